Context: an optimization exercise on an open-source flow, tuned for small area. The choices shown serve that exercise and are no tape-out recipe.
Where RTL was checked, it was by simulation tests only, not by an equivalence proof against the original.
Order is by start time. A run may have started before the one above it ended, and the first run may already hold edits.
Some runs may be left out. An edit can pass the tests and still lose a function that they never use.
For runs 3 to 9, only the layout was checked, not whether the RTL still works.

===== flow/run.sh =====
#!/bin/bash
# synth_recipe.tcl (not shown) runs the flow's synth.tcl, then flattens the netlist and writes it again
# the make line also repeats each setting of config.mk as NAME=value (left out here)
make -C /OpenROAD-flow-scripts/flow DESIGN_CONFIG=/design/flow/config.mk WORK_HOME=/design/flow/orfs CLKGATE_MAP_FILE= SYNTH_SCRIPT=/design/flow/synth_recipe.tcl finish

===== flow/config.mk =====
export PLATFORM = sky130hd
export DESIGN_NAME = game_of_silicon
export DESIGN_NICKNAME = game_of_silicon
export VERILOG_FILES = /design/flow/design.v
export SDC_FILE = /design/flow/constraint.sdc
export NUM_CORES = 8
export LEC_CHECK = 0
export ABC_AREA = 1
export CAP_MARGIN = 20
export CORE_MARGIN = 2
export CORE_UTILIZATION = 40
export SLEW_MARGIN = 20

===== flow/constraint.sdc =====
create_clock -name core_clock -period 400.0 [get_ports {clk}]
set_input_delay 80.0000 -clock core_clock [delete_from_list [all_inputs] [get_ports {clk}]]
set_output_delay 80.0000 -clock core_clock [all_outputs]
set_load 0.01 [all_outputs]

===== flow/design.v =====
module clock_divider #(
    parameter IN_FREQUENCY  = 10 ** 7,
    parameter OUT_FREQUENCY = 100
) (
    input  logic clk,
    input  logic rst,
    input  logic en,
    output logic tick
);
  localparam MAX_COUNT = IN_FREQUENCY / OUT_FREQUENCY / 2 - 1;
  localparam COUNTER_WIDTH = $clog2(MAX_COUNT + 1);
  logic [COUNTER_WIDTH-1:0] counter;
  logic outclk;
  assign tick = en && counter >= COUNTER_WIDTH'(MAX_COUNT) && !outclk;
  always_ff @(posedge clk) begin
    if (rst) begin
      counter <= 0;
      outclk  <= 0;
    end else if (en) begin
      if (counter >= COUNTER_WIDTH'(MAX_COUNT)) begin
        counter <= 0;
        outclk  <= ~outclk;
      end else begin
        counter <= counter + 1'b1;
      end
    end
  end
endmodule
module game_of_life #(
    parameter WIDTH = 20,
    HEIGHT = 15
) (
    input logic clk,
    input logic rst,
    input logic reset,
    input logic step,
    input logic load,
    input logic [HEIGHT-1:0][WIDTH-1:0] load_grid,
    output logic [HEIGHT-1:0][WIDTH-1:0] grid
);
  logic [HEIGHT-1:0][WIDTH-1:0] next_grid;
  function automatic logic [3:0] count_neighbors(input int x, input int y);
    logic [3:0] count;
    int nx;
    int ny;
    count = 0;
    for (int dx = -1; dx <= 1; dx++) begin
      for (int dy = -1; dy <= 1; dy++) begin
        nx = x + dx;
        ny = y + dy;
        if ((dx != 0 || dy != 0) && nx >= 0 && nx < WIDTH && ny >= 0 && ny < HEIGHT) begin
          count += grid[ny][nx];
        end
      end
    end
    count_neighbors = count;
  endfunction
  logic [HEIGHT-1:0][WIDTH-1:0] counter;
  logic [HEIGHT-1:0][WIDTH-1:0] next_counter;
  always_comb begin
    next_counter = counter;
    next_counter += 1;
    next_counter ^= next_counter >> 3;
    next_counter <<= next_counter % 4;
  end
  always_ff @(posedge clk) begin
    if (rst) begin
      counter <= 0;
    end else if (reset) begin
      counter <= next_counter;
    end
  end
  always_comb begin
    for (int x = 0; x < WIDTH; x++) begin
      for (int y = 0; y < HEIGHT; y++) begin
        logic [3:0] neighbors;
        neighbors = count_neighbors(x, y);
        if (grid[y][x] == 1 && (neighbors < 2 || neighbors > 3)) begin
          next_grid[y][x] = 0;
        end else if (grid[y][x] == 0 && neighbors == 3) begin
          next_grid[y][x] = 1;
        end else begin
          next_grid[y][x] = grid[y][x];
        end
      end
    end
  end
  always_ff @(posedge clk) begin
    if (rst) begin
      grid <= 0;
    end else if (load) begin
      grid <= load_grid;
    end else if (~reset) begin
      grid <= counter;
    end else if (step) begin
      grid <= next_grid;
    end
  end
endmodule
module vga #(
    parameter H_PIXELS = 800,
    H_SYNCTIME = 128,
    H_PORCH = 88 + 40,
    V_LINES = 600,
    V_SYNCTIME = 4,
    V_PORCH = 1 + 23,
    CELL_SIZE = 40
) (
    input logic clk,
    input logic rst,
    output logic hsync,
    output logic vsync,
    output logic [2:0] rgb,
    input logic [V_LINES/CELL_SIZE-1:0][H_PIXELS/CELL_SIZE-1:0] grid
);
  localparam H_PERIOD = H_PIXELS + H_SYNCTIME + H_PORCH;
  localparam V_PERIOD = V_LINES + V_SYNCTIME + V_PORCH;
  logic [$clog2(H_PERIOD):0] hcnt;
  logic [$clog2(V_PERIOD):0] vcnt;
  logic blank;
  assign blank = (hcnt >= H_PIXELS || vcnt >= V_LINES) ? 1 : 0;
  logic hsync_rise;
  assign hsync_rise = !hsync && hcnt >= H_PIXELS && hcnt < (H_PIXELS + H_SYNCTIME);
  always_ff @(posedge clk) begin
    if (rst) begin
      hcnt <= 0;
    end else if (hcnt < H_PERIOD) begin
      hcnt <= hcnt + 1;
    end else begin
      hcnt <= 0;
    end
  end
  always_ff @(posedge clk) begin
    if (rst) begin
      vcnt <= 0;
    end else if (hsync_rise) begin
      if (vcnt < V_PERIOD) begin
        vcnt <= vcnt + 1;
      end else begin
        vcnt <= 0;
      end
    end
  end
  always_ff @(posedge clk) begin
    if (rst) begin
      hsync <= 0;
    end else if (hcnt >= H_PIXELS && hcnt < (H_PIXELS + H_SYNCTIME)) begin
      hsync <= 1;
    end else begin
      hsync <= 0;
    end
  end
  always_ff @(posedge clk) begin
    if (rst) begin
      vsync <= 0;
    end else if (hsync_rise) begin
      if (vcnt >= V_LINES && vcnt < (V_LINES + V_SYNCTIME)) begin
        vsync <= 1;
      end else begin
        vsync <= 0;
      end
    end
  end
  always_ff @(posedge clk) begin
    if (rst) begin
      rgb <= 3'b000;
    end else if (!blank && grid[vcnt/CELL_SIZE][hcnt/CELL_SIZE]) begin
      rgb <= 3'b101;   
    end else begin
      rgb <= 3'b000;   
    end
  end
endmodule
module counter #(
    parameter WIDTH = 20,
    HEIGHT = 15
) (
    input logic [HEIGHT-1:0][WIDTH-1:0] grid,
    output logic [31:0] display_data
);
  typedef enum logic [7:0] {
    SEG_EMPTY = 8'b00000000,
    SEG_TM = 8'b00000001,
    SEG_TR = 8'b00000010,
    SEG_BR = 8'b00000100,
    SEG_BM = 8'b00001000,
    SEG_BL = 8'b00010000,
    SEG_TL = 8'b00100000,
    SEG_MM = 8'b01000000,
    SEG_DOT = 8'b10000000,
    SEG_0 = 8'b00111111,
    SEG_1 = 8'b00000110,
    SEG_2 = 8'b01011011,
    SEG_3 = 8'b01001111,
    SEG_4 = 8'b01100110,
    SEG_5 = 8'b01101101,
    SEG_6 = 8'b01111101,
    SEG_7 = 8'b00000111,
    SEG_8 = 8'b01111111,
    SEG_9 = 8'b01101111
  } segment_t;
  function automatic segment_t digit(int index);
    case (index)
      0: digit = SEG_0;
      1: digit = SEG_1;
      2: digit = SEG_2;
      3: digit = SEG_3;
      4: digit = SEG_4;
      5: digit = SEG_5;
      6: digit = SEG_6;
      7: digit = SEG_7;
      8: digit = SEG_8;
      9: digit = SEG_9;
      default: digit = SEG_EMPTY;
    endcase
  endfunction
  always_comb begin
    int live_cell_count;
    live_cell_count = 0;
    for (int i = 0; i < HEIGHT; i++) begin
      for (int j = 0; j < WIDTH; j++) begin
        if (grid[i][j]) begin
          live_cell_count += 1;
        end
      end
    end
    display_data = {
      digit((live_cell_count / 1000) % 10),
      digit((live_cell_count / 100) % 10),
      digit((live_cell_count / 10) % 10),
      digit(live_cell_count % 10)
    };
  end
endmodule
module display (
    input logic clk,
    input logic rst,
    input logic tick,
    input logic [31:0] display_data,
    output logic [7:0] segment_pins,
    output logic [3:0] display_select
);
  logic [1:0] display_counter;
  always_ff @(posedge clk) begin
    if (rst) begin
      display_select  <= 0;
      segment_pins    <= 0;
      display_counter <= 0;
    end else if (tick) begin
      display_select  <= 4'b1 << display_counter;
      segment_pins    <= display_data[display_counter*8+:8];
      display_counter <= display_counter + 1;
    end
  end
endmodule
module game_of_silicon (
    input logic clk,
    input logic rst,
    input logic reset,
    input logic load,
    input logic [299:0] load_grid,
    output logic [299:0] grid_out,
    output logic [7:0] segment_pins,
    output logic [3:0] display_select,
    output logic [2:0] rgb,
    output logic vsync,
    output logic hsync
);
  logic tick_display;
  clock_divider #(
      .IN_FREQUENCY (16),
      .OUT_FREQUENCY(1)
  ) divider_display (
      .clk (clk),
      .rst (rst),
      .en  (1'b1),
      .tick(tick_display)
  );
  logic tick_generation;
  clock_divider #(
      .IN_FREQUENCY (8),
      .OUT_FREQUENCY(1)
  ) divider_generation (
      .clk (clk),
      .rst (rst),
      .en  (tick_display),
      .tick(tick_generation)
  );
  localparam WIDTH = 20;
  localparam HEIGHT = 15;
  localparam CELL_SIZE = 40;
  logic [HEIGHT-1:0][WIDTH-1:0] grid;
  game_of_life #(
      .WIDTH (WIDTH),
      .HEIGHT(HEIGHT)
  ) game_of_life (
      .clk  (clk),
      .rst  (rst),
      .reset(reset),
      .step (tick_generation),
      .load (load),
      .load_grid(load_grid),
      .grid (grid)
  );
  assign grid_out = grid;
  vga #(
      .CELL_SIZE(CELL_SIZE)
  ) vga (
      .clk  (clk),
      .rst  (rst),
      .hsync(hsync),
      .vsync(vsync),
      .rgb  (rgb),
      .grid (grid)
  );
  logic [31:0] display_data;
  counter counter (
      .grid(grid),
      .display_data(display_data)
  );
  display display (
      .clk(clk),
      .rst(rst),
      .tick(tick_display),
      .display_data(display_data),
      .segment_pins(segment_pins),
      .display_select(display_select)
  );
endmodule

==> impl_metrics.yaml, run 1 <==
outcome:
  status: "timing/DRC/antenna clean"
global_route:
  grt_max_degree: 205
  grt_overflow: 0
  grt_pass1_wl_um: 2150000
  antenna_found_initial: 120
  grt_use_total_pct: 28.3
  grt_pass1_vias: 380000
timing:
  setup_viol: 0
  worst_slew_pin_slew_ns: 1.24
  rsz0062_at_grt: "false"
  max_freq_mhz: 3.71
  slew_headroom_pct: 16.8
  period_share_pct: 67.5
  fin_crit_ns: 269.85
  finalHoldWorstSlack_ns: 0.446
  report.final.slew_viol_count: 0
  worst_slack_ns: 130.15
  worst_clock_skew_ns: 0.154
  tns_ns: 0
  hold_viol: 0
synthesis:
  async_flop_share_pct: 0
  synth-xor-area-share_pct: 2.22
  synth-seq-cells: 645
  synth_edf_count: 0
  synthesis.instances: 69600
  yosysWarnings: 6
  synth-compound-area-share_pct: 6.73
  ys.flop_type: "dfxtp_1"
  mappedNetlistArea_um2: 375000
  synth_adder_area_share_pct: 9.64
  synth_top_family_by_area: "simple AND/OR/NAND/NOR gates"
  synth.distinct_cells: 129
  yosysSeqAreaShare_pct: 3.44
  synth-simple-area-share_pct: 63.3
  postSynthAreaPerCell_um2: 5.39
  synthMuxAreaShare_pct: 0.0304
clock_tree:
  cts_buffers: 100
  postCtsSetupBuffers: 0
  h-tree-depth: 3
  cts_sinks: 645
  cts-root-buf: "clkbuf_16"
  insertion_delay_ns: 1.05
  cts_max_path_buffers: 4
  cts_hold_buf: 0
  ctsResizeCount: 0
  cts_tree: "done"
  path_clk_slew_ns: 0.06
routing:
  avgRoutedWirePerCell_um: 16.8
  via_count: 420000
  routed_wl_um: 1380000
  drt-pass1-iter-count: 9
  ant_nets: 0
  drc: 0
  drt_iter0_drc: 34100
  viasPerCell: 5.08
floorplan:
  core_um2: 935000
  die_w_um: 972
  die_area_um2: 945000
  ioPinCount: 621
  die_h_um: 972
  std_cell_rows: 355
  start_util_pct: 40.1
setup_path:
  cp_common_cell: "nand2_1"
  cpPeakStageDelay_ns: 0.49
  cp_num_buf_inv: 128
  cp-endpoint: "display.segment_pins[0]$_SDFFE_PP0P_"
  slowest_stage: "dfxtp_1"
  r2r_cells: 1478
  worstPathRequired_ns: 400.88
  r2r_start: "game_of_life.grid[1]$_SDFFE_PP0P_"
  critical_path_depth: 736
  reg2reg_to: "display.segment_pins[0]$_SDFFE_PP0P_"
  start_kind: "flip-flop"
  reg2reg_slack_ns: 130.15
  crit_fanout: 7
  endpoint_kind: "flip-flop"
  critPathKind: "reg -> reg"
  critPathTopFamily: "simple AND/OR/NAND/NOR gates"
  worstPathArrival_ns: 270.73
  cp-startpoint: "game_of_life.grid[1]$_SDFFE_PP0P_"
layout:
  areaGrowthSynthToFinish_pct: 6.18
  finish.utilization_pct: 42.6
  nets: 72500
  drive_gt1_share_pct: 16.8
placement:
  gp_congestion: 1.03
  dp.final_hpwl_um: 1180000
  dp_worst_setup_slack_ns: 132.10
  port_buffers: 618
min_path:
  min-delay-start: "divider_display.counter[0]$_SDFF_PP0_"
  min_path_cells: 1
  min_to: "divider_display.counter[0]$_SDFF_PP0_"
  hold_path.class: "reg -> reg"
flow_run:
  cap_violations: 0
sequential cells by signal (all words and copies together) (netlist names):
| name | flops |
|---|---|
| vga.vcnt | 11 |
| divider_display.outclk | 1 |
| display.display_select | 4 |
| display.segment_pins | 7 |
| vga.hsync | 1 |
| divider_generation.counter | 2 |
| vga.vsync | 1 |
| game_of_life.counter | 299 |
| divider_display.counter | 3 |
| display.display_counter | 2 |
| vga.hcnt | 12 |
| divider_generation.outclk | 1 |
| vga.rgb | 1 |
| game_of_life.grid | 300 |
Yosys cell counts (645+ instances only):
library cell  count  share of area [%]
nand4_1        1742                2.9
nand2_1       19300                 19
nand3_2        1698                4.5
dfxtp_1         645                3.4
nor2_1         7008                7.0
fa_1           1073                5.7
inv_2           896               0.90
xor2_1          746                1.7
a21oi_1        1116                1.5
nand3b_1       1223                2.4
nand2_2        5744                9.6
nor2_2          995                1.7
nand3_1        8200                 11
ha_1           1172                3.9
o21ai_0        1234                1.6
inv_1         11600                 12
per-stage QoR:
step | cell area, um^2 | std cells
after floorplan | 375000 | 69600
after detailed placement | 395000 | 82300
final | 398000 | 82600
after global routing | 398000 | 82500
after CTS | 398000 | 82500
after global placement | 395000 | 82300
routing by layer:
metal	track usage, %	share of wire (%)	vias up
li1	-	-	221000
met1	39.4	47	187000
met2	42.2	40	11100
met3	8.18	10	1445
met4	8.10	3.5	66
met5	0.165	0.045	-
kinds of logic (layout without fill, tap and decap cells):
kind of cell	Yosys count	count (layout)
and+or+nand+nor	48000	48000
AOI/OAI and AO/OA	4133	4133
xor gates and xnor gates	901	901
buffers and inverters	13700	14100
DFF	645	645
muxes	11	11
other	1	57
adders and majority gates	2245	2245
cells in the final DEF (no fill, tap or decap), types with 896 or more instances in the layout:
cell,Yosys,layout
nand2_1,19300,19300
inv_1,11600,11600
nand3_1,8200,8200
nor2_1,7008,7001
nand2_2,5744,5744
nand4_1,1742,1742
nand3_2,1698,1698
nand3b_1,1223,1223
o21ai_0,1234,1222
ha_1,1172,1171
a21oi_1,1116,1116
fa_1,1073,1073
nor2_2,995,997
inv_2,896,896
area by class of cell:
type / count / area (um^2)
sequential: 645 / 12900
antenna: 54 / 135
fill: 105000 / 536000
tap: 12500 / 15600
inverter: 12800 / 48900
clock inverter: 50 / 633
clock buffer: 130 / 2770
multi-input combinational: 55300 / 307000
timing repair buffer: 1084 / 9740
Power of run 1 is not shown: the default activity estimate is doubtful for this run.
==> run 2, diff against run 1 <==
==> flow/design.v (replaced) <==
module gos_ha (input logic a, b, output logic s, c);
  assign s = a ^ b;
  assign c = a & b;
endmodule
module gos_fa (input logic a, b, ci, output logic s, co);
  assign s  = a ^ b ^ ci;
  assign co = (a & b) | (ci & (a ^ b));
endmodule
module gos_xor2 (input logic a, b, output logic y);
  assign y = a ^ b;
endmodule
module gos_a21o (input logic a1, a2, b1, output logic y);
  assign y = (a1 & a2) | b1;
endmodule
module gos_colsum (input logic d0, d1, s, output logic c0, c1);
  gos_xor2 u_x (.a(d0), .b(s), .y(c0));
  gos_a21o u_o (.a1(d0), .a2(s), .b1(d1), .y(c1));
endmodule
module gos_cellnext #(parameter U1Z = 0) (
    input  logic u0, u1, k, n0, s,
    input  logic nsel_f, sel_h, sel_l, sel_s,
    input  logic lg, sv,
    output logic d
);
  logic u1e, f;
  assign u1e = U1Z ? 1'b0 : u1;
  assign f = ~nsel_f & ~u1e & (u0 ^ k) & (n0 | s);
  assign d = f | (sel_h & s) | (sel_l & lg) | (sel_s & sv);
endmodule
module gos_add3 #(parameter N = 3) (input logic a, b, ci, output logic s, co);
  if (N == 3) begin : g3
    gos_fa u (.a(a), .b(b), .ci(ci), .s(s), .co(co));
  end else if (N == 2) begin : g2
    gos_ha u (.a(a), .b(b), .s(s), .c(co));
  end else begin : g1
    assign s  = a;
    assign co = 1'b0;
  end
endmodule
module gos_sbit #(parameter NY = 4) (
    input logic [3:0] z, input logic hs,
    input logic [3:0] y, input logic sq,
    output logic d
);
  logic [3:0] ze;
  assign ze = z & ((4'b1 << NY) - 4'b1);
  assign d = (ze[0] & y[0]) | (ze[1] & y[1]) | (ze[2] & y[2]) | (ze[3] & y[3]) | (hs & sq);
endmodule
module gos_life (
    input  logic [299:0] g,
    input  logic [299:0] lg,
    input  logic [299:0] sv,
    input  logic nsel_f, sel_h, sel_l, sel_s,
    output logic [299:0] gn,
    output logic [299:0] pn0, pk, pu0, pu1, pc0, pc1
);
  logic [299:0] d0, d1, c0, c1, n0, k, u0, u1;
  genvar x, y;
  for (y = 0; y < 15; y++) begin : row
    for (x = 0; x < 20; x++) begin : col
      localparam int I = y * 20 + x;
      if (y > 0 && y < 14) begin : gd
        gos_ha u_d (.a(g[I-20]), .b(g[I+20]), .s(d0[I]), .c(d1[I]));
        gos_colsum u_c (.d0(d0[I]), .d1(d1[I]), .s(g[I]), .c0(c0[I]), .c1(c1[I]));
      end else if (y == 0) begin : gt
        assign d0[I] = g[I+20];
        assign d1[I] = 1'b0;
        gos_ha u_c (.a(d0[I]), .b(g[I]), .s(c0[I]), .c(c1[I]));
      end else begin : gb
        assign d0[I] = g[I-20];
        assign d1[I] = 1'b0;
        gos_ha u_c (.a(d0[I]), .b(g[I]), .s(c0[I]), .c(c1[I]));
      end
    end
  end
  for (y = 0; y < 15; y++) begin : row2
    for (x = 0; x < 20; x++) begin : col2
      localparam int I = y * 20 + x;
      localparam int NL = (x > 0 ? 1 : 0) + (x < 19 ? 1 : 0);
      localparam int NH = NL + ((y > 0 && y < 14) ? 1 : 0);
      logic lo_b, lo_c, hi_a, hi_b, hi_c;
      logic l0, l1, r0, r1;
      if (x > 0) begin : gl
        assign l0 = c0[I-1];
        assign l1 = c1[I-1];
      end else begin : gl0
        assign l0 = 1'b0;
        assign l1 = 1'b0;
      end
      if (x < 19) begin : gr
        assign r0 = c0[I+1];
        assign r1 = c1[I+1];
      end else begin : gr0
        assign r0 = 1'b0;
        assign r1 = 1'b0;
      end
      assign lo_b = (x > 0) ? l0 : r0;
      assign lo_c = (x > 0 && x < 19) ? r0 : 1'b0;
      gos_add3 #(.N(NL + 1)) u_lo (.a(d0[I]), .b(lo_b), .ci(lo_c), .s(n0[I]), .co(k[I]));
      if (y > 0 && y < 14) begin : gh3
        assign hi_a = d1[I];
        assign hi_b = (x > 0) ? l1 : r1;
        assign hi_c = (x > 0 && x < 19) ? r1 : 1'b0;
      end else begin : gh2
        assign hi_a = (x > 0) ? l1 : r1;
        assign hi_b = (x > 0 && x < 19) ? r1 : 1'b0;
        assign hi_c = 1'b0;
      end
      gos_add3 #(.N(NH)) u_hi (.a(hi_a), .b(hi_b), .ci(hi_c), .s(u0[I]), .co(u1[I]));
      gos_cellnext #(.U1Z(NH == 1 ? 1 : 0)) u_n (
          .u0(u0[I]), .u1(u1[I]), .k(k[I]), .n0(n0[I]), .s(g[I]),
          .nsel_f(nsel_f), .sel_h(sel_h), .sel_l(sel_l), .sel_s(sel_s),
          .lg(lg[I]), .sv(sv[I]), .d(gn[I]));
    end
  end
  assign pn0 = n0;
  assign pk  = k;
  assign pu0 = u0;
  assign pu1 = u1;
  assign pc0 = c0;
  assign pc1 = c1;
endmodule
module gos_gen (
    input  logic [299:0] s,
    input  logic rst, reset,
    output logic [299:0] sn
);
  logic [299:0] x, y;
  logic [300:0] c;
  logic [3:0] z;
  logic hs;
  assign c[1] = s[0];
  assign x[0] = ~s[0];
  genvar i;
  for (i = 1; i < 300; i++) begin : inc
    if (i < 299) begin : h
      gos_ha u (.a(s[i]), .b(c[i]), .s(x[i]), .c(c[i+1]));
    end else begin : t
      gos_xor2 u (.a(s[i]), .b(c[i]), .y(x[i]));
    end
  end
  for (i = 0; i < 300; i++) begin : xs
    if (i < 297) begin : g
      gos_xor2 u (.a(x[i]), .b(x[i+3]), .y(y[i]));
    end else begin : t
      assign y[i] = x[i];
    end
  end
  gos_selgen u_sel (.rst(rst), .reset(reset), .sh(y[1:0]), .z(z), .hs(hs));
  for (i = 0; i < 300; i++) begin : sb
    localparam int NY = (i < 3) ? i + 1 : 4;
    logic [3:0] yy;
    assign yy[0] = y[i];
    assign yy[1] = (i >= 1) ? y[(i >= 1) ? i-1 : 0] : 1'b0;
    assign yy[2] = (i >= 2) ? y[(i >= 2) ? i-2 : 0] : 1'b0;
    assign yy[3] = (i >= 3) ? y[(i >= 3) ? i-3 : 0] : 1'b0;
    gos_sbit #(.NY(NY)) u (.z(z), .hs(hs), .y(yy), .sq(s[i]), .d(sn[i]));
  end
endmodule
module gos_selgen (input logic rst, reset, input logic [1:0] sh,
                   output logic [3:0] z, output logic hs);
  assign z  = {4{~rst & reset}} & (4'b1 << sh);
  assign hs = ~rst & ~reset;
endmodule
module gos_vga (
    input  logic rst,
    input  logic [5:0] hs, vs,
    input  logic [4:0] hc,
    input  logic [3:0] vc,
    output logic [5:0] hs_n, vs_n,
    output logic [4:0] hc_n,
    output logic [3:0] vc_n,
    output logic hsync, vsync,
    output logic [19:0] colsel,
    output logic [14:0] rowsel
);
  logic hwrap, hsw, vadv, vwrap, vsw;
  assign hwrap = (hc == 5'd26) && (hs == 6'd16);
  assign hsw   = (hs == 6'd39);
  assign hs_n  = (rst || hwrap || hsw) ? 6'd0 : hs + 6'd1;
  assign hc_n  = (rst || hwrap) ? 5'd0 : (hsw ? hc + 5'd1 : hc);
  assign vadv  = (hc == 5'd20) && (hs == 6'd0);
  assign vwrap = (vc == 4'd15) && (vs == 6'd28);
  assign vsw   = (vs == 6'd39);
  assign vs_n  = rst ? 6'd0 : (vadv ? ((vwrap || vsw) ? 6'd0 : vs + 6'd1) : vs);
  assign vc_n  = rst ? 4'd0 : (vadv ? (vwrap ? 4'd0 : (vsw ? vc + 4'd1 : vc)) : vc);
  assign hsync = ((hc == 5'd20) && (hs != 6'd0)) || (hc == 5'd21) || (hc == 5'd22) ||
                 ((hc == 5'd23) && (hs <= 6'd8));
  assign vsync = (vc == 4'd15) && (vs >= 6'd1) && (vs <= 6'd4);
  for (genvar i = 0; i < 20; i++) begin : cs
    assign colsel[i] = (hc == 5'(i));
  end
  for (genvar i = 0; i < 15; i++) begin : rs
    assign rowsel[i] = ~rst && (vc == 4'(i));
  end
endmodule
module gos_pixel (
    input  logic [299:0] g,
    input  logic [19:0] colsel,
    input  logic [14:0] rowsel,
    output logic pix
);
  logic [14:0] rv;
  for (genvar r = 0; r < 15; r++) begin : rr
    assign rv[r] = |(g[r*20 +: 20] & colsel);
  end
  assign pix = |(rv & rowsel);
endmodule
module gos_count (
    input  logic [299:0] g, pn0, pk, pu0, pu1, pc0, pc1,
    output logic [8:0] n
);
  logic t1, t2, t3, t4, t5, t6, t7, t8, t9, t10, t11, t12, t13, t14, t15, t16, t17, t18, t19, t20, t21, t22, t23, t24, t25, t26, t27, t28, t29, t30, t31, t32, t33, t34, t35, t36, t37, t38, t39, t40, t41, t42, t43, t44, t45, t46, t47, t48, t49, t50, t51, t52, t53, t54, t55, t56, t57, t58, t59, t60, t61, t62, t63, t64, t65, t66, t67, t68, t69, t70, t71, t72, t73, t74, t75, t76, t77, t78, t79, t80, t81, t82, t83, t84, t85, t86, t87, t88, t89, t90, t91, t92, t93, t94, t95, t96, t97, t98, t99, t100, t101, t102, t103, t104, t105, t106, t107, t108, t109, t110, t111, t112, t113, t114, t115, t116, t117, t118, t119, t120, t121, t122, t123, t124, t125, t126, t127, t128, t129, t130, t131, t132, t133, t134, t135, t136, t137, t138, t139, t140, t141, t142, t143, t144, t145, t146, t147, t148, t149, t150, t151, t152, t153, t154, t155, t156, t157, t158, t159, t160, t161, t162, t163, t164, t165, t166, t167, t168, t169, t170, t171, t172, t173, t174, t175, t176, t177, t178, t179, t180, t181, t182, t183, t184, t185, t186, t187, t188, t189, t190, t191, t192, t193, t194, t195, t196, t197, t198, t199, t200, t201, t202, t203, t204, t205, t206, t207, t208, t209, t210, t211, t212, t213, t214, t215, t216, t217, t218, t219, t220, t221, t222, t223, t224, t225, t226, t227, t228, t229, t230, t231, t232, t233, t234, t235, t236, t237, t238, t239, t240, t241, t242, t243, t244, t245, t246, t247, t248, t249, t250, t251, t252, t253, t254, t255, t256, t257, t258, t259, t260, t261, t262, t263, t264, t265, t266, t267, t268, t269, t270, t271, t272, t273, t274, t275, t276, t277, t278, t279, t280, t281, t282, t283, t284, t285, t286, t287, t288, t289, t290, t291, t292, t293, t294, t295, t296, t297, t298, t299, t300, t301, t302, t303, t304, t305, t306, t307, t308, t309, t310, t311, t312, t313, t314, t315, t316, t317, t318, t319, t320, t321, t322, t323, t324, t325, t326, t327, t328, t329, t330, t331, t332;
  gos_fa u_t1 (.a(pn0[21]), .b(g[21]), .ci(pn0[24]), .s(t1), .co(t2));
  gos_fa u_t3 (.a(g[24]), .b(pn0[27]), .ci(g[27]), .s(t3), .co(t4));
  gos_fa u_t5 (.a(pn0[30]), .b(g[30]), .ci(pn0[33]), .s(t5), .co(t6));
  gos_fa u_t7 (.a(g[33]), .b(pn0[36]), .ci(g[36]), .s(t7), .co(t8));
  gos_fa u_t9 (.a(pc0[38]), .b(pc0[39]), .ci(pn0[81]), .s(t9), .co(t10));
  gos_fa u_t11 (.a(g[81]), .b(pn0[84]), .ci(g[84]), .s(t11), .co(t12));
  gos_fa u_t13 (.a(pn0[87]), .b(g[87]), .ci(pn0[90]), .s(t13), .co(t14));
  gos_fa u_t15 (.a(g[90]), .b(pn0[93]), .ci(g[93]), .s(t15), .co(t16));
  gos_fa u_t17 (.a(pn0[96]), .b(g[96]), .ci(pc0[98]), .s(t17), .co(t18));
  gos_fa u_t19 (.a(pc0[99]), .b(pn0[141]), .ci(g[141]), .s(t19), .co(t20));
  gos_fa u_t21 (.a(pn0[144]), .b(g[144]), .ci(pn0[147]), .s(t21), .co(t22));
  gos_fa u_t23 (.a(g[147]), .b(pn0[150]), .ci(g[150]), .s(t23), .co(t24));
  gos_fa u_t25 (.a(pn0[153]), .b(g[153]), .ci(pn0[156]), .s(t25), .co(t26));
  gos_fa u_t27 (.a(g[156]), .b(pc0[158]), .ci(pc0[159]), .s(t27), .co(t28));
  gos_fa u_t29 (.a(pn0[201]), .b(g[201]), .ci(pn0[204]), .s(t29), .co(t30));
  gos_fa u_t31 (.a(g[204]), .b(pn0[207]), .ci(g[207]), .s(t31), .co(t32));
  gos_fa u_t33 (.a(pn0[210]), .b(g[210]), .ci(pn0[213]), .s(t33), .co(t34));
  gos_fa u_t35 (.a(g[213]), .b(pn0[216]), .ci(g[216]), .s(t35), .co(t36));
  gos_fa u_t37 (.a(pc0[218]), .b(pc0[219]), .ci(pn0[261]), .s(t37), .co(t38));
  gos_fa u_t39 (.a(g[261]), .b(pn0[264]), .ci(g[264]), .s(t39), .co(t40));
  gos_fa u_t41 (.a(pn0[267]), .b(g[267]), .ci(pn0[270]), .s(t41), .co(t42));
  gos_fa u_t43 (.a(g[270]), .b(pn0[273]), .ci(g[273]), .s(t43), .co(t44));
  gos_fa u_t45 (.a(pn0[276]), .b(g[276]), .ci(pc0[278]), .s(t45), .co(t46));
  gos_fa u_t47 (.a(pc0[279]), .b(t1), .ci(t3), .s(t47), .co(t48));
  gos_fa u_t49 (.a(t5), .b(t7), .ci(t9), .s(t49), .co(t50));
  gos_fa u_t51 (.a(t11), .b(t13), .ci(t15), .s(t51), .co(t52));
  gos_fa u_t53 (.a(t17), .b(t19), .ci(t21), .s(t53), .co(t54));
  gos_fa u_t55 (.a(t23), .b(t25), .ci(t27), .s(t55), .co(t56));
  gos_fa u_t57 (.a(t29), .b(t31), .ci(t33), .s(t57), .co(t58));
  gos_fa u_t59 (.a(t35), .b(t37), .ci(t39), .s(t59), .co(t60));
  gos_fa u_t61 (.a(t41), .b(t43), .ci(t45), .s(t61), .co(t62));
  gos_fa u_t63 (.a(t47), .b(t49), .ci(t51), .s(t63), .co(t64));
  gos_fa u_t65 (.a(t53), .b(t55), .ci(t57), .s(t65), .co(t66));
  gos_fa u_t67 (.a(t59), .b(t61), .ci(t63), .s(t67), .co(t68));
  gos_ha u_t69 (.a(t65), .b(t67), .s(t69), .c(t70));
  gos_fa u_t71 (.a(pk[21]), .b(pu0[21]), .ci(pk[24]), .s(t71), .co(t72));
  gos_fa u_t73 (.a(pu0[24]), .b(pk[27]), .ci(pu0[27]), .s(t73), .co(t74));
  gos_fa u_t75 (.a(pk[30]), .b(pu0[30]), .ci(pk[33]), .s(t75), .co(t76));
  gos_fa u_t77 (.a(pu0[33]), .b(pk[36]), .ci(pu0[36]), .s(t77), .co(t78));
  gos_fa u_t79 (.a(pc1[38]), .b(pc1[39]), .ci(pk[81]), .s(t79), .co(t80));
  gos_fa u_t81 (.a(pu0[81]), .b(pk[84]), .ci(pu0[84]), .s(t81), .co(t82));
  gos_fa u_t83 (.a(pk[87]), .b(pu0[87]), .ci(pk[90]), .s(t83), .co(t84));
  gos_fa u_t85 (.a(pu0[90]), .b(pk[93]), .ci(pu0[93]), .s(t85), .co(t86));
  gos_fa u_t87 (.a(pk[96]), .b(pu0[96]), .ci(pc1[98]), .s(t87), .co(t88));
  gos_fa u_t89 (.a(pc1[99]), .b(pk[141]), .ci(pu0[141]), .s(t89), .co(t90));
  gos_fa u_t91 (.a(pk[144]), .b(pu0[144]), .ci(pk[147]), .s(t91), .co(t92));
  gos_fa u_t93 (.a(pu0[147]), .b(pk[150]), .ci(pu0[150]), .s(t93), .co(t94));
  gos_fa u_t95 (.a(pk[153]), .b(pu0[153]), .ci(pk[156]), .s(t95), .co(t96));
  gos_fa u_t97 (.a(pu0[156]), .b(pc1[158]), .ci(pc1[159]), .s(t97), .co(t98));
  gos_fa u_t99 (.a(pk[201]), .b(pu0[201]), .ci(pk[204]), .s(t99), .co(t100));
  gos_fa u_t101 (.a(pu0[204]), .b(pk[207]), .ci(pu0[207]), .s(t101), .co(t102));
  gos_fa u_t103 (.a(pk[210]), .b(pu0[210]), .ci(pk[213]), .s(t103), .co(t104));
  gos_fa u_t105 (.a(pu0[213]), .b(pk[216]), .ci(pu0[216]), .s(t105), .co(t106));
  gos_fa u_t107 (.a(pc1[218]), .b(pc1[219]), .ci(pk[261]), .s(t107), .co(t108));
  gos_fa u_t109 (.a(pu0[261]), .b(pk[264]), .ci(pu0[264]), .s(t109), .co(t110));
  gos_fa u_t111 (.a(pk[267]), .b(pu0[267]), .ci(pk[270]), .s(t111), .co(t112));
  gos_fa u_t113 (.a(pu0[270]), .b(pk[273]), .ci(pu0[273]), .s(t113), .co(t114));
  gos_fa u_t115 (.a(pk[276]), .b(pu0[276]), .ci(pc1[278]), .s(t115), .co(t116));
  gos_fa u_t117 (.a(pc1[279]), .b(t2), .ci(t4), .s(t117), .co(t118));
  gos_fa u_t119 (.a(t6), .b(t8), .ci(t10), .s(t119), .co(t120));
  gos_fa u_t121 (.a(t12), .b(t14), .ci(t16), .s(t121), .co(t122));
  gos_fa u_t123 (.a(t18), .b(t20), .ci(t22), .s(t123), .co(t124));
  gos_fa u_t125 (.a(t24), .b(t26), .ci(t28), .s(t125), .co(t126));
  gos_fa u_t127 (.a(t30), .b(t32), .ci(t34), .s(t127), .co(t128));
  gos_fa u_t129 (.a(t36), .b(t38), .ci(t40), .s(t129), .co(t130));
  gos_fa u_t131 (.a(t42), .b(t44), .ci(t46), .s(t131), .co(t132));
  gos_fa u_t133 (.a(t48), .b(t50), .ci(t52), .s(t133), .co(t134));
  gos_fa u_t135 (.a(t54), .b(t56), .ci(t58), .s(t135), .co(t136));
  gos_fa u_t137 (.a(t60), .b(t62), .ci(t64), .s(t137), .co(t138));
  gos_fa u_t139 (.a(t66), .b(t68), .ci(t70), .s(t139), .co(t140));
  gos_fa u_t141 (.a(t71), .b(t73), .ci(t75), .s(t141), .co(t142));
  gos_fa u_t143 (.a(t77), .b(t79), .ci(t81), .s(t143), .co(t144));
  gos_fa u_t145 (.a(t83), .b(t85), .ci(t87), .s(t145), .co(t146));
  gos_fa u_t147 (.a(t89), .b(t91), .ci(t93), .s(t147), .co(t148));
  gos_fa u_t149 (.a(t95), .b(t97), .ci(t99), .s(t149), .co(t150));
  gos_fa u_t151 (.a(t101), .b(t103), .ci(t105), .s(t151), .co(t152));
  gos_fa u_t153 (.a(t107), .b(t109), .ci(t111), .s(t153), .co(t154));
  gos_fa u_t155 (.a(t113), .b(t115), .ci(t117), .s(t155), .co(t156));
  gos_fa u_t157 (.a(t119), .b(t121), .ci(t123), .s(t157), .co(t158));
  gos_fa u_t159 (.a(t125), .b(t127), .ci(t129), .s(t159), .co(t160));
  gos_fa u_t161 (.a(t131), .b(t133), .ci(t135), .s(t161), .co(t162));
  gos_fa u_t163 (.a(t137), .b(t139), .ci(t141), .s(t163), .co(t164));
  gos_fa u_t165 (.a(t143), .b(t145), .ci(t147), .s(t165), .co(t166));
  gos_fa u_t167 (.a(t149), .b(t151), .ci(t153), .s(t167), .co(t168));
  gos_fa u_t169 (.a(t155), .b(t157), .ci(t159), .s(t169), .co(t170));
  gos_fa u_t171 (.a(t161), .b(t163), .ci(t165), .s(t171), .co(t172));
  gos_fa u_t173 (.a(t167), .b(t169), .ci(t171), .s(t173), .co(t174));
  gos_fa u_t175 (.a(pu1[21]), .b(pu1[24]), .ci(pu1[27]), .s(t175), .co(t176));
  gos_fa u_t177 (.a(pu1[30]), .b(pu1[33]), .ci(pu1[36]), .s(t177), .co(t178));
  gos_fa u_t179 (.a(pu1[81]), .b(pu1[84]), .ci(pu1[87]), .s(t179), .co(t180));
  gos_fa u_t181 (.a(pu1[90]), .b(pu1[93]), .ci(pu1[96]), .s(t181), .co(t182));
  gos_fa u_t183 (.a(pu1[141]), .b(pu1[144]), .ci(pu1[147]), .s(t183), .co(t184));
  gos_fa u_t185 (.a(pu1[150]), .b(pu1[153]), .ci(pu1[156]), .s(t185), .co(t186));
  gos_fa u_t187 (.a(pu1[201]), .b(pu1[204]), .ci(pu1[207]), .s(t187), .co(t188));
  gos_fa u_t189 (.a(pu1[210]), .b(pu1[213]), .ci(pu1[216]), .s(t189), .co(t190));
  gos_fa u_t191 (.a(pu1[261]), .b(pu1[264]), .ci(pu1[267]), .s(t191), .co(t192));
  gos_fa u_t193 (.a(pu1[270]), .b(pu1[273]), .ci(pu1[276]), .s(t193), .co(t194));
  gos_fa u_t195 (.a(t72), .b(t74), .ci(t76), .s(t195), .co(t196));
  gos_fa u_t197 (.a(t78), .b(t80), .ci(t82), .s(t197), .co(t198));
  gos_fa u_t199 (.a(t84), .b(t86), .ci(t88), .s(t199), .co(t200));
  gos_fa u_t201 (.a(t90), .b(t92), .ci(t94), .s(t201), .co(t202));
  gos_fa u_t203 (.a(t96), .b(t98), .ci(t100), .s(t203), .co(t204));
  gos_fa u_t205 (.a(t102), .b(t104), .ci(t106), .s(t205), .co(t206));
  gos_fa u_t207 (.a(t108), .b(t110), .ci(t112), .s(t207), .co(t208));
  gos_fa u_t209 (.a(t114), .b(t116), .ci(t118), .s(t209), .co(t210));
  gos_fa u_t211 (.a(t120), .b(t122), .ci(t124), .s(t211), .co(t212));
  gos_fa u_t213 (.a(t126), .b(t128), .ci(t130), .s(t213), .co(t214));
  gos_fa u_t215 (.a(t132), .b(t134), .ci(t136), .s(t215), .co(t216));
  gos_fa u_t217 (.a(t138), .b(t140), .ci(t142), .s(t217), .co(t218));
  gos_fa u_t219 (.a(t144), .b(t146), .ci(t148), .s(t219), .co(t220));
  gos_fa u_t221 (.a(t150), .b(t152), .ci(t154), .s(t221), .co(t222));
  gos_fa u_t223 (.a(t156), .b(t158), .ci(t160), .s(t223), .co(t224));
  gos_fa u_t225 (.a(t162), .b(t164), .ci(t166), .s(t225), .co(t226));
  gos_fa u_t227 (.a(t168), .b(t170), .ci(t172), .s(t227), .co(t228));
  gos_fa u_t229 (.a(t174), .b(t175), .ci(t177), .s(t229), .co(t230));
  gos_fa u_t231 (.a(t179), .b(t181), .ci(t183), .s(t231), .co(t232));
  gos_fa u_t233 (.a(t185), .b(t187), .ci(t189), .s(t233), .co(t234));
  gos_fa u_t235 (.a(t191), .b(t193), .ci(t195), .s(t235), .co(t236));
  gos_fa u_t237 (.a(t197), .b(t199), .ci(t201), .s(t237), .co(t238));
  gos_fa u_t239 (.a(t203), .b(t205), .ci(t207), .s(t239), .co(t240));
  gos_fa u_t241 (.a(t209), .b(t211), .ci(t213), .s(t241), .co(t242));
  gos_fa u_t243 (.a(t215), .b(t217), .ci(t219), .s(t243), .co(t244));
  gos_fa u_t245 (.a(t221), .b(t223), .ci(t225), .s(t245), .co(t246));
  gos_fa u_t247 (.a(t227), .b(t229), .ci(t231), .s(t247), .co(t248));
  gos_fa u_t249 (.a(t233), .b(t235), .ci(t237), .s(t249), .co(t250));
  gos_fa u_t251 (.a(t239), .b(t241), .ci(t243), .s(t251), .co(t252));
  gos_fa u_t253 (.a(t245), .b(t247), .ci(t249), .s(t253), .co(t254));
  gos_ha u_t255 (.a(t251), .b(t253), .s(t255), .c(t256));
  gos_fa u_t257 (.a(t176), .b(t178), .ci(t180), .s(t257), .co(t258));
  gos_fa u_t259 (.a(t182), .b(t184), .ci(t186), .s(t259), .co(t260));
  gos_fa u_t261 (.a(t188), .b(t190), .ci(t192), .s(t261), .co(t262));
  gos_fa u_t263 (.a(t194), .b(t196), .ci(t198), .s(t263), .co(t264));
  gos_fa u_t265 (.a(t200), .b(t202), .ci(t204), .s(t265), .co(t266));
  gos_fa u_t267 (.a(t206), .b(t208), .ci(t210), .s(t267), .co(t268));
  gos_fa u_t269 (.a(t212), .b(t214), .ci(t216), .s(t269), .co(t270));
  gos_fa u_t271 (.a(t218), .b(t220), .ci(t222), .s(t271), .co(t272));
  gos_fa u_t273 (.a(t224), .b(t226), .ci(t228), .s(t273), .co(t274));
  gos_fa u_t275 (.a(t230), .b(t232), .ci(t234), .s(t275), .co(t276));
  gos_fa u_t277 (.a(t236), .b(t238), .ci(t240), .s(t277), .co(t278));
  gos_fa u_t279 (.a(t242), .b(t244), .ci(t246), .s(t279), .co(t280));
  gos_fa u_t281 (.a(t248), .b(t250), .ci(t252), .s(t281), .co(t282));
  gos_fa u_t283 (.a(t254), .b(t256), .ci(t257), .s(t283), .co(t284));
  gos_fa u_t285 (.a(t259), .b(t261), .ci(t263), .s(t285), .co(t286));
  gos_fa u_t287 (.a(t265), .b(t267), .ci(t269), .s(t287), .co(t288));
  gos_fa u_t289 (.a(t271), .b(t273), .ci(t275), .s(t289), .co(t290));
  gos_fa u_t291 (.a(t277), .b(t279), .ci(t281), .s(t291), .co(t292));
  gos_fa u_t293 (.a(t283), .b(t285), .ci(t287), .s(t293), .co(t294));
  gos_fa u_t295 (.a(t289), .b(t291), .ci(t293), .s(t295), .co(t296));
  gos_fa u_t297 (.a(t258), .b(t260), .ci(t262), .s(t297), .co(t298));
  gos_fa u_t299 (.a(t264), .b(t266), .ci(t268), .s(t299), .co(t300));
  gos_fa u_t301 (.a(t270), .b(t272), .ci(t274), .s(t301), .co(t302));
  gos_fa u_t303 (.a(t276), .b(t278), .ci(t280), .s(t303), .co(t304));
  gos_fa u_t305 (.a(t282), .b(t284), .ci(t286), .s(t305), .co(t306));
  gos_fa u_t307 (.a(t288), .b(t290), .ci(t292), .s(t307), .co(t308));
  gos_fa u_t309 (.a(t294), .b(t296), .ci(t297), .s(t309), .co(t310));
  gos_fa u_t311 (.a(t299), .b(t301), .ci(t303), .s(t311), .co(t312));
  gos_fa u_t313 (.a(t305), .b(t307), .ci(t309), .s(t313), .co(t314));
  gos_ha u_t315 (.a(t311), .b(t313), .s(t315), .c(t316));
  gos_fa u_t317 (.a(t298), .b(t300), .ci(t302), .s(t317), .co(t318));
  gos_fa u_t319 (.a(t304), .b(t306), .ci(t308), .s(t319), .co(t320));
  gos_fa u_t321 (.a(t310), .b(t312), .ci(t314), .s(t321), .co(t322));
  gos_fa u_t323 (.a(t316), .b(t317), .ci(t319), .s(t323), .co(t324));
  gos_ha u_t325 (.a(t321), .b(t323), .s(t325), .c(t326));
  gos_fa u_t327 (.a(t318), .b(t320), .ci(t322), .s(t327), .co(t328));
  gos_fa u_t329 (.a(t324), .b(t326), .ci(t327), .s(t329), .co(t330));
  gos_ha u_t331 (.a(t328), .b(t330), .s(t331), .c(t332));
  assign n = {t332, t331, t329, t325, t315, t295, t255, t173, t69};
endmodule
module gos_display (
    input  logic [8:0] n,
    input  logic rst, tick,
    input  logic [1:0] kp,
    input  logic [3:0] code,
    output logic [1:0] kp_n,
    output logic [3:0] code_n,
    output logic [7:0] segment_pins,
    output logic [3:0] display_select
);
  logic [3:0] ones, tens;
  logic [1:0] hund;
  gos_bcd2 u_bcd (.n(n), .ones(ones), .tens(tens), .hund(hund));
  gos_dispsel u_sel (.ones(ones), .tens(tens), .hund(hund), .rst(rst), .tick(tick), .kp(kp),
                     .code(code), .kp_n(kp_n), .code_n(code_n));
  gos_seg u_seg (.code(code), .kp(kp), .segment_pins(segment_pins), .display_select(display_select));
endmodule
module gos_dd3 #(parameter TOP0 = 0) (input logic [3:0] x, output logic [3:0] y);
  logic x3;
  assign x3 = TOP0 ? 1'b0 : x[3];
  assign y[3] = x3 | (x[2] & x[0]) | (x[2] & x[1]);
  assign y[2] = (x3 & x[0]) | (x[2] & ~x[1] & ~x[0]);
  assign y[1] = (x3 & ~x[0]) | (~x[2] & x[1]) | (x[1] & x[0]);
  assign y[0] = (x3 & ~x[0]) | (~x3 & ~x[2] & x[0]) | (x[2] & x[1] & ~x[0]);
endmodule
module gos_bcd2 (input logic [8:0] n, output logic [3:0] ones, tens, output logic [1:0] hund);
  logic [3:0] a1,a2,a3,a4,a5,a6,b1,b2,b3;
  gos_dd3 #(1) u1 (.x({1'b0,n[8:6]}), .y(a1));
  gos_dd3 #(0) u2 (.x({a1[2:0],n[5]}), .y(a2));
  gos_dd3 #(0) u3 (.x({a2[2:0],n[4]}), .y(a3));
  gos_dd3 #(0) u4 (.x({a3[2:0],n[3]}), .y(a4));
  gos_dd3 #(1) v1 (.x({1'b0,a1[3],a2[3],a3[3]}), .y(b1));
  gos_dd3 #(0) u5 (.x({a4[2:0],n[2]}), .y(a5));
  gos_dd3 #(0) v2 (.x({b1[2:0],a4[3]}), .y(b2));
  gos_dd3 #(0) u6 (.x({a5[2:0],n[1]}), .y(a6));
  gos_dd3 #(0) v3 (.x({b2[2:0],a5[3]}), .y(b3));
  assign ones = {a6[2:0], n[0]};
  assign tens = {b3[2:0], a6[3]};
  assign hund = {b2[3], b3[3]};   
endmodule
module gos_dispsel (input logic [3:0] ones, tens, input logic [1:0] hund,
    input logic rst, tick, input logic [1:0] kp, input logic [3:0] code,
    output logic [1:0] kp_n, output logic [3:0] code_n);
  logic [1:0] k; logic [3:0] dig;
  assign k = kp + 2'd1;
  always_comb case (k) 2'd0: dig = ones; 2'd1: dig = tens; 2'd2: dig = {2'b0,hund}; default: dig = 4'd0; endcase
  assign kp_n   = rst ? 2'd3 : (tick ? k : kp);
  assign code_n = rst ? 4'd15 : (tick ? dig : code);
endmodule
module gos_seg (input logic [3:0] code, input logic [1:0] kp, output logic [7:0] segment_pins, output logic [3:0] display_select);
  always_comb begin
    case (code)
      4'd0: segment_pins = 8'h3f; 4'd1: segment_pins = 8'h06; 4'd2: segment_pins = 8'h5b; 4'd3: segment_pins = 8'h4f;
      4'd4: segment_pins = 8'h66; 4'd5: segment_pins = 8'h6d; 4'd6: segment_pins = 8'h7d; 4'd7: segment_pins = 8'h07;
      4'd8: segment_pins = 8'h7f; 4'd9: segment_pins = 8'h6f; default: segment_pins = 8'h00;
    endcase
  end
  assign display_select = (code == 4'd15) ? 4'd0 : (4'd1 << kp);
endmodule
module game_of_silicon (
    input logic clk,
    input logic rst,
    input logic reset,
    input logic load,
    input logic [299:0] load_grid,
    output logic [299:0] grid_out,
    output logic [7:0] segment_pins,
    output logic [3:0] display_select,
    output logic [2:0] rgb,
    output logic vsync,
    output logic hsync
);
  logic [299:0] grid, gen;
  logic [6:0]   tcnt;       
  logic [1:0]   kp;
  logic [3:0]   code;
  logic [5:0]   hs, vs;
  logic [4:0]   hc;
  logic [3:0]   vc;
  logic         pix_q;
  logic [299:0] grid_n, gen_n;
  logic [6:0]   tcnt_n;
  logic [1:0]   kp_n;
  logic [3:0]   code_n;
  logic [5:0]   hs_n, vs_n;
  logic [4:0]   hc_n;
  logic [3:0]   vc_n;
  logic         pix;
  always_ff @(posedge clk) begin
    grid  <= grid_n;
    gen   <= gen_n;
    tcnt  <= tcnt_n;
    kp    <= kp_n;
    code  <= code_n;
    hs    <= hs_n;
    vs    <= vs_n;
    hc    <= hc_n;
    vc    <= vc_n;
    pix_q <= pix;
  end
  logic tick_display, tick_generation;
  gos_ticks u_ticks (.rst(rst), .t(tcnt), .t_n(tcnt_n), .td(tick_display), .tg(tick_generation));
  logic nsel_f, sel_h, sel_l, sel_s;
  gos_gridsel u_gsel (.rst(rst), .load(load), .reset(reset), .step(tick_generation),
                      .nsel_f(nsel_f), .sel_h(sel_h), .sel_l(sel_l), .sel_s(sel_s));
  logic [299:0] pn0, pk, pu0, pu1, pc0, pc1;
  gos_life u_life (.g(grid), .lg(load_grid), .sv(gen), .nsel_f(nsel_f), .sel_h(sel_h),
                   .sel_l(sel_l), .sel_s(sel_s), .gn(grid_n),
                   .pn0(pn0), .pk(pk), .pu0(pu0), .pu1(pu1), .pc0(pc0), .pc1(pc1));
  gos_gen u_gen (.s(gen), .rst(rst), .reset(reset), .sn(gen_n));
  logic [8:0] n;
  gos_count u_cnt (.g(grid), .pn0(pn0), .pk(pk), .pu0(pu0), .pu1(pu1), .pc0(pc0), .pc1(pc1), .n(n));
  gos_display u_disp (.n(n), .rst(rst), .tick(tick_display), .kp(kp), .code(code),
                      .kp_n(kp_n), .code_n(code_n), .segment_pins(segment_pins),
                      .display_select(display_select));
  logic [19:0] colsel;
  logic [14:0] rowsel;
  gos_vga u_vga (.rst(rst), .hs(hs), .vs(vs), .hc(hc), .vc(vc), .hs_n(hs_n), .vs_n(vs_n),
                 .hc_n(hc_n), .vc_n(vc_n), .hsync(hsync), .vsync(vsync),
                 .colsel(colsel), .rowsel(rowsel));
  gos_pixel u_pix (.g(grid), .colsel(colsel), .rowsel(rowsel), .pix(pix));
  assign grid_out = grid;
  assign rgb = {pix_q, 1'b0, pix_q};
endmodule
module gos_ticks (input logic rst, input logic [6:0] t, output logic [6:0] t_n,
                  output logic td, tg);
  assign td  = (t[3:0] == 4'hf);
  assign tg  = (t == 7'd63);
  assign t_n = rst ? 7'd8 : t + 7'd1;
endmodule
module gos_gridsel (input logic rst, load, reset, step,
                    output logic nsel_f, sel_h, sel_l, sel_s);
  assign sel_l  = ~rst & load;
  assign sel_s  = ~rst & ~load & ~reset;
  assign sel_h  = ~rst & ~load & reset & ~step;
  assign nsel_f = ~(~rst & ~load & reset & step);
endmodule
--- a/flow/config.mk
+++ b/flow/config.mk
@@ -7,3 +7,3 @@
 export LEC_CHECK = 0
-export ABC_AREA = 1
+export ABC_AREA = 0
 export CAP_MARGIN = 20
@@ -12 +12,2 @@
 export SLEW_MARGIN = 20
+export SYNTH_HIERARCHICAL = 1
==> run 2 against run 1 <==
Design area fell by 81%. Global-route usage rose by 5.7 points. Die area fell by 83%. Non-clock buffer count fell by 279. Synthesized cell count fell by 92%. Still clean on timing, DRC and antenna. Register-to-register slack improved by 210 ns. Utilization rose by 5.9 points. Via count fell by 86%. Count of clock-buffer cells in the layout fell by 3. Largest cell class unchanged. Clock skew fell by 0.11 ns. Sequential share of layout area rose by 14 points. Synthesized area fell by 84%.
==> impl_metrics.yaml, run 2 <==
timing:
  tns_ns: 0
  rsz0062_at_grt: "false"
  max_freq_mhz: 12.0
  finalHoldWorstSlack_ns: 0.447
  setup_viol: 0
  period_share_pct: 20.8
  worst_slew_pin_slew_ns: 1.34
  slew_headroom_pct: 10.4
  report.final.slew_viol_count: 0
  hold_viol: 0
  fin_crit_ns: 83.24
  worst_clock_skew_ns: 0.0442
layout:
  top_regs: "gen x300, grid x300, tcnt x7"
  areaGrowthSynthToFinish_pct: 20.8
  drive_gt1_share_pct: 6.14
  final_common_cell: "ha_1"
  num-fill-cells: 14000
  nets: 8037
  mostFrequentLayoutCells: "ha_1 (721), fa_1 (665), dfxtp_1 (635), clkdlybuf4s50_1 (618), a222oi_1 (600)"
placement:
  port_buffers: 618
  dp.final_hpwl_um: 208000
  gp_congestion: 0.962
setup_path:
  crit_fanout: 7
  worstPathRequired_ns: 320.00
  reg2reg_slack_ns: 344.06
  critPathKind: "reg -> out"
  endpoint_kind: "output port"
  r2r_start: "gen[1]$_DFF_P_"
  r2r_cells: 302
  start_kind: "flip-flop"
  reg2reg_to: "gen[296]$_DFF_P_"
  worstPathArrival_ns: 3.24
clock_tree:
  cts_hold_buf: 0
  cts_buffers: 87
  ctsResizeCount: 0
  insertion_delay_ns: 0.73
  postCtsSetupBuffers: 0
  cts_tree: "done"
  cts_sinks: 635
  path_clk_slew_ns: 0.06
  h-tree-depth: 3
  cts_max_path_buffers: 3
  cts-root-buf: "clkbuf_16"
synthesis:
  yosysWarnings: 9
  mappedNetlistArea_um2: 61600
  synthesis.instances: 5521
  postSynthAreaPerCell_um2: 11.2
routing:
  drc: 0
  ant_nets: 0
  drt_iter0_drc: 9563
  routed_wl_um: 274000
  via_count: 57200
  drt-pass1-iter-count: 13
  viasPerCell: 6.76
  avgRoutedWirePerCell_um: 32.4
floorplan:
  std_cell_rows: 144
  die_h_um: 396
  die_area_um2: 157000
  die_w_um: 396
  ioPinCount: 621
  core_um2: 154000
  start_util_pct: 40.1
global_route:
  grt_use_total_pct: 34.1
  grt_pass1_vias: 57400
  antenna_found_initial: 4
  grt_max_degree: 169
  grt_overflow: 0
  grt_pass1_wl_um: 399000
min_path:
  min-delay-start: "tcnt[0]$_DFF_P_"
  min_path_cells: 1
  min_to: "tcnt[0]$_DFF_P_"
  hold_path.class: "reg -> reg"
flow_run:
  cap_violations: 0
outcome:
  status: "timing/DRC/antenna clean"
-- run 2: cell type report --
class / count / area [um^2] / share of cell area, %
clock buffer: 127 / 2580 / 3.47
sequential: 635 / 12700 / 17.1
tap: 2044 / 2560 / 3.44
antenna: 4 / 10.0 / 0.0134
multi-input combinational: 4778 / 48400 / 65.1
clock inverter: 31 / 357 / 0.479
inverter: 39 / 146 / 0.197
timing repair buffer: 805 / 7620 / 10.2
-- run 2: worst max path at each step --
stage                   from               end  slack [ns]  cells past startpoint
2_1_floorplan           load   grid[0]$_DFF_P_      303.80                      3
3_3_place_gp           reset  gen[154]$_DFF_P_      316.33                      7
3_5_place_dp             rst  grid[34]$_DFF_P_      316.28                      7
4_1_cts        hs[0]$_DFF_P_             hsync      316.70                      6
5_1_grt        hs[0]$_DFF_P_             hsync      316.56                      6
6_report       hs[0]$_DFF_P_             hsync      316.76                      6
-- run 2: per-layer routing --
| metal | global-route usage (%) | vias to the layer above | routed length [um] |
|---|---|---|---|
| met4 | 21.4 | 6 | 19100 |
| met3 | 8.90 | 780 | 31500 |
| met2 | 50.3 | 3968 | 117000 |
| met1 | 44.2 | 28500 | 106000 |
| met5 | 0 | - | 34 |
| li1 | - | 24000 | - |
-- run 2: per-stage QoR --
| stage | instance area, um^2 | worst slack (ns) | instances | utilization, % |
|---|---|---|---|---|
| after CTS | 74400 | 316.70 | 8459 | 48.5 |
| after detailed placement | 71500 | 316.28 | 8301 | 46.5 |
| after floorplan | 61600 | 303.80 | 5521 | - |
| after global routing | 74400 | 316.56 | 8459 | 48.5 |
| final | 74400 | 316.76 | 8463 | 48.5 |
| after global placement | 71500 | 316.33 | 8301 | 46.5 |
-- run 2: critical path: stages, from the launching register on --
cell             delay (ns)
dfxtp_1                0.37
inv_1                  0.06
ha_1                   0.22
or4b_1                 0.31
o21ai_0                0.12
a211oi_1               0.75
clkdlybuf4s50_1        0.69
Power of run 2 is left out: the tool's default activity adds up to more than one toggle a clock period on the data nets, which glitch-free logic cannot reach.
==> run 3, diff against run 2 <==
--- a/flow/design.v
+++ b/flow/design.v
@@ -193,16 +193,33 @@
   for (genvar i = 0; i < 15; i++) begin : rs
-    assign rowsel[i] = ~rst && (vc == 4'(i));
+    assign rowsel[i] = (vc == 4'(i));
   end
 endmodule
-module gos_pixel (
-    input  logic [299:0] g,
-    input  logic [19:0] colsel,
-    input  logic [14:0] rowsel,
-    output logic pix
-);
-  logic [14:0] rv;
+module gos_aoi222 (input logic a1, a2, b1, b2, c1, c2, output logic y);
+  assign y = ~((a1 & a2) | (b1 & b2) | (c1 & c2));
+endmodule
+module gos_aoi22 (input logic a1, a2, b1, b2, output logic y);
+  assign y = ~((a1 & a2) | (b1 & b2));
+endmodule
+module gos_rowpix (input logic [19:0] g, colsel, input logic rowsel, output logic yn);
+  logic [6:0] t;
+  for (genvar i = 0; i < 6; i++) begin : a
+    gos_aoi222 u (.a1(g[3*i]), .a2(colsel[3*i]), .b1(g[3*i+1]), .b2(colsel[3*i+1]),
+                  .c1(g[3*i+2]), .c2(colsel[3*i+2]), .y(t[i]));
+  end
+  gos_aoi22 u6 (.a1(g[18]), .a2(colsel[18]), .b1(g[19]), .b2(colsel[19]), .y(t[6]));
+  gos_rowcomb u_c (.t(t), .rowsel(rowsel), .yn(yn));
+endmodule
+module gos_rowcomb (input logic [6:0] t, input logic rowsel, output logic yn);
+  assign yn = ~(rowsel & ~(&t));
+endmodule
+module gos_pixel (input logic [299:0] g, input logic [19:0] colsel, input logic [14:0] rowsel, input logic rst,
+                  output logic pix);
+  logic [14:0] rn;
   for (genvar r = 0; r < 15; r++) begin : rr
-    assign rv[r] = |(g[r*20 +: 20] & colsel);
+    gos_rowpix u (.g(g[r*20 +: 20]), .colsel(colsel), .rowsel(rowsel[r]), .yn(rn[r]));
   end
-  assign pix = |(rv & rowsel);
+  gos_pixcomb u_c (.rn(rn), .rst(rst), .pix(pix));
+endmodule
+module gos_pixcomb (input logic [14:0] rn, input logic rst, output logic pix);
+  assign pix = ~rst & ~(&rn);
 endmodule
@@ -501,3 +518,3 @@
                  .colsel(colsel), .rowsel(rowsel));
-  gos_pixel u_pix (.g(grid), .colsel(colsel), .rowsel(rowsel), .pix(pix));
+  gos_pixel u_pix (.g(grid), .colsel(colsel), .rowsel(rowsel), .rst(rst), .pix(pix));
   assign grid_out = grid;
--- a/flow/config.mk
+++ b/flow/config.mk
@@ -8,6 +8,7 @@
 export ABC_AREA = 0
-export CAP_MARGIN = 20
+export CAP_MARGIN = 0
 export CORE_MARGIN = 2
-export CORE_UTILIZATION = 40
-export SLEW_MARGIN = 20
+export CORE_UTILIZATION = 65
+export CTS_BUF_LIST = sky130_fd_sc_hd__clkbuf_2 sky130_fd_sc_hd__clkbuf_4
+export SLEW_MARGIN = 0
 export SYNTH_HIERARCHICAL = 1
==> run 3 against run 2 <==
Sequential cell count unchanged. Register-to-register slack got worse by 0.18 ns. Global-route usage increased by 15 points. First-iteration DRC count rose by 25%. Maximum frequency is essentially flat. Design area shrank 3.1%. Non-clock buffer count decreased by 52. Critical path type unchanged. Highest routed layer unchanged.
==> impl_metrics.yaml, run 3 <==
outcome:
  status: "timing/DRC/antenna clean"
timing:
  worst_slew_pin_slew_ns: 1.26
  period_share_pct: 20.8
  slew_headroom_pct: 16.1
  worst_clock_skew_ns: 0.0682
  hold_viol: 0
  rsz0062_at_grt: "false"
  report.final.slew_viol_count: 0
  max_freq_mhz: 12.0
  fin_crit_ns: 83.32
  tns_ns: 0
  setup_viol: 0
setup_path:
  r2r_cells: 302
  reg2reg_to: "gen[296]$_DFF_P_"
  slowest_stage: "clkdlybuf4s50_1"
  worstPathArrival_ns: 3.32
  crit_chain: "inv_1, ha_1, inv_1, or4_1, o21ai_0, a211oi_1, clkdlybuf4s50_1"
  r2r_start: "gen[0]$_DFF_P_"
  cpPeakStageDelay_ns: 0.68
  cp_common_cell: "inv_1"
  reg2reg_slack_ns: 343.88
  worstPathRequired_ns: 320.00
  start_kind: "flip-flop"
  endpoint_kind: "output port"
  critPathKind: "reg -> out"
  crit_fanout: 4
placement:
  port_buffers: 618
  gp_congestion: 1.00
  dp.final_hpwl_um: 180000
min_path:
  min_path_cells: 1
  min_to: "tcnt[0]$_DFF_P_"
  min-delay-start: "tcnt[0]$_DFF_P_"
  hold_path.class: "reg -> reg"
layout:
  drive_gt1_share_pct: 7.30
  mostFrequentLayoutCells: "ha_1 (722), a222oi_1 (690), fa_1 (665), dfxtp_1 (635), clkdlybuf4s50_1 (618)"
  areaGrowthSynthToFinish_pct: 17.9
  final_common_cell: "ha_1"
  nets: 8044
  top_regs: "gen x300, grid x300, tcnt x7"
routing:
  drt_iter0_drc: 12000
  ant_nets: 0
  drt-pass1-iter-count: 17
  avgRoutedWirePerCell_um: 31.2
  drc: 0
  via_count: 58300
  viasPerCell: 7.52
  routed_wl_um: 242000
global_route:
  grt_overflow: 0
  grt_pass1_wl_um: 363000
  grt_use_total_pct: 48.9
  antenna_found_initial: 9
  grt_max_degree: 179
  grt_pass1_vias: 58400
clock_tree:
  cts-root-buf: "clkbuf_4"
  insertion_delay_ns: 1.21
  h-tree-depth: 4
  postCtsSetupBuffers: 0
  cts_sinks: 635
  cts_hold_buf: 0
  cts_buffers: 190
  cts_tree: "done"
  ctsResizeCount: 0
  cts_max_path_buffers: 3
  path_clk_slew_ns: 0.07
floorplan:
  die_w_um: 311
  core_um2: 93300
  std_cell_rows: 112
  start_util_pct: 65.6
  die_area_um2: 96600
  die_h_um: 311
  ioPinCount: 621
synthesis:
  synthesis.instances: 5457
  mappedNetlistArea_um2: 61200
  postSynthAreaPerCell_um2: 11.2
  yosysWarnings: 9
flow_run:
  cap_violations: 0
run 3: cell types whose count changed in the layout (fill, tap and decap cells not counted), moves of 14 or more:
cell	change
buf_4	-50
clkbuf_1	-18
a22oi_2	+15
clkbuf_16	-90
clkinv_1	+41
a221oi_2	-24
clkbuf_4	+275
a22oi_1	-72
clkbuf_8	-19
a222oi_1	+90
a221oi_1	-14
a22o_1	-38
run 3: critical path: cells and delay by family (launching register included):
kind	cells	cell delay, ns
flip-flops	1	0.37
buffers and inverters	3	0.80
AO/OA/AOI/OAI	2	0.68
AND/OR/NAND/NOR	1	0.10
adder cells (fa/ha/maj)	1	0.20
run 3: area by class of cell:
class                      instances  area, um^2
fill                            6488       21200
multi-input combinational       4732       48100
timing repair buffer             753        7220
inverter                          41         154
sequential                       635       12700
tap                             1254        1570
clock buffer                     275        2060
clock inverter                    56         287
antenna                           11        27.5
run 3: metal layers:
metal / GRT usage [%] / part of all wire, % / up-vias
met1: 60.8 / 34 / 28000
met2: 71.1 / 42 / 5046
li1: - / - / 24100
met3: 16.5 / 15 / 1136
met5: 0 / 0.029 / -
met4: 35.6 / 8.7 / 12
run 3: per-stage QoR:
stage | cell area [um^2] | hold WS, ns | setup WS (ns) | instances | util, %
after global placement | 69800 | 0.428 | 316.03 | 7415 | 74.7
after floorplan | 61200 | 0.413 | 303.80 | 5457 | -
after global routing | 72100 | 0.485 | 316.56 | 7754 | 77.3
after detailed placement | 69800 | 0.445 | 315.89 | 7415 | 74.7
after CTS | 72100 | 0.461 | 316.67 | 7746 | 77.3
final | 72100 | 0.460 | 316.68 | 7757 | 77.3
run 3: how the worst max path moves through the flow:
| stage | startpoint | end | slack [ns] | cells past startpoint |
|---|---|---|---|---|
| detailed placement | reset | grid[157]$_DFF_P_ | 315.89 | 7 |
| CTS | hs[0]$_DFF_P_ | hsync | 316.67 | 7 |
| global route | hs[0]$_DFF_P_ | hsync | 316.56 | 7 |
| global placement | reset | grid[177]$_DFF_P_ | 316.03 | 7 |
| floorplan | load | grid[0]$_DFF_P_ | 303.80 | 3 |
| finish | hs[0]$_DFF_P_ | hsync | 316.68 | 7 |
Power of run 3 is left out for the same reason.
==> run 4, diff against run 3 <==
--- a/flow/config.mk
+++ b/flow/config.mk
@@ -8,7 +8,7 @@
 export ABC_AREA = 0
-export CAP_MARGIN = 0
+export CAP_MARGIN = 20
 export CORE_MARGIN = 2
 export CORE_UTILIZATION = 65
-export CTS_BUF_LIST = sky130_fd_sc_hd__clkbuf_2 sky130_fd_sc_hd__clkbuf_4
-export SLEW_MARGIN = 0
+export CTS_BUF_LIST = sky130_fd_sc_hd__clkbuf_4 sky130_fd_sc_hd__clkbuf_8
+export SLEW_MARGIN = 20
 export SYNTH_HIERARCHICAL = 1
==> run 4 against run 3 <==
Sequential cell count did not move. Routed wire length barely moved. First-iteration DRC count fell by 4.0%. Design area rose by 0.40%. Count of clock-buffer cells in the layout fell by 82. Critical path depth did not move. Final cell count fell by 1.5%.
==> impl_metrics.yaml, run 4 <==
outcome:
  status: "timing/DRC/antenna clean"
setup_path:
  endpoint_kind: "flip-flop"
  worstPathArrival_ns: 84.20
  crit_chain: "clkdlybuf4s50_1, nor4b_4, buf_4, buf_4, buf_4, a222oi_1, o41ai_1"
  r2r_cells: 302
  cp_num_buf_inv: 4
  crit_fanout: 82
  start_kind: "input port"
  slowest_stage: "buf_4"
  cpPeakStageDelay_ns: 0.94
  worstPathRequired_ns: 400.72
  critPathKind: "in -> reg"
  reg2reg_to: "gen[296]$_DFF_P_"
  reg2reg_slack_ns: 343.75
  cp_common_cell: "buf_4"
  critPathTopFamily: "buffers and inverters"
  r2r_start: "gen[0]$_DFF_P_"
clock_tree:
  insertion_delay_ns: 0.86
  cts_buffers: 119
  postCtsSetupBuffers: 0
  cts_max_path_buffers: 3
  cts_hold_buf: 0
  h-tree-depth: 3
  ctsResizeCount: 0
  cts_sinks: 635
  path_clk_slew_ns: 0.07
  cts_tree: "done"
  cts-root-buf: "clkbuf_8"
synthesis:
  postSynthAreaPerCell_um2: 11.2
  mappedNetlistArea_um2: 61200
  yosysWarnings: 9
  synthesis.instances: 5457
global_route:
  grt_pass1_vias: 57900
  grt_overflow: 0
  grt_pass1_wl_um: 363000
  grt_max_degree: 179
  grt_use_total_pct: 48.8
  antenna_found_initial: 13
routing:
  via_count: 58000
  ant_nets: 0
  routed_wl_um: 242000
  viasPerCell: 7.59
  drt-pass1-iter-count: 17
  avgRoutedWirePerCell_um: 31.6
  drc: 0
  drt_iter0_drc: 11500
flow_run:
  cap_violations: 0
timing:
  period_share_pct: 20.9
  rsz0062_at_grt: "false"
  report.final.slew_viol_count: 0
  fin_crit_ns: 83.48
  max_freq_mhz: 12.0
  finalHoldWorstSlack_ns: 0.464
  tns_ns: 0
  worst_clock_skew_ns: 0.0432
  setup_viol: 0
  worst_slew_pin_slew_ns: 1.18
  hold_viol: 0
  slew_headroom_pct: 21.0
  worst_slack_ns: 316.52
min_path:
  min-delay-start: "tcnt[0]$_DFF_P_"
  min_path_cells: 1
  hold_path.class: "reg -> reg"
  min_to: "tcnt[0]$_DFF_P_"
floorplan:
  start_util_pct: 65.6
  die_area_um2: 96600
  die_h_um: 311
  ioPinCount: 621
  die_w_um: 311
  core_um2: 93300
  std_cell_rows: 112
placement:
  gp_congestion: 1.00
  place_area_um2: 69800
  dp.final_hpwl_um: 180000
  dp_worst_setup_slack_ns: 315.89
  port_buffers: 618
layout:
  drive_gt1_share_pct: 6.35
  final_common_cell: "ha_1"
  areaGrowthSynthToFinish_pct: 18.3
  final_area_um2: 72400
  nets: 7973
  mostFrequentLayoutCells: "ha_1 (722), a222oi_1 (690), fa_1 (665), dfxtp_1 (635), clkdlybuf4s50_1 (618)"
  top_regs: "gen x300, grid x300, tcnt x7"
[run 4: layer usage]
layer	vias up	part of all wire [%]	global-route usage (%)
met5	-	0.058	0.247
met4	18	8.8	35.2
met3	1115	15	15.8
met2	5107	42	71.2
met1	27900	34	60.9
li1	23900	-	-
[run 4: through the flow]
step	std cells	util, %
after floorplan	5457	-
after global placement	7415	74.7
after detailed placement	7415	74.7
after CTS	7636	77.6
after global routing	7639	77.6
final	7642	77.6
[run 4: worst max-delay path by stage]
stage	start	endpoint	slack, ns	depth (start not counted)
after floorplan	load	grid[0]$_DFF_P_	303.80	3
after global placement	reset	grid[177]$_DFF_P_	316.03	7
after detailed placement	reset	grid[157]$_DFF_P_	315.89	7
after CTS	reset	grid[155]$_DFF_P_	316.77	7
after global routing	reset	grid[200]$_DFF_P_	316.42	7
final	reset	grid[155]$_DFF_P_	316.52	7
[run 4: worst register-to-register path, delay by kind of cell (launching register included)]
family | cells | cell delay (ns)
AO/OA/AOI/OAI | 1 | 0.33
XOR/XNOR | 2 | 0.41
flip-flops | 1 | 0.35
adder cells (fa/ha/maj) | 298 | 54.96
AND/OR/NAND/NOR | 1 | 0.08
[run 4: final cells by class]
type | count | area, um^2
Inverter | 41 | 154
Tap cell | 1254 | 1570
Clock buffer | 193 | 2410
Multi-Input combinational cell | 4732 | 48100
Timing Repair Buffer | 753 | 7220
Antenna cell | 6 | 15.0
Clock inverter | 28 | 239
Sequential cell | 635 | 12700
Fill cell | 6407 | 20900
Power of run 4 is left out for the same reason.
==> run 5, diff against run 4 <==
==> flow/flow/run.sh (new file) <==
#!/bin/bash
set -o pipefail
cp standard.sh standard_copy.txt
export BUFFER_PORTS_ARGS="-buffer_cell sky130_fd_sc_hd__buf_1"
bash standard.sh > standard_run.log 2>&1
==> flow/standard.sh (new file) <==
#!/bin/bash
# synth_recipe.tcl (not shown) runs the flow's synth.tcl, then flattens the netlist and writes it again
# the make line also repeats each setting of config.mk as NAME=value (left out here)
make -C /OpenROAD-flow-scripts/flow DESIGN_CONFIG=/design/flow/config.mk WORK_HOME=/design/flow/orfs CLKGATE_MAP_FILE= SYNTH_SCRIPT=/design/flow/synth_recipe.tcl "${@:-finish}"
removed: flow/run.sh
==> run 5 against run 4 <==
Critical path depth is 1 lower. Routed wire length decreased by 0.13%. Critical endpoint is now gen[163]$_DFF_P_. Sequential cell count is the same. Critical path type unchanged. Still clean. Non-clock buffer count rose by 1.
==> impl_metrics.yaml, run 5 <==
outcome:
  status: "timing/DRC/antenna clean"
global_route:
  grt_max_degree: 159
  grt_overflow: 0
  grt_pass1_vias: 56800
  grt_pass1_wl_um: 361000
  grt_use_total_pct: 48.9
  antenna_found_initial: 7
layout:
  areaGrowthSynthToFinish_pct: 12.0
  mostFrequentLayoutCells: "ha_1 (722), a222oi_1 (690), fa_1 (665), dfxtp_1 (635), buf_1 (618)"
  final_common_cell: "ha_1"
  nets: 7973
  top_regs: "gen x300, grid x300, tcnt x7"
  num-fill-cells: 7032
  drive_gt1_share_pct: 6.30
timing:
  max_freq_mhz: 12.1
  period_share_pct: 20.7
  report.final.slew_viol_count: 0
  worst_clock_skew_ns: 0.0436
  tns_ns: 0
  setup_viol: 0
  slew_headroom_pct: 16.0
  fin_crit_ns: 82.76
  worst_slew_pin_slew_ns: 1.26
  rsz0062_at_grt: "false"
  hold_viol: 0
clock_tree:
  cts-root-buf: "clkbuf_8"
  cts_tree: "done"
  cts_buffers: 118
  h-tree-depth: 3
  ctsResizeCount: 0
  cts_hold_buf: 0
  insertion_delay_ns: 0.84
  path_clk_slew_ns: 0.06
  cts_sinks: 635
  postCtsSetupBuffers: 0
  cts_max_path_buffers: 3
routing:
  drc: 0
  via_count: 57600
  viasPerCell: 7.54
  routed_wl_um: 241000
  ant_nets: 0
  avgRoutedWirePerCell_um: 31.6
  drt-pass1-iter-count: 14
  drt_iter0_drc: 11600
setup_path:
  slowest_stage: "buf_4"
  cp_num_buf_inv: 3
  critPathTopFamily: "buffers and inverters"
  endpoint_kind: "flip-flop"
  cp_common_cell: "buf_4"
  crit_chain: "buf_1, and4b_4, buf_4, buf_4, a222oi_1, nand2_1"
  start_kind: "input port"
  worstPathArrival_ns: 83.51
  cpPeakStageDelay_ns: 0.91
  critPathKind: "in -> reg"
  worstPathRequired_ns: 400.74
  crit_fanout: 89
synthesis:
  mappedNetlistArea_um2: 61200
  yosysWarnings: 9
  postSynthAreaPerCell_um2: 11.2
  synthesis.instances: 5457
flow_run:
  cap_violations: 0
floorplan:
  start_util_pct: 65.6
  die_w_um: 311
  ioPinCount: 621
  std_cell_rows: 112
  die_h_um: 311
  die_area_um2: 96600
  core_um2: 93300
placement:
  dp.final_hpwl_um: 179000
  port_buffers: 618
  gp_congestion: 1.00
min_path:
  hold_path.class: "reg -> reg"
[run 5: path summary, 6_finish.rpt]
| check | startpoint | end | slack [ns] | cells after the start |
|---|---|---|---|---|
| max | reset | gen[163]$_DFF_P_ | 317.24 | 6 |
| min | tcnt[0]$_DFF_P_ | tcnt[0]$_DFF_P_ | 0.45 | 1 |
| max reg2reg | gen[1]$_DFF_P_ | gen[296]$_DFF_P_ | 343.80 | 302 |
| min reg2reg | tcnt[0]$_DFF_P_ | tcnt[0]$_DFF_P_ | 0.45 | 1 |
[run 5: layer usage]
metal  vias to the layer above  GRT usage [%]  wire length, um
met4                         8           33.9            20200
met3                       974           15.0            34700
met5                         -              0               51
met1                     28000           61.9            84400
met2                      4753           71.3           102000
li1                      23800              -                -
[run 5: area by class of cell]
type                    instances  area, um^2  area share [%]
repair buffers                754        3400            4.96
clock inverters                21         138           0.201
flip-flops and latches        635       12700            18.5
clock buffers                 196        2480            3.62
multi-input cells            4732       48100            70.2
diodes                          3        7.51          0.0110
inverters                      41         154           0.224
well taps                    1254        1570            2.29
[run 5: stage by stage]
step / hold slack [ns] / instance area, um^2 / setup slack (ns) / std cells / util [%]
5_1_grt: 0.473 / 68600 / 317.19 / 7635 / 73.5
3_5_place_dp: 0.434 / 65900 / 316.65 / 7413 / 70.6
2_1_floorplan: 0.413 / 61200 / 303.80 / 5457 / -
6_report: 0.447 / 68600 / 317.24 / 7636 / 73.5
3_3_place_gp: 0.429 / 65900 / 316.76 / 7413 / 70.6
4_1_cts: 0.450 / 68500 / 317.47 / 7630 / 73.4
Power of run 5 is left out for the same reason.
==> run 6, diff against run 5 <==
--- a/flow/design.v
+++ b/flow/design.v
@@ -52,3 +52,3 @@
     input  logic [299:0] sv,
-    input  logic nsel_f, sel_h, sel_l, sel_s,
+    input  logic rst, nload, rl, nrl, reset, nreset, step,
     output logic [299:0] gn,
@@ -57,3 +57,9 @@
   logic [299:0] d0, d1, c0, c1, n0, k, u0, u1;
+  logic [14:0] nsel_f, sel_h, sel_l, sel_s;
   genvar x, y;
+  for (y = 0; y < 15; y++) begin : rsel
+    gos_rowsel u (.rst(rst), .nload(nload), .rl(rl), .nrl(nrl), .reset(reset), .nreset(nreset),
+                  .step(step), .nsel_f(nsel_f[y]), .sel_h(sel_h[y]), .sel_l(sel_l[y]),
+                  .sel_s(sel_s[y]));
+  end
   for (y = 0; y < 15; y++) begin : row
@@ -111,3 +117,3 @@
           .u0(u0[I]), .u1(u1[I]), .k(k[I]), .n0(n0[I]), .s(g[I]),
-          .nsel_f(nsel_f), .sel_h(sel_h), .sel_l(sel_l), .sel_s(sel_s),
+          .nsel_f(nsel_f[y]), .sel_h(sel_h[y]), .sel_l(sel_l[y]), .sel_s(sel_s[y]),
           .lg(lg[I]), .sv(sv[I]), .d(gn[I]));
@@ -122,2 +128,9 @@
 endmodule
+module gos_rowsel (input logic rst, nload, rl, nrl, reset, nreset, step,
+                   output logic nsel_f, sel_h, sel_l, sel_s);
+  gos_nor2 u_l (.a(rst), .b(nload), .y(sel_l));
+  gos_nor2 u_s (.a(rl), .b(reset), .y(sel_s));
+  gos_nor3 u_h (.a(rl), .b(nreset), .c(step), .y(sel_h));
+  gos_nand3 u_f (.a(nrl), .b(reset), .c(step), .y(nsel_f));
+endmodule
 module gos_gen (
@@ -129,4 +142,6 @@
   logic [300:0] c;
-  logic [3:0] z;
-  logic hs;
+  logic [3:0] shn;
+  logic nrr;
+  logic [14:0][3:0] z;
+  logic [14:0] hs;
   assign c[1] = s[0];
@@ -148,3 +163,6 @@
   end
-  gos_selgen u_sel (.rst(rst), .reset(reset), .sh(y[1:0]), .z(z), .hs(hs));
+  gos_selgen u_sel (.rst(rst), .reset(reset), .sh(y[1:0]), .shn(shn), .nrr(nrr));
+  for (i = 0; i < 15; i++) begin : gsel
+    gos_grpsel u (.rst(rst), .reset(reset), .nrr(nrr), .shn(shn), .z(z[i]), .hs(hs[i]));
+  end
   for (i = 0; i < 300; i++) begin : sb
@@ -156,3 +174,3 @@
     assign yy[3] = (i >= 3) ? y[(i >= 3) ? i-3 : 0] : 1'b0;
-    gos_sbit #(.NY(NY)) u (.z(z), .hs(hs), .y(yy), .sq(s[i]), .d(sn[i]));
+    gos_sbit #(.NY(NY)) u (.z(z[i/20]), .hs(hs[i/20]), .y(yy), .sq(s[i]), .d(sn[i]));
   end
@@ -160,5 +178,18 @@
 module gos_selgen (input logic rst, reset, input logic [1:0] sh,
+                   output logic [3:0] shn, output logic nrr);
+  assign shn = ~(4'b1 << sh);
+  assign nrr = rst | ~reset;
+endmodule
+module gos_grpsel (input logic rst, reset, nrr, input logic [3:0] shn,
                    output logic [3:0] z, output logic hs);
-  assign z  = {4{~rst & reset}} & (4'b1 << sh);
-  assign hs = ~rst & ~reset;
+  for (genvar k = 0; k < 4; k++) begin : zk
+    gos_nor2 u (.a(nrr), .b(shn[k]), .y(z[k]));
+  end
+  gos_nor2 u_h (.a(rst), .b(reset), .y(hs));
+endmodule
+module gos_nor3 (input logic a, b, c, output logic y);
+  assign y = ~(a | b | c);
+endmodule
+module gos_nand3 (input logic a, b, c, output logic y);
+  assign y = ~(a & b & c);
 endmodule
@@ -176,22 +207,51 @@
 );
-  logic hwrap, hsw, vadv, vwrap, vsw;
-  assign hwrap = (hc == 5'd26) && (hs == 6'd16);
-  assign hsw   = (hs == 6'd39);
-  assign hs_n  = (rst || hwrap || hsw) ? 6'd0 : hs + 6'd1;
-  assign hc_n  = (rst || hwrap) ? 5'd0 : (hsw ? hc + 5'd1 : hc);
-  assign vadv  = (hc == 5'd20) && (hs == 6'd0);
-  assign vwrap = (vc == 4'd15) && (vs == 6'd28);
-  assign vsw   = (vs == 6'd39);
-  assign vs_n  = rst ? 6'd0 : (vadv ? ((vwrap || vsw) ? 6'd0 : vs + 6'd1) : vs);
-  assign vc_n  = rst ? 4'd0 : (vadv ? (vwrap ? 4'd0 : (vsw ? vc + 4'd1 : vc)) : vc);
-  assign hsync = ((hc == 5'd20) && (hs != 6'd0)) || (hc == 5'd21) || (hc == 5'd22) ||
-                 ((hc == 5'd23) && (hs <= 6'd8));
-  assign vsync = (vc == 4'd15) && (vs >= 6'd1) && (vs <= 6'd4);
+  logic vadv;
+  logic [3:0] ca, ra, rb;
+  logic [4:0] cb;
+  gos_hcnt u_h (.rst(rst), .hs(hs), .hc(hc), .hs_n(hs_n), .hc_n(hc_n), .vadv(vadv), .hsync(hsync));
+  gos_vcnt u_v (.rst(rst), .vadv(vadv), .vs(vs), .vc(vc), .vs_n(vs_n), .vc_n(vc_n), .vsync(vsync));
+  gos_pre2 u_ca (.a(hc[1:0]), .yn(ca));
+  gos_pre3 u_cb (.a(hc[4:2]), .yn(cb));
+  gos_pre2 u_ra (.a(vc[1:0]), .yn(ra));
+  gos_pre2 u_rb (.a(vc[3:2]), .yn(rb));
   for (genvar i = 0; i < 20; i++) begin : cs
-    assign colsel[i] = (hc == 5'(i));
+    gos_nor2 u (.a(ca[i % 4]), .b(cb[i / 4]), .y(colsel[i]));
   end
   for (genvar i = 0; i < 15; i++) begin : rs
-    assign rowsel[i] = (vc == 4'(i));
+    gos_nor2 u (.a(ra[i % 4]), .b(rb[i / 4]), .y(rowsel[i]));
   end
 endmodule
+module gos_nor2 (input logic a, b, output logic y);
+  assign y = ~(a | b);
+endmodule
+module gos_pre2 (input logic [1:0] a, output logic [3:0] yn);
+  for (genvar i = 0; i < 4; i++) begin : p
+    assign yn[i] = (a != 2'(i));
+  end
+endmodule
+module gos_pre3 (input logic [2:0] a, output logic [4:0] yn);
+  for (genvar i = 0; i < 5; i++) begin : p
+    assign yn[i] = (a != 3'(i));
+  end
+endmodule
+module gos_hcnt (input logic rst, input logic [5:0] hs, input logic [4:0] hc,
+                 output logic [5:0] hs_n, output logic [4:0] hc_n, output logic vadv, hsync);
+  logic hsw, hwrap;
+  assign hsw   = hs[5] & hs[2] & hs[1] & hs[0];
+  assign hwrap = hc[4] & hc[3] & hc[1] & (hs == 6'd16);
+  assign hs_n  = (rst | hwrap | hsw) ? 6'd0 : hs + 6'd1;
+  assign hc_n  = (rst | hwrap) ? 5'd0 : hc + {4'd0, hsw};
+  assign vadv  = (hc == 5'd20) & (hs == 6'd0);
+  assign hsync = ((hc == 5'd20) & (hs != 6'd0)) | (hc == 5'd21) | (hc == 5'd22) |
+                 ((hc == 5'd23) & (hs <= 6'd8));
+endmodule
+module gos_vcnt (input logic rst, vadv, input logic [5:0] vs, input logic [3:0] vc,
+                 output logic [5:0] vs_n, output logic [3:0] vc_n, output logic vsync);
+  logic vsw, vwrap;
+  assign vsw   = vs[5] & vs[2] & vs[1] & vs[0];
+  assign vwrap = (&vc) & (vs == 6'd28);
+  assign vs_n  = (rst | (vadv & (vsw | vwrap))) ? 6'd0 : vs + {5'd0, vadv};
+  assign vc_n  = rst ? 4'd0 : vc + {3'd0, vadv & (vsw | vwrap)};
+  assign vsync = (&vc) & (vs >= 6'd1) & (vs <= 6'd4);
+endmodule
 module gos_aoi222 (input logic a1, a2, b1, b2, c1, c2, output logic y);
@@ -410,6 +470,69 @@
   logic [1:0] hund;
+  logic [3:0] ksel;
+  logic hold;
   gos_bcd2 u_bcd (.n(n), .ones(ones), .tens(tens), .hund(hund));
-  gos_dispsel u_sel (.ones(ones), .tens(tens), .hund(hund), .rst(rst), .tick(tick), .kp(kp),
-                     .code(code), .kp_n(kp_n), .code_n(code_n));
-  gos_seg u_seg (.code(code), .kp(kp), .segment_pins(segment_pins), .display_select(display_select));
+  gos_kp u_kp (.rst(rst), .tick(tick), .kp(kp), .kp_n(kp_n), .ksel(ksel), .hold(hold));
+  for (genvar b = 0; b < 4; b++) begin : cb
+    gos_codebit #(.HB(b < 2)) u (.rst(rst), .hold(hold), .ksel(ksel), .o(ones[b]), .t(tens[b]),
+                                 .h(hund[b < 2 ? b : 0]), .q(code[b]), .d(code_n[b]));
+  end
+  gos_seg7 u_seg (.c(code), .seg(segment_pins[6:0]));
+  assign segment_pins[7] = 1'b0;
+  gos_dsel u_ds (.c(code), .kp(kp), .sel(display_select));
+endmodule
+module gos_kp (input logic rst, tick, input logic [1:0] kp, output logic [1:0] kp_n,
+               output logic [3:0] ksel, output logic hold);
+  logic t;
+  assign t = tick & ~rst;
+  assign kp_n[0] = rst | (kp[0] ^ tick);
+  assign kp_n[1] = rst | (kp[1] ^ (tick & kp[0]));
+  assign ksel[0] = t & kp[1] & kp[0];
+  assign ksel[1] = t & ~kp[1] & ~kp[0];
+  assign ksel[2] = t & ~kp[1] & kp[0];
+  assign ksel[3] = t & kp[1] & ~kp[0];
+  assign hold = ~tick & ~rst;
+endmodule
+module gos_codebit #(parameter HB = 1) (input logic rst, hold, input logic [3:0] ksel,
+                                        input logic o, t, h, q, output logic d);
+  logic he;
+  assign he = HB ? h : 1'b0;
+  assign d = rst | (ksel[0] & o) | (ksel[1] & t) | (ksel[2] & he) | (hold & q);
+endmodule
+module gos_seg7 (input logic [3:0] c, output logic [6:0] seg);
+  gos_s0 u0 (.c(c), .y(seg[0]));
+  gos_s1 u1 (.c(c), .y(seg[1]));
+  gos_s2 u2 (.c(c), .y(seg[2]));
+  gos_s3 u3 (.c(c), .y(seg[3]));
+  gos_s4 u4 (.c(c), .y(seg[4]));
+  gos_s5 u5 (.c(c), .y(seg[5]));
+  gos_s6 u6 (.c(c), .y(seg[6]));
+endmodule
+module gos_s0 (input logic [3:0] c, output logic y);
+  assign y = ~(c[3] & c[2] | c[2] & ~c[1] & ~c[0] | ~c[3] & ~c[2] & ~c[1] & c[0]);
+endmodule
+module gos_s1 (input logic [3:0] c, output logic y);
+  assign y = ~c[2] | ~c[1] & ~c[0] | ~c[3] & c[1] & c[0];
+endmodule
+module gos_s2 (input logic [3:0] c, output logic y);
+  assign y = ~c[1] | ~c[3] & c[2] | ~c[2] & c[0];
+endmodule
+module gos_s3 (input logic [3:0] c, output logic y);
+  assign y = ~(c[2] & c[1] & c[0] | c[2] & ~c[1] & ~c[0] | ~c[3] & ~c[2] & ~c[1] & c[0]);
+endmodule
+module gos_s4 (input logic [3:0] c, output logic y);
+  assign y = ~c[0] & (~c[2] | c[1]);
+endmodule
+module gos_s5 (input logic [3:0] c, output logic y);
+  assign y = ~(c[1] & c[0] | ~c[2] & c[1] | ~c[3] & ~c[2] & c[0]);
+endmodule
+module gos_s6 (input logic [3:0] c, output logic y);
+  assign y = ~(~c[3] & ~c[2] & ~c[1] | c[2] & c[1] & c[0]);
+endmodule
+module gos_dsel (input logic [3:0] c, input logic [1:0] kp, output logic [3:0] sel);
+  logic v;
+  assign v = ~(&c);
+  assign sel[0] = v & ~kp[1] & ~kp[0];
+  assign sel[1] = v & ~kp[1] & kp[0];
+  assign sel[2] = v & kp[1] & ~kp[0];
+  assign sel[3] = v & kp[1] & kp[0];
 endmodule
@@ -438,21 +561,2 @@
 endmodule
-module gos_dispsel (input logic [3:0] ones, tens, input logic [1:0] hund,
-    input logic rst, tick, input logic [1:0] kp, input logic [3:0] code,
-    output logic [1:0] kp_n, output logic [3:0] code_n);
-  logic [1:0] k; logic [3:0] dig;
-  assign k = kp + 2'd1;
-  always_comb case (k) 2'd0: dig = ones; 2'd1: dig = tens; 2'd2: dig = {2'b0,hund}; default: dig = 4'd0; endcase
-  assign kp_n   = rst ? 2'd3 : (tick ? k : kp);
-  assign code_n = rst ? 4'd15 : (tick ? dig : code);
-endmodule
-module gos_seg (input logic [3:0] code, input logic [1:0] kp, output logic [7:0] segment_pins, output logic [3:0] display_select);
-  always_comb begin
-    case (code)
-      4'd0: segment_pins = 8'h3f; 4'd1: segment_pins = 8'h06; 4'd2: segment_pins = 8'h5b; 4'd3: segment_pins = 8'h4f;
-      4'd4: segment_pins = 8'h66; 4'd5: segment_pins = 8'h6d; 4'd6: segment_pins = 8'h7d; 4'd7: segment_pins = 8'h07;
-      4'd8: segment_pins = 8'h7f; 4'd9: segment_pins = 8'h6f; default: segment_pins = 8'h00;
-    endcase
-  end
-  assign display_select = (code == 4'd15) ? 4'd0 : (4'd1 << kp);
-endmodule
 module game_of_silicon (
@@ -500,8 +604,8 @@
   gos_ticks u_ticks (.rst(rst), .t(tcnt), .t_n(tcnt_n), .td(tick_display), .tg(tick_generation));
-  logic nsel_f, sel_h, sel_l, sel_s;
-  gos_gridsel u_gsel (.rst(rst), .load(load), .reset(reset), .step(tick_generation),
-                      .nsel_f(nsel_f), .sel_h(sel_h), .sel_l(sel_l), .sel_s(sel_s));
+  logic nload, rl, nrl, nreset;
+  gos_gridsel u_gsel (.rst(rst), .load(load), .reset(reset),
+                      .nload(nload), .rl(rl), .nrl(nrl), .nreset(nreset));
   logic [299:0] pn0, pk, pu0, pu1, pc0, pc1;
-  gos_life u_life (.g(grid), .lg(load_grid), .sv(gen), .nsel_f(nsel_f), .sel_h(sel_h),
-                   .sel_l(sel_l), .sel_s(sel_s), .gn(grid_n),
+  gos_life u_life (.g(grid), .lg(load_grid), .sv(gen), .rst(rst), .nload(nload), .rl(rl),
+                   .nrl(nrl), .reset(reset), .nreset(nreset), .step(tick_generation), .gn(grid_n),
                    .pn0(pn0), .pk(pk), .pu0(pu0), .pu1(pu1), .pc0(pc0), .pc1(pc1));
@@ -528,8 +632,8 @@
 endmodule
-module gos_gridsel (input logic rst, load, reset, step,
-                    output logic nsel_f, sel_h, sel_l, sel_s);
-  assign sel_l  = ~rst & load;
-  assign sel_s  = ~rst & ~load & ~reset;
-  assign sel_h  = ~rst & ~load & reset & ~step;
-  assign nsel_f = ~(~rst & ~load & reset & step);
+module gos_gridsel (input logic rst, load, reset,
+                    output logic nload, rl, nrl, nreset);
+  assign nload  = ~load;
+  assign rl     = rst | load;
+  assign nrl    = ~(rst | load);
+  assign nreset = ~reset;
 endmodule
==> flow/flow/run.sh (replaced) <==
#!/bin/bash
# Layout flow: the standard flow (standard.sh: ORFS synthesis to finish),
# with three changes to how the layout is made:
#  - the port buffers that ORFS puts on every input and output are the
#    smallest buffer cell (buf_1) instead of ORFS's default pick;
#  - the clock tree uses larger sink clusters and no dummy loads;
#  - after placement, logic cells that drive only a few pins are swapped to the
#    smallest drive strength of the same function (flow/downsize.tcl), and
#    repair_design then fixes any slew or capacitance limit.
# Every tool's output goes to standard_run.log here and to ORFS's own logs
# under orfs/logs.
set -o pipefail
HERE=$(pwd)
export BUFFER_PORTS_ARGS="-buffer_cell sky130_fd_sc_hd__buf_1"
export CTS_ARGS="-sink_clustering_enable -repair_clock_nets -dont_use_dummy_load -sink_clustering_size 22 -sink_clustering_max_diameter 120 -buf_list {sky130_fd_sc_hd__clkbuf_8 sky130_fd_sc_hd__clkbuf_16}"
export POST_RESIZE_TCL="$HERE/flow/downsize.tcl"
bash standard.sh > standard_run.log 2>&1
==> flow/flow/downsize.tcl (new file) <==
# Swap logic cells to the smallest drive strength of the same function when
# they drive only a few pins; repair_design afterwards fixes any slew or
# capacitance limit the smaller cells break.
set block [ord::get_db_block]
set db [ord::get_db]
set swapped 0
set saved 0.0
foreach inst [$block getInsts] {
  set master [$inst getMaster]
  set name [$master getName]
  if {![regexp {^(sky130_fd_sc_hd__[a-z0-9]+)_([0-9]+)$} $name -> base drive]} { continue }
  if {$drive <= 1} { continue }
  # leave clock-tree, delay and port buffers alone
  set short [string range $base 16 end]
  if {[regexp {^(clkbuf|clkinv|clkdly|dlygate|dlymetal|bufinv|buf|conb|diode|tap|fill|decap|df|dl|sdf|edf|sedf)} $short]} { continue }
  # fanout of the output pins
  set fanout 0
  foreach it [$inst getITerms] {
    if {[$it isOutputSignal]} {
      set net [$it getNet]
      if {$net ne "NULL"} { set fanout [expr {$fanout + [llength [$net getITerms]] - 1 + [llength [$net getBTerms]]}] }
    }
  }
  if {$fanout > 6} { continue }
  set best ""
  set best_area [expr {[$master getWidth] * [$master getHeight]}]
  foreach d {1 0} {
    set cand [$db findMaster ${base}_$d]
    if {$cand eq "NULL"} { continue }
    set a [expr {[$cand getWidth] * [$cand getHeight]}]
    if {$a < $best_area} { set best $cand; set best_area $a }
  }
  if {$best eq ""} { continue }
  set old [expr {[$master getWidth] * [$master getHeight]}]
  replace_cell [$inst getName] [$best getName]
  incr swapped
  set saved [expr {$saved + ($old - $best_area) / 1e6}]
}
puts "downsize: swapped $swapped cells, [format %.1f $saved] um2 less"
estimate_parasitics -placement
repair_design
--- a/flow/config.mk
+++ b/flow/config.mk
@@ -10,4 +10,3 @@
 export CORE_MARGIN = 2
-export CORE_UTILIZATION = 65
-export CTS_BUF_LIST = sky130_fd_sc_hd__clkbuf_4 sky130_fd_sc_hd__clkbuf_8
+export CORE_UTILIZATION = 45
 export SLEW_MARGIN = 20
==> run 6 against run 5 <==
Via count down 1.2%. Die area up 44%. Global-route usage fell by 12 points. Critical path depth unchanged. Maximum frequency grew 0.43%. Critical endpoint is now hsync. Design area fell by 0.23%. Final cell count up 7.1%. Clock skew increased by 0.028 ns. Setup slack improved by 0.36 ns.
==> impl_metrics.yaml, run 6 <==
outcome:
  status: "timing/DRC/antenna clean"
synthesis:
  postSynthAreaPerCell_um2: 11.1
  yosysWarnings: 7
  synthesis.instances: 5532
  mappedNetlistArea_um2: 61400
flow_run:
  cap_violations: 0
global_route:
  grt_max_degree: 61
  grt_use_total_pct: 37.1
  antenna_found_initial: 5
  grt_pass1_vias: 55700
  grt_overflow: 0
  grt_pass1_wl_um: 387000
setup_path:
  crit_chain: "inv_1, ha_1, or4b_1, o41ai_1, a31oi_1, buf_1"
  worstPathRequired_ns: 320.00
  crit_fanout: 4
  cpPeakStageDelay_ns: 0.54
  critPathKind: "reg -> out"
  cp_num_buf_inv: 2
  worstPathArrival_ns: 2.41
  critPathTopFamily: "simple AND/OR/NAND/NOR gates"
  start_kind: "flip-flop"
  slowest_stage: "or4b_1"
  endpoint_kind: "output port"
layout:
  mostFrequentLayoutCells: "ha_1 (705), a222oi_1 (690), fa_1 (665), dfxtp_1 (635), buf_1 (617)"
  drive_gt1_share_pct: 5.32
  final_common_cell: "ha_1"
  areaGrowthSynthToFinish_pct: 11.4
  num-fill-cells: 12500
  top_regs: "gen x300, grid x300, tcnt x7"
  nets: 8070
timing:
  tns_ns: 0
  hold_viol: 0
  max_freq_mhz: 12.1
  period_share_pct: 20.6
  setup_viol: 0
  slew_headroom_pct: 22.2
  fin_crit_ns: 82.41
  report.final.slew_viol_count: 0
  worst_clock_skew_ns: 0.0719
  worst_slew_pin_slew_ns: 1.16
  rsz0062_at_grt: "false"
clock_tree:
  path_clk_slew_ns: 0.11
  postCtsSetupBuffers: 0
  cts_max_path_buffers: 3
  cts_tree: "done"
  cts_sinks: 635
  cts_hold_buf: 0
  insertion_delay_ns: 0.69
  ctsResizeCount: 0
  cts-root-buf: "clkbuf_16"
  h-tree-depth: 2
  cts_buffers: 37
floorplan:
  std_cell_rows: 135
  die_h_um: 373
  start_util_pct: 45.3
  ioPinCount: 621
  die_w_um: 373
  die_area_um2: 139000
  core_um2: 135000
routing:
  avgRoutedWirePerCell_um: 32.7
  drc: 0
  via_count: 56900
  drt_iter0_drc: 10800
  routed_wl_um: 267000
  viasPerCell: 6.96
  ant_nets: 0
  drt-pass1-iter-count: 14
placement:
  dp.final_hpwl_um: 209000
  gp_congestion: 1.03
  port_buffers: 618
min_path:
  hold_path.class: "reg -> reg"
## run 6: metal layers
metal	global-route usage, %	vias to the layer above	part of all wire, %
li1	-	24000	-
met1	49.1	28200	39
met4	21.8	12	6.9
met5	0.274	-	0.037
met3	9.85	686	12
met2	54.5	4001	42
## run 6: worst register-to-register path, delay by kind of cell, from the launching register on
kind	cells	cell delay, ns
AO/OA/AOI/OAI	1	0.34
AND/OR/NAND/NOR	1	0.10
flip-flops	1	0.38
adder cells (fa/ha/maj)	298	54.39
XOR/XNOR	2	0.41
## run 6: cell type report
| cell class | instances | area, um^2 | area share [%] |
|---|---|---|---|
| sequential | 635 | 12700 | 18.6 |
| multi-input combinational | 4835 | 48300 | 70.6 |
| tap | 1781 | 2230 | 3.26 |
| clock buffer | 37 | 926 | 1.35 |
| antenna | 2 | 5.00 | 0.00732 |
| timing repair buffer | 864 | 4170 | 6.09 |
| inverter | 23 | 86.3 | 0.126 |
## run 6: metrics by stage
step	util [%]	instance area, um^2	setup slack, ns	hold WS, ns	cells
detailed placement	49.8	67500	317.18	0.421	8138
floorplan	-	61400	317.73	0.413	5532
finish	50.5	68400	317.59	0.437	8177
global route	50.5	68400	317.48	0.460	8175
CTS	50.5	68400	317.58	0.443	8175
global placement	49.9	67600	316.98	0.425	8137
## run 6: path summary, 6_finish.rpt
path | from | endpoint | slack (ns) | cells after the start
min reg2reg | tcnt[0]$_DFF_P_ | tcnt[0]$_DFF_P_ | 0.44 | 1
min | tcnt[0]$_DFF_P_ | tcnt[0]$_DFF_P_ | 0.44 | 1
max reg2reg | gen[0]$_DFF_P_ | gen[296]$_DFF_P_ | 344.34 | 302
max | hs[0]$_DFF_P_ | hsync | 317.59 | 6
Power of run 6 is left out for the same reason.
==> run 7, diff against run 6 <==
--- a/flow/flow/run.sh
+++ b/flow/flow/run.sh
@@ -14,3 +14,3 @@
 export BUFFER_PORTS_ARGS="-buffer_cell sky130_fd_sc_hd__buf_1"
-export CTS_ARGS="-sink_clustering_enable -repair_clock_nets -dont_use_dummy_load -sink_clustering_size 22 -sink_clustering_max_diameter 120 -buf_list {sky130_fd_sc_hd__clkbuf_8 sky130_fd_sc_hd__clkbuf_16}"
+export CTS_ARGS="-sink_clustering_enable -repair_clock_nets -dont_use_dummy_load -sink_clustering_size 25 -sink_clustering_max_diameter 110 -buf_list {sky130_fd_sc_hd__clkbuf_8 sky130_fd_sc_hd__clkbuf_16}"
 export POST_RESIZE_TCL="$HERE/flow/downsize.tcl"
==> run 7 against run 6 <==
Via count increased by 0.21%. Setup slack got worse by 0.0050 ns. Utilization increased by 0.057 points. Still clean. Non-clock buffer count did not move. Routed wire length is 0.12% higher.
==> impl_metrics.yaml, run 7 <==
placement:
  dp_worst_setup_slack_ns: 317.18
  gp_congestion: 1.03
  dp.final_hpwl_um: 209000
  port_buffers: 618
global_route:
  grt_use_total_pct: 37.1
  grt_overflow: 0
  grt_pass1_wl_um: 387000
  grt_pass1_vias: 55700
  grt_max_degree: 61
  antenna_found_initial: 6
synthesis:
  yosysWarnings: 7
  synthesis.instances: 5532
  mappedNetlistArea_um2: 61400
  postSynthAreaPerCell_um2: 11.1
clock_tree:
  h-tree-depth: 2
  cts_tree: "done"
  cts_hold_buf: 0
  cts_buffers: 40
  cts-root-buf: "clkbuf_16"
  path_clk_slew_ns: 0.10
  postCtsSetupBuffers: 0
  cts_max_path_buffers: 3
  insertion_delay_ns: 0.68
  ctsResizeCount: 0
  cts_sinks: 635
flow_run:
  cap_violations: 0
timing:
  max_freq_mhz: 12.1
  tns_ns: 0
  setup_viol: 0
  fin_crit_ns: 82.41
  finalHoldWorstSlack_ns: 0.440
  worst_clock_skew_ns: 0.0746
  period_share_pct: 20.6
  worst_slack_ns: 317.59
  slew_headroom_pct: 21.3
  report.final.slew_viol_count: 0
  rsz0062_at_grt: "false"
  worst_slew_pin_slew_ns: 1.18
  hold_viol: 0
routing:
  routed_wl_um: 268000
  ant_nets: 0
  avgRoutedWirePerCell_um: 32.7
  drc: 0
  drt_iter0_drc: 10800
  via_count: 57100
  drt-pass1-iter-count: 14
  viasPerCell: 6.97
setup_path:
  worstPathArrival_ns: 2.41
  critPathKind: "reg -> out"
  endpoint_kind: "output port"
  crit_fanout: 3
  worstPathRequired_ns: 320.00
  start_kind: "flip-flop"
floorplan:
  die_area_um2: 139000
  die_w_um: 373
  die_h_um: 373
  ioPinCount: 621
  std_cell_rows: 135
  start_util_pct: 45.3
  core_um2: 135000
layout:
  mostFrequentLayoutCells: "ha_1 (705), a222oi_1 (690), fa_1 (665), dfxtp_1 (635), buf_1 (617)"
  final_common_cell: "ha_1"
  nets: 8073
  areaGrowthSynthToFinish_pct: 11.5
  drive_gt1_share_pct: 5.36
  top_regs: "gen x300, grid x300, tcnt x7"
min_path:
  hold_path.class: "reg -> reg"
outcome:
  status: "timing/DRC/antenna clean"
==> run 7: metal layers <==
metal  global-route usage [%]  vias up  routed length, um
met5                    0.274        -                102
met4                     22.0       10              18300
met3                     9.93      665              32900
met2                     54.5     4068             113000
met1                     49.0    28200             103000
li1                         -    24100                  -
==> run 7: cell type report <==
cell class	count	area [um^2]
fillers	12500	67000
multi-input cells	4835	48300
flip-flops and latches	635	12700
repair buffers	864	4170
well taps	1781	2230
clock buffers	40	1000
inverters	23	86.3
diodes	3	7.51
==> run 7: final timing paths <==
check / start / slack [ns] / cells past startpoint / end
worst max-delay path: hs[1]$_DFF_P_ / 317.59 / 6 / hsync
worst min-delay path: tcnt[0]$_DFF_P_ / 0.44 / 1 / tcnt[0]$_DFF_P_
worst max register to register: gen[0]$_DFF_P_ / 344.29 / 302 / gen[296]$_DFF_P_
worst min register to register: tcnt[0]$_DFF_P_ / 0.44 / 1 / tcnt[0]$_DFF_P_
==> run 7: worst max-delay path, stage by stage, from the launching register on <==
cell     delay, ns
dfxtp_1       0.34
inv_1         0.06
ha_1          0.15
or4b_1        0.55
o41ai_1       0.30
a31oi_1       0.14
buf_1         0.22
==> run 7: through the flow <==
step	instances	utilization, %	area, um^2
6_report	8181	50.5	68500
2_1_floorplan	5532	-	61400
3_3_place_gp	8137	49.9	67600
3_5_place_dp	8138	49.8	67500
4_1_cts	8178	50.5	68500
5_1_grt	8178	50.5	68500
Power of run 7 is left out for the same reason.
==> run 8, diff against run 7 <==
--- a/flow/flow/run.sh
+++ b/flow/flow/run.sh
@@ -14,3 +14,3 @@
 export BUFFER_PORTS_ARGS="-buffer_cell sky130_fd_sc_hd__buf_1"
-export CTS_ARGS="-sink_clustering_enable -repair_clock_nets -dont_use_dummy_load -sink_clustering_size 25 -sink_clustering_max_diameter 110 -buf_list {sky130_fd_sc_hd__clkbuf_8 sky130_fd_sc_hd__clkbuf_16}"
+export CTS_ARGS="-sink_clustering_enable -repair_clock_nets -dont_use_dummy_load -sink_clustering_size 22 -sink_clustering_max_diameter 120 -buf_list {sky130_fd_sc_hd__clkbuf_8 sky130_fd_sc_hd__clkbuf_16}"
 export POST_RESIZE_TCL="$HERE/flow/downsize.tcl"
--- a/flow/config.mk
+++ b/flow/config.mk
@@ -11,2 +11,3 @@
 export CORE_UTILIZATION = 45
+export GPL_TIMING_DRIVEN = 0
 export SLEW_MARGIN = 20
==> run 8 against run 7 <==
Via count shrank 2.4%. Count of clock-buffer cells in the layout down 3. Synthesized area is the same. Utilization shrank 0.38 points. Worst hold slack better by 0.0048 ns. Critical path depth grew 3. Maximum frequency is 0.10% lower. First-iteration DRC count fell by 16%. Synthesized cell count unchanged. Global-route usage is 1.5 points lower. Setup slack got worse by 0.085 ns. Critical path type is now in -> reg. Critical endpoint is now gen[82]$_DFF_P_.
==> impl_metrics.yaml, run 8 <==
outcome:
  status: "timing/DRC/antenna clean"
layout:
  final_common_cell: "ha_1"
  mostFrequentLayoutCells: "ha_1 (705), a222oi_1 (690), fa_1 (665), buf_1 (655), dfxtp_1 (635)"
  nets: 7908
  top_regs: "gen x300, grid x300, tcnt x7"
  drive_gt1_share_pct: 3.69
  areaGrowthSynthToFinish_pct: 10.7
floorplan:
  core_um2: 135000
  die_h_um: 373
  die_area_um2: 139000
  start_util_pct: 45.3
  std_cell_rows: 135
  ioPinCount: 621
  die_w_um: 373
global_route:
  grt_max_degree: 33
  grt_pass1_vias: 54700
  grt_use_total_pct: 35.6
  grt_overflow: 0
  antenna_found_initial: 8
  grt_pass1_wl_um: 373000
synthesis:
  synthesis.instances: 5532
  mappedNetlistArea_um2: 61400
  postSynthAreaPerCell_um2: 11.1
  yosysWarnings: 7
clock_tree:
  path_clk_slew_ns: 0.10
  cts_tree: "done"
  cts-root-buf: "clkbuf_16"
  insertion_delay_ns: 0.68
  cts_hold_buf: 0
  ctsResizeCount: 0
  h-tree-depth: 2
  postCtsSetupBuffers: 0
  cts_buffers: 37
  cts_max_path_buffers: 3
  cts_sinks: 635
setup_path:
  critPathTopFamily: "buffers and inverters"
  cp_num_buf_inv: 5
  worstPathRequired_ns: 400.59
  crit_fanout: 32
  cpPeakStageDelay_ns: 0.77
  slowest_stage: "nor2_2"
  critPathKind: "in -> reg"
  crit_chain: "buf_2, buf_12, buf_16, buf_12, nand2b_4, buf_16, nor2_2, a222oi_1, nand2_1"
  worstPathArrival_ns: 83.09
  endpoint_kind: "flip-flop"
  start_kind: "input port"
routing:
  via_count: 55700
  drt_iter0_drc: 9108
  avgRoutedWirePerCell_um: 32.0
  routed_wl_um: 256000
  ant_nets: 0
  drc: 0
  drt-pass1-iter-count: 14
  viasPerCell: 6.95
timing:
  tns_ns: 0
  report.final.slew_viol_count: 0
  rsz0062_at_grt: "false"
  period_share_pct: 20.6
  worst_slew_pin_slew_ns: 1.23
  max_freq_mhz: 12.1
  slew_headroom_pct: 17.9
  hold_viol: 0
  worst_clock_skew_ns: 0.0690
  setup_viol: 0
  fin_crit_ns: 82.50
min_path:
  hold_path.class: "reg -> reg"
placement:
  dp.final_hpwl_um: 202000
  gp_congestion: 0.968
  port_buffers: 618
flow_run:
  cap_violations: 0
-- run 8: worst paths after layout --
check | startpoint | endpoint | slack, ns | cells after the start
setup reg to reg | gen[1]$_DFF_P_ | gen[296]$_DFF_P_ | 344.33 | 302
hold reg to reg | tcnt[0]$_DFF_P_ | tcnt[0]$_DFF_P_ | 0.44 | 1
hold / removal | tcnt[0]$_DFF_P_ | tcnt[0]$_DFF_P_ | 0.44 | 1
setup / recovery | reset | gen[82]$_DFF_P_ | 317.50 | 9
-- run 8: routing by layer --
| metal | up-vias | track usage, % | wire length [um] |
|---|---|---|---|
| li1 | 23800 | - | - |
| met1 | 27700 | 47.1 | 101000 |
| met2 | 3552 | 53.4 | 110000 |
| met3 | 591 | 9.27 | 29100 |
| met4 | 14 | 18.6 | 15900 |
| met5 | - | 0 | 88 |
-- run 8: final cells by class --
cell class,instances,area (um^2)
plain buffers,39,154
well taps,1781,2230
repair buffers,663,3240
inverters,23,88.8
diodes,1,2.50
flip-flops and latches,635,12700
fillers,12500,67500
multi-input cells,4835,48600
clock buffers,37,926
-- run 8: per-stage QoR --
stage               setup WS [ns]  utilization (%)  instances  hold slack, ns  area (um^2)
global route               317.43             50.2       8013           0.498        68000
floorplan                  317.73                -       5532           0.413        61400
CTS                        317.46             50.1       8012           0.442        67900
detailed placement         316.74             49.5       7975           0.424        67000
finish                     317.50             50.2       8014           0.445        68000
global placement           310.59             48.7       7931           0.426        65900
-- run 8: worst register-to-register path: cells and delay by family (launching register included) --
family,cells,cell delay [ns]
AO/OA/AOI/OAI,1,0.33
XOR/XNOR,2,0.40
adder cells (fa/ha/maj),298,54.36
flip-flops,1,0.35
AND/OR/NAND/NOR,1,0.08
Power of run 8 is left out for the same reason.
==> run 9, diff against run 8 <==
--- a/flow/flow/run.sh
+++ b/flow/flow/run.sh
@@ -15,2 +15,3 @@
 export CTS_ARGS="-sink_clustering_enable -repair_clock_nets -dont_use_dummy_load -sink_clustering_size 22 -sink_clustering_max_diameter 120 -buf_list {sky130_fd_sc_hd__clkbuf_8 sky130_fd_sc_hd__clkbuf_16}"
+export GPL_KEEP_OVERFLOW=0
 export POST_RESIZE_TCL="$HERE/flow/downsize.tcl"
--- a/flow/config.mk
+++ b/flow/config.mk
@@ -11,3 +11,2 @@
 export CORE_UTILIZATION = 45
-export GPL_TIMING_DRIVEN = 0
 export SLEW_MARGIN = 20
==> run 9 against run 8 <==
Largest cell class unchanged. Maximum frequency decreased by 0.10%. Clock skew is 0.027 ns lower. Still clean. Sequential share of layout area about the same. Final cell count down 0.44%. Synthesized area is the same.
==> impl_metrics.yaml, run 9 <==
routing:
  route.met3.wl_um: 30900
  drc: 0
  viasPerCell: 7.05
  top_layer: "met5"
  ant_nets: 0
  drt_iter0_drc: 10100
  met1_length_um: 103000
  avgRoutedWirePerCell_um: 32.8
  drt-pass1-iter-count: 13
  routed_wl_um: 262000
  met2WireLength_um: 113000
  via_count: 56300
layout:
  final_common_cell: "ha_1"
  num_antenna_cells: 0
  areaGrowthSynthToFinish_pct: 10.5
  nets: 7874
  finish.utilization_pct: 50.1
  mostFrequentLayoutCells: "ha_1 (705), a222oi_1 (690), fa_1 (665), dfxtp_1 (635), buf_1 (616)"
  drive_gt1_share_pct: 3.74
  num-fill-cells: 12500
  top_regs: "gen x300, grid x300, tcnt x7"
  finalNonFillerCells: 7979
placement:
  port_buffers: 618
  dp_worst_setup_slack_ns: 316.94
  dp.final_hpwl_um: 205000
  gp_congestion: 0.995
  dp_cells: 7942
clock_tree:
  h-tree-depth: 2
  cts_buffers: 37
  cts_hold_buf: 0
  ctsResizeCount: 0
  cts_max_path_buffers: 3
  cts-root-buf: "clkbuf_16"
  cts_tree: "done"
  cts_sinks: 635
  path_clk_slew_ns: 0.09
  insertion_delay_ns: 0.68
  postCtsSetupBuffers: 0
setup_path:
  worstPathRequired_ns: 320.00
  crit_chain: "nand4_1, or2_2, a2111oi_1, buf_1"
  r2r_cells: 302
  slowest_stage: "a2111oi_1"
  critPathKind: "reg -> out"
  reg2reg_slack_ns: 344.27
  crit_fanout: 7
  endpoint_kind: "output port"
  reg2reg_to: "gen[296]$_DFF_P_"
  r2r_start: "gen[1]$_DFF_P_"
  worstPathArrival_ns: 2.58
  start_kind: "flip-flop"
  cpPeakStageDelay_ns: 0.68
timing:
  period_share_pct: 20.6
  hold_viol: 0
  rsz0062_at_grt: "false"
  worst_slack_ns: 317.42
  setup_viol: 0
  max_freq_mhz: 12.1
  fin_crit_ns: 82.58
  worst_clock_skew_ns: 0.0417
  slew_headroom_pct: 15.4
  report.final.slew_viol_count: 0
  worst_slew_pin_slew_ns: 1.26
  tns_ns: 0
synthesis:
  yosysWarnings: 7
  postSynthAreaPerCell_um2: 11.1
  mappedNetlistArea_um2: 61400
  synthesis.instances: 5532
min_path:
  min_path_cells: 1
  hold_path.class: "reg -> reg"
  min_to: "tcnt[0]$_DFF_P_"
  min-delay-start: "tcnt[0]$_DFF_P_"
floorplan:
  std_cell_rows: 135
  start_util_pct: 45.3
  die_h_um: 373
  die_area_um2: 139000
  die_w_um: 373
  core_um2: 135000
  ioPinCount: 621
global_route:
  grt_overflow: 0
  grt_pass1_vias: 54900
  grt_pass1_wl_um: 382000
  antenna_found_initial: 3
  grt_use_total_pct: 36.5
  grt_max_degree: 33
flow_run:
  cap_violations: 0
outcome:
  status: "timing/DRC/antenna clean"
==> run 9: worst max-delay path by stage <==
stage	startpoint	to	slack, ns	cells past startpoint
after floorplan	rst	gen[10]$_DFF_P_	317.73	4
after detailed placement	rst	grid[5]$_DFF_P_	316.94	5
after CTS	vc[2]$_DFF_P_	vsync	316.95	4
after global placement	reset	gen[96]$_DFF_P_	311.87	5
after global routing	vc[2]$_DFF_P_	vsync	317.15	4
final	vc[2]$_DFF_P_	vsync	317.42	4
==> run 9: stage by stage <==
step	hold slack, ns	instance area [um^2]
finish	0.444	67800
global route	0.467	67800
CTS	0.445	67800
detailed placement	0.425	66900
global placement	0.426	65700
floorplan	0.413	61400
==> run 9: final cells by class <==
cell class	instances	area (um^2)	area share, %
clock buffers	37	926	1.36
multi-input cells	4835	48600	71.7
inverters	23	88.8	0.131
well taps	1781	2230	3.28
repair buffers	668	3280	4.83
flip-flops and latches	635	12700	18.7
==> run 9: metal layers <==
metal	vias to the layer above	track usage (%)
met4	6	16.4
met1	28100	49.5
li1	23700	-
met2	3827	55.2
met3	617	8.38
met5	-	0
==> run 9: worst max-delay path, delay by kind of cell, from the launching register on <==
family	cells	cell delay, ns
AOI/OAI and AO/OA	1	0.68
buffers and inverters	1	0.22
DFF	1	0.50
and+or+nand+nor	2	0.54
Power of run 9 is left out for the same reason.
==> run 10, diff against run 9 <==
--- a/flow/design.v
+++ b/flow/design.v
@@ -52,3 +52,3 @@
     input  logic [299:0] sv,
-    input  logic rst, nload, rl, nrl, reset, nreset, step,
+    input  logic nsel_f, sel_h, sel_l, sel_s,
     output logic [299:0] gn,
@@ -57,9 +57,3 @@
   logic [299:0] d0, d1, c0, c1, n0, k, u0, u1;
-  logic [14:0] nsel_f, sel_h, sel_l, sel_s;
   genvar x, y;
-  for (y = 0; y < 15; y++) begin : rsel
-    gos_rowsel u (.rst(rst), .nload(nload), .rl(rl), .nrl(nrl), .reset(reset), .nreset(nreset),
-                  .step(step), .nsel_f(nsel_f[y]), .sel_h(sel_h[y]), .sel_l(sel_l[y]),
-                  .sel_s(sel_s[y]));
-  end
   for (y = 0; y < 15; y++) begin : row
@@ -117,3 +111,3 @@
           .u0(u0[I]), .u1(u1[I]), .k(k[I]), .n0(n0[I]), .s(g[I]),
-          .nsel_f(nsel_f[y]), .sel_h(sel_h[y]), .sel_l(sel_l[y]), .sel_s(sel_s[y]),
+          .nsel_f(nsel_f), .sel_h(sel_h), .sel_l(sel_l), .sel_s(sel_s),
           .lg(lg[I]), .sv(sv[I]), .d(gn[I]));
@@ -128,9 +122,2 @@
 endmodule
-module gos_rowsel (input logic rst, nload, rl, nrl, reset, nreset, step,
-                   output logic nsel_f, sel_h, sel_l, sel_s);
-  gos_nor2 u_l (.a(rst), .b(nload), .y(sel_l));
-  gos_nor2 u_s (.a(rl), .b(reset), .y(sel_s));
-  gos_nor3 u_h (.a(rl), .b(nreset), .c(step), .y(sel_h));
-  gos_nand3 u_f (.a(nrl), .b(reset), .c(step), .y(nsel_f));
-endmodule
 module gos_gen (
@@ -142,6 +129,4 @@
   logic [300:0] c;
-  logic [3:0] shn;
-  logic nrr;
-  logic [14:0][3:0] z;
-  logic [14:0] hs;
+  logic [3:0] z;
+  logic hs;
   assign c[1] = s[0];
@@ -163,6 +148,3 @@
   end
-  gos_selgen u_sel (.rst(rst), .reset(reset), .sh(y[1:0]), .shn(shn), .nrr(nrr));
-  for (i = 0; i < 15; i++) begin : gsel
-    gos_grpsel u (.rst(rst), .reset(reset), .nrr(nrr), .shn(shn), .z(z[i]), .hs(hs[i]));
-  end
+  gos_selgen u_sel (.rst(rst), .reset(reset), .sh(y[1:0]), .z(z), .hs(hs));
   for (i = 0; i < 300; i++) begin : sb
@@ -174,3 +156,3 @@
     assign yy[3] = (i >= 3) ? y[(i >= 3) ? i-3 : 0] : 1'b0;
-    gos_sbit #(.NY(NY)) u (.z(z[i/20]), .hs(hs[i/20]), .y(yy), .sq(s[i]), .d(sn[i]));
+    gos_sbit #(.NY(NY)) u (.z(z), .hs(hs), .y(yy), .sq(s[i]), .d(sn[i]));
   end
@@ -178,18 +160,5 @@
 module gos_selgen (input logic rst, reset, input logic [1:0] sh,
-                   output logic [3:0] shn, output logic nrr);
-  assign shn = ~(4'b1 << sh);
-  assign nrr = rst | ~reset;
-endmodule
-module gos_grpsel (input logic rst, reset, nrr, input logic [3:0] shn,
                    output logic [3:0] z, output logic hs);
-  for (genvar k = 0; k < 4; k++) begin : zk
-    gos_nor2 u (.a(nrr), .b(shn[k]), .y(z[k]));
-  end
-  gos_nor2 u_h (.a(rst), .b(reset), .y(hs));
-endmodule
-module gos_nor3 (input logic a, b, c, output logic y);
-  assign y = ~(a | b | c);
-endmodule
-module gos_nand3 (input logic a, b, c, output logic y);
-  assign y = ~(a & b & c);
+  assign z  = {4{~rst & reset}} & (4'b1 << sh);
+  assign hs = ~rst & ~reset;
 endmodule
@@ -461,5 +430,4 @@
     input  logic rst, tick,
-    input  logic [1:0] kp,
+    input  logic [1:0] m,
     input  logic [3:0] code,
-    output logic [1:0] kp_n,
     output logic [3:0] code_n,
@@ -473,3 +441,3 @@
   gos_bcd2 u_bcd (.n(n), .ones(ones), .tens(tens), .hund(hund));
-  gos_kp u_kp (.rst(rst), .tick(tick), .kp(kp), .kp_n(kp_n), .ksel(ksel), .hold(hold));
+  gos_ksel u_kp (.rst(rst), .tick(tick), .m(m), .ksel(ksel), .hold(hold));
   for (genvar b = 0; b < 4; b++) begin : cb
@@ -480,14 +448,12 @@
   assign segment_pins[7] = 1'b0;
-  gos_dsel u_ds (.c(code), .kp(kp), .sel(display_select));
+  gos_dsel u_ds (.c(code), .m(m), .sel(display_select));
 endmodule
-module gos_kp (input logic rst, tick, input logic [1:0] kp, output logic [1:0] kp_n,
-               output logic [3:0] ksel, output logic hold);
+module gos_ksel (input logic rst, tick, input logic [1:0] m,
+                 output logic [3:0] ksel, output logic hold);
   logic t;
   assign t = tick & ~rst;
-  assign kp_n[0] = rst | (kp[0] ^ tick);
-  assign kp_n[1] = rst | (kp[1] ^ (tick & kp[0]));
-  assign ksel[0] = t & kp[1] & kp[0];
-  assign ksel[1] = t & ~kp[1] & ~kp[0];
-  assign ksel[2] = t & ~kp[1] & kp[0];
-  assign ksel[3] = t & kp[1] & ~kp[0];
+  assign ksel[0] = t & ~m[1] & ~m[0];
+  assign ksel[1] = t & ~m[1] & m[0];
+  assign ksel[2] = t & m[1] & ~m[0];
+  assign ksel[3] = t & m[1] & m[0];
   assign hold = ~tick & ~rst;
@@ -530,9 +496,9 @@
 endmodule
-module gos_dsel (input logic [3:0] c, input logic [1:0] kp, output logic [3:0] sel);
+module gos_dsel (input logic [3:0] c, input logic [1:0] m, output logic [3:0] sel);
   logic v;
   assign v = ~(&c);
-  assign sel[0] = v & ~kp[1] & ~kp[0];
-  assign sel[1] = v & ~kp[1] & kp[0];
-  assign sel[2] = v & kp[1] & ~kp[0];
-  assign sel[3] = v & kp[1] & kp[0];
+  assign sel[0] = v & ~m[1] & m[0];
+  assign sel[1] = v & m[1] & ~m[0];
+  assign sel[2] = v & m[1] & m[0];
+  assign sel[3] = v & ~m[1] & ~m[0];
 endmodule
@@ -576,3 +542,2 @@
   logic [6:0]   tcnt;       
-  logic [1:0]   kp;
   logic [3:0]   code;
@@ -584,3 +549,2 @@
   logic [6:0]   tcnt_n;
-  logic [1:0]   kp_n;
   logic [3:0]   code_n;
@@ -594,3 +558,2 @@
     tcnt  <= tcnt_n;
-    kp    <= kp_n;
     code  <= code_n;
@@ -604,8 +567,8 @@
   gos_ticks u_ticks (.rst(rst), .t(tcnt), .t_n(tcnt_n), .td(tick_display), .tg(tick_generation));
-  logic nload, rl, nrl, nreset;
-  gos_gridsel u_gsel (.rst(rst), .load(load), .reset(reset),
-                      .nload(nload), .rl(rl), .nrl(nrl), .nreset(nreset));
+  logic nsel_f, sel_h, sel_l, sel_s;
+  gos_gridsel u_gsel (.rst(rst), .load(load), .reset(reset), .step(tick_generation),
+                      .nsel_f(nsel_f), .sel_h(sel_h), .sel_l(sel_l), .sel_s(sel_s));
   logic [299:0] pn0, pk, pu0, pu1, pc0, pc1;
-  gos_life u_life (.g(grid), .lg(load_grid), .sv(gen), .rst(rst), .nload(nload), .rl(rl),
-                   .nrl(nrl), .reset(reset), .nreset(nreset), .step(tick_generation), .gn(grid_n),
+  gos_life u_life (.g(grid), .lg(load_grid), .sv(gen), .nsel_f(nsel_f), .sel_h(sel_h),
+                   .sel_l(sel_l), .sel_s(sel_s), .gn(grid_n),
                    .pn0(pn0), .pk(pk), .pu0(pu0), .pu1(pu1), .pc0(pc0), .pc1(pc1));
@@ -614,4 +577,4 @@
   gos_count u_cnt (.g(grid), .pn0(pn0), .pk(pk), .pu0(pu0), .pu1(pu1), .pc0(pc0), .pc1(pc1), .n(n));
-  gos_display u_disp (.n(n), .rst(rst), .tick(tick_display), .kp(kp), .code(code),
-                      .kp_n(kp_n), .code_n(code_n), .segment_pins(segment_pins),
+  gos_display u_disp (.n(n), .rst(rst), .tick(tick_display), .m(tcnt[5:4]), .code(code),
+                      .code_n(code_n), .segment_pins(segment_pins),
                       .display_select(display_select));
@@ -632,8 +595,8 @@
 endmodule
-module gos_gridsel (input logic rst, load, reset,
-                    output logic nload, rl, nrl, nreset);
-  assign nload  = ~load;
-  assign rl     = rst | load;
-  assign nrl    = ~(rst | load);
-  assign nreset = ~reset;
+module gos_gridsel (input logic rst, load, reset, step,
+                    output logic nsel_f, sel_h, sel_l, sel_s);
+  assign sel_l  = ~rst & load;
+  assign sel_s  = ~rst & ~load & ~reset;
+  assign sel_h  = ~rst & ~load & reset & ~step;
+  assign nsel_f = ~(~rst & ~load & reset & step);
 endmodule
==> flow/flow/run.sh (replaced) <==
#!/bin/bash
# Layout flow: the standard flow (standard.sh: ORFS synthesis to finish),
# with these changes to how the layout is made:
#  - the port buffers that ORFS puts on every input and output are the
#    smallest buffer cell (buf_1) instead of ORFS's default pick;
#  - placement keeps every net to at most 40 pins (flow/fanout.tcl);
#  - after global placement, the buffers that timing-driven placement put on
#    flip-flop outputs are taken out again (flow/unbuf.tcl);
#  - after the resize step, logic cells that drive only a few pins are swapped
#    to the smallest drive strength of the same function (flow/downsize.tcl),
#    and repair_design then fixes any slew or capacitance limit;
#  - the clock tree uses larger sink clusters and no dummy loads.
# Every tool's output goes to standard_run.log here and to ORFS's own logs
# under orfs/logs.
set -o pipefail
HERE=$(pwd)
export BUFFER_PORTS_ARGS="-buffer_cell sky130_fd_sc_hd__buf_1"
export CTS_ARGS="-sink_clustering_enable -repair_clock_nets -dont_use_dummy_load -sink_clustering_size 22 -sink_clustering_max_diameter 120 -buf_list {sky130_fd_sc_hd__clkbuf_8 sky130_fd_sc_hd__clkbuf_16}"
export PRE_GLOBAL_PLACE_TCL="$HERE/flow/fanout.tcl"
export POST_GLOBAL_PLACE_TCL="$HERE/flow/unbuf.tcl"
export POST_RESIZE_TCL="$HERE/flow/downsize.tcl"
bash standard.sh > standard_run.log 2>&1
==> flow/flow/fanout.tcl (new file) <==
set_max_fanout 40 [current_design]
==> flow/flow/unbuf.tcl (new file) <==
# Timing-driven global placement buffers some flip-flop outputs although every
# path has hundreds of ns of slack; take those buffers out again (the port
# buffers stay).  repair_design in the resize step adds back any buffer a
# slew or capacitance limit needs.
set block [ord::get_db_block]
set removed 0
for {set pass 0} {$pass < 4} {incr pass} {
  set victims {}
  foreach inst [$block getInsts] {
    set name [$inst getName]
    if {[string match input* $name] || [string match output* $name]} { continue }
    if {![regexp {^sky130_fd_sc_hd__buf_[0-9]+$} [[$inst getMaster] getName]]} { continue }
    set a [$inst findITerm A]
    set x [$inst findITerm X]
    if {$a eq "NULL" || $x eq "NULL"} { continue }
    set in_net [$a getNet]
    set out_net [$x getNet]
    if {$in_net eq "NULL" || $out_net eq "NULL"} { continue }
    if {[llength [$out_net getBTerms]] > 0 || [llength [$in_net getBTerms]] > 0} { continue }
    set drv ""
    foreach it [$in_net getITerms] {
      if {[$it isOutputSignal]} { set drv [$it getInst] }
    }
    if {$drv eq ""} { continue }
    if {[string match "*dfxtp*" [[$drv getMaster] getName]]} { lappend victims $inst }
  }
  if {[llength $victims] == 0} { break }
  foreach inst $victims {
    set in_net [[$inst findITerm A] getNet]
    set out_net [[$inst findITerm X] getNet]
    set loads {}
    foreach it [$out_net getITerms] {
      if {[$it getInst] ne $inst} { lappend loads $it }
    }
    foreach it $loads {
      $it disconnect
      $it connect $in_net
    }
    odb::dbInst_destroy $inst
    odb::dbNet_destroy $out_net
    incr removed
  }
}
puts "unbuf: removed $removed buffers on flip-flop outputs"
--- a/flow/config.mk
+++ b/flow/config.mk
@@ -10,3 +10,3 @@
 export CORE_MARGIN = 2
-export CORE_UTILIZATION = 45
+export CORE_UTILIZATION = 60
 export SLEW_MARGIN = 20
==> run 10 against run 9 <==
Critical path depth is the same. Non-clock buffer count grew 50. Die area shrank 26%. Critical path type unchanged. Worst hold slack lost 0.0031 ns. Design area shrank 2.7%. Synthesized area shrank 1.1%. Still clean.
==> impl_metrics.yaml, run 10 <==
timing:
  slew_headroom_pct: 26.0
  report.final.slew_viol_count: 0
  fin_crit_ns: 82.75
  max_freq_mhz: 12.1
  rsz0062_at_grt: "false"
  tns_ns: 0
  setup_viol: 0
  worst_slew_pin_slew_ns: 1.11
  worst_clock_skew_ns: 0.0263
  period_share_pct: 20.7
  hold_viol: 0
floorplan:
  die_area_um2: 104000
  std_cell_rows: 116
  start_util_pct: 60.6
  ioPinCount: 621
  die_w_um: 322
  die_h_um: 322
  core_um2: 100000
global_route:
  grt_pass1_wl_um: 356000
  antenna_found_initial: 10
  grt_pass1_vias: 55000
  grt_use_total_pct: 45.5
  grt_max_degree: 41
  grt_overflow: 0
routing:
  avgRoutedWirePerCell_um: 32.1
  drt-pass1-iter-count: 12
  drc: 0
  routed_wl_um: 240000
  ant_nets: 0
  via_count: 56100
  drt_iter0_drc: 10700
  viasPerCell: 7.51
setup_path:
  critPathKind: "reg -> out"
  endpoint_kind: "output port"
  crit_chain: "nand4_1, or2_2, a2111oi_0, buf_1"
  worstPathArrival_ns: 2.75
  crit_fanout: 7
  slowest_stage: "a2111oi_0"
  cpPeakStageDelay_ns: 0.80
  worstPathRequired_ns: 320.00
  start_kind: "flip-flop"
clock_tree:
  cts_sinks: 633
  postCtsSetupBuffers: 0
  cts_tree: "done"
  h-tree-depth: 2
  cts-root-buf: "clkbuf_16"
  ctsResizeCount: 0
  cts_buffers: 35
  cts_hold_buf: 0
  path_clk_slew_ns: 0.09
  cts_max_path_buffers: 3
  insertion_delay_ns: 0.63
synthesis:
  mappedNetlistArea_um2: 60800
  postSynthAreaPerCell_um2: 11.3
  synthesis.instances: 5391
  yosysWarnings: 7
layout:
  finalNonFillerCells: 7471
  top_regs: "gen x300, grid x300, tcnt x7"
  num-fill-cells: 8211
  mostFrequentLayoutCells: "ha_1 (704), a222oi_1 (690), fa_1 (665), dfxtp_1 (633), buf_1 (619)"
  final_common_cell: "ha_1"
  areaGrowthSynthToFinish_pct: 8.61
  nets: 7780
  final_area_um2: 66000
  drive_gt1_share_pct: 2.57
outcome:
  status: "timing/DRC/antenna clean"
placement:
  port_buffers: 618
  dp_cells: 7427
  place_area_um2: 65100
  dp.final_hpwl_um: 186000
flow_run:
  cap_violations: 0
min_path:
  hold_path.class: "reg -> reg"
[run 10: changes by cell type in the layout (fill, tap and decap cells not counted), sizes merged, moves of 3 or more]
cell | previous run | this run
and4bb | 1 | 4
buf | 668 | 718
diode | 0 | 9
nor2 | 463 | 358
nand3 | 40 | 25
nor3 | 20 | 6
or2 | 7 | 4
nand2b | 26 | 22
[run 10: through the flow]
| stage | hold WS, ns | utilization [%] | worst slack [ns] |
|---|---|---|---|
| after floorplan | 0.413 | - | 303.80 |
| after global placement | 0.424 | 66.0 | 316.87 |
| after detailed placement | 0.425 | 64.9 | 316.86 |
| after CTS | 0.448 | 65.8 | 317.41 |
| after global routing | 0.465 | 65.8 | 317.25 |
| final | 0.441 | 65.8 | 317.25 |
[run 10: metal layers]
| metal | up-vias | wire length (um) | global-route usage (%) |
|---|---|---|---|
| met3 | 791 | 31200 | 10.8 |
| met2 | 4347 | 103000 | 67.7 |
| li1 | 23400 | - | - |
| met1 | 27600 | 88500 | 60.2 |
| met4 | 2 | 17000 | 27.4 |
| met5 | - | 17 | 0 |
[run 10: layout make-up]
| type | instances | area (um^2) | share of cell area (%) |
|---|---|---|---|
| diodes | 9 | 22.5 | 0.0341 |
| repair buffers | 718 | 3070 | 4.65 |
| multi-input cells | 4698 | 47600 | 72.1 |
| inverters | 21 | 78.8 | 0.119 |
| clock buffers | 35 | 876 | 1.33 |
| flip-flops and latches | 633 | 12700 | 19.2 |
| well taps | 1357 | 1700 | 2.57 |
[run 10: final timing paths]
kind	startpoint	to	slack (ns)	depth (start not counted)
min reg2reg	tcnt[0]$_DFF_P_	tcnt[0]$_DFF_P_	0.44	1
max	vc[2]$_DFF_P_	vsync	317.25	4
min	tcnt[0]$_DFF_P_	tcnt[0]$_DFF_P_	0.44	1
max reg2reg	gen[1]$_DFF_P_	gen[296]$_DFF_P_	343.94	302
[run 10: critical path: cells and delay by family (launching register included)]
kind,cells,cell delay (ns)
flops,1,0.56
simple gates,2,0.54
buf+inv,1,0.22
compound gates,1,0.80
Power of run 10 is left out for the same reason.
==> run 11, diff against run 10 <==
--- a/flow/config.mk
+++ b/flow/config.mk
@@ -10,3 +10,3 @@
 export CORE_MARGIN = 2
-export CORE_UTILIZATION = 60
+export CORE_UTILIZATION = 45
 export SLEW_MARGIN = 20
==> run 11 against run 10 <==
Still clean on timing, DRC and antenna. First-iteration DRC count decreased by 8.9%. Die area increased by 33%. Via count decreased by 1.2%. Count of clock-buffer cells in the layout increased by 2. Register-to-register slack improved by 0.28 ns. Critical path depth unchanged. Sequential share of layout area decreased by 0.15 points. Largest cell class unchanged.
==> impl_metrics.yaml, run 11 <==
outcome:
  status: "timing/DRC/antenna clean"
global_route:
  grt_overflow: 0
  grt_pass1_vias: 54400
  grt_max_degree: 41
  grt_use_total_pct: 36.5
  antenna_found_initial: 6
  grt_pass1_wl_um: 374000
setup_path:
  reg2reg_slack_ns: 344.22
  start_kind: "flip-flop"
  worstPathArrival_ns: 2.88
  crit_chain: "nand4_1, or2_2, a2111oi_0, buf_1"
  worstPathRequired_ns: 320.00
  r2r_start: "gen[1]$_DFF_P_"
  cp-startpoint: "vc[2]$_DFF_P_"
  endpoint_kind: "output port"
  cpPeakStageDelay_ns: 0.94
  cp-endpoint: "vsync"
  crit_fanout: 7
  critPathKind: "reg -> out"
  r2r_cells: 302
  reg2reg_to: "gen[296]$_DFF_P_"
  slowest_stage: "a2111oi_0"
floorplan:
  ioPinCount: 621
  die_h_um: 371
  die_area_um2: 138000
  core_um2: 134000
  std_cell_rows: 134
  die_w_um: 371
  start_util_pct: 45.4
routing:
  drt-pass1-iter-count: 13
  avgRoutedWirePerCell_um: 32.7
  drt_iter0_drc: 9732
  viasPerCell: 7.04
  via_count: 55400
  routed_wl_um: 258000
  ant_nets: 0
  drc: 0
clock_tree:
  path_clk_slew_ns: 0.10
  cts_max_path_buffers: 3
  cts_hold_buf: 0
  cts_sinks: 633
  insertion_delay_ns: 0.67
  cts-root-buf: "clkbuf_16"
  postCtsSetupBuffers: 0
  ctsResizeCount: 0
  cts_buffers: 37
  cts_tree: "done"
  h-tree-depth: 2
timing:
  slew_headroom_pct: 18.3
  hold_viol: 0
  max_freq_mhz: 12.1
  setup_viol: 0
  worst_clock_skew_ns: 0.0671
  tns_ns: 0
  fin_crit_ns: 82.88
  rsz0062_at_grt: "false"
  period_share_pct: 20.7
  worst_slack_ns: 317.12
  finalHoldWorstSlack_ns: 0.455
  report.final.slew_viol_count: 0
  worst_slew_pin_slew_ns: 1.20
flow_run:
  cap_violations: 0
placement:
  dp.final_hpwl_um: 199000
  port_buffers: 618
  dp_worst_setup_slack_ns: 316.67
layout:
  final_common_cell: "ha_1"
  num-fill-cells: 12400
  areaGrowthSynthToFinish_pct: 9.49
  nets: 7773
  drive_gt1_share_pct: 2.49
  mostFrequentLayoutCells: "ha_1 (704), a222oi_1 (690), fa_1 (665), dfxtp_1 (633), buf_1 (618)"
  top_regs: "gen x300, grid x300, tcnt x7"
synthesis:
  yosysWarnings: 7
  mappedNetlistArea_um2: 60800
  synthesis.instances: 5391
  postSynthAreaPerCell_um2: 11.3
min_path:
  hold_path.class: "reg -> reg"
[run 11: area by class of cell]
| class | instances | area, um^2 | share of cell area [%] |
|---|---|---|---|
| multi-input combinational | 4698 | 47600 | 71.6 |
| inverter | 21 | 78.8 | 0.118 |
| timing repair buffer | 709 | 3000 | 4.52 |
| clock buffer | 37 | 926 | 1.39 |
| tap | 1768 | 2210 | 3.33 |
| sequential | 633 | 12700 | 19.0 |
| antenna | 4 | 10.0 | 0.0150 |
[run 11: how the worst min path moves through the flow]
stage | startpoint | to | slack, ns | cells after the start
final | tcnt[0]$_DFF_P_ | tcnt[0]$_DFF_P_ | 0.45 | 1
after detailed placement | tcnt[0]$_DFF_P_ | tcnt[0]$_DFF_P_ | 0.43 | 1
after global routing | tcnt[0]$_DFF_P_ | tcnt[0]$_DFF_P_ | 0.49 | 1
after floorplan | tcnt[0]$_DFF_P_ | tcnt[0]$_DFF_P_ | 0.41 | 1
after CTS | tcnt[0]$_DFF_P_ | tcnt[0]$_DFF_P_ | 0.45 | 1
after global placement | tcnt[0]$_DFF_P_ | tcnt[0]$_DFF_P_ | 0.43 | 1
[run 11: per-stage QoR]
stage          area (um^2)  utilization, %  cells
2_1_floorplan        60800               -   5391
3_3_place_gp         66900            50.0   7966
3_5_place_dp         65600            49.0   7828
4_1_cts              66500            49.7   7865
5_1_grt              66500            49.7   7868
6_report             66500            49.7   7870
[run 11: critical path, delay by kind of cell, from the launching register on]
family / cells / cell delay (ns)
DFF: 1 / 0.54
and+or+nand+nor: 2 / 0.52
buffers and inverters: 1 / 0.24
AOI/OAI and AO/OA: 1 / 0.94
[run 11: layer usage]
| layer | global-route usage, % | share of wire (%) | vias up |
|---|---|---|---|
| met2 | 54.8 | 44 | 3673 |
| met3 | 8.18 | 11 | 655 |
| met4 | 20.6 | 6.6 | 2 |
| met5 | 0 | 0.0093 | - |
| li1 | - | - | 23300 |
| met1 | 48.5 | 39 | 27800 |
Power of run 11 is left out for the same reason.
==> run 12, diff against run 11 <==
--- a/flow/flow/run.sh
+++ b/flow/flow/run.sh
@@ -17,3 +17,3 @@
 export BUFFER_PORTS_ARGS="-buffer_cell sky130_fd_sc_hd__buf_1"
-export CTS_ARGS="-sink_clustering_enable -repair_clock_nets -dont_use_dummy_load -sink_clustering_size 22 -sink_clustering_max_diameter 120 -buf_list {sky130_fd_sc_hd__clkbuf_8 sky130_fd_sc_hd__clkbuf_16}"
+export CTS_ARGS="-sink_clustering_enable -repair_clock_nets -dont_use_dummy_load -sink_clustering_size 13 -sink_clustering_max_diameter 80 -buf_list {sky130_fd_sc_hd__clkbuf_8}"
 export PRE_GLOBAL_PLACE_TCL="$HERE/flow/fanout.tcl"
==> run 12 against run 11 <==
Maximum frequency barely moved. Sequential share of layout area barely moved. Global-route usage increased by 0.18 points. Register-to-register slack about the same. Clock skew grew 0.011 ns. Synthesized cell count is the same. Critical endpoint unchanged. Count of clock-buffer cells in the layout up 29. Final cell count increased by 0.41%. Via count up 0.26%. Worst hold slack got worse by 0.011 ns. Utilization barely moved. Critical path depth did not move.
==> impl_metrics.yaml, run 12 <==
floorplan:
  core_um2: 134000
  std_cell_rows: 134
  die_w_um: 371
  die_h_um: 371
  start_util_pct: 45.4
  ioPinCount: 621
  die_area_um2: 138000
layout:
  drive_gt1_share_pct: 2.94
  mostFrequentLayoutCells: "ha_1 (704), a222oi_1 (690), fa_1 (665), dfxtp_1 (633), buf_1 (618)"
  areaGrowthSynthToFinish_pct: 9.46
  final_common_cell: "ha_1"
  top_regs: "gen x300, grid x300, tcnt x7"
  finalNonFillerCells: 7902
  nets: 7801
min_path:
  min-delay-start: "tcnt[0]$_DFF_P_"
  hold_path.class: "reg -> reg"
setup_path:
  crit_chain: "nand4_1, or2_2, a2111oi_0, buf_1"
  crit_fanout: 7
  worstPathRequired_ns: 320.00
  slowest_stage: "a2111oi_0"
  cp-startpoint: "vc[2]$_DFF_P_"
  cpPeakStageDelay_ns: 0.91
  r2r_start: "gen[1]$_DFF_P_"
  worstPathArrival_ns: 2.95
  critPathKind: "reg -> out"
  endpoint_kind: "output port"
  start_kind: "flip-flop"
clock_tree:
  cts-root-buf: "clkbuf_8"
  cts_sinks: 633
  ctsResizeCount: 0
  cts_buffers: 66
  path_clk_slew_ns: 0.09
  cts_max_path_buffers: 3
  postCtsSetupBuffers: 0
  cts_hold_buf: 0
  cts_tree: "done"
  insertion_delay_ns: 0.82
  h-tree-depth: 3
routing:
  ant_nets: 0
  drt_iter0_drc: 9727
  routed_wl_um: 259000
  viasPerCell: 7.03
  drt-pass1-iter-count: 14
  avgRoutedWirePerCell_um: 32.7
  via_count: 55600
  drc: 0
synthesis:
  yosysWarnings: 7
  synthesis.instances: 5391
  mappedNetlistArea_um2: 60800
  postSynthAreaPerCell_um2: 11.3
placement:
  dp.final_hpwl_um: 199000
  port_buffers: 618
  dp_cells: 7828
timing:
  worst_slew_pin_slew_ns: 1.20
  hold_viol: 0
  worst_clock_skew_ns: 0.0782
  report.final.slew_viol_count: 0
  rsz0062_at_grt: "false"
  fin_crit_ns: 82.95
  slew_headroom_pct: 19.8
  period_share_pct: 20.7
  max_freq_mhz: 12.1
  tns_ns: 0
  setup_viol: 0
global_route:
  grt_overflow: 0
  grt_use_total_pct: 36.7
  grt_max_degree: 41
  grt_pass1_vias: 54600
  grt_pass1_wl_um: 375000
  antenna_found_initial: 11
flow_run:
  cap_violations: 0
outcome:
  status: "timing/DRC/antenna clean"
[run 12: layout make-up]
type	count	area, um^2
well taps	1768	2210
diodes	8	20.0
inverters	21	78.8
clock buffers	66	908
fillers	12400	67300
repair buffers	708	2990
flip-flops and latches	633	12700
multi-input cells	4698	47600
[run 12: worst max-delay path: cells and delay by family, from the launching register on]
family | cells | cell delay [ns]
AOI/OAI and AO/OA | 1 | 0.91
buffers and inverters | 1 | 0.23
DFF | 1 | 0.53
and+or+nand+nor | 2 | 0.52
[run 12: routing by layer]
| layer | part of all wire (%) | global-route usage [%] |
|---|---|---|
| met2 | 44 | 54.6 |
| met5 | 0.0089 | 0 |
| met1 | 38 | 48.5 |
| met4 | 6.6 | 21.6 |
| met3 | 12 | 8.56 |
[run 12: path summary, 6_finish.rpt]
check	endpoint	slack [ns]	depth (start not counted)
max	vsync	317.05	4
min reg2reg	tcnt[0]$_DFF_P_	0.44	1
min	tcnt[0]$_DFF_P_	0.44	1
max reg2reg	gen[296]$_DFF_P_	344.21	302
[run 12: per-stage QoR]
stage / setup slack [ns] / hold WS, ns / utilization, % / instance area (um^2)
2_1_floorplan: 303.80 / 0.413 / - / 60800
3_3_place_gp: 316.64 / 0.432 / 50.0 / 66900
3_5_place_dp: 316.67 / 0.429 / 49.0 / 65600
4_1_cts: 317.02 / 0.450 / 49.7 / 66500
5_1_grt: 316.96 / 0.484 / 49.7 / 66500
6_report: 317.05 / 0.443 / 49.7 / 66500
Power of run 12 is left out for the same reason.
==> run 13, diff against run 12 <==
--- a/flow/flow/run.sh
+++ b/flow/flow/run.sh
@@ -17,3 +17,3 @@
 export BUFFER_PORTS_ARGS="-buffer_cell sky130_fd_sc_hd__buf_1"
-export CTS_ARGS="-sink_clustering_enable -repair_clock_nets -dont_use_dummy_load -sink_clustering_size 13 -sink_clustering_max_diameter 80 -buf_list {sky130_fd_sc_hd__clkbuf_8}"
+export CTS_ARGS="-sink_clustering_enable -repair_clock_nets -dont_use_dummy_load -sink_clustering_size 28 -sink_clustering_max_diameter 90 -buf_list {sky130_fd_sc_hd__clkbuf_16}"
 export PRE_GLOBAL_PLACE_TCL="$HERE/flow/fanout.tcl"
==> run 13 against run 12 <==
Die area did not move. Register-to-register slack got worse by 0.02 ns. Critical path depth rose by 4. Final cell count down 0.27%. Global-route usage fell by 0.12 points. Non-clock buffer count grew 1. Synthesized cell count unchanged. Largest cell class unchanged.
==> impl_metrics.yaml, run 13 <==
routing:
  routed_wl_um: 259000
  viasPerCell: 7.05
  avgRoutedWirePerCell_um: 32.8
  ant_nets: 0
  via_count: 55600
  drc: 0
  drt_iter0_drc: 9850
  drt-pass1-iter-count: 13
timing:
  report.final.slew_viol_count: 0
  worst_clock_skew_ns: 0.0742
  worst_slew_pin_slew_ns: 1.23
  hold_viol: 0
  setup_viol: 0
  rsz0062_at_grt: "false"
  period_share_pct: 20.7
  fin_crit_ns: 82.79
  tns_ns: 0
  max_freq_mhz: 12.1
  slew_headroom_pct: 17.5
layout:
  seqCellArea_um2: 12700
  nets: 7783
  num-fill-cells: 12400
  mostFrequentLayoutCells: "ha_1 (704), a222oi_1 (690), fa_1 (665), dfxtp_1 (633), buf_1 (618)"
  final_area_um2: 66800
  multi_input_area_um2: 47600
  finish.utilization_pct: 49.9
  areaGrowthSynthToFinish_pct: 9.91
  top_regs: "gen x300, grid x300, tcnt x7"
  drive_gt1_share_pct: 2.65
  final_common_cell: "ha_1"
  finalNonFillerCells: 7881
setup_path:
  worstPathRequired_ns: 400.62
  critPathKind: "in -> reg"
  cp_common_cell: "buf_4"
  crit_fanout: 40
  slowest_stage: "and4bb_2"
  endpoint_kind: "flip-flop"
  worstPathArrival_ns: 83.41
  cpPeakStageDelay_ns: 0.72
  crit_chain: "clkbuf_2, and4bb_2, buf_4, buf_4, buf_4, buf_4, a22oi_1, nand2_1"
  start_kind: "input port"
floorplan:
  start_util_pct: 45.4
  die_area_um2: 138000
  die_h_um: 371
  ioPinCount: 621
  std_cell_rows: 134
  core_um2: 134000
  die_w_um: 371
clock_tree:
  cts_hold_buf: 0
  insertion_delay_ns: 0.69
  cts_sinks: 633
  postCtsSetupBuffers: 0
  h-tree-depth: 2
  cts_tree: "done"
  ctsResizeCount: 0
  path_clk_slew_ns: 0.11
  cts_buffers: 47
  cts_max_path_buffers: 3
  cts-root-buf: "clkbuf_16"
synthesis:
  yosysWarnings: 7
  postSynthAreaPerCell_um2: 11.3
  synthesis.instances: 5391
  mappedNetlistArea_um2: 60800
global_route:
  grt_use_total_pct: 36.5
  grt_pass1_wl_um: 374000
  grt_overflow: 0
  antenna_found_initial: 6
  grt_pass1_vias: 54500
  grt_max_degree: 41
placement:
  dp.final_hpwl_um: 199000
  place_area_um2: 65600
  port_buffers: 618
  dp_cells: 7828
min_path:
  hold_path.class: "reg -> reg"
flow_run:
  cap_violations: 0
outcome:
  status: "timing/DRC/antenna clean"
run 13: metal layers:
layer	vias up	part of all wire, %	global-route usage (%)
met5	-	0	0
met4	0	6.8	21.2
met1	27800	39	48.6
met3	713	11	8.06
li1	23400	-	-
met2	3755	43	54.7
run 13: critical path: cells and delay by family:
kind / cells / cell delay [ns]
compound gates: 1 / 0.16
buf+inv: 5 / 2.29
simple gates: 2 / 0.83
run 13: final cells by class:
type | instances | area share [%]
clock buffer | 47 | 1.76
tap | 1768 | 3.31
sequential | 633 | 19.0
antenna | 5 | 0.0187
multi-input combinational | 4698 | 71.3
inverter | 21 | 0.118
timing repair buffer | 709 | 4.50
run 13: stage by stage:
stage / setup slack, ns / hold slack (ns)
after floorplan: 303.80 / 0.413
after global placement: 316.64 / 0.432
after detailed placement: 316.67 / 0.429
after CTS: 317.18 / 0.456
after global routing: 317.09 / 0.487
final: 317.21 / 0.455
run 13: final timing paths:
path	depth (start not counted)	slack [ns]	endpoint	start
setup reg to reg	302	344.19	gen[296]$_DFF_P_	gen[1]$_DFF_P_
hold / removal	1	0.46	tcnt[0]$_DFF_P_	tcnt[0]$_DFF_P_
hold reg to reg	1	0.46	tcnt[0]$_DFF_P_	tcnt[0]$_DFF_P_
setup / recovery	8	317.21	gen[168]$_DFF_P_	rst
Power of run 13 is left out for the same reason.
==> run 14, diff against run 13 <==
--- a/flow/flow/run.sh
+++ b/flow/flow/run.sh
@@ -10,3 +10,4 @@
 #    to the smallest drive strength of the same function (flow/downsize.tcl),
-#    and repair_design then fixes any slew or capacitance limit;
+#    placement buffers are made buf_2, and repair_design then fixes any slew
+#    or capacitance limit;
 #  - the clock tree uses larger sink clusters and no dummy loads.
@@ -17,3 +18,3 @@
 export BUFFER_PORTS_ARGS="-buffer_cell sky130_fd_sc_hd__buf_1"
-export CTS_ARGS="-sink_clustering_enable -repair_clock_nets -dont_use_dummy_load -sink_clustering_size 28 -sink_clustering_max_diameter 90 -buf_list {sky130_fd_sc_hd__clkbuf_16}"
+export CTS_ARGS="-sink_clustering_enable -repair_clock_nets -dont_use_dummy_load -sink_clustering_size 22 -sink_clustering_max_diameter 120 -buf_list {sky130_fd_sc_hd__clkbuf_8 sky130_fd_sc_hd__clkbuf_16}"
 export PRE_GLOBAL_PLACE_TCL="$HERE/flow/fanout.tcl"
--- a/flow/flow/downsize.tcl
+++ b/flow/flow/downsize.tcl
@@ -38,3 +38,14 @@
 }
-puts "downsize: swapped $swapped cells, [format %.1f $saved] um2 less"
+# buffers that placement put into high-fanout nets: buf_2 is enough for
+# nearly all of them (repair_design below upsizes any that is not)
+set bufswapped 0
+foreach inst [$block getInsts] {
+  set name [[$inst getMaster] getName]
+  if {![regexp {^sky130_fd_sc_hd__buf_([0-9]+)$} $name -> drive]} { continue }
+  if {$drive <= 2} { continue }
+  if {[string match input* [$inst getName]] || [string match output* [$inst getName]]} { continue }
+  replace_cell [$inst getName] sky130_fd_sc_hd__buf_2
+  incr bufswapped
+}
+puts "downsize: swapped $swapped cells, [format %.1f $saved] um2 less; $bufswapped buffers to buf_2"
 estimate_parasitics -placement
==> run 14 against run 13 <==
Clock skew grew 0.0024 ns. Synthesized area is the same. Count of clock-buffer cells in the layout down 10. Setup slack lost 1.0 ns. Utilization shrank 0.36 points. Design area fell by 0.73%. Global-route usage hardly changed. Non-clock buffer count decreased by 1. Via count shrank 0.12%. Final cell count decreased by 0.16%. First-iteration DRC count grew 3.3%. Maximum frequency down 1.2%. Critical path type unchanged. Highest routed layer is now met5.
==> impl_metrics.yaml, run 14 <==
min_path:
  min_path_cells: 1
  hold_path.class: "reg -> reg"
  min-delay-start: "tcnt[0]$_DFF_P_"
  min_to: "tcnt[0]$_DFF_P_"
global_route:
  grt_max_degree: 41
  grt_overflow: 0
  grt_use_total_pct: 36.6
  grt_pass1_vias: 54400
  grt_pass1_wl_um: 374000
  antenna_found_initial: 10
synthesis:
  postSynthAreaPerCell_um2: 11.3
  mappedNetlistArea_um2: 60800
  yosysWarnings: 7
  synthesis.instances: 5391
placement:
  place_area_um2: 65400
  dp.final_hpwl_um: 199000
  port_buffers: 618
  dp_cells: 7828
routing:
  avgRoutedWirePerCell_um: 32.8
  drc: 0
  routed_wl_um: 258000
  drt_iter0_drc: 10200
  viasPerCell: 7.06
  ant_nets: 0
  drt-pass1-iter-count: 15
  via_count: 55500
flow_run:
  cap_violations: 0
layout:
  areaGrowthSynthToFinish_pct: 9.11
  num-fill-cells: 12400
  finalNonFillerCells: 7868
  nets: 7772
  top_regs: "gen x300, grid x300, tcnt x7"
  final_area_um2: 66300
  mostFrequentLayoutCells: "ha_1 (704), a222oi_1 (690), fa_1 (665), dfxtp_1 (633), buf_1 (618)"
  drive_gt1_share_pct: 2.48
  final_common_cell: "ha_1"
setup_path:
  r2r_start: "gen[1]$_DFF_P_"
  start_kind: "input port"
  reg2reg_to: "gen[296]$_DFF_P_"
  crit_fanout: 40
  reg2reg_slack_ns: 344.23
  worstPathRequired_ns: 400.60
  r2r_cells: 302
  worstPathArrival_ns: 84.42
  endpoint_kind: "flip-flop"
  critPathKind: "in -> reg"
clock_tree:
  insertion_delay_ns: 0.68
  path_clk_slew_ns: 0.10
  cts_max_path_buffers: 3
  cts-root-buf: "clkbuf_16"
  cts_buffers: 37
  cts_sinks: 633
  cts_tree: "done"
  h-tree-depth: 2
  postCtsSetupBuffers: 0
  cts_hold_buf: 0
  ctsResizeCount: 0
floorplan:
  ioPinCount: 621
  start_util_pct: 45.4
  die_h_um: 371
  die_area_um2: 138000
  std_cell_rows: 134
  core_um2: 134000
  die_w_um: 371
timing:
  fin_crit_ns: 83.82
  tns_ns: 0
  report.final.slew_viol_count: 0
  hold_viol: 0
  worst_clock_skew_ns: 0.0765
  worst_slew_pin_slew_ns: 1.20
  rsz0062_at_grt: "false"
  setup_viol: 0
  slew_headroom_pct: 19.5
  max_freq_mhz: 11.9
  period_share_pct: 21.0
outcome:
  status: "timing/DRC/antenna clean"
==> run 14: cell type report <==
class	count	area (um^2)	share of cell area, %
Tap cell	1768	2210	3.34
Clock buffer	37	926	1.40
Antenna cell	3	7.51	0.0113
Multi-Input combinational cell	4698	47600	71.8
Sequential cell	633	12700	19.1
Inverter	21	78.8	0.119
Timing Repair Buffer	708	2770	4.18
==> run 14: worst max path at each step <==
stage / from / to / depth (start not counted)
5_1_grt: rst / gen[159]$_DFF_P_ / 8
6_report: rst / gen[168]$_DFF_P_ / 8
3_3_place_gp: rst / gen[168]$_DFF_P_ / 8
2_1_floorplan: load / grid[0]$_DFF_P_ / 3
4_1_cts: rst / gen[168]$_DFF_P_ / 8
3_5_place_dp: rst / gen[168]$_DFF_P_ / 8
==> run 14: worst max-delay path, cell delays in order <==
cell and delay [ns]:
clkbuf_2 0.37, and4bb_2 0.72, buf_2 0.70, buf_2 0.71, buf_2 0.75, buf_2 0.74, a22oi_1 0.21, nand2_1 0.11
==> run 14: per-layer routing <==
layer	part of all wire (%)	global-route usage [%]
met2	44	54.8
met5	0.011	0
met4	6.7	20.8
met3	11	8.22
met1	38	48.6
==> run 14: stage by stage <==
stage                     setup slack, ns  utilization (%)  hold WS, ns
after floorplan                    303.80                -        0.413
after global placement             316.64             50.0        0.432
after detailed placement           315.65             48.8        0.428
after CTS                          316.34             49.5        0.451
after global routing               315.98             49.5        0.466
final                              316.18             49.5        0.448
Power of run 14 is left out for the same reason.
==> run 15, diff against run 14 <==
--- a/flow/design.v
+++ b/flow/design.v
@@ -127,21 +127,12 @@
 );
-  logic [299:0] x, y;
-  logic [300:0] c;
+  logic [299:0] y;
   logic [3:0] z;
   logic hs;
-  assign c[1] = s[0];
-  assign x[0] = ~s[0];
   genvar i;
-  for (i = 1; i < 300; i++) begin : inc
-    if (i < 299) begin : h
-      gos_ha u (.a(s[i]), .b(c[i]), .s(x[i]), .c(c[i+1]));
-    end else begin : t
-      gos_xor2 u (.a(s[i]), .b(c[i]), .y(x[i]));
-    end
-  end
-  for (i = 0; i < 300; i++) begin : xs
+  assign y[0] = ~s[3];
+  for (i = 1; i < 300; i++) begin : xs
     if (i < 297) begin : g
-      gos_xor2 u (.a(x[i]), .b(x[i+3]), .y(y[i]));
+      gos_xor2 u (.a(s[i]), .b(s[i+3]), .y(y[i]));
     end else begin : t
-      assign y[i] = x[i];
+      assign y[i] = s[i];
     end
@@ -149,3 +140,4 @@
   gos_selgen u_sel (.rst(rst), .reset(reset), .sh(y[1:0]), .z(z), .hs(hs));
-  for (i = 0; i < 300; i++) begin : sb
+  assign sn[0] = 1'b0;
+  for (i = 1; i < 300; i++) begin : sb
     localparam int NY = (i < 3) ? i + 1 : 4;
@@ -540,3 +532,4 @@
 );
-  logic [299:0] grid, gen;
+  logic [299:0] grid;
+  logic [299:1] gen;        
   logic [6:0]   tcnt;       
@@ -556,3 +549,3 @@
     grid  <= grid_n;
-    gen   <= gen_n;
+    gen   <= gen_n[299:1];
     tcnt  <= tcnt_n;
@@ -571,6 +564,6 @@
   logic [299:0] pn0, pk, pu0, pu1, pc0, pc1;
-  gos_life u_life (.g(grid), .lg(load_grid), .sv(gen), .nsel_f(nsel_f), .sel_h(sel_h),
+  gos_life u_life (.g(grid), .lg(load_grid), .sv({gen, 1'b0}), .nsel_f(nsel_f), .sel_h(sel_h),
                    .sel_l(sel_l), .sel_s(sel_s), .gn(grid_n),
                    .pn0(pn0), .pk(pk), .pu0(pu0), .pu1(pu1), .pc0(pc0), .pc1(pc1));
-  gos_gen u_gen (.s(gen), .rst(rst), .reset(reset), .sn(gen_n));
+  gos_gen u_gen (.s({gen, 1'b0}), .rst(rst), .reset(reset), .sn(gen_n));
   logic [8:0] n;
==> run 15 against run 14 <==
Routed wire length shrank 6.2%. Register-to-register slack gained 41 ns. Synthesized cell count shrank 5.6%. Highest routed layer unchanged. Die area shrank 6.1%. Utilization grew 0.16 points. Via count shrank 5.4%. Final cell count shrank 5.3%.
==> impl_metrics.yaml, run 15 <==
setup_path:
  cp_num_buf_inv: 5
  endpoint_kind: "flip-flop"
  worstPathArrival_ns: 84.90
  crit_fanout: 39
  critPathKind: "in -> reg"
  reg2reg_slack_ns: 385.16
  cp-startpoint: "rst"
  reg2reg_to: "code[0]$_DFF_P_"
  worstPathRequired_ns: 400.49
  cpPeakStageDelay_ns: 0.97
  start_kind: "input port"
  critPathTopFamily: "buffers and inverters"
  r2r_cells: 36
  r2r_start: "grid[42]$_DFF_P_"
  slowest_stage: "buf_2"
  cp_common_cell: "buf_2"
  crit_chain: "clkbuf_2, nand4bb_1, buf_2, buf_2, buf_2, buf_2, o41ai_1"
timing:
  hold_viol: 0
  worst_clock_skew_ns: 0.0366
  rsz0062_at_grt: "false"
  report.final.slew_viol_count: 0
  period_share_pct: 21.1
  worst_slew_pin_slew_ns: 1.12
  tns_ns: 0
  slew_headroom_pct: 25.4
  setup_viol: 0
  max_freq_mhz: 11.8
  fin_crit_ns: 84.41
clock_tree:
  h-tree-depth: 2
  cts_hold_buf: 0
  insertion_delay_ns: 0.66
  path_clk_slew_ns: 0.10
  cts-root-buf: "clkbuf_16"
  postCtsSetupBuffers: 0
  cts_buffers: 38
  cts_tree: "done"
  ctsResizeCount: 0
  cts_sinks: 632
  cts_max_path_buffers: 3
routing:
  via_count: 52500
  drt_iter0_drc: 9533
  drt-pass1-iter-count: 14
  avgRoutedWirePerCell_um: 32.5
  top_layer: "met5"
  route.met3.wl_um: 27400
  ant_nets: 0
  viasPerCell: 7.05
  drc: 0
  met1_length_um: 92100
  routed_wl_um: 242000
  met2WireLength_um: 107000
min_path:
  hold_path.class: "reg -> reg"
  min-delay-start: "tcnt[0]$_DFF_P_"
  min_to: "tcnt[0]$_DFF_P_"
  min_path_cells: 1
layout:
  drive_gt1_share_pct: 2.64
  regMostFlops: "grid"
  largest_reg_flops: 300
  mostFrequentLayoutCells: "a222oi_1 (690), fa_1 (665), dfxtp_1 (632), buf_1 (617), xor2_1 (563)"
  top_regs: "grid x300, gen x299, tcnt x7"
  final_common_cell: "a222oi_1"
  nets: 7174
  areaGrowthSynthToFinish_pct: 9.53
synthesis:
  postSynthAreaPerCell_um2: 11.2
  yosysWarnings: 7
  synthesis.instances: 5089
  mappedNetlistArea_um2: 57000
global_route:
  grt_max_degree: 41
  grt_overflow: 0
  antenna_found_initial: 6
  grt_use_total_pct: 36.2
  grt_pass1_wl_um: 352000
  grt_pass1_vias: 51400
outcome:
  status: "timing/DRC/antenna clean"
floorplan:
  die_h_um: 360
  std_cell_rows: 130
  core_um2: 126000
  ioPinCount: 621
  die_area_um2: 129000
  die_w_um: 360
  start_util_pct: 45.4
placement:
  port_buffers: 618
  dp.final_hpwl_um: 184000
flow_run:
  cap_violations: 0
-- run 15: cell count changes in the layout (fill, tap and decap cells not counted), sizes merged --
cell,delta
clkbuf,+2
ha,-298
buf,-1
xor2,-2
a22o,-1
diode,+1
conb,+1
dfxtp,-1
-- run 15: worst max-delay path by stage --
stage,depth (start not counted),slack [ns],to
3_5_place_dp,7,314.99,grid[115]$_DFF_P_
2_1_floorplan,3,303.80,grid[19]$_DFF_P_
4_1_cts,7,315.64,grid[137]$_DFF_P_
6_report,7,315.59,grid[138]$_DFF_P_
3_3_place_gp,7,316.18,grid[139]$_DFF_P_
5_1_grt,7,315.38,grid[117]$_DFF_P_
-- run 15: layout make-up --
cell class | instances | area (um^2)
inverter | 21 | 78.8
clock buffer | 38 | 951
timing repair buffer | 708 | 2770
fill | 11700 | 63200
multi-input combinational | 4398 | 43900
antenna | 4 | 10.0
tap | 1650 | 2060
sequential | 632 | 12700
-- run 15: layer usage --
metal	vias up	global-route usage, %
met3	619	7.81
met2	3529	55.8
met4	4	20.3
met1	26300	47.3
li1	22100	-
met5	-	0.222
-- run 15: worst register-to-register path, delay by kind of cell (launching register included) --
kind	cells	cell delay (ns)
AOI/OAI and AO/OA	6	1.77
and+or+nand+nor	4	0.94
adders and majority gates	25	10.88
xor gates and xnor gates	1	0.34
DFF	1	0.80
-- run 15: metrics by stage --
stage	hold WS (ns)	utilization [%]	area, um^2	setup WS (ns)	std cells
2_1_floorplan	0.413	-	57000	303.80	5090
3_3_place_gp	0.427	49.9	62700	316.18	7519
3_5_place_dp	0.427	48.9	61500	314.99	7409
4_1_cts	0.453	49.7	62400	315.64	7447
5_1_grt	0.463	49.7	62400	315.38	7448
6_report	0.456	49.7	62400	315.59	7451
Power of run 15 is left out for the same reason.
==> run 16, diff against run 15 <==
--- a/flow/flow/run.sh
+++ b/flow/flow/run.sh
@@ -18,3 +18,3 @@
 export BUFFER_PORTS_ARGS="-buffer_cell sky130_fd_sc_hd__buf_1"
-export CTS_ARGS="-sink_clustering_enable -repair_clock_nets -dont_use_dummy_load -sink_clustering_size 22 -sink_clustering_max_diameter 120 -buf_list {sky130_fd_sc_hd__clkbuf_8 sky130_fd_sc_hd__clkbuf_16}"
+export CTS_ARGS="-sink_clustering_enable -repair_clock_nets -dont_use_dummy_load -sink_clustering_size 22 -sink_clustering_max_diameter 120 -buf_list {sky130_fd_sc_hd__clkbuf_8 sky130_fd_sc_hd__clkbuf_16} -root_buf sky130_fd_sc_hd__clkbuf_16 -sink_clustering_buffer sky130_fd_sc_hd__clkbuf_16"
 export PRE_GLOBAL_PLACE_TCL="$HERE/flow/fanout.tcl"
==> run 16 against run 15 <==
Still clean. Final cell count stayed put. Worst hold slack unchanged. Non-clock buffer count unchanged. Clock skew unchanged. Register-to-register slack about the same. Sequential cell count stayed put. First-iteration DRC count is the same.
==> impl_metrics.yaml, run 16 <==
global_route:
  antenna_found_initial: 6
  grt_overflow: 0
  grt_pass1_wl_um: 352000
  grt_use_total_pct: 36.2
  grt_pass1_vias: 51400
  grt_max_degree: 41
layout:
  top_regs: "grid x300, gen x299, tcnt x7"
  nets: 7174
  drive_gt1_share_pct: 2.64
  final_area_um2: 62400
  largest_reg_flops: 300
  regMostFlops: "grid"
  areaGrowthSynthToFinish_pct: 9.53
  mostFrequentLayoutCells: "a222oi_1 (690), fa_1 (665), dfxtp_1 (632), buf_1 (617), xor2_1 (563)"
  num-fill-cells: 11700
  seqCellArea_um2: 12700
  final_common_cell: "a222oi_1"
  multi_input_area_um2: 43900
placement:
  dp_worst_setup_slack_ns: 314.99
  dp.final_hpwl_um: 184000
  port_buffers: 618
  place_area_um2: 61500
clock_tree:
  insertion_delay_ns: 0.66
  cts_max_path_buffers: 3
  h-tree-depth: 2
  path_clk_slew_ns: 0.10
  cts-root-buf: "clkbuf_16"
  ctsResizeCount: 0
  postCtsSetupBuffers: 0
  cts_sinks: 632
  cts_buffers: 38
  cts_hold_buf: 0
  cts_tree: "done"
floorplan:
  start_util_pct: 45.4
  std_cell_rows: 130
  die_area_um2: 129000
  die_w_um: 360
  core_um2: 126000
  die_h_um: 360
  ioPinCount: 621
timing:
  setup_viol: 0
  rsz0062_at_grt: "false"
  worst_slew_pin_slew_ns: 1.12
  finalHoldWorstSlack_ns: 0.456
  report.final.slew_viol_count: 0
  worst_clock_skew_ns: 0.0366
  slew_headroom_pct: 25.4
  fin_crit_ns: 84.41
  worst_slack_ns: 315.59
  hold_viol: 0
  max_freq_mhz: 11.8
  tns_ns: 0
  period_share_pct: 21.1
setup_path:
  cpPeakStageDelay_ns: 0.97
  r2r_start: "grid[42]$_DFF_P_"
  cp_common_cell: "buf_2"
  crit_chain: "clkbuf_2, nand4bb_1, buf_2, buf_2, buf_2, buf_2, o41ai_1"
  reg2reg_to: "code[0]$_DFF_P_"
  endpoint_kind: "flip-flop"
  cp-endpoint: "grid[138]$_DFF_P_"
  worstPathArrival_ns: 84.90
  slowest_stage: "buf_2"
  r2r_cells: 36
  worstPathRequired_ns: 400.49
  critPathKind: "in -> reg"
  cp-startpoint: "rst"
  start_kind: "input port"
  reg2reg_slack_ns: 385.16
  crit_fanout: 39
routing:
  routed_wl_um: 242000
  drc: 0
  avgRoutedWirePerCell_um: 32.5
  drt-pass1-iter-count: 14
  viasPerCell: 7.05
  via_count: 52500
  ant_nets: 0
  drt_iter0_drc: 9533
synthesis:
  yosysWarnings: 7
  postSynthAreaPerCell_um2: 11.2
  mappedNetlistArea_um2: 57000
  synthesis.instances: 5089
min_path:
  hold_path.class: "reg -> reg"
flow_run:
  cap_violations: 0
outcome:
  status: "timing/DRC/antenna clean"
[run 16: worst max-delay path: cells and delay by family]
kind	cells	cell delay, ns
AND/OR/NAND/NOR	1	0.84
AO/OA/AOI/OAI	1	0.16
buffers and inverters	5	3.81
[run 16: final cells by class]
| type | instances | area share, % |
|---|---|---|
| multi-input combinational | 4398 | 70.3 |
| sequential | 632 | 20.3 |
| timing repair buffer | 708 | 4.44 |
| tap | 1650 | 3.31 |
| clock buffer | 38 | 1.52 |
| inverter | 21 | 0.126 |
| antenna | 4 | 0.0160 |
[run 16: metrics by stage]
step / utilization (%) / cells
6_report: 49.7 / 7451
5_1_grt: 49.7 / 7448
4_1_cts: 49.7 / 7447
3_5_place_dp: 48.9 / 7409
3_3_place_gp: 49.9 / 7519
2_1_floorplan: - / 5090
[run 16: worst min path at each step]
stage                     slack, ns               to             from  cells past startpoint
after floorplan                0.41  tcnt[0]$_DFF_P_  tcnt[0]$_DFF_P_                      1
after global placement         0.43  tcnt[0]$_DFF_P_  tcnt[0]$_DFF_P_                      1
after detailed placement       0.43  tcnt[0]$_DFF_P_  tcnt[0]$_DFF_P_                      1
after CTS                      0.45  tcnt[0]$_DFF_P_  tcnt[0]$_DFF_P_                      1
after global routing           0.46  tcnt[0]$_DFF_P_  tcnt[0]$_DFF_P_                      1
final                          0.46  tcnt[0]$_DFF_P_  tcnt[0]$_DFF_P_                      1
[run 16: metal layers]
layer	vias up	share of wire, %	GRT usage, %
met5	-	0.023	0.222
met4	4	6.4	20.3
met3	619	11	7.81
met2	3529	44	55.8
met1	26300	38	47.3
li1	22100	-	-
Power of run 16 is left out for the same reason.
==> run 17, diff against run 16 <==
--- a/flow/flow/run.sh
+++ b/flow/flow/run.sh
@@ -18,3 +18,3 @@
 export BUFFER_PORTS_ARGS="-buffer_cell sky130_fd_sc_hd__buf_1"
-export CTS_ARGS="-sink_clustering_enable -repair_clock_nets -dont_use_dummy_load -sink_clustering_size 22 -sink_clustering_max_diameter 120 -buf_list {sky130_fd_sc_hd__clkbuf_8 sky130_fd_sc_hd__clkbuf_16} -root_buf sky130_fd_sc_hd__clkbuf_16 -sink_clustering_buffer sky130_fd_sc_hd__clkbuf_16"
+export CTS_ARGS="-sink_clustering_enable -repair_clock_nets -dont_use_dummy_load -sink_clustering_size 7 -sink_clustering_max_diameter 45 -buf_list {sky130_fd_sc_hd__clkbuf_4}"
 export PRE_GLOBAL_PLACE_TCL="$HERE/flow/fanout.tcl"
==> run 17 against run 16 <==
Routed wire length increased by 0.44%. Non-clock buffer count stayed put. Die area unchanged. Critical path depth unchanged. Critical endpoint is now grid[111]$_DFF_P_. Synthesized cell count stayed put. Maximum frequency rose by 0.64%. Setup slack better by 0.54 ns. Via count up 1.3%. Largest cell class unchanged. Design area increased by 0.19%. Utilization up 0.096 points. Global-route usage up 0.39 points.
==> impl_metrics.yaml, run 17 <==
outcome:
  status: "timing/DRC/antenna clean"
setup_path:
  endpoint_kind: "flip-flop"
  critPathKind: "in -> reg"
  worstPathRequired_ns: 400.99
  cp_common_cell: "buf_2"
  r2r_cells: 37
  reg2reg_slack_ns: 385.14
  crit_chain: "clkbuf_2, nand4bb_1, buf_2, buf_2, buf_2, buf_2, o41ai_1"
  reg2reg_to: "code[1]$_DFF_P_"
  worstPathArrival_ns: 84.87
  start_kind: "input port"
  r2r_start: "grid[42]$_DFF_P_"
  cpPeakStageDelay_ns: 0.95
  slowest_stage: "buf_2"
  crit_fanout: 39
clock_tree:
  cts_max_path_buffers: 3
  cts-root-buf: "clkbuf_4"
  cts_tree: "done"
  cts_hold_buf: 0
  h-tree-depth: 4
  ctsResizeCount: 0
  insertion_delay_ns: 1.23
  path_clk_slew_ns: 0.06
  cts_buffers: 141
  postCtsSetupBuffers: 0
  cts_sinks: 632
global_route:
  antenna_found_initial: 10
  grt_pass1_wl_um: 354000
  grt_overflow: 0
  grt_max_degree: 41
  grt_use_total_pct: 36.6
  grt_pass1_vias: 52200
timing:
  report.final.slew_viol_count: 0
  fin_crit_ns: 83.88
  tns_ns: 0
  hold_viol: 0
  period_share_pct: 21.0
  worst_slew_pin_slew_ns: 1.10
  max_freq_mhz: 11.9
  setup_viol: 0
  slew_headroom_pct: 26.2
  rsz0062_at_grt: "false"
  worst_clock_skew_ns: 0.116
min_path:
  min_to: "tcnt[0]$_DFF_P_"
  hold_path.class: "reg -> reg"
  min-delay-start: "tcnt[0]$_DFF_P_"
  min_path_cells: 1
floorplan:
  die_w_um: 360
  die_area_um2: 129000
  ioPinCount: 621
  die_h_um: 360
  core_um2: 126000
  start_util_pct: 45.4
  std_cell_rows: 130
routing:
  drt_iter0_drc: 9696
  avgRoutedWirePerCell_um: 32.2
  viasPerCell: 7.04
  ant_nets: 0
  drt-pass1-iter-count: 14
  via_count: 53200
  drc: 0
  routed_wl_um: 243000
synthesis:
  mappedNetlistArea_um2: 57000
  synthesis.instances: 5089
  postSynthAreaPerCell_um2: 11.2
  yosysWarnings: 7
layout:
  num-fill-cells: 11700
  mostFrequentLayoutCells: "a222oi_1 (690), fa_1 (665), dfxtp_1 (632), buf_1 (617), xor2_1 (563)"
  top_regs: "grid x300, gen x299, tcnt x7"
  largest_reg_flops: 300
  regMostFlops: "grid"
  nets: 7277
  drive_gt1_share_pct: 4.34
  areaGrowthSynthToFinish_pct: 9.75
  final_common_cell: "a222oi_1"
placement:
  port_buffers: 618
  dp.final_hpwl_um: 184000
flow_run:
  cap_violations: 0
==> run 17: cell count changes in the layout (fill, tap and decap cells not counted), sizes merged <==
cell,change
clkbuf,+103
diode,+5
==> run 17: final cells by class <==
| cell class | count | area, um^2 | area share (%) |
|---|---|---|---|
| multi-input cells | 4398 | 43900 | 70.2 |
| flip-flops and latches | 632 | 12700 | 20.2 |
| repair buffers | 708 | 2770 | 4.43 |
| well taps | 1650 | 2060 | 3.30 |
| clock buffers | 141 | 1060 | 1.69 |
| inverters | 21 | 78.8 | 0.126 |
| diodes | 9 | 22.5 | 0.0360 |
==> run 17: routing by layer <==
metal  GRT usage [%]  up-vias  share of wire, %  routed length [um]
li1                -    22400                 -                   -
met1            47.3    26400                38               91700
met2            55.5     3703                44              107000
met3            8.85      744                12               28000
met4            22.1        4               6.7               16300
met5           0.222        -             0.021                  50
==> run 17: metrics by stage <==
stage | std cells | util, % | cell area (um^2) | hold WS [ns] | setup slack, ns
2_1_floorplan | 5090 | - | 57000 | 0.413 | 303.80
3_3_place_gp | 7519 | 49.9 | 62700 | 0.427 | 316.18
3_5_place_dp | 7409 | 48.9 | 61500 | 0.427 | 314.99
4_1_cts | 7550 | 49.8 | 62500 | 0.443 | 316.21
5_1_grt | 7554 | 49.8 | 62500 | 0.453 | 315.93
6_report | 7559 | 49.8 | 62500 | 0.444 | 316.13
==> run 17: worst max-delay path: cells and delay by family <==
kind	cells	cell delay (ns)
AOI/OAI and AO/OA	1	0.17
buffers and inverters	5	3.80
and+or+nand+nor	1	0.83
==> run 17: worst max-delay path by stage <==
stage / endpoint / slack [ns] / startpoint / cells past startpoint
global placement: grid[139]$_DFF_P_ / 316.18 / rst / 7
floorplan: grid[19]$_DFF_P_ / 303.80 / load / 3
global route: grid[111]$_DFF_P_ / 315.93 / rst / 7
finish: grid[111]$_DFF_P_ / 316.13 / rst / 7
CTS: grid[111]$_DFF_P_ / 316.21 / rst / 7
detailed placement: grid[115]$_DFF_P_ / 314.99 / rst / 7
Power of run 17 is left out for the same reason.
==> run 18, diff against run 17 <==
--- a/flow/flow/run.sh
+++ b/flow/flow/run.sh
@@ -18,3 +18,3 @@
 export BUFFER_PORTS_ARGS="-buffer_cell sky130_fd_sc_hd__buf_1"
-export CTS_ARGS="-sink_clustering_enable -repair_clock_nets -dont_use_dummy_load -sink_clustering_size 7 -sink_clustering_max_diameter 45 -buf_list {sky130_fd_sc_hd__clkbuf_4}"
+export CTS_ARGS="-sink_clustering_enable -repair_clock_nets -dont_use_dummy_load -sink_clustering_size 8 -sink_clustering_max_diameter 50 -buf_list {sky130_fd_sc_hd__clkbuf_4 sky130_fd_sc_hd__clkbuf_8}"
 export PRE_GLOBAL_PLACE_TCL="$HERE/flow/fanout.tcl"
==> run 18 against run 17 <==
Still clean on timing, DRC and antenna. Design area is 0.89% higher. Maximum frequency is 0.42% lower. Synthesized area stayed put. Synthesized cell count stayed put. Routed wire length is 0.19% higher. Register-to-register slack better by 0.06 ns. Sequential cell count stayed put. Clock skew is 0.039 ns lower. Die area stayed put. Count of clock-buffer cells in the layout is 23 lower. Setup slack worse by 0.35 ns. Critical path type unchanged. Highest routed layer is now met4.
==> impl_metrics.yaml, run 18 <==
synthesis:
  postSynthAreaPerCell_um2: 11.2
  yosysWarnings: 7
  synthesis.instances: 5089
  mappedNetlistArea_um2: 57000
layout:
  mostFrequentLayoutCells: "a222oi_1 (690), fa_1 (665), dfxtp_1 (632), buf_1 (617), xor2_1 (563)"
  largest_reg_flops: 300
  final_area_um2: 63100
  finish.utilization_pct: 50.2
  num-fill-cells: 11700
  top_regs: "grid x300, gen x299, tcnt x7"
  drive_gt1_share_pct: 3.96
  areaGrowthSynthToFinish_pct: 10.7
  multi_input_area_um2: 43900
  regMostFlops: "grid"
  nets: 7254
  final_common_cell: "a222oi_1"
  seqCellArea_um2: 12700
floorplan:
  die_w_um: 360
  die_h_um: 360
  core_um2: 126000
  die_area_um2: 129000
  std_cell_rows: 130
  start_util_pct: 45.4
  ioPinCount: 621
clock_tree:
  insertion_delay_ns: 0.88
  cts_hold_buf: 0
  h-tree-depth: 3
  postCtsSetupBuffers: 0
  cts_sinks: 632
  path_clk_slew_ns: 0.06
  cts_max_path_buffers: 3
  cts_buffers: 118
  cts-root-buf: "clkbuf_8"
  cts_tree: "done"
  ctsResizeCount: 0
setup_path:
  r2r_start: "grid[42]$_DFF_P_"
  critPathKind: "in -> reg"
  worstPathRequired_ns: 400.67
  worstPathArrival_ns: 84.89
  endpoint_kind: "flip-flop"
  cp-startpoint: "rst"
  crit_fanout: 39
  start_kind: "input port"
placement:
  place_area_um2: 61500
  port_buffers: 618
  dp.final_hpwl_um: 184000
global_route:
  grt_use_total_pct: 36.6
  grt_pass1_vias: 52200
  grt_max_degree: 41
  grt_pass1_wl_um: 355000
  antenna_found_initial: 6
  grt_overflow: 0
routing:
  routed_wl_um: 244000
  via_count: 53100
  drt_iter0_drc: 10100
  drc: 0
  drt-pass1-iter-count: 14
  ant_nets: 0
  avgRoutedWirePerCell_um: 32.4
  viasPerCell: 7.06
timing:
  fin_crit_ns: 84.23
  finalHoldWorstSlack_ns: 0.441
  max_freq_mhz: 11.9
  period_share_pct: 21.1
  worst_slew_pin_slew_ns: 1.09
  setup_viol: 0
  slew_headroom_pct: 27.2
  worst_clock_skew_ns: 0.0771
  tns_ns: 0
  rsz0062_at_grt: "false"
  hold_viol: 0
  report.final.slew_viol_count: 0
min_path:
  hold_path.class: "reg -> reg"
  min-delay-start: "tcnt[0]$_DFF_P_"
flow_run:
  cap_violations: 0
outcome:
  status: "timing/DRC/antenna clean"
## run 18: cell count changes in the layout (fill, tap and decap cells not counted)
cell	before	now
clkbuf_8	0	118
clkbuf_4	141	0
diode_2	9	6
## run 18: final timing paths
| path | end | cells after the start | slack [ns] |
|---|---|---|---|
| hold reg to reg | tcnt[0]$_DFF_P_ | 1 | 0.44 |
| setup / recovery | grid[138]$_DFF_P_ | 7 | 315.78 |
| setup reg to reg | code[1]$_DFF_P_ | 37 | 385.20 |
| hold / removal | tcnt[0]$_DFF_P_ | 1 | 0.44 |
## run 18: metal layers
layer	up-vias	share of wire, %	track usage (%)
met1	26500	38	47.6
met2	3724	44	55.7
li1	22300	-	-
met4	0	6.6	21.3
met5	-	0	0
met3	695	11	8.27
## run 18: area by class of cell
class / instances / share of cell area (%)
Sequential cell: 632 / 20.1
Timing Repair Buffer: 708 / 4.39
Multi-Input combinational cell: 4398 / 69.6
Antenna cell: 6 / 0.0238
Inverter: 21 / 0.125
Clock buffer: 118 / 2.57
Tap cell: 1650 / 3.27
## run 18: worst max-delay path: stages
cell and delay (ns):
clkbuf_2 0.46, nand4bb_1 0.83, buf_2 0.88, buf_2 0.96, buf_2 0.76, buf_2 0.76, o41ai_1 0.16
## run 18: through the flow
stage | setup slack, ns | std cells
final | 315.78 | 7533
after global routing | 315.58 | 7531
after CTS | 315.88 | 7527
after detailed placement | 314.99 | 7409
after global placement | 316.18 | 7519
after floorplan | 303.80 | 5090
Power of run 18 is left out for the same reason.

==> separate check: timing with driven ports <==
No port has a modelled driver above. Below, the same layouts with a new extraction and two added sets of constraints. Step 1: set_driving_cell puts a clkbuf_16 on clk and a buf_2 on each other input, an assumption about the parent block. Step 2 adds t to the input delays and takes it off the output delays; t is the mean of the earliest and latest rising clock arrival at the registers after step 1. Input paths then give back, and output paths get back, about the clock's delay inside the block. Slacks: no drivers / after step 1 / after step 2; pairs: no drivers / after step 1.
run	shift t [ns]	setup WS [ns]	worst register clock-pin slew, ns	pins driven straight from the clock port
run 1	1.105	130.153 / 130.153 / 130.153	0.09 / 0.09	1
run 2	0.796	316.761 / 316.676 / 316.115	0.07 / 0.07	1
run 3	1.246	316.684 / 316.610 / 315.673	0.08 / 0.08	1
run 4	0.915	316.520 / 316.570 / 315.655	0.07 / 0.07	1
run 5	0.903	317.235 / 317.292 / 316.389	0.07 / 0.07	1
run 6	0.742	317.591 / 317.506 / 316.941	0.11 / 0.11	1
run 7	0.728	317.586 / 317.505 / 316.946	0.12 / 0.12	1
run 8	0.726	317.501 / 317.560 / 316.835	0.11 / 0.11	1
run 9	0.734	317.417 / 317.335 / 316.869	0.12 / 0.12	1
run 10	0.696	317.253 / 317.171 / 316.696	0.11 / 0.11	1
run 11	0.720	317.121 / 317.039 / 316.521	0.11 / 0.11	1
run 12	0.859	317.054 / 316.973 / 316.498	0.11 / 0.11	1
run 13	0.740	317.206 / 317.135 / 316.521	0.11 / 0.11	1
run 14	0.725	316.176 / 316.227 / 315.502	0.11 / 0.11	1
run 15	0.716	315.589 / 315.644 / 314.928	0.11 / 0.11	1
run 16	0.716	315.589 / 315.644 / 314.928	0.11 / 0.11	1
run 17	1.253	316.125 / 316.177 / 314.924	0.10 / 0.10	1
run 18	0.919	315.775 / 315.832 / 314.913	0.07 / 0.07	1
After both steps every run listed still meets setup and hold. The setup slack of run 17, which loses most, moves by +0.052 ns with the drivers and by -1.201 ns with both steps.
